Source: an optimization exercise on an open RTL-to-GDS flow (aim: small area, a short achievable clock period and few clock cycles). Production flows keep margins and buffers that such runs may drop.
Only simulation tests tie the RTL to the original design; equivalence was not proved.
Order is by start time. A run may have started before the one above it ended, and the first run may already hold edits.
Not every run is shown, and edits may drop behaviour that the tests do not exercise.
Power is estimated from default activity; no workload was simulated.

==> flow/design.v <==
module pq_search_mem (
  input             clock,
  input             reset,
  input      [2:0]  rd_address,
  output     [71:0] rd_data,
  input      [2:0]  wr_address,
  input      [3:0]  wr_mask,
  input      [71:0] wr_data,
  input             wr_write,
  input      [5:0]  srch_refID,
  input      [5:0]  srch_heapSize,
  output     [5:0]  srch_res,
  input             srch_search,
  output            srch_error,
  output reg        srch_done
);
  localparam S_IDLE = 2'd0, S_SEARCH = 2'd1, S_SETUP = 2'd2;
  reg [71:0] mem [0:7];
  reg [2:0]  rdAddrReg;
  reg [2:0]  wrAddrReg;
  reg [1:0]  stateReg;
  reg [5:0]  pointerReg;
  reg        errorFlag;
  reg [2:0]  rdAddr;
  reg [2:0]  wrAddr;
  reg [71:0] wrData;
  reg [3:0]  wrMask;
  reg        write;
  reg [1:0]  stateNext;
  reg [5:0]  pointerNext;
  reg        errorNext;
  wire [71:0] rdData = mem[rdAddrReg];
  assign rd_data = rdData;
  wire [3:0] resVec;
  assign resVec[0] = rdData[5:0]   == srch_refID;
  assign resVec[1] = rdData[23:18] == srch_refID;
  assign resVec[2] = rdData[41:36] == srch_refID;
  assign resVec[3] = rdData[59:54] == srch_refID;
  wire [1:0] resIdx = resVec[0] ? 2'd0 : resVec[1] ? 2'd1 : resVec[2] ? 2'd2 : 2'd3;
  wire [5:0] heapSizeM1 = srch_heapSize - 6'd1;
  wire [5:0] lastAddr = (srch_heapSize == 6'd0) ? 6'd0 : {2'b00, heapSizeM1[5:2]};
  wire [5:0] pointerInc = pointerReg + 6'd1;
  assign srch_res = pointerReg;
  assign srch_error = errorFlag;
  always @* begin
    rdAddr = rd_address;
    wrAddr = wr_address;
    wrData = wr_data;
    wrMask = wr_mask;
    write = wr_write;
    srch_done = 1'b1;
    stateNext = stateReg;
    pointerNext = pointerReg;
    errorNext = errorFlag;
    case (stateReg)
      S_SETUP: begin
        srch_done = 1'b0;
        pointerNext = pointerInc;
        wrAddr = pointerReg[2:0];
        wrData = {72{1'b1}};
        wrMask = 4'hf;
        write = 1'b1;
        if (pointerReg == 6'd9) stateNext = S_IDLE;
      end
      S_IDLE: begin
        if (srch_search) begin
          pointerNext = 6'd0;
          rdAddr = 3'd0;
          errorNext = 1'b0;
          stateNext = S_SEARCH;
        end
      end
      S_SEARCH: begin
        errorNext = 1'b0;
        srch_done = 1'b0;
        rdAddr = pointerInc[2:0];
        pointerNext = pointerInc;
        if ((resVec != 4'd0) || !srch_search) begin
          stateNext = S_IDLE;
          pointerNext = {pointerReg[3:0], 2'b00} + {4'd0, resIdx} + 6'd1;
        end else if (pointerReg >= lastAddr) begin
          errorNext = 1'b1;
          stateNext = S_IDLE;
        end
      end
      default: ;
    endcase
  end
  always @(posedge clock) begin
    rdAddrReg <= rdAddr;
    wrAddrReg <= wrAddr;
    if (write) begin
      if (wrMask[0]) mem[wrAddrReg][17:0]  <= wrData[17:0];
      if (wrMask[1]) mem[wrAddrReg][35:18] <= wrData[35:18];
      if (wrMask[2]) mem[wrAddrReg][53:36] <= wrData[53:36];
      if (wrMask[3]) mem[wrAddrReg][71:54] <= wrData[71:54];
    end
    if (reset) begin
      stateReg <= S_SETUP;
      pointerReg <= 6'd0;
      errorFlag <= 1'b0;
    end else begin
      stateReg <= stateNext;
      pointerReg <= pointerNext;
      errorFlag <= errorNext;
    end
  end
endmodule
module pq_min_finder (
  input  [17:0] v0,
  input  [17:0] v1,
  input  [17:0] v2,
  input  [17:0] v3,
  input  [17:0] v4,
  output [17:0] res,
  output [2:0]  index
);
  wire s01 = (((v0[9:6]) < (v1[9:6])) || (((v0[9:6]) == (v1[9:6])) && ((v0[17:10]) < (v1[17:10])))) || (((v0[9:6]) == (v1[9:6])) && ((v0[17:10]) == (v1[17:10])));
  wire [17:0] r01 = s01 ? v0 : v1;
  wire [2:0]  i01 = s01 ? 3'd0 : 3'd1;
  wire s012 = (((r01[9:6]) < (v2[9:6])) || (((r01[9:6]) == (v2[9:6])) && ((r01[17:10]) < (v2[17:10])))) || (((r01[9:6]) == (v2[9:6])) && ((r01[17:10]) == (v2[17:10])));
  wire [17:0] r012 = s012 ? r01 : v2;
  wire [2:0]  i012 = s012 ? i01 : 3'd2;
  wire s0123 = (((r012[9:6]) < (v3[9:6])) || (((r012[9:6]) == (v3[9:6])) && ((r012[17:10]) < (v3[17:10])))) || (((r012[9:6]) == (v3[9:6])) && ((r012[17:10]) == (v3[17:10])));
  wire [17:0] r0123 = s0123 ? r012 : v3;
  wire [2:0]  i0123 = s0123 ? i012 : 3'd3;
  wire s4 = (((r0123[9:6]) < (v4[9:6])) || (((r0123[9:6]) == (v4[9:6])) && ((r0123[17:10]) < (v4[17:10])))) || (((r0123[9:6]) == (v4[9:6])) && ((r0123[17:10]) == (v4[17:10])));
  assign res = s4 ? r0123 : v4;
  assign index = s4 ? i0123 : 3'd4;
endmodule
module pq_heapifier (
  input             clock,
  input             reset,
  input             heapifyUp,
  input             heapifyDown,
  output reg        done,
  output            swapped,
  input      [5:0]  idx,
  input      [5:0]  heapSize,
  output reg [2:0]  rd_address,
  input      [71:0] rd_data,
  output reg [2:0]  wr_address,
  output reg [3:0]  wr_mask,
  output reg [71:0] wr_data,
  output reg        wr_write,
  input      [17:0] head_rdData,
  output reg [17:0] head_wrData,
  output reg        head_write
);
  localparam IDLE = 4'd0, PRE_UP1 = 4'd1, PRE_DOWN1 = 4'd2, PRE_UP2 = 4'd3, PRE_DOWN2 = 4'd4,
             READ_UP = 4'd5, READ_DOWN = 4'd6, WB_UP1 = 4'd7, WB_DOWN1 = 4'd8,
             WB_UP2 = 4'd9, WB_DOWN2 = 4'd10;
  reg [3:0]  stateReg;
  reg [5:0]  indexReg;
  reg        swappedReg;
  reg [71:0] parentReg;
  reg [71:0] childrenReg;
  reg [2:0]  minIndexReg;
  reg [3:0]  stateNext;
  reg [5:0]  indexNext;
  reg        swappedNext;
  reg [71:0] parentNext;
  reg [71:0] childrenNext;
  reg [5:0]  addressIndex;
  wire [5:0] addrM1 = addressIndex - 6'd1;
  wire [2:0] ramAddressChildren = addressIndex[2:0];
  wire [2:0] ramAddressParent = addrM1[4:2];
  wire [5:0] idxM1 = indexReg - 6'd1;
  wire [1:0] parentOffset = (indexReg == 6'd0) ? 2'd0 : idxM1[1:0];
  wire [17:0] parent = parentReg[parentOffset*18 +: 18];
  wire [17:0] minRes;
  wire [2:0]  minIndex;
  pq_min_finder u_minFinder (
    .v0(parent), .v1(childrenReg[17:0]), .v2(childrenReg[35:18]),
    .v3(childrenReg[53:36]), .v4(childrenReg[71:54]),
    .res(minRes), .index(minIndex)
  );
  wire [5:0] nextIndexUp = {2'b00, idxM1[5:2]};
  wire [7:0] nextIndexDownW = {indexReg, 2'b00} + {5'd0, minIndexReg};
  wire [5:0] nextIndexDown = nextIndexDownW[5:0];
  wire [7:0] nextIndexDownSh = {nextIndexDown, 2'b00};
  wire swapRequired = minIndex != 3'd0;
  wire [2:0] minIndexM1 = minIndex - 3'd1;
  wire [1:0] childSlot = minIndexM1[1:0];
  assign swapped = swappedReg;
  always @* begin
    done = 1'b0;
    stateNext = stateReg;
    indexNext = indexReg;
    swappedNext = swappedReg;
    addressIndex = indexReg;
    case (stateReg)
      IDLE: begin
        done = 1'b1;
        indexNext = idx;
        if (heapifyUp) begin
          swappedNext = 1'b0;
          stateNext = PRE_UP1;
        end else if (heapifyDown) begin
          swappedNext = 1'b0;
          stateNext = PRE_DOWN1;
        end else begin
          stateNext = IDLE;
        end
      end
      PRE_UP1: stateNext = PRE_UP2;
      PRE_UP2: stateNext = READ_UP;
      READ_UP: stateNext = WB_UP1;
      WB_UP1: begin
        stateNext = WB_UP2;
        if (!swapRequired) stateNext = IDLE;
        else swappedNext = 1'b1;
      end
      WB_UP2: begin
        stateNext = READ_UP;
        indexNext = nextIndexUp;
        addressIndex = nextIndexUp;
        if (indexReg == 6'd0) stateNext = IDLE;
      end
      PRE_DOWN1: stateNext = PRE_DOWN2;
      PRE_DOWN2: stateNext = READ_DOWN;
      READ_DOWN: stateNext = WB_DOWN1;
      WB_DOWN1: begin
        stateNext = WB_DOWN2;
        if (!swapRequired) stateNext = IDLE;
        else swappedNext = 1'b1;
      end
      WB_DOWN2: begin
        stateNext = READ_DOWN;
        indexNext = nextIndexDown;
        addressIndex = nextIndexDown;
        if (nextIndexDownSh >= {2'b00, heapSize}) stateNext = IDLE;
      end
      default: ;
    endcase
  end
  always @* begin
    rd_address = 3'd0;
    wr_address = 3'd0;
    wr_data = childrenReg;
    wr_write = 1'b0;
    wr_mask = 4'hf;
    head_write = 1'b0;
    head_wrData = parentReg[17:0];
    parentNext = parentReg;
    childrenNext = childrenReg;
    case (stateReg)
      PRE_UP1: rd_address = ramAddressChildren;
      PRE_UP2: begin
        rd_address = ramAddressParent;
        childrenNext = rd_data;
      end
      READ_UP: begin
        wr_address = ramAddressChildren;
        if (indexReg == 6'd0) parentNext[17:0] = head_rdData;
        else parentNext = rd_data;
      end
      WB_UP1: begin
        wr_address = ramAddressParent;
        if (swapRequired) begin
          wr_data = childrenReg;
          wr_data[childSlot*18 +: 18] = parent;
          wr_write = 1'b1;
        end
      end
      WB_UP2: begin
        rd_address = ramAddressParent;
        childrenNext = parentReg;
        childrenNext[parentOffset*18 +: 18] = minRes;
        if (swapRequired) begin
          if (indexReg == 6'd0) begin
            head_wrData = minRes;
            head_write = 1'b1;
          end else begin
            wr_data = parentReg;
            wr_data[parentOffset*18 +: 18] = minRes;
            wr_write = 1'b1;
          end
        end
      end
      PRE_DOWN1: rd_address = ramAddressParent;
      PRE_DOWN2: begin
        rd_address = ramAddressChildren;
        if (indexReg == 6'd0) parentNext[17:0] = head_rdData;
        else parentNext = rd_data;
      end
      READ_DOWN: begin
        wr_address = ramAddressParent;
        childrenNext = rd_data;
      end
      WB_DOWN1: begin
        wr_address = ramAddressChildren;
        if (swapRequired) begin
          if (indexReg == 6'd0) begin
            head_wrData = minRes;
            head_write = 1'b1;
          end else begin
            wr_data = parentReg;
            wr_data[parentOffset*18 +: 18] = minRes;
            wr_write = 1'b1;
          end
        end
      end
      WB_DOWN2: begin
        rd_address = ramAddressChildren;
        parentNext = childrenReg;
        parentNext[childSlot*18 +: 18] = parent;
        if (swapRequired) begin
          wr_data = childrenReg;
          wr_data[childSlot*18 +: 18] = parent;
          wr_write = 1'b1;
        end
      end
      default: ;
    endcase
  end
  always @(posedge clock) begin
    minIndexReg <= minIndex;
    if (reset) begin
      stateReg <= IDLE;
      indexReg <= 6'd0;
      swappedReg <= 1'b0;
      parentReg <= 72'd0;
      childrenReg <= 72'd0;
    end else begin
      stateReg <= stateNext;
      indexReg <= indexNext;
      swappedReg <= swappedNext;
      parentReg <= parentNext;
      childrenReg <= childrenNext;
    end
  end
endmodule
module pq_queue_control (
  input             clock,
  input             reset,
  output            head_valid,
  output            head_none,
  output     [17:0] head_data,
  input             cmd_valid,
  input             cmd_op,
  input      [11:0] cmd_prio,      
  input      [5:0]  cmd_refID,
  output reg        cmd_done,
  output            cmd_result,
  output     [11:0] cmd_rm_prio,   
  output reg [2:0]  rd_address,
  input      [71:0] rd_data,
  output reg [2:0]  wr_address,
  output reg [3:0]  wr_mask,
  output reg [71:0] wr_data,
  output reg        wr_write,
  output     [5:0]  srch_refID,
  output     [5:0]  srch_heapSize,
  input      [5:0]  srch_res,
  output reg        srch_search,
  input             srch_error,
  input             srch_done
);
  localparam IDLE = 4'd0, HEAD_INSERTION = 4'd1, NORMAL_INSERTION = 4'd2, INIT_SEARCH = 4'd3,
             WAIT_FOR_SEARCH = 4'd4, RESET_CELL = 4'd5, LAST_REMOVAL = 4'd6, HEAD_REMOVAL = 4'd7,
             TAIL_REMOVAL = 4'd8, REMOVAL = 4'd9, WAIT_FOR_HEAPIFY_UP = 4'd10,
             WAIT_FOR_HEAPIFY_DOWN = 4'd11;
  reg [3:0]  stateReg;
  reg [5:0]  heapSizeReg;
  reg [17:0] headReg;
  reg [71:0] tempReg;
  reg [5:0]  removalIndex;
  reg [11:0] removedPrio;
  reg        headValid;
  reg        errorReg;
  reg [3:0]  stateNext;
  reg [5:0]  heapSizeNext;
  reg [17:0] headNext;
  reg [71:0] tempNext;
  reg [5:0]  removalIndexNext;
  reg [11:0] removedPrioNext;
  reg        headValidNext;
  reg        errorNext;
  reg [5:0]  wrIndex;
  reg [5:0]  rdIndex;
  wire [5:0] wrIndexM1 = wrIndex - 6'd1;
  wire [5:0] rdIndexM1 = rdIndex - 6'd1;
  wire [2:0] wrIndexToRam = wrIndexM1[4:2];
  wire [2:0] rdIndexToRam = rdIndexM1[4:2];
  wire [1:0] wrIndexOffset = (wrIndex == 6'd0) ? 2'd0 : wrIndexM1[1:0];
  wire [1:0] rdIndexOffset = (rdIndex == 6'd0) ? 2'd0 : rdIndexM1[1:0];
  wire [5:0] incHeapsize = heapSizeReg + 6'd1;
  wire [5:0] decHeapsize = heapSizeReg - 6'd1;
  reg        hf_heapifyUp;
  reg        hf_heapifyDown;
  reg [5:0]  hf_idx;
  wire       hf_done;
  wire       hf_swapped;
  wire [2:0] hf_rd_address;
  wire [2:0] hf_wr_address;
  wire [3:0] hf_wr_mask;
  wire [71:0] hf_wr_data;
  wire       hf_wr_write;
  wire [17:0] hf_head_wrData;
  wire       hf_head_write;
  pq_heapifier u_heapifier (
    .clock(clock), .reset(reset),
    .heapifyUp(hf_heapifyUp), .heapifyDown(hf_heapifyDown),
    .done(hf_done), .swapped(hf_swapped), .idx(hf_idx), .heapSize(heapSizeReg),
    .rd_address(hf_rd_address), .rd_data(rd_data),
    .wr_address(hf_wr_address), .wr_mask(hf_wr_mask), .wr_data(hf_wr_data), .wr_write(hf_wr_write),
    .head_rdData(headReg), .head_wrData(hf_head_wrData), .head_write(hf_head_write)
  );
  wire [17:0] cmdElem = {cmd_prio, cmd_refID};
  wire [17:0] tempAtRd = tempReg[rdIndexOffset*18 +: 18];
  wire [17:0] rdAtRd = rd_data[rdIndexOffset*18 +: 18];
  wire [17:0] rdAtWr = rd_data[wrIndexOffset*18 +: 18];
  wire [7:0]  remShift = {removalIndex, 2'b00} + 8'd1;
  wire [5:0]  removalIndexM1 = removalIndex - 6'd1;
  wire [5:0]  heapSizeM1 = heapSizeReg - 6'd1;
  assign head_data = headReg;
  assign head_none = heapSizeReg == 6'd0;
  assign head_valid = headValid;
  assign cmd_result = errorReg;
  assign cmd_rm_prio = removedPrio;
  assign srch_refID = cmd_refID;
  assign srch_heapSize = heapSizeReg;
  always @* begin
    stateNext = stateReg;
    heapSizeNext = heapSizeReg;
    headNext = hf_head_write ? hf_head_wrData : headReg;
    tempNext = tempReg;
    removalIndexNext = removalIndex;
    removedPrioNext = removedPrio;
    headValidNext = headValid;
    errorNext = errorReg;
    wrIndex = 6'd0;
    rdIndex = 6'd0;
    hf_heapifyUp = 1'b0;
    hf_heapifyDown = 1'b0;
    hf_idx = heapSizeReg;
    rd_address = hf_rd_address;
    wr_address = hf_wr_address;
    wr_data = hf_wr_data;
    wr_write = hf_wr_write;
    wr_mask = hf_wr_mask;
    cmd_done = 1'b0;
    srch_search = 1'b0;
    case (stateReg)
      IDLE: begin
        cmd_done = 1'b1;
        wrIndex = heapSizeReg;
        rdIndex = decHeapsize;
        wr_address = wrIndexToRam;
        rd_address = rdIndexToRam;
        if (heapSizeReg != 6'd0) headValidNext = 1'b1;
        if (cmd_valid) begin
          errorNext = 1'b0;
          if (cmd_op) begin
            headValidNext = 1'b0;
            stateNext = NORMAL_INSERTION;
            if (heapSizeReg == 6'd33) begin
              errorNext = 1'b1;
              stateNext = IDLE;
            end else if (heapSizeReg == 6'd0) begin
              stateNext = HEAD_INSERTION;
            end
          end else begin
            headValidNext = 1'b0;
            if (heapSizeReg != 6'd0) begin
              if (heapSizeReg == 6'd1 && headReg[5:0] != cmd_refID) begin
                errorNext = 1'b1;
                stateNext = IDLE;
                removedPrioNext = 12'd0;
              end else if (heapSizeReg == 6'd1 && headReg[5:0] == cmd_refID) begin
                stateNext = LAST_REMOVAL;
              end else begin
                stateNext = INIT_SEARCH;
              end
            end else begin
              removedPrioNext = 12'd0;
              stateNext = IDLE;
              errorNext = 1'b1;
            end
          end
        end
      end
      HEAD_INSERTION: begin
        headNext = cmdElem;
        heapSizeNext = incHeapsize;
        stateNext = IDLE;
      end
      NORMAL_INSERTION: begin
        wrIndex = heapSizeReg;
        wr_data[wrIndexOffset*18 +: 18] = cmdElem;
        wr_mask = 4'b0001 << wrIndexOffset;
        wr_write = 1'b1;
        heapSizeNext = incHeapsize;
        hf_idx = (heapSizeReg < 6'd5) ? 6'd0 : {2'b00, heapSizeM1[5:2]};
        hf_heapifyUp = 1'b1;
        stateNext = WAIT_FOR_HEAPIFY_UP;
      end
      INIT_SEARCH: begin
        srch_search = 1'b1;
        heapSizeNext = decHeapsize;
        rdIndex = decHeapsize;
        tempNext = rd_data;
        wrIndex = decHeapsize;
        wr_address = wrIndexToRam;
        stateNext = WAIT_FOR_SEARCH;
        headValidNext = 1'b1;
        if (headReg[5:0] == cmd_refID) begin
          stateNext = HEAD_REMOVAL;
          headValidNext = 1'b0;
          removedPrioNext = headReg[17:6];
        end else if (rdAtRd[5:0] == cmd_refID) begin
          stateNext = TAIL_REMOVAL;
          removedPrioNext = rdAtRd[17:6];
        end
      end
      WAIT_FOR_SEARCH: begin
        wrIndex = heapSizeReg;
        wr_address = wrIndexToRam;
        rdIndex = srch_res;
        rd_address = rdIndexToRam;
        srch_search = 1'b1;
        if (srch_error) begin
          removedPrioNext = 12'd0;
          errorNext = 1'b1;
          stateNext = IDLE;
          heapSizeNext = incHeapsize;
          srch_search = 1'b0;
        end else if (srch_done) begin
          removalIndexNext = srch_res;
          stateNext = RESET_CELL;
          srch_search = 1'b0;
        end
      end
      RESET_CELL: begin
        rdIndex = heapSizeReg;
        wr_data[rdIndexOffset*18 +: 18] = {18{1'b1}};
        wr_mask = 4'b0001 << rdIndexOffset;
        wr_write = 1'b1;
        wrIndex = removalIndex;
        wr_address = wrIndexToRam;
        removedPrioNext = rdAtWr[17:6];
        stateNext = REMOVAL;
      end
      LAST_REMOVAL: begin
        removedPrioNext = headReg[17:6];
        heapSizeNext = decHeapsize;
        stateNext = IDLE;
      end
      HEAD_REMOVAL: begin
        rdIndex = heapSizeReg;
        wrIndex = removalIndex;
        headNext = tempAtRd;
        wr_data[rdIndexOffset*18 +: 18] = {18{1'b1}};
        wr_mask = 4'b0001 << rdIndexOffset;
        wr_write = 1'b1;
        hf_heapifyDown = 1'b1;
        hf_idx = 6'd0;
        stateNext = WAIT_FOR_HEAPIFY_DOWN;
      end
      TAIL_REMOVAL: begin
        wrIndex = heapSizeReg;
        wr_data[wrIndexOffset*18 +: 18] = {18{1'b1}};
        wr_mask = 4'b0001 << wrIndexOffset;
        wr_write = 1'b1;
        stateNext = IDLE;
      end
      REMOVAL: begin
        wrIndex = removalIndex;
        rdIndex = heapSizeReg;
        wr_data[wrIndexOffset*18 +: 18] = tempAtRd;
        wr_mask = 4'b0001 << wrIndexOffset;
        wr_write = 1'b1;
        hf_heapifyUp = 1'b1;
        hf_idx = (removalIndex < 6'd5) ? 6'd0 : {2'b00, removalIndexM1[5:2]};
        stateNext = WAIT_FOR_HEAPIFY_UP;
      end
      WAIT_FOR_HEAPIFY_UP: begin
        stateNext = WAIT_FOR_HEAPIFY_UP;
        if (hf_done) begin
          stateNext = IDLE;
          if (!cmd_op && !hf_swapped && (remShift < 8'd33)) begin
            hf_idx = removalIndex;
            hf_heapifyDown = 1'b1;
            stateNext = WAIT_FOR_HEAPIFY_DOWN;
          end
        end else begin
          hf_heapifyUp = 1'b1;
        end
      end
      WAIT_FOR_HEAPIFY_DOWN: begin
        stateNext = WAIT_FOR_HEAPIFY_DOWN;
        if (hf_done) stateNext = IDLE;
        else hf_heapifyDown = 1'b1;
      end
      default: ;
    endcase
  end
  always @(posedge clock) begin
    if (reset) begin
      stateReg <= IDLE;
      heapSizeReg <= 6'd0;
      headReg <= {18{1'b1}};
      tempReg <= 72'd0;
      removalIndex <= 6'd0;
      removedPrio <= 12'd0;
      headValid <= 1'b1;
      errorReg <= 1'b0;
    end else begin
      stateReg <= stateNext;
      heapSizeReg <= heapSizeNext;
      headReg <= headNext;
      tempReg <= tempNext;
      removalIndex <= removalIndexNext;
      removedPrio <= removedPrioNext;
      headValid <= headValidNext;
      errorReg <= errorNext;
    end
  end
endmodule
module PriorityQueue (
  input         clock,
  input         reset,
  output        io_head_valid,
  output        io_head_none,
  output [7:0]  io_head_prio_cycle,
  output [3:0]  io_head_prio_superCycle,
  output [5:0]  io_head_refID,
  input         io_cmd_valid,
  input         io_cmd_op,
  input  [7:0]  io_cmd_prio_cycle,
  input  [3:0]  io_cmd_prio_superCycle,
  input  [5:0]  io_cmd_refID,
  output        io_cmd_done,
  output        io_cmd_result,
  output [7:0]  io_cmd_rm_prio_cycle,
  output [3:0]  io_cmd_rm_prio_superCycle
);
  wire [2:0]  rd_address;
  wire [71:0] rd_data;
  wire [2:0]  wr_address;
  wire [3:0]  wr_mask;
  wire [71:0] wr_data;
  wire        wr_write;
  wire [5:0]  srch_refID;
  wire [5:0]  srch_heapSize;
  wire [5:0]  srch_res;
  wire        srch_search;
  wire        srch_error;
  wire        srch_done;
  wire        queue_done;
  wire [17:0] head_data;
  wire [11:0] rm_prio;
  pq_search_mem u_mem (
    .clock(clock), .reset(reset),
    .rd_address(rd_address), .rd_data(rd_data),
    .wr_address(wr_address), .wr_mask(wr_mask), .wr_data(wr_data), .wr_write(wr_write),
    .srch_refID(srch_refID), .srch_heapSize(srch_heapSize), .srch_res(srch_res),
    .srch_search(srch_search), .srch_error(srch_error), .srch_done(srch_done)
  );
  pq_queue_control u_queue (
    .clock(clock), .reset(reset),
    .head_valid(io_head_valid), .head_none(io_head_none), .head_data(head_data),
    .cmd_valid(io_cmd_valid), .cmd_op(io_cmd_op),
    .cmd_prio({io_cmd_prio_cycle, io_cmd_prio_superCycle}), .cmd_refID(io_cmd_refID),
    .cmd_done(queue_done), .cmd_result(io_cmd_result), .cmd_rm_prio(rm_prio),
    .rd_address(rd_address), .rd_data(rd_data),
    .wr_address(wr_address), .wr_mask(wr_mask), .wr_data(wr_data), .wr_write(wr_write),
    .srch_refID(srch_refID), .srch_heapSize(srch_heapSize), .srch_res(srch_res),
    .srch_search(srch_search), .srch_error(srch_error), .srch_done(srch_done)
  );
  assign io_head_prio_cycle = head_data[17:10];
  assign io_head_prio_superCycle = head_data[9:6];
  assign io_head_refID = head_data[5:0];
  assign io_cmd_done = srch_done && queue_done;
  assign io_cmd_rm_prio_cycle = rm_prio[11:4];
  assign io_cmd_rm_prio_superCycle = rm_prio[3:0];
endmodule
==> flow/run.sh <==
#!/bin/bash
# synth_recipe.tcl (not shown) runs the flow's synth.tcl, then flattens the netlist and writes it again
# the make line also repeats each setting of config.mk as NAME=value (left out here)
make -C /OpenROAD-flow-scripts/flow DESIGN_CONFIG=/design/flow/config.mk WORK_HOME=/design/flow/orfs CLKGATE_MAP_FILE= SYNTH_SCRIPT=/design/flow/synth_recipe.tcl finish
==> flow/config.mk <==
export PLATFORM = sky130hd
export DESIGN_NAME = PriorityQueue
export DESIGN_NICKNAME = PriorityQueue
export VERILOG_FILES = /design/flow/design.v
export SDC_FILE = /design/flow/constraint.sdc
export NUM_CORES = 4
export LEC_CHECK = 0
export CAP_MARGIN = 20
export CORE_MARGIN = 2
export CORE_UTILIZATION = 30
export SETUP_SLACK_MARGIN = 0.6
export SLEW_MARGIN = 20
==> flow/constraint.sdc <==
create_clock -name core_clock -period 12.0 [get_ports {clock}]
set_input_delay 2.4000 -clock core_clock [delete_from_list [all_inputs] [get_ports {clock}]]
set_output_delay 2.4000 -clock core_clock [all_outputs]
set_load 0.01 [all_outputs]
==> run_results.csv, run 1 <==
group,metric,value,unit
synth,synth-main-ff-cell,"edfxtp_1",
synth,synth_cell_type_count,103,
die,core_area,0.165,mm^2
clock_tree,cts_tree,"done",
worst_setup_path,cpPeakStageDelay,530,ps
worst_setup_path,arrival,11650,ps
global_routing,grt_start_max_net_pins,79,
placement,dp.final_hpwl,235000,um
synth,synth_seq_area_share,46.5,%
drt,dr.pass1.iters,7,
die,dieArea,0.169,mm^2
clock_tree,clock-root-buffer,"clkbuf_16",
worst_setup_path,end_kind,"flop",
drt,first_iter_violations,7758,
sta,rsz0062_at_grt,"no",
worst_setup_path,critical_path_class,"reg2reg",
sta,skew,62.1,ps
worst_setup_path,start_kind,"flop",
finish,layout-drive-gt1-share,19.9,%
worst_setup_path,cpMaxStageDelayCell,"a211oi_1",
sta,hold-worst-slack,464,ps
clock_tree,clock-sinks,869,
placement,port_buffers,55,
global_routing,grtUsageTotal,35.3,%
global_routing,antenna_found_initial,33,
worst_setup_path,crit_required,12510,ps
sta,setup_slack,864,ps
finish,multi_input_area,0.0252,mm^2
placement,post-place-ws,-155,ps
clock_tree,clk_pin_slew,60,ps
synth,synth.avg_cell_area,10.2,um^2
synth,async_reset_ff_share,0,%
sta,hold_viol,0,
synth,synth_enable_flop_cells,576,
drt,drt-vias-per-instance,6.45,
worst_setup_path,crit_top_cell,"buf_4",
synth,syn-cell-area,0.0498,mm^2
die,start_util,30.2,%
sta,relSlewSlack,18.0,%
sta,finalCritPeriodShare,92.8,%
synth,netlist_top_cells_area,"edfxtp_1 35%, dfxtp_1 12%, mux4_2 6.0%",
sta,finalCriticalPeriod,11140,ps
clock_tree,cts_buffer_depth,3,
hold_path,hp-class,"reg2reg",
synth,yosysTopAreaCellShare,34.7,%
clock_tree,numCtsBuffers,99,
drt,wl,307000,um
finish,area_growth,19.9,%
global_routing,overflow,0,
status,status,"no timing/DRC/antenna violations",
drt,drc,0,
die,fp.dieH,411,um
synth,synthCells,4899,
drt,routedWlPerCell,41.0,um
global_routing,grt_pass1_vias,45121,
die,chipWidth,411,um
finish,fillers,16501,
drt,ant_nets,0,
die,io_pins,56,
global_routing,grt_pass1_wl,408000,um
finish,seq_area,0.0232,mm^2
clock_tree,clkLatencyLatePin,780,ps
sta,max_freq,0.0898,GHz
sta,setup_viol_count_final,0,
synth,yosys_warnings,3,
die,rows,149,
flow_run,max_cap_violations,0,
sta,fin_tns_setup,0,ps
synth,synth_top_cell_by_area,"edfxtp_1",
finish,fin_util,36.2,%
worst_setup_path,worstPathMaxFanout,18,
placement,gp_congestion,1.08,
synth,ys_ff_latch,869,
sta,worst-slew-pin-transition,1230,ps
finish,nNetsFinal,5318,
clock_tree,cts_max_level,3,
sta,finalMaxSlewViolations,0,
drt,vias,48291,
==> metrics by stage <==
stage               std cells  cell area (um^2)
floorplan                4899             49800
global placement         7279             55800
detailed placement       7280             55900
CTS                      7469             59400
global route             7474             59600
finish                   7491             59700
==> cells by family (layout without fill, tap and decap cells) <==
family	Yosys count	in the layout	share of synthesized area [%]
xor+xnor	59	59	1.04
other cells	0	17	0
flops	869	869	46.5
mux	330	330	10.1
compound gates	1561	1562	22.5
simple gates	1475	1475	13.3
fa+ha+maj	96	96	2.41
buf+inv	509	894	4.19
==> worst paths after layout <==
path	from	end	slack, ps	cells past startpoint
hold reg to reg	u_queue.tempReg[18]	u_queue.tempReg[18]	460	2
hold / removal	u_queue.tempReg[18]	u_queue.tempReg[18]	460	2
setup / recovery	u_queue.u_heapifier.indexReg[0]	u_mem.mem[1][24]	860	50
setup reg to reg	u_queue.u_heapifier.indexReg[0]	u_mem.mem[1][24]	860	50
==> registers in the layout, summed over array words and instances (netlist names), 2 cells and up, named ones only <==
| name | flops |
|---|---|
| u_queue.heapSizeReg | 6 |
| u_queue.removedPrio | 12 |
| u_mem.wrAddrReg | 3 |
| u_queue.tempReg | 72 |
| u_queue.headReg | 18 |
| u_mem.pointerReg | 6 |
| u_queue.u_heapifier.indexReg | 6 |
| u_queue.stateReg | 4 |
| u_queue.u_heapifier.parentReg | 72 |
| u_queue.removalIndex | 6 |
| u_queue.u_heapifier.childrenReg | 72 |
| u_mem.mem | 576 |
| u_mem.stateReg | 2 |
| u_queue.u_heapifier.minIndexReg | 3 |
| u_queue.u_heapifier.stateReg | 4 |
==> placed cells by master, fill, tap and decap left out, types with 43 or more instances in the layout <==
cell type        instances
nor2_1                 566
a211oi_1               114
dfxtp_1                289
o211ai_1                74
inv_1                  125
ha_1                    92
a31oi_1                 54
a21oi_1                258
clkdlybuf4s50_1         54
and2_1                  48
o21ai_0                219
nand3_1                 91
buf_4                  505
a221oi_1               140
mux2i_1                138
clkbuf_16               99
a22oi_1                 96
nand2_1                380
edfxtp_1               576
o221ai_1                51
o22ai_1                 80
nor2_2                  43
mux4_2                 133
a221o_1                 44
nor3_1                 110
==> routing by layer <==
metal | GRT usage [%] | wire length (um) | vias to the layer above
met5 | 0 | 170 | -
met2 | 51.5 | 128000 | 3252
met1 | 46.3 | 125000 | 24445
met4 | 21.0 | 22600 | 22
li1 | - | - | 19701
met3 | 9.81 | 31800 | 871
==> area by class of cell <==
cell class,count,area share (%)
repair buffers,576,7.73
clock buffers,113,4.26
inverters,133,0.838
clock inverters,72,1.50
well taps,2189,4.59
flip-flops and latches,869,38.8
multi-input cells,3522,42.2
diodes,17,0.0713
==> what timing repair did <==
action / CTS / global route
resized for setup: 15 / 45
endpoints found under the setup margin: 511 / 1221
pin swaps: 2 / 4
setup buffers: 4 / 3
cloned: 0 / 1
hold buffers: 0 / 0
==> Yosys cell counts, types with 16 or more instances <==
| library cell | count |
|---|---|
| a2111oi_0 | 16 |
| o211ai_1 | 74 |
| ha_1 | 95 |
| mux2_2 | 39 |
| a211o_1 | 20 |
| mux2i_1 | 157 |
| nand4_1 | 39 |
| o31ai_1 | 26 |
| o2bb2ai_1 | 25 |
| o22ai_1 | 83 |
| xnor2_1 | 39 |
| o21ai_1 | 19 |
| o221ai_1 | 54 |
| nand3_1 | 91 |
| a22oi_1 | 98 |
| o21ai_0 | 232 |
| nor2b_1 | 44 |
| mux4_2 | 133 |
| nand2_1 | 380 |
| buf_2 | 55 |
| a22o_1 | 34 |
| a221o_1 | 44 |
| a31oi_1 | 55 |
| and3_1 | 19 |
| a21o_1 | 36 |
| and2_1 | 48 |
| dfxtp_1 | 293 |
| edfxtp_1 | 576 |
| a211oi_1 | 121 |
| nand2b_1 | 33 |
| buf_1 | 24 |
| a221oi_1 | 146 |
| nor2_1 | 612 |
| xor2_1 | 20 |
| clkbuf_1 | 276 |
| a21oi_1 | 263 |
| a222oi_1 | 26 |
| nor3_1 | 117 |
| inv_1 | 126 |
==> worst max-delay path, delay by kind of cell (launching register included) <==
kind / cells / cell delay, ps
buffers and inverters: 12 / 2170
flip-flops: 1 / 370
multiplexers: 1 / 320
AO/OA/AOI/OAI: 22 / 4970
AND/OR/NAND/NOR: 9 / 1230
adder cells (fa/ha/maj): 6 / 1760
Testbench counts, summed over its fixed seeds: cycles 35,271.
Power of run 1 is left out: the tool's default activity adds up to more than one toggle a clock period on the data nets, which glitch-free logic cannot reach.
==> run 2: changes to the inputs <==
==> flow/design.v (replaced) <==
module pq_le12 (
  input  [11:0] na,    
  input  [11:0] b,
  output        le
);
  wire [11:0] g = b & na;
  wire [11:0] p = b | na;
  wire [5:0]  g1, p1;
  wire [2:0]  g2, p2;
  genvar j;
  generate
    for (j = 0; j < 6; j = j + 1) begin : g_l1
      assign g1[j] = g[2*j+1] | (p[2*j+1] & g[2*j]);
      assign p1[j] = p[2*j+1] & p[2*j];
    end
    for (j = 0; j < 3; j = j + 1) begin : g_l2
      assign g2[j] = g1[2*j+1] | (p1[2*j+1] & g1[2*j]);
      assign p2[j] = p1[2*j+1] & p1[2*j];
    end
  endgenerate
  assign le = g2[2] | (p2[2] & (g2[1] | (p2[1] & (g2[0] | p2[0]))));
endmodule
module pq_slotmux #(parameter W = 18) (
  input          selL,
  input          selN,
  input          selR,
  input          selH,
  input  [W-1:0] left,
  input  [W-1:0] newe,
  input  [W-1:0] right,
  input  [W-1:0] hold,
  output [W-1:0] out
);
  assign out = ({W{selL}} & left) | ({W{selN}} & newe) |
               ({W{selR}} & right) | ({W{selH}} & hold);
endmodule
module PriorityQueue (
  input         clock,
  input         reset,
  output        io_head_valid,
  output        io_head_none,
  output [7:0]  io_head_prio_cycle,
  output [3:0]  io_head_prio_superCycle,
  output [5:0]  io_head_refID,
  input         io_cmd_valid,
  input         io_cmd_op,
  input  [7:0]  io_cmd_prio_cycle,
  input  [3:0]  io_cmd_prio_superCycle,
  input  [5:0]  io_cmd_refID,
  output        io_cmd_done,
  output        io_cmd_result,
  output [7:0]  io_cmd_rm_prio_cycle,
  output [3:0]  io_cmd_rm_prio_superCycle
);
  localparam N = 33;
  localparam W = 18;             
  reg  [W-1:0] s [0:N-1];
  reg          pValid;           
  reg          pOp;
  reg  [W-1:0] pElem;            
  reg  [N-1:0] le;               
  reg  [N-1:0] match;            
  reg  [5:0]   clrCnt;           
  reg          idle;             
  reg  [W-1:0] headReg;
  reg          headNone;
  reg          headValid;
  reg          resultReg;
  reg  [11:0]  rmPrioReg;
  wire         full = ~&s[N-1][5:0];
  wire         ins = pValid & pOp & ~full;
  wire         rem = pValid & ~pOp;
  wire [N-1:0] after;    
  wire [W-1:0] sn [0:N-1];
  wire [11:0]  ck = {io_cmd_prio_superCycle, io_cmd_prio_cycle};
  wire [11:0]  nck = ~ck;
  wire [W-1:0] cElem = {ck, io_cmd_refID};
  wire         cValid = io_cmd_valid & idle;
  wire [N-1:0] cLe;      
  wire [N-1:0] cMatch;   
  wire [11:0]  cRm [0:N-1];
  genvar i;
  generate
    for (i = 0; i < N; i = i + 1) begin : g_slot
      if (i == 0) begin : g_first
        assign after[i] = match[i];
        assign cRm[i] = {12{cMatch[i]}} & sn[i][17:6];
      end else begin : g_rest
        assign after[i] = after[i-1] | match[i];
        assign cRm[i] = cRm[i-1] | ({12{cMatch[i]}} & sn[i][17:6]);
      end
      wire [W-1:0] left  = (i == 0) ? {W{1'b0}} : s[(i == 0) ? 0 : i-1];
      wire [W-1:0] right = (i == N-1) ? {W{1'b1}} : s[(i == N-1) ? i : i+1];
      wire         lle   = (i == 0) ? 1'b0 : le[(i == 0) ? 0 : i-1];
      wire selL = ins & lle;
      wire selN = ins & le[i] & ~lle;
      wire selR = ~idle | (rem & after[i]);
      wire selH = ~(selL | selN | selR);
      pq_slotmux #(.W(W)) u_mux (
        .selL(selL), .selN(selN), .selR(selR), .selH(selH),
        .left(left), .newe(pElem), .right(right), .hold(s[i]), .out(sn[i])
      );
      if (i == N-1) begin : g_lelast
        assign cLe[i] = 1'b1;
      end else begin : g_le
        pq_le12 u_le (.na(nck), .b(sn[i][17:6]), .le(cLe[i]));
      end
      assign cMatch[i] = sn[i][5:0] == io_cmd_refID;
      always @(posedge clock) begin
        s[i] <= sn[i];
        le[i] <= cLe[i];
        match[i] <= cMatch[i];
      end
    end
  endgenerate
  wire fullN = ~&sn[N-1][5:0];
  wire cIns = cValid & io_cmd_op & ~fullN & cLe[0];
  wire cRemHead = cValid & ~io_cmd_op & cMatch[0];
  wire [W-1:0] headNext = cIns ? cElem : cRemHead ? sn[1] : sn[0];
  wire headNoneNext = ~cIns & (cRemHead ? &sn[1][5:0] : &sn[0][5:0]);
  always @(posedge clock) begin
    pValid <= cValid & ~reset;
    pOp <= io_cmd_op;
    pElem <= cElem;
    headReg <= headNext;
    headNone <= headNoneNext;
    headValid <= ~headNoneNext;
    resultReg <= io_cmd_op ? fullN : ~|cMatch;
    rmPrioReg <= cRm[N-1];
    if (reset) begin
      clrCnt <= N;
      idle <= 1'b0;
    end else if (!idle) begin
      clrCnt <= clrCnt - 6'd1;
      idle <= clrCnt == 6'd1;
    end
  end
  assign io_cmd_done = idle;
  assign io_cmd_result = resultReg;
  assign io_cmd_rm_prio_superCycle = rmPrioReg[11:8];
  assign io_cmd_rm_prio_cycle = rmPrioReg[7:0];
  assign io_head_none = headNone;
  assign io_head_valid = headValid;
  assign io_head_prio_superCycle = headReg[17:14];
  assign io_head_prio_cycle = headReg[13:6];
  assign io_head_refID = headReg[5:0];
endmodule
==> flow/flow/run.sh (new file) <==
#!/bin/bash
set -euo pipefail
MARGIN=$(cat flow/margin.txt)
bash standard.sh SETUP_SLACK_MARGIN=$MARGIN finish > flow_make.log 2>&1
==> flow/flow/margin.txt (new file) <==
8.0
==> flow/standard.sh (new file) <==
#!/bin/bash
# synth_recipe.tcl (not shown) runs the flow's synth.tcl, then flattens the netlist and writes it again
# the make line also repeats each setting of config.mk as NAME=value (left out here)
make -C /OpenROAD-flow-scripts/flow DESIGN_CONFIG=/design/flow/config.mk WORK_HOME=/design/flow/orfs CLKGATE_MAP_FILE= SYNTH_SCRIPT=/design/flow/synth_recipe.tcl "${@:-finish}"
--- a/flow/config.mk
+++ b/flow/config.mk
@@ -9,4 +9,4 @@
 export CORE_MARGIN = 2
 export CORE_UTILIZATION = 30
-export SETUP_SLACK_MARGIN = 0.6
 export SLEW_MARGIN = 20
+export SYNTH_HIERARCHICAL = 1
removed: flow/run.sh
==> run_results.csv, run 2 <==
group,metric,value,unit
worst_setup_path,critical_path_class,"reg2reg",
pwr,power.leakage,19.9,nW
worst_setup_path,arrival,4670,ps
sta,rsz0062_at_grt,"yes",
finish,multi_input_area,0.0281,mm^2
pwr,power,15.1,mW
placement,port_buffers,55,
synth,netlist_top_cells_area,"dfxtp_1 33%, a22oi_1 14%, a22oi_2 10%",
worst_setup_path,crit_family,"simple AND/OR/NAND/NOR gates",
sta,hold-worst-slack,502,ps
sta,finalCritPeriodShare,34.4,%
synth,yosys_warnings,9,
sta,worst-slew-pin-transition,1110,ps
drt,first_iter_violations,7334,
pwr,net-switching-power,7.20,mW
synth,synth_commonest_cells,"840 x a22oi_1, 721 x nand2_1, 719 x dfxtp_1",
drt,drt-vias-per-instance,6.50,
global_routing,grt_start_max_net_pins,65,
clock_tree,clkLatencyLatePin,700,ps
sta,finalMaxSlewViolations,0,
die,io_pins,56,
flow_run,max_cap_violations,0,
finish,seq_area,0.0144,mm^2
drt,dr.pass1.iters,6,
sta,skew,29.5,ps
placement,dp.final_hpwl,156000,um
sta,setup_slack,7880,ps
global_routing,overflow,0,
clock_tree,hold_buffers,0,
pwr,ir_drop,0.115,mV
synth,yosysMostFrequentCell,"a22oi_1",
sta,finalCriticalPeriod,4120,ps
finish,fin_util,36.3,%
drt,wl,233000,um
sta,max_freq,0.242,GHz
drt,vias,45330,
finish,layout-drive-gt1-share,28.5,%
pwr,seqPwrFrac,32.4,%
finish,largest_reg_flops,594,
global_routing,top_usage_layer,"met2",
global_routing,grt_util_met3,7.96,%
sta,hold_viol,0,
synth,syn-cell-area,0.0437,mm^2
clock_tree,clk_pin_slew,70,ps
worst_setup_path,crit_top_cell,"buf_6",
finish,layout_commonest_cell,"a22oi_1",
sta,relSlewSlack,26.2,%
die,core_area,0.145,mm^2
drt,routedWlPerCell,33.5,um
die,chipWidth,386,um
synth,synth_top_cell_by_area,"dfxtp_1",
finish,nNetsFinal,5011,
pwr,power_frac_comb,49.8,%
die,start_util,30.1,%
synth,synth.avg_cell_area,9.17,um^2
clock_tree,clock-root-buffer,"clkbuf_16",
clock_tree,numCtsBuffers,85,
clock_tree,cts_tree,"done",
placement,gp_congestion,1.10,
worst_setup_path,crit_required,12550,ps
global_routing,grtUsageTotal,29.8,%
global_routing,antenna_found_initial,11,
drt,drc,0,
placement,post-place-ws,6030,ps
finish,area_growth,20.7,%
clock_tree,clock-sinks,719,
worst_setup_path,cp_cell_sequence,"or4_4 > nor4_4 > buf_6 > buf_6 > buf_4 > nand2_4 > o21ai_2 > nand2_2 > buf_12 > nor3_4 > buf_6 > a22oi_1 > nand2_1 > xor2_2 > nor4_4 > buf_4 > nand3_1 > nand4_1 > nor4_2 > nand3_1",
synth,synth_enable_flop_cells,0,
global_routing,use_met1,38.3,%
drt,ant_nets,0,
sta,fin_tns_setup,0,ps
status,status,"no timing/DRC/antenna violations",
die,dieArea,0.149,mm^2
synth,synth_cell_type_count,68,
synth,ys_ff_latch,719,
sta,setup_viol_count_final,0,
worst_setup_path,cpMaxStageDelayCell,"or4_4",
worst_setup_path,worstPathMaxFanout,5,
synth,async_reset_ff_share,0,%
die,fp.dieH,386,um
pwr,p_sw_share,47.5,%
hold_path,hp-class,"reg2reg",
pwr,p_int,7.95,mW
synth,synthCells,4763,
finish,final_cell_mix,"812 x a22oi_1, 688 x nand2_1, 687 x dfxtp_1, 391 x a22oi_2, 280 x buf_4",
global_routing,grt_pass1_vias,41368,
worst_setup_path,end_kind,"flop",
clock_tree,cts_max_level,3,
pwr,p_clk_share,17.8,%
finish,fillers,14674,
finish,regMostFlops,"s",
global_routing,grt.met2_usage,42.9,%
global_routing,grt_pass1_wl,320000,um
synth,yosysTopAreaCellShare,33.0,%
synth,synth-main-ff-cell,"dfxtp_1",
worst_setup_path,path_buf_inv,6,
synth,synth_seq_area_share,33.0,%
worst_setup_path,cpPeakStageDelay,570,ps
clock_tree,cts_buffer_depth,3,
pwr,cellPowerDensity,287,mW/mm^2
die,rows,140,
worst_setup_path,start_kind,"flop",
## run 2: cell count changes in the layout (fill, tap and decap cells not counted), sizes merged, moves of 93 or more
| cell | delta |
|---|---|
| mux2i | -139 |
| nand2 | +340 |
| dfxtp | +426 |
| and3 | +103 |
| xor2 | +180 |
| a22oi | +1103 |
| edfxtp | -576 |
| mux4 | -133 |
| nor2 | -391 |
| ha | -93 |
| o21ai | -180 |
| buf | -148 |
| a21oi | -164 |
| inv | -128 |
## run 2: worst register-to-register path, stage by stage, from the launching register on
cell and delay (ps):
dfxtp_2 320, or4_4 570, nor4_4 190, buf_6 190
buf_6 130, buf_4 110, nand2_4 60, o21ai_2 140
nand2_2 80, buf_12 140, nor3_4 160, buf_6 140
a22oi_1 70, nand2_1 170, xor2_2 210, nor4_4 70
buf_4 170, nand3_1 150, nand4_1 290, nor4_2 490
nand3_1 130
## run 2: worst paths after layout
kind / from / endpoint / slack (ps) / cells after the start
max: match[1] / rmPrioReg[1] / 7880 / 20
max reg2reg: match[1] / rmPrioReg[1] / 7880 / 20
min reg2reg: clrCnt[5] / clrCnt[5] / 500 / 2
min: clrCnt[5] / clrCnt[5] / 500 / 2
## run 2: power groups by stage
| stage | clock, mW | combinational, mW | sequential (mW) |
|---|---|---|---|
| 2_1_floorplan | 0 | 4.63 | 4.39 |
| 3_3_place_gp | 0 | 6.36 | 4.85 |
| 3_5_place_dp | 0 | 6.42 | 4.85 |
| 4_1_cts | 2.69 | 6.94 | 4.82 |
| 5_1_grt | 2.79 | 7.83 | 4.99 |
| 6_report | 2.70 | 7.55 | 4.90 |
## run 2: logic make-up after synthesis
logic type	Yosys count	synth area share, %
compound gates	1889	36.6
xor+xnor	203	4.21
fa+ha+maj	2	0.0573
buf+inv	372	8.73
flops	719	33.0
mux	18	0.413
other cells	2	0.0172
simple gates	1558	17.1
## run 2: per-module statistics from Yosys, one instance, submodules excluded, excerpt
module / cells / flops+latches
PriorityQueue: 1853 / 719
pq_le12: 27 / 0
## run 2: cell type report
cell class | count | share of cell area (%)
clock buffers | 123 | 4.79
repair inverters | 4 | 0.0427
diodes | 3 | 0.0142
repair buffers | 446 | 9.07
well taps | 1917 | 4.55
flip-flops and latches | 719 | 27.4
clock inverters | 28 | 0.534
inverters | 20 | 0.254
multi-input cells | 3711 | 53.3
## run 2: per-layer routing
layer,vias to the layer above,wire length (um),part of all wire (%)
li1,19031,-,-
met1,22044,89300,38
met2,3417,95200,41
met3,828,29000,12
met4,10,19900,8.5
met5,-,64,0.027
## run 2: per-stage QoR
stage / cells / cell area (um^2)
floorplan: 4798 / 44300
global placement: 6588 / 45000
detailed placement: 6589 / 45000
CTS: 6868 / 51000
global route: 6968 / 52700
finish: 6971 / 52700
## run 2: timing repair
| item | 4_1_cts | 5_1_grt |
|---|---|---|
| resized for setup | 462 | 194 |
| cloned | 28 | 10 |
| setup endpoints to repair | 116 | 43 |
| buffers inserted | 100 | 89 |
| pin swaps | 45 | 67 |
Testbench counts for the RTL of run 2, summed over its fixed seeds: cycles 3,200.
==> run 3: changes to the inputs <==
--- a/flow/design.v
+++ b/flow/design.v
@@ -35,4 +35,25 @@
                ({W{selR}} & right) | ({W{selH}} & hold);
 endmodule
+module pq_prefix_or #(parameter N = 33) (
+  input  [N-1:0] x,
+  output [N-1:0] y
+);
+  localparam L = 6;            
+  wire [N-1:0] t [0:L];
+  assign t[0] = x;
+  genvar k, i;
+  generate
+    for (k = 0; k < L; k = k + 1) begin : g_lvl
+      for (i = 0; i < N; i = i + 1) begin : g_bit
+        if ((i >> k) & 1) begin : g_or
+          assign t[k+1][i] = t[k][i] | t[k][((i >> (k+1)) << (k+1)) + (1 << k) - 1];
+        end else begin : g_pass
+          assign t[k+1][i] = t[k][i];
+        end
+      end
+    end
+  endgenerate
+  assign y = t[L];
+endmodule
 module PriorityQueue (
   input         clock,
@@ -56,37 +77,35 @@
   localparam W = 18;             
   reg  [W-1:0] s [0:N-1];
-  reg          pValid;           
-  reg          pOp;
-  reg  [W-1:0] pElem;            
-  reg  [N-1:0] le;               
-  reg  [N-1:0] match;            
   reg  [5:0]   clrCnt;           
   reg          idle;             
-  reg  [W-1:0] headReg;
   reg          headNone;
   reg          headValid;
   reg          resultReg;
   reg  [11:0]  rmPrioReg;
-  wire         full = ~&s[N-1][5:0];
-  wire         ins = pValid & pOp & ~full;
-  wire         rem = pValid & ~pOp;
-  wire [N-1:0] after;    
-  wire [W-1:0] sn [0:N-1];
   wire [11:0]  ck = {io_cmd_prio_superCycle, io_cmd_prio_cycle};
   wire [11:0]  nck = ~ck;
   wire [W-1:0] cElem = {ck, io_cmd_refID};
   wire         cValid = io_cmd_valid & idle;
-  wire [N-1:0] cLe;      
-  wire [N-1:0] cMatch;   
-  wire [11:0]  cRm [0:N-1];
+  wire         full = ~&s[N-1][5:0];
+  wire         ins = cValid & io_cmd_op & ~full;
+  wire         rem = cValid & ~io_cmd_op;
+  wire [N-1:0] le;       
+  wire [N-1:0] match;    
+  wire [N-1:0] after;    
+  wire [11:0]  rmk [0:N-1];
+  pq_prefix_or #(.N(N)) u_after (.x(match), .y(after));
   genvar i;
   generate
     for (i = 0; i < N; i = i + 1) begin : g_slot
+      if (i == N-1) begin : g_lelast
+        assign le[i] = 1'b1;
+      end else begin : g_le
+        pq_le12 u_le (.na(nck), .b(s[i][17:6]), .le(le[i]));
+      end
+      assign match[i] = s[i][5:0] == io_cmd_refID;
       if (i == 0) begin : g_first
-        assign after[i] = match[i];
-        assign cRm[i] = {12{cMatch[i]}} & sn[i][17:6];
+        assign rmk[i] = {12{match[i]}} & s[i][17:6];
       end else begin : g_rest
-        assign after[i] = after[i-1] | match[i];
-        assign cRm[i] = cRm[i-1] | ({12{cMatch[i]}} & sn[i][17:6]);
+        assign rmk[i] = rmk[i-1] | ({12{match[i]}} & s[i][17:6]);
       end
       wire [W-1:0] left  = (i == 0) ? {W{1'b0}} : s[(i == 0) ? 0 : i-1];
@@ -97,35 +116,19 @@
       wire selR = ~idle | (rem & after[i]);
       wire selH = ~(selL | selN | selR);
+      wire [W-1:0] sn;
       pq_slotmux #(.W(W)) u_mux (
         .selL(selL), .selN(selN), .selR(selR), .selH(selH),
-        .left(left), .newe(pElem), .right(right), .hold(s[i]), .out(sn[i])
+        .left(left), .newe(cElem), .right(right), .hold(s[i]), .out(sn)
       );
-      if (i == N-1) begin : g_lelast
-        assign cLe[i] = 1'b1;
-      end else begin : g_le
-        pq_le12 u_le (.na(nck), .b(sn[i][17:6]), .le(cLe[i]));
-      end
-      assign cMatch[i] = sn[i][5:0] == io_cmd_refID;
-      always @(posedge clock) begin
-        s[i] <= sn[i];
-        le[i] <= cLe[i];
-        match[i] <= cMatch[i];
-      end
+      always @(posedge clock) s[i] <= sn;
     end
   endgenerate
-  wire fullN = ~&sn[N-1][5:0];
-  wire cIns = cValid & io_cmd_op & ~fullN & cLe[0];
-  wire cRemHead = cValid & ~io_cmd_op & cMatch[0];
-  wire [W-1:0] headNext = cIns ? cElem : cRemHead ? sn[1] : sn[0];
-  wire headNoneNext = ~cIns & (cRemHead ? &sn[1][5:0] : &sn[0][5:0]);
+  wire headNoneNext = ~(cValid & io_cmd_op) &
+                      ((~idle | (rem & match[0])) ? &s[1][5:0] : &s[0][5:0]);
   always @(posedge clock) begin
-    pValid <= cValid & ~reset;
-    pOp <= io_cmd_op;
-    pElem <= cElem;
-    headReg <= headNext;
     headNone <= headNoneNext;
     headValid <= ~headNoneNext;
-    resultReg <= io_cmd_op ? fullN : ~|cMatch;
-    rmPrioReg <= cRm[N-1];
+    resultReg <= io_cmd_op ? full : ~after[N-1];
+    rmPrioReg <= rmk[N-1];
     if (reset) begin
       clrCnt <= N;
@@ -142,6 +145,6 @@
   assign io_head_none = headNone;
   assign io_head_valid = headValid;
-  assign io_head_prio_superCycle = headReg[17:14];
-  assign io_head_prio_cycle = headReg[13:6];
-  assign io_head_refID = headReg[5:0];
+  assign io_head_prio_superCycle = s[0][17:14];
+  assign io_head_prio_cycle = s[0][13:6];
+  assign io_head_refID = s[0][5:0];
 endmodule
==> run_results.csv, run 3 <==
group,metric,value,unit
status,status,"no timing/DRC/antenna violations",
clock_tree,clock-root-buffer,"clkbuf_16",
drt,wl_met2,95500,um
finish,seq_area,0.0124,mm^2
worst_setup_path,start_kind,"input port",
sta,setup_viol_count_final,0,
pwr,power,14.9,mW
sta,fin_tns_setup,0,ps
flow_run,max_cap_violations,0,
drt,top_layer,"met5",
clock_tree,clk_pin_slew,60,ps
synth,yosysTopAreaCellShare,30.6,%
die,dieArea,0.137,mm^2
drt,route.met3.wl,41900,um
sta,finalCriticalPeriod,4550,ps
worst_setup_path,worstSetupStartpoint,"io_cmd_refID[0]",
finish,layout_commonest_cell,"nand2_1",
synth,netlist_top_cells_area,"dfxtp_1 31%, a22oi_1 18%, a22oi_2 11%",
synth,synth-main-ff-cell,"dfxtp_1",
synth,yosysMostFrequentCell,"a22oi_1",
placement,port_buffers,55,
die,fp.dieH,370,um
hold_path,hp-class,"reg2reg",
worst_setup_path,crit_family,"simple AND/OR/NAND/NOR gates",
finish,fillers,12571,
sta,hold_viol,0,
sta,max_freq,0.220,GHz
sta,rsz0062_at_grt,"yes",
drt,drc,0,
clock_tree,cts_max_level,3,
synth,async_reset_ff_share,0,%
synth,synth.avg_cell_area,8.97,um^2
placement,postPlaceCellArea,0.0412,mm^2
synth,synthCells,4491,
drt,drt-vias-per-instance,6.97,
drt,vias,48579,
finish,design_area,0.0568,mm^2
synth,yosys_warnings,10,
die,core_area,0.133,mm^2
clock_tree,cts_tree,"done",
placement,dp.final_hpwl,138000,um
synth,synth_commonest_cells,"940 x a22oi_1, 746 x nand2_1, 616 x dfxtp_1",
synth,ys_ff_latch,616,
clock_tree,cts_buffer_depth,3,
finish,layout-drive-gt1-share,40.2,%
synth,synth_top_cell_by_area,"dfxtp_1",
global_routing,grt_start_max_net_pins,52,
sta,worst-slew-pin-transition,1240,ps
drt,ant_nets,0,
hold_path,hold_start,"clrCnt[5]",
pwr,power.leakage,21.6,nW
global_routing,grt_pass1_wl,342000,um
finish,nNetsFinal,5149,
global_routing,overflow,0,
finish,final_cell_mix,"702 x nand2_1, 652 x a22oi_1, 651 x a22oi_2, 597 x dfxtp_1, 358 x buf_4",
drt,wl,249000,um
drt,m1WireLength,87200,um
finish,area_growth,41.1,%
die,rows,134,
die,start_util,30.2,%
global_routing,antenna_found_initial,29,
sta,finalCritPeriodShare,37.9,%
finish,regMostFlops,"s",
worst_setup_path,cpPeakStageDelay,340,ps
global_routing,grt_pass1_vias,44170,
synth,synth_enable_flop_cells,0,
finish,multi_input_area,0.0291,mm^2
sta,skew,39.7,ps
worst_setup_path,path_buf_inv,5,
sta,hold-worst-slack,513,ps
finish,largest_reg_flops,594,
pwr,cellPowerDensity,262,mW/mm^2
synth,syn-cell-area,0.0403,mm^2
worst_setup_path,r2r-start,"s[4][4]",
sta,relSlewSlack,17.5,%
clock_tree,hold_buffers,0,
drt,dr.pass1.iters,10,
synth,synth_cell_type_count,63,
drt,routedWlPerCell,35.7,um
worst_setup_path,worstPathMaxFanout,6,
worst_setup_path,critical_path_class,"in2reg",
sta,finalMaxSlewViolations,0,
placement,gp_congestion,1.06,
pwr,ir_drop,0.157,mV
synth,synth_seq_area_share,30.6,%
worst_setup_path,crit_required,12570,ps
global_routing,grtUsageTotal,34.4,%
worst_setup_path,arrival,5120,ps
drt,first_iter_violations,9294,
worst_setup_path,cpMaxStageDelayCell,"nor4_4",
worst_setup_path,end_kind,"flop",
worst_setup_path,cp_cell_sequence,"buf_16 > buf_12 > xor2_2 > nor4_4 > and2_4 > nor2_4 > and4_4 > buf_12 > buf_16 > nand4b_1 > nor2b_4 > nand2_4 > nand2_8 > nor2_4 > buf_6 > a22oi_2 > nand2_1",
die,chipWidth,370,um
clock_tree,clock-sinks,616,
clock_tree,clkLatencyLatePin,690,ps
clock_tree,numCtsBuffers,71,
die,io_pins,56,
run 3: cells by family after synthesis:
logic type,count (synthesis),synth area share (%)
compound gates,1934,40.7
other cells,2,0.0186
xor+xnor,203,4.45
flops,616,30.6
simple gates,1370,15.3
buf+inv,364,8.89
fa+ha+maj,2,0.0621
run 3: what timing repair did:
item                                     CTS  global route
endpoints found under the setup margin   627           610
resized for setup                       1246           218
cloned                                   163             9
hold endpoints to repair                   0             0
buffers inserted                         426            66
pin swaps                                767           360
run 3: worst register-to-register path, stage by stage (launching register included):
cell	delay (ps)
dfxtp_1	470
xor2_1	390
nor4_4	110
nand2_2	120
clkinv_4	70
nor3_4	190
and4_4	310
buf_12	130
buf_8	100
buf_16	110
nand4b_1	110
nand2_1	120
nand2_4	90
nor3_4	350
buf_6	190
a22oi_2	60
nand2_1	110
run 3: cell type report:
| type | count | share of cell area, % |
|---|---|---|
| Timing Repair inverter | 9 | 0.125 |
| Multi-Input combinational cell | 3573 | 51.1 |
| Inverter | 34 | 0.429 |
| Antenna cell | 21 | 0.0925 |
| Timing Repair Buffer | 820 | 18.4 |
| Tap cell | 1768 | 3.89 |
| Sequential cell | 616 | 21.8 |
| Clock inverter | 23 | 0.390 |
| Clock buffer | 103 | 3.79 |
run 3: metal layers:
layer	up-vias	global-route usage [%]
met4	32	25.3
met2	4790	46.7
met3	1510	15.6
met5	-	0.629
met1	23318	42.2
li1	18929	-
run 3: Yosys stat by module, one instance, submodules excluded, excerpt:
module,flops+latches,cells inside,area (um^2)
PriorityQueue,616,1526,18500
pq_le12,0,27,171
run 3: final timing paths:
| path | endpoint | slack, ps | depth (start not counted) |
|---|---|---|---|
| worst min register to register | clrCnt[5] | 510 | 2 |
| worst min-delay path | clrCnt[5] | 510 | 2 |
| worst max register to register | s[30][16] | 8860 | 16 |
| worst max-delay path | s[32][4] | 7450 | 17 |
run 3: per-stage QoR:
stage / cells / setup WS, ps / utilization, %
4_1_cts: 6871 / 7530 / 41.3
3_3_place_gp: 6156 / 4320 / 30.9
2_1_floorplan: 4526 / 6830 / -
6_report: 6967 / 7450 / 42.6
5_1_grt: 6946 / 7410 / 42.6
3_5_place_dp: 6156 / 4260 / 30.9
run 3: power breakdown:
group          switching (mW)  internal [mW]  total (mW)
clock                    1.01           1.31        2.32
combinational            3.10           3.22        6.32
sequential               3.14           3.10        6.24
total                    7.25           7.64        14.9
Testbench counts for the RTL of run 3, summed over its fixed seeds: cycles 3,200.
==> run 4: changes to the inputs <==
==> flow/flow/margin.txt (replaced) <==
8.4
==> run_results.csv, run 4 <==
group,metric,value,unit
global_routing,antenna_found_initial,23,
synth,yosysMostFrequentCell,"a22oi_1",
finish,regMostFlops,"s",
finish,fillers,12586,
worst_setup_path,arrival,5210,ps
clock_tree,hold_buffers,0,
placement,post-place-ws,4250,ps
synth,synth-main-ff-cell,"dfxtp_1",
synth,synth_commonest_cells,"940 x a22oi_1, 746 x nand2_1, 616 x dfxtp_1",
worst_setup_path,r2r-start,"s[21][5]",
global_routing,grt_pass1_wl,341000,um
drt,drc,0,
sta,fin_tns_setup,0,ps
synth,synth.avg_cell_area,8.97,um^2
drt,drt-vias-per-instance,6.94,
synth,synthCells,4491,
finish,nNetsFinal,5101,
sta,hold_viol,0,
die,chipWidth,370,um
global_routing,overflow,0,
clock_tree,cts_max_level,3,
placement,port_buffers,55,
die,start_util,30.2,%
worst_setup_path,start_kind,"input port",
global_routing,grt_start_max_net_pins,54,
global_routing,grt_pass1_vias,43698,
synth,syn-cell-area,0.0403,mm^2
placement,dp.final_hpwl,135000,um
synth,ys_ff_latch,616,
hold_path,hold_start,"clrCnt[5]",
die,rows,134,
worst_setup_path,end_kind,"flop",
die,fp.dieH,370,um
global_routing,grt.met2_usage,46.6,%
global_routing,use_met1,41.5,%
drt,wl,250000,um
finish,layout-drive-gt1-share,38.1,%
sta,max_freq,0.215,GHz
hold_path,hp-class,"reg2reg",
drt,ant_nets,0,
sta,setup_slack,7350,ps
finish,multi_input_area,0.0284,mm^2
clock_tree,cts_tree,"done",
finish,largest_reg_flops,594,
status,status,"no timing/DRC/antenna violations",
sta,rsz0062_at_grt,"yes",
synth,async_reset_ff_share,0,%
die,core_area,0.133,mm^2
synth,synth_enable_flop_cells,0,
synth,synth_seq_area_share,30.6,%
worst_setup_path,critical_path_class,"in2reg",
worst_setup_path,cp_cell_sequence,"buf_16 > buf_16 > xor2_4 > nor4_4 > and2_4 > nor4_4 > and4_4 > nand4b_1 > nor2b_4 > nand2_4 > nand2_8 > nor2_4 > buf_6 > clkbuf_16 > a22oi_2 > nand2_1",
worst_setup_path,crit_required,12560,ps
pwr,cellPowerDensity,260,mW/mm^2
synth,yosysTopAreaCellShare,30.6,%
clock_tree,cts_buffer_depth,3,
die,io_pins,56,
synth,synth_top_cell_by_area,"dfxtp_1",
clock_tree,clock-sinks,616,
drt,vias,47961,
sta,worst-slew-pin-transition,1110,ps
finish,area_growth,38.3,%
global_routing,grt_util_met3,15.5,%
finish,final_cell_mix,"729 x a22oi_1, 709 x nand2_1, 597 x dfxtp_1, 574 x a22oi_2, 308 x buf_4",
pwr,power.leakage,21.3,nW
worst_setup_path,worstSetupStartpoint,"io_cmd_refID[5]",
sta,relSlewSlack,25.7,%
sta,finalCritPeriodShare,38.7,%
worst_setup_path,worstPathMaxFanout,5,
synth,yosys_warnings,10,
global_routing,grtUsageTotal,34.3,%
sta,finalMaxSlewViolations,0,
finish,seq_area,0.0124,mm^2
clock_tree,clk_pin_slew,60,ps
synth,netlist_top_cells_area,"dfxtp_1 31%, a22oi_1 18%, a22oi_2 11%",
synth,synth_cell_type_count,63,
worst_setup_path,rrSetupSlack,8850,ps
clock_tree,numCtsBuffers,74,
die,dieArea,0.137,mm^2
clock_tree,clock-root-buffer,"clkbuf_16",
global_routing,top_usage_layer,"met2",
flow_run,max_cap_violations,0,
finish,layout_commonest_cell,"a22oi_1",
drt,routedWlPerCell,36.2,um
worst_setup_path,cpMaxStageDelayCell,"nor4_4",
clock_tree,clkLatencyLatePin,690,ps
worst_setup_path,cpPeakStageDelay,550,ps
drt,first_iter_violations,8309,
drt,dr.pass1.iters,10,
sta,skew,29.7,ps
sta,hold-worst-slack,509,ps
placement,gp_congestion,1.05,
sta,finalCriticalPeriod,4650,ps
pwr,ir_drop,0.139,mV
sta,setup_viol_count_final,0,
run 4: cell counts after synthesis:
No cell type changed its count.
run 4: per-stage QoR:
stage / total power, mW / util (%) / area, um^2 / cells
5_1_grt: 14.8 / 41.8 / 55700 / 6900
4_1_cts: 13.6 / 40.3 / 53700 / 6819
3_5_place_dp: 10.0 / 31.0 / 41300 / 6168
2_1_floorplan: 7.96 / - / 41000 / 4526
6_report: 14.5 / 41.8 / 55700 / 6908
3_3_place_gp: 9.93 / 31.0 / 41300 / 6168
run 4: layout make-up:
type                            count  share of cell area (%)
Multi-Input combinational cell   3570                    50.9
Sequential cell                   616                    22.3
Timing Repair Buffer              770                    18.0
Clock buffer                      112                    3.98
Tap cell                         1768                    3.97
Inverter                           34                   0.411
Clock inverter                     16                   0.216
Timing Repair inverter             11                   0.155
Antenna cell                       11                  0.0494
run 4: logic make-up (layout without fill, tap and decap cells):
group / count (synthesis) / count (layout) / synth area share, %
AOI/OAI and AO/OA: 1934 / 1934 / 40.7
xor gates and xnor gates: 203 / 203 / 4.45
adders and majority gates: 2 / 2 / 0.0621
buffers and inverters: 364 / 943 / 8.89
DFF: 616 / 616 / 30.6
other: 2 / 48 / 0.0186
and+or+nand+nor: 1370 / 1394 / 15.3
run 4: Yosys stat by module (local to each module, per instance), excerpt:
module,times used,cell area (um^2),cells inside
PriorityQueue,1,18500,1526
pq_le12,32,171,27
run 4: power breakdown:
part	leakage [nW]	total (mW)	switching, mW	internal (mW)
Sequential	5.18	6.06	2.96	3.11
Combinational	14.9	6.16	3.05	3.11
Clock	1.16	2.29	0.995	1.29
run 4: routing by layer:
metal / part of all wire, % / vias up
li1: - / 18744
met1: 35 / 22910
met2: 38 / 4807
met3: 16 / 1480
met4: 11 / 20
met5: 0.13 / -
run 4: path summary, 6_finish.rpt:
path / cells past startpoint / to
setup / recovery: 16 / s[32][9]
hold / removal: 2 / clrCnt[5]
setup reg to reg: 14 / s[32][15]
hold reg to reg: 2 / clrCnt[5]
run 4: critical path: cells and delay by family:
| family | cells | cell delay (ps) |
|---|---|---|
| AO/OA/AOI/OAI | 1 | 130 |
| AND/OR/NAND/NOR | 10 | 1830 |
| buffers and inverters | 4 | 620 |
| XOR/XNOR | 1 | 190 |
run 4: what timing repair did:
action	4_1_cts	5_1_grt
setup buffers	374	58
gates cloned	149	20
resized for setup	1273	225
setup endpoints to repair	643	615
pin swaps	461	319
==> run 5: changes to the inputs <==
--- a/flow/design.v
+++ b/flow/design.v
@@ -77,35 +77,36 @@
   localparam W = 18;             
   reg  [W-1:0] s [0:N-1];
+  reg          pValid;           
+  reg          pOp;
+  reg  [W-1:0] pElem;            
+  reg  [N-1:0] le;               
+  reg  [N-1:0] match;            
   reg  [5:0]   clrCnt;           
   reg          idle;             
+  reg  [W-1:0] headReg;
   reg          headNone;
   reg          headValid;
   reg          resultReg;
   reg  [11:0]  rmPrioReg;
+  wire         full = ~&s[N-1][5:0];
+  wire         ins = pValid & pOp & ~full;
+  wire         rem = pValid & ~pOp;
+  wire [N-1:0] after;    
+  wire [W-1:0] sn [0:N-1];
   wire [11:0]  ck = {io_cmd_prio_superCycle, io_cmd_prio_cycle};
   wire [11:0]  nck = ~ck;
   wire [W-1:0] cElem = {ck, io_cmd_refID};
   wire         cValid = io_cmd_valid & idle;
-  wire         full = ~&s[N-1][5:0];
-  wire         ins = cValid & io_cmd_op & ~full;
-  wire         rem = cValid & ~io_cmd_op;
-  wire [N-1:0] le;       
-  wire [N-1:0] match;    
-  wire [N-1:0] after;    
-  wire [11:0]  rmk [0:N-1];
+  wire [N-1:0] cLe;      
+  wire [N-1:0] cMatch;   
+  wire [11:0]  cRm [0:N-1];
   pq_prefix_or #(.N(N)) u_after (.x(match), .y(after));
   genvar i;
   generate
     for (i = 0; i < N; i = i + 1) begin : g_slot
-      if (i == N-1) begin : g_lelast
-        assign le[i] = 1'b1;
-      end else begin : g_le
-        pq_le12 u_le (.na(nck), .b(s[i][17:6]), .le(le[i]));
-      end
-      assign match[i] = s[i][5:0] == io_cmd_refID;
       if (i == 0) begin : g_first
-        assign rmk[i] = {12{match[i]}} & s[i][17:6];
+        assign cRm[i] = {12{cMatch[i]}} & sn[i][17:6];
       end else begin : g_rest
-        assign rmk[i] = rmk[i-1] | ({12{match[i]}} & s[i][17:6]);
+        assign cRm[i] = cRm[i-1] | ({12{cMatch[i]}} & sn[i][17:6]);
       end
       wire [W-1:0] left  = (i == 0) ? {W{1'b0}} : s[(i == 0) ? 0 : i-1];
@@ -116,19 +117,35 @@
       wire selR = ~idle | (rem & after[i]);
       wire selH = ~(selL | selN | selR);
-      wire [W-1:0] sn;
       pq_slotmux #(.W(W)) u_mux (
         .selL(selL), .selN(selN), .selR(selR), .selH(selH),
-        .left(left), .newe(cElem), .right(right), .hold(s[i]), .out(sn)
+        .left(left), .newe(pElem), .right(right), .hold(s[i]), .out(sn[i])
       );
-      always @(posedge clock) s[i] <= sn;
+      if (i == N-1) begin : g_lelast
+        assign cLe[i] = 1'b1;
+      end else begin : g_le
+        pq_le12 u_le (.na(nck), .b(sn[i][17:6]), .le(cLe[i]));
+      end
+      assign cMatch[i] = sn[i][5:0] == io_cmd_refID;
+      always @(posedge clock) begin
+        s[i] <= sn[i];
+        le[i] <= cLe[i];
+        match[i] <= cMatch[i];
+      end
     end
   endgenerate
-  wire headNoneNext = ~(cValid & io_cmd_op) &
-                      ((~idle | (rem & match[0])) ? &s[1][5:0] : &s[0][5:0]);
+  wire fullN = ~&sn[N-1][5:0];
+  wire cIns = cValid & io_cmd_op & ~fullN & cLe[0];
+  wire cRemHead = cValid & ~io_cmd_op & cMatch[0];
+  wire [W-1:0] headNext = cIns ? cElem : cRemHead ? sn[1] : sn[0];
+  wire headNoneNext = ~cIns & (cRemHead ? &sn[1][5:0] : &sn[0][5:0]);
   always @(posedge clock) begin
+    pValid <= cValid & ~reset;
+    pOp <= io_cmd_op;
+    pElem <= cElem;
+    headReg <= headNext;
     headNone <= headNoneNext;
     headValid <= ~headNoneNext;
-    resultReg <= io_cmd_op ? full : ~after[N-1];
-    rmPrioReg <= rmk[N-1];
+    resultReg <= io_cmd_op ? fullN : ~|cMatch;
+    rmPrioReg <= cRm[N-1];
     if (reset) begin
       clrCnt <= N;
@@ -145,6 +162,6 @@
   assign io_head_none = headNone;
   assign io_head_valid = headValid;
-  assign io_head_prio_superCycle = s[0][17:14];
-  assign io_head_prio_cycle = s[0][13:6];
-  assign io_head_refID = s[0][5:0];
+  assign io_head_prio_superCycle = headReg[17:14];
+  assign io_head_prio_cycle = headReg[13:6];
+  assign io_head_refID = headReg[5:0];
 endmodule
==> flow/flow/margin.txt (replaced) <==
8.2
==> run_results.csv, run 5 <==
group,metric,value,unit
die,rows,139,
clock_tree,cts_tree,"done",
worst_setup_path,r2r-start,"match[11]",
drt,top_layer,"met5",
sta,hold_viol,0,
synth,async_reset_ff_share,0,%
finish,layout-drive-gt1-share,28.1,%
placement,postPlaceCellArea,0.0445,mm^2
finish,design_area,0.0530,mm^2
drt,ant_nets,0,
worst_setup_path,r2r_end,"rmPrioReg[1]",
die,core_area,0.144,mm^2
sta,max_freq,0.244,GHz
finish,largest_reg_flops,594,
clock_tree,clock-root-buffer,"clkbuf_16",
clock_tree,clk_pin_slew,70,ps
sta,relSlewSlack,36.0,%
drt,m1WireLength,91200,um
pwr,power.leakage,20.0,nW
sta,rsz0062_at_grt,"yes",
sta,finalCritPeriodShare,34.1,%
synth,synth-main-ff-cell,"dfxtp_1",
sta,setup_viol_count_final,0,
global_routing,grt_start_max_net_pins,85,
drt,routedWlPerCell,33.4,um
worst_setup_path,path_buf_inv,3,
sta,setup_slack,7910,ps
drt,drt-vias-per-instance,6.58,
worst_setup_path,start_kind,"flop",
finish,nNetsFinal,5009,
die,chipWidth,385,um
flow_run,max_cap_violations,0,
hold_path,min_path_cells,2,
clock_tree,numCtsBuffers,84,
sta,fin_tns_setup,0,ps
global_routing,antenna_found_initial,22,
worst_setup_path,worstPathMaxFanout,19,
worst_setup_path,cp_cell_sequence,"nor4_4 > and4_4 > buf_12 > nand4b_1 > nand2_1 > nand2_1 > buf_12 > nor3_4 > buf_4 > a22oi_1 > nand2_1 > xor2_2 > nor4_4 > nand3_1 > nand4_1 > nor4_4 > nand3_1",
synth,ys_ff_latch,719,
worst_setup_path,crit_family,"simple AND/OR/NAND/NOR gates",
synth,synthCells,4750,
placement,port_buffers,55,
worst_setup_path,crit_required,12610,ps
synth,yosysMostFrequentCell,"a22oi_1",
sta,hold-worst-slack,521,ps
clock_tree,hold_buffers,0,
sta,finalCriticalPeriod,4090,ps
worst_setup_path,critical_path_class,"reg2reg",
synth,synth_top_cell_by_area,"dfxtp_1",
placement,gp_congestion,1.10,
finish,layout_commonest_cell,"a22oi_1",
drt,first_iter_violations,7105,
sta,finalMaxSlewViolations,0,
pwr,power,15.2,mW
synth,synth_seq_area_share,33.0,%
clock_tree,cts_max_level,3,
synth,syn-cell-area,0.0436,mm^2
synth,synth.avg_cell_area,9.19,um^2
die,start_util,30.3,%
clock_tree,clock-sinks,719,
finish,fillers,14478,
sta,worst-slew-pin-transition,961,ps
synth,yosysTopAreaCellShare,33.0,%
worst_setup_path,cpPeakStageDelay,600,ps
die,dieArea,0.149,mm^2
worst_setup_path,arrival,4700,ps
synth,synth_enable_flop_cells,0,
placement,post-place-ws,5750,ps
hold_path,hold_end,"clrCnt[5]",
finish,area_growth,21.5,%
sta,skew,26.9,ps
hold_path,hp-class,"reg2reg",
synth,synth_commonest_cells,"875 x a22oi_1, 753 x nand2_1, 719 x dfxtp_1",
placement,dp.final_hpwl,152000,um
pwr,cellPowerDensity,287,mW/mm^2
die,io_pins,56,
placement,post-place-cells,6541,
pwr,ir_drop,0.136,mV
die,fp.dieH,385,um
synth,synth_cell_type_count,63,
drt,route.met3.wl,30300,um
global_routing,overflow,0,
finish,instances_no_fill,6961,
finish,final_cell_mix,"865 x a22oi_1, 724 x nand2_1, 690 x dfxtp_1, 373 x a22oi_2, 264 x buf_4",
worst_setup_path,r2r_cells,17,
drt,vias,45795,
worst_setup_path,rrSetupSlack,7910,ps
finish,regMostFlops,"s",
status,status,"no timing/DRC/antenna violations",
finish,seq_area,0.0144,mm^2
drt,wl_met2,92600,um
drt,drc,0,
hold_path,hold_start,"clrCnt[5]",
worst_setup_path,cpMaxStageDelayCell,"nor4_4",
synth,netlist_top_cells_area,"dfxtp_1 33%, a22oi_1 15%, a22oi_2 10%",
drt,dr.pass1.iters,9,
global_routing,grtUsageTotal,29.2,%
global_routing,grt_pass1_vias,40911,
global_routing,grt_pass1_wl,315000,um
worst_setup_path,end_kind,"flop",
clock_tree,cts_buffer_depth,3,
finish,fin_util,36.8,%
drt,wl,232000,um
finish,multi_input_area,0.0282,mm^2
clock_tree,clkLatencyLatePin,690,ps
synth,yosys_warnings,10,
run 5: worst reg2reg max path: stages, from the launching register on:
cell      delay, ps
dfxtp_2         340
nor4_4          380
and4_4          320
buf_12          170
nand4b_1        120
nand2_1          80
nand2_1          90
buf_12          200
nor3_4          210
buf_4           180
a22oi_1          70
nand2_1         150
xor2_2          100
nor4_4          600
nand3_1         460
nand4_1         330
nor4_4          110
nand3_1         110
run 5: cells by family (layout without fill, tap and decap cells):
logic type / after synthesis / after routing / share of synthesized area, %
multiplexers: 18 / 18 / 0.413
other: 2 / 50 / 0.0172
buffers and inverters: 363 / 609 / 8.59
AND/OR/NAND/NOR: 1565 / 1579 / 17.3
AO/OA/AOI/OAI: 1878 / 1878 / 36.5
adder cells (fa/ha/maj): 2 / 2 / 0.0573
XOR/XNOR: 203 / 203 / 4.14
flip-flops: 719 / 719 / 33.0
run 5: area by class of cell:
type | count | area share, %
well taps | 1903 | 4.49
repair buffers | 442 | 9.64
flip-flops and latches | 719 | 27.2
multi-input cells | 3717 | 53.2
repair inverters | 5 | 0.0661
clock buffers | 120 | 4.58
inverters | 16 | 0.189
clock inverters | 26 | 0.548
diodes | 13 | 0.0614
run 5: how the worst max path moves through the flow:
| stage | from | endpoint | slack, ps | cells after the start |
|---|---|---|---|---|
| final | match[11] | rmPrioReg[1] | 7910 | 17 |
| after global routing | match[11] | rmPrioReg[4] | 7980 | 17 |
| after CTS | match[8] | rmPrioReg[4] | 7980 | 17 |
| after detailed placement | io_cmd_prio_superCycle[1] | headReg[17] | 5750 | 11 |
| after global placement | io_cmd_prio_superCycle[1] | headReg[17] | 5780 | 11 |
| after floorplan | io_cmd_prio_superCycle[2] | headReg[0] | 7110 | 11 |
run 5: what timing repair did:
item,in CTS,in global routing
resized for setup,470,275
gates cloned,38,15
pin swaps,34,71
setup endpoints to repair,132,61
setup buffers,73,135
run 5: power by group:
part	total, mW	switching (mW)	internal (mW)
Combinational	7.68	4.88	2.80
Sequential	4.88	1.34	3.55
Clock	2.64	1.13	1.51
run 5: Yosys stat by module (local to each module, per instance), a selection:
| module | times used | flip-flops and latches | cell area (um^2) |
|---|---|---|---|
| pq_le12 | 32 | 0 | 171 |
| PriorityQueue | 1 | 719 | 21800 |
run 5: per-layer routing:
metal	GRT usage, %	vias up
li1	-	18978
met1	38.5	22338
met2	41.0	3614
met3	9.14	843
met4	18.3	22
met5	0.0975	-
Testbench counts for the RTL of run 5, summed over its fixed seeds: cycles 3,200.
==> run 6: changes to the inputs <==
--- a/flow/design.v
+++ b/flow/design.v
@@ -100,5 +100,9 @@
   wire [N-1:0] cLe;      
   wire [N-1:0] cMatch;   
-  wire [11:0]  cRm [0:N-1];
+  wire [11:0]  cRm [0:N-1];    
+  wire [N-1:0] eqS;      
+  wire         eqP = pElem[5:0] == io_cmd_refID;
+  wire         pRemSame = pValid & ~pOp & eqP;
+  wire         pInsSame = pValid & pOp & ~full & eqP;
   pq_prefix_or #(.N(N)) u_after (.x(match), .y(after));
   genvar i;
@@ -106,7 +110,7 @@
     for (i = 0; i < N; i = i + 1) begin : g_slot
       if (i == 0) begin : g_first
-        assign cRm[i] = {12{cMatch[i]}} & sn[i][17:6];
+        assign cRm[i] = {12{eqS[i]}} & s[i][17:6];
       end else begin : g_rest
-        assign cRm[i] = cRm[i-1] | ({12{cMatch[i]}} & sn[i][17:6]);
+        assign cRm[i] = cRm[i-1] | ({12{eqS[i]}} & s[i][17:6]);
       end
       wire [W-1:0] left  = (i == 0) ? {W{1'b0}} : s[(i == 0) ? 0 : i-1];
@@ -126,5 +130,8 @@
         pq_le12 u_le (.na(nck), .b(sn[i][17:6]), .le(cLe[i]));
       end
-      assign cMatch[i] = sn[i][5:0] == io_cmd_refID;
+      assign eqS[i] = s[i][5:0] == io_cmd_refID;
+      wire eqLeft  = (i == 0) ? 1'b0 : eqS[(i == 0) ? 0 : i-1];
+      wire eqRight = (i == N-1) ? 1'b0 : eqS[(i == N-1) ? i : i+1];
+      assign cMatch[i] = (selL & eqLeft) | (selN & eqP) | (selR & eqRight) | (selH & eqS[i]);
       always @(posedge clock) begin
         s[i] <= sn[i];
@@ -146,6 +153,6 @@
     headNone <= headNoneNext;
     headValid <= ~headNoneNext;
-    resultReg <= io_cmd_op ? fullN : ~|cMatch;
-    rmPrioReg <= cRm[N-1];
+    resultReg <= io_cmd_op ? fullN : (pRemSame | (~pInsSame & ~|eqS));
+    rmPrioReg <= pRemSame ? 12'd0 : pInsSame ? pElem[17:6] : cRm[N-1];
     if (reset) begin
       clrCnt <= N;
==> flow/flow/margin.txt (replaced) <==
8.3
==> run_results.csv, run 6 <==
group,metric,value,unit
clock_tree,cts_buffer_depth,3,
pwr,p_int,7.81,mW
sta,rsz0062_at_grt,"yes",
synth,async_reset_ff_share,0,%
worst_setup_path,arrival,4470,ps
die,rows,139,
synth,synthCells,4770,
worst_setup_path,start_kind,"input port",
global_routing,grtUsageTotal,30.3,%
pwr,p_clk_share,19.8,%
synth,synth_cell_type_count,63,
global_routing,overflow,0,
synth,yosysTopAreaCellShare,33.1,%
synth,synth_commonest_cells,"938 x a22oi_1, 812 x nand2_1, 719 x dfxtp_1",
worst_setup_path,end_kind,"flop",
synth,netlist_top_cells_area,"dfxtp_1 33%, a22oi_1 16%, a22oi_2 10%",
worst_setup_path,r2r_cells,13,
synth,synth.avg_cell_area,9.11,um^2
synth,yosys_warnings,10,
drt,drc,0,
pwr,power_frac_comb,38.1,%
sta,hold_viol,0,
placement,port_buffers,55,
finish,fillers,14527,
global_routing,grt_pass1_vias,42785,
pwr,seqPwrFrac,42.1,%
drt,first_iter_violations,8435,
sta,hold-worst-slack,509,ps
die,fp.dieH,385,um
worst_setup_path,worstPathMaxFanout,8,
placement,dp.final_hpwl,147000,um
die,io_pins,56,
pwr,net-switching-power,6.91,mW
clock_tree,hold_buffers,0,
global_routing,grt_start_max_net_pins,58,
finish,regMostFlops,"s",
global_routing,grt_pass1_wl,326000,um
synth,synthAdderAreaFrac,0.0576,%
sta,relSlewSlack,35.3,%
drt,drt-vias-per-instance,6.68,
synth,synth-main-ff-cell,"dfxtp_1",
placement,gp_congestion,1.07,
synth,synthMuxAreaShare,0.463,%
drt,dr.pass1.iters,9,
finish,final_cell_mix,"908 x a22oi_1, 798 x nand2_1, 692 x dfxtp_1, 394 x a22oi_2, 280 x buf_4",
sta,setup_viol_count_final,0,
pwr,p_sw_share,47.0,%
status,status,"no timing/DRC/antenna violations",
clock_tree,cts_tree,"done",
clock_tree,clock-root-buffer,"clkbuf_16",
sta,max_freq,0.257,GHz
synth,synth_top_cell_by_area,"dfxtp_1",
flow_run,max_cap_violations,0,
pwr,cellPowerDensity,279,mW/mm^2
die,core_area,0.144,mm^2
clock_tree,cts_max_level,3,
pwr,power.leakage,19.8,nW
clock_tree,numCtsBuffers,87,
finish,area_growth,21.4,%
synth,syn-cell-area,0.0435,mm^2
synth,yosysMostFrequentCell,"a22oi_1",
drt,vias,46520,
synth,synth_seq_area_share,33.1,%
die,dieArea,0.148,mm^2
finish,layout-drive-gt1-share,27.2,%
drt,ant_nets,0,
die,chipWidth,385,um
hold_path,hold_end,"clrCnt[1]",
drt,routedWlPerCell,33.8,um
hold_path,hp-class,"reg2reg",
sta,finalCritPeriodShare,32.4,%
worst_setup_path,crit_required,12580,ps
hold_path,min_path_cells,2,
synth,synth_compound_area_share,39.6,%
worst_setup_path,r2r_end,"g_slot[7].lle",
sta,skew,31.9,ps
worst_setup_path,rrSetupSlack,8350,ps
sta,finalCriticalPeriod,3880,ps
worst_setup_path,critical_path_class,"in2reg",
synth,synth_enable_flop_cells,0,
sta,finalMaxSlewViolations,0,
clock_tree,clkLatencyLatePin,710,ps
finish,nNetsFinal,5006,
die,start_util,30.3,%
synth,synth_top_family_by_area,"compound AO/OA/AOI/OAI gates",
sta,fin_tns_setup,0,ps
clock_tree,clock-sinks,719,
finish,largest_reg_flops,594,
synth,synth-xor-area-share,4.21,%
finish,layout_commonest_cell,"a22oi_1",
synth,synthSimpleGateAreaFrac,14.1,%
pwr,ir_drop,0.123,mV
hold_path,hold_start,"clrCnt[1]",
global_routing,antenna_found_initial,33,
clock_tree,clk_pin_slew,60,ps
synth,ys_ff_latch,719,
worst_setup_path,r2r-start,"s[32][2]",
drt,wl,236000,um
sta,worst-slew-pin-transition,968,ps
## run 6: logic make-up after synthesis
group           after synthesis
xor+xnor                    209
fa+ha+maj                     2
buf+inv                     402
other cells                   2
simple gates               1372
flops                       719
compound gates             2044
mux                          20
## run 6: layer usage
metal / GRT usage [%] / vias to the layer above / share of wire [%]
met5: 0 / - / 0.074
met1: 38.0 / 22881 / 37
met4: 21.7 / 28 / 8.5
met3: 9.85 / 966 / 14
li1: - / 19004 / -
met2: 43.5 / 3641 / 41
## run 6: power by group through the flow
| stage | Sequential, mW | Clock [mW] | Combinational [mW] |
|---|---|---|---|
| final | 6.20 | 2.91 | 5.61 |
| after CTS | 5.96 | 2.91 | 5.32 |
| after global placement | 5.99 | 0 | 4.97 |
| after floorplan | 4.64 | 0 | 4.15 |
| after global routing | 6.12 | 3.01 | 5.99 |
| after detailed placement | 5.95 | 0 | 5.05 |
## run 6: per-stage QoR
step           setup slack [ps]  instances  util, %  area, um^2  power, mW
2_1_floorplan              7080       4805        -       44500       8.80
3_3_place_gp               5630       6529     31.2       44800       11.0
3_5_place_dp               6240       6530     31.2       44800       11.0
4_1_cts                    8170       6884     35.9       51500       14.2
5_1_grt                    8080       6958     36.7       52800       15.1
6_report                   8120       6966     36.7       52800       14.7
## run 6: Yosys stat by module (local to each module, per instance), excerpt
module / cells / flip-flops and latches / cell area [um^2]
PriorityQueue: 1805 / 719 / 21700
pq_le12: 27 / 0 / 171
## run 6: how the worst max path moves through the flow
stage                               to  cells after the start                      start  slack (ps)
final                       headReg[2]                     11            io_cmd_refID[4]        8120
after global routing         headValid                     10            io_cmd_refID[4]        8080
after CTS                   headReg[2]                     12            io_cmd_refID[1]        8170
after detailed placement    headReg[0]                     11       io_cmd_prio_cycle[6]        6240
after global placement    rmPrioReg[5]                     10            io_cmd_refID[2]        5630
after floorplan            headReg[16]                      9  io_cmd_prio_superCycle[2]        7080
## run 6: final cells by class
type                       instances  area (um^2)  share of cell area (%)
timing repair inverter            14          104                   0.197
antenna                            9         22.5                  0.0427
tap                             1903         2380                    4.51
clock buffer                     120         2510                    4.76
inverter                          18          131                   0.249
multi-input combinational       3687        27400                    51.9
sequential                       719        14500                    27.4
clock inverter                    41          579                    1.10
timing repair buffer             455         5190                    9.83
## run 6: critical path, cell delays in order
cell     delay [ps]
buf_16          150
buf_16          170
xor2_2          150
nor4_2          330
and2_4          210
a22oi_2          70
a211o_4         410
buf_12          160
buf_6           110
mux2i_1         170
a21oi_1          90
## run 6: timing repair
action	4_1_cts	5_1_grt
setup buffers	154	66
gates resized for setup	463	133
gates cloned	39	7
setup endpoints to repair	142	67
pin swaps	67	54
Testbench counts for the RTL of run 6, summed over its fixed seeds: cycles 3,200.
==> run 7: changes to the inputs <==
--- a/flow/config.mk
+++ b/flow/config.mk
@@ -9,4 +9,6 @@
 export CORE_MARGIN = 2
 export CORE_UTILIZATION = 30
+export CTS_BUF_LIST = sky130_fd_sc_hd__clkbuf_8
 export SLEW_MARGIN = 20
 export SYNTH_HIERARCHICAL = 1
+export TNS_END_PERCENT = 0
==> run_results.csv, run 7 <==
group,metric,value,unit
sta,max_freq,0.257,GHz
clock_tree,cts_max_level,4,
synth,synth_top_cell_by_area,"dfxtp_1",
sta,finalCritPeriodShare,32.5,%
placement,gp_congestion,1.07,
global_routing,overflow,0,
global_routing,grt_util_met3,7.41,%
clock_tree,cts_buffer_depth,3,
global_routing,grt.met2_usage,42.2,%
worst_setup_path,worstSetupStartpoint,"io_cmd_refID[3]",
global_routing,grt_start_max_net_pins,91,
pwr,power.leakage,18.9,nW
clock_tree,clkLatencyLatePin,870,ps
drt,first_iter_violations,7606,
synth,synth_compound_area_share,39.6,%
finish,regMostFlops,"s",
die,start_util,30.3,%
drt,ant_nets,0,
finish,layout-drive-gt1-share,23.6,%
synth,synth-xor-area-share,4.21,%
placement,port_buffers,55,
pwr,cellPowerDensity,279,mW/mm^2
sta,hold-worst-slack,511,ps
worst_setup_path,r2r_cells,13,
worst_setup_path,critical_path_class,"in2reg",
synth,synth_top_family_by_area,"compound AO/OA/AOI/OAI gates",
placement,post-place-cells,6552,
synth,synth_commonest_cells,"938 x a22oi_1, 812 x nand2_1, 719 x dfxtp_1",
finish,fillers,14803,
sta,relSlewSlack,33.6,%
placement,dp.final_hpwl,147000,um
sta,setup_viol_count_final,0,
sta,skew,54.7,ps
global_routing,grt_pass1_vias,42069,
synth,netlist_top_cells_area,"dfxtp_1 33%, a22oi_1 16%, a22oi_2 10%",
finish,area_growth,15.0,%
synth,synth_cell_type_count,63,
finish,largest_reg_flops,594,
die,fp.dieH,385,um
drt,drt-vias-per-instance,6.61,
worst_setup_path,worstPathMaxFanout,13,
worst_setup_path,cpMaxStageDelayCell,"a221oi_1",
sta,finalCriticalPeriod,3900,ps
finish,multi_input_area,0.0263,mm^2
synth,synth_seq_area_share,33.1,%
hold_path,hp-class,"reg2reg",
synth,syn-cell-area,0.0435,mm^2
finish,design_area,0.0500,mm^2
global_routing,grtUsageTotal,28.3,%
global_routing,grt_pass1_wl,307000,um
synth,async_reset_ff_share,0,%
sta,worst-slew-pin-transition,993,ps
synth,synthCells,4770,
finish,nNetsFinal,4973,
sta,rsz0062_at_grt,"yes",
synth,synthAdderAreaFrac,0.0576,%
drt,wl,229000,um
worst_setup_path,cp_cell_sequence,"buf_12 > clkbuf_16 > xor2_1 > nor3_2 > buf_6 > buf_4 > a22o_1 > a221oi_1 > and3_1 > a21oi_1",
drt,drc,0,
die,chipWidth,385,um
worst_setup_path,crit_required,12730,ps
finish,fin_util,34.8,%
worst_setup_path,r2r_end,"g_slot[12].lle",
worst_setup_path,rrSetupSlack,8220,ps
drt,dr.pass1.iters,19,
synth,synth_enable_flop_cells,0,
hold_path,hold_end,"clrCnt[5]",
hold_path,hold_start,"clrCnt[5]",
hold_path,min_path_cells,2,
sta,finalMaxSlewViolations,0,
finish,instances_no_fill,6961,
finish,seq_area,0.0145,mm^2
drt,routedWlPerCell,32.8,um
synth,yosysMostFrequentCell,"a22oi_1",
drt,vias,46039,
sta,hold_viol,0,
die,core_area,0.144,mm^2
global_routing,top_usage_layer,"met2",
global_routing,use_met1,36.1,%
synth,synth.avg_cell_area,9.11,um^2
finish,layout_commonest_cell,"a22oi_1",
worst_setup_path,cpPeakStageDelay,470,ps
worst_setup_path,arrival,4630,ps
worst_setup_path,end_kind,"flop",
die,dieArea,0.148,mm^2
status,status,"no timing/DRC/antenna violations",
clock_tree,numCtsBuffers,134,
die,io_pins,56,
worst_setup_path,start_kind,"input port",
worst_setup_path,path_buf_inv,4,
clock_tree,cts_tree,"done",
worst_setup_path,crit_family,"buffers and inverters",
worst_setup_path,r2r-start,"s[32][5]",
die,rows,139,
clock_tree,clk_pin_slew,70,ps
synth,ys_ff_latch,719,
clock_tree,clock-sinks,719,
clock_tree,clock-root-buffer,"clkbuf_8",
flow_run,max_cap_violations,0,
synth,yosys_warnings,10,
global_routing,antenna_found_initial,23,
synth,synth-main-ff-cell,"dfxtp_1",
synth,synthSimpleGateAreaFrac,14.1,%
synth,synthMuxAreaShare,0.463,%
sta,fin_tns_setup,0,ps
placement,postPlaceCellArea,0.0445,mm^2
pwr,ir_drop,0.106,mV
synth,yosysTopAreaCellShare,33.1,%
finish,final_cell_mix,"926 x a22oi_1, 808 x nand2_1, 691 x dfxtp_1, 376 x a22oi_2, 250 x buf_4",
==> run 7: where the power goes <==
group | switching (mW) | total [mW] | internal [mW]
clock network | 1.18 | 2.43 | 1.25
logic | 2.97 | 5.38 | 2.40
registers | 2.58 | 6.12 | 3.54
==> run 7: final cells by class <==
type	instances	share of cell area, %
Timing Repair Buffer	385	7.99
Multi-Input combinational cell	3684	52.6
Inverter	18	0.268
Tap cell	1903	4.76
Clock buffer	166	4.57
Timing Repair inverter	7	0.110
Sequential cell	719	28.9
Clock inverter	68	0.711
Antenna cell	11	0.0551
==> run 7: worst max path at each step <==
stage          slack [ps]  depth (start not counted)              to
6_report             8100                         10   rmPrioReg[10]
5_1_grt              8090                         13  g_slot[12].lle
4_1_cts              8120                          2     io_cmd_done
3_5_place_dp         6030                          9    rmPrioReg[1]
3_3_place_gp         6110                          9    rmPrioReg[9]
2_1_floorplan        7060                          9      headReg[5]
==> run 7: per-layer routing <==
layer	up-vias	wire length, um
met5	-	113
met3	907	29600
met1	22457	85200
met4	18	19000
met2	3649	94600
li1	19008	-
==> run 7: cells by family (layout without fill, tap and decap cells) <==
| kind of cell | count (synthesis) | after routing |
|---|---|---|
| AO/OA/AOI/OAI | 2044 | 2044 |
| AND/OR/NAND/NOR | 1372 | 1372 |
| flip-flops | 719 | 719 |
| buffers and inverters | 402 | 644 |
| XOR/XNOR | 209 | 209 |
| multiplexers | 20 | 20 |
| adder cells (fa/ha/maj) | 2 | 2 |
| other | 2 | 48 |
==> run 7: per-module statistics from Yosys (local to each module, per instance), a selection <==
module,flip-flops and latches,cells
PriorityQueue,719,1805
pq_le12,0,27
==> run 7: per-stage QoR <==
step                setup WS [ps]  power (mW)
floorplan                    7060        8.68
global placement             6110        10.9
detailed placement           6030        10.9
CTS                          8120        13.4
global route                 8090        14.4
finish                       8100        13.9
==> run 7: worst reg2reg max path, stage by stage (launching register included) <==
cell and delay, ps:
dfxtp_1 410, nand4_1 350, nor2_4 240, buf_12 310, and2_1 300, buf_4 290
nor2b_2 380, buf_4 280, a22oi_1 100, nand2_1 150, o22a_1 150, a221oi_1 80
or3_1 440, a211oi_2 190
==> run 7: repair_timing <==
action	CTS	global route
setup buffers	37	96
pin swaps	7	27
resized for setup	267	145
hold buffers	0	0
setup endpoints to repair	136	98
cloned	14	17
==> run 8: changes to the inputs <==
--- a/flow/config.mk
+++ b/flow/config.mk
@@ -8,5 +8,5 @@
 export CAP_MARGIN = 20
 export CORE_MARGIN = 2
-export CORE_UTILIZATION = 30
+export CORE_UTILIZATION = 45
 export CTS_BUF_LIST = sky130_fd_sc_hd__clkbuf_8
 export SLEW_MARGIN = 20
==> run_results.csv, run 8 <==
group,metric,value,unit
sta,fin_tns_setup,0,ps
synth,syn-cell-area,0.0435,mm^2
synth,yosysTopAreaCellShare,33.1,%
synth,synth-main-ff-cell,"dfxtp_1",
sta,setup_slack,8130,ps
finish,layout-drive-gt1-share,22.7,%
die,dieArea,0.0991,mm^2
clock_tree,cts_buffer_depth,3,
pwr,net-switching-power,6.62,mW
finish,nNetsFinal,4901,
sta,rsz0062_at_grt,"yes",
worst_setup_path,start_kind,"input port",
worst_setup_path,worstSetupStartpoint,"io_cmd_refID[0]",
die,core_area,0.0963,mm^2
worst_setup_path,r2r_cells,11,
pwr,power.leakage,18.5,nW
synth,synth-xor-area-share,4.21,%
synth,synth.avg_cell_area,9.11,um^2
synth,async_reset_ff_share,0,%
clock_tree,clkLatencyLatePin,870,ps
drt,vias,44738,
drt,ant_nets,0,
placement,postPlaceCellArea,0.0436,mm^2
drt,first_iter_violations,6896,
sta,setup_viol_count_final,0,
synth,netlist_top_cells_area,"dfxtp_1 33%, a22oi_1 16%, a22oi_2 10%",
die,chipWidth,315,um
status,status,"no timing/DRC/antenna violations",
pwr,cellPowerDensity,286,mW/mm^2
clock_tree,clock-root-buffer,"clkbuf_8",
synth,synth_top_family_by_area,"compound AO/OA/AOI/OAI gates",
drt,route.met3.wl,28400,um
drt,drt-vias-per-instance,7.14,
synth,synthAdderAreaFrac,0.0576,%
synth,yosys_warnings,10,
finish,design_area,0.0484,mm^2
flow_run,max_cap_violations,0,
placement,port_buffers,55,
placement,post-place-ws,5930,ps
drt,top_layer,"met5",
worst_setup_path,r2r-start,"idle",
sta,finalCritPeriodShare,32.2,%
finish,final_cell_mix,"932 x a22oi_1, 802 x nand2_1, 690 x dfxtp_1, 370 x a22oi_2, 205 x buf_4",
die,rows,114,
drt,wl,220000,um
hold_path,hold_start,"clrCnt[5]",
die,start_util,45.2,%
sta,relSlewSlack,27.9,%
drt,drc,0,
synth,synthSimpleGateAreaFrac,14.1,%
synth,ys_ff_latch,719,
global_routing,grt_pass1_vias,41150,
sta,worst-slew-pin-transition,1080,ps
pwr,power_frac_comb,38.1,%
finish,fin_util,50.2,%
worst_setup_path,critical_path_class,"in2reg",
worst_setup_path,rrSetupSlack,8230,ps
pwr,seqPwrFrac,44.0,%
pwr,p_sw_share,47.9,%
worst_setup_path,arrival,4640,ps
drt,m1WireLength,85100,um
finish,largest_reg_flops,594,
synth,synth_top_cell_by_area,"dfxtp_1",
clock_tree,numCtsBuffers,135,
synth,synthCells,4770,
pwr,p_clk_share,17.9,%
pwr,power,13.8,mW
drt,routedWlPerCell,35.1,um
sta,skew,48.6,ps
worst_setup_path,r2r_end,"g_slot[7].lle",
drt,wl_met2,90900,um
drt,dr.pass1.iters,7,
hold_path,hold_end,"clrCnt[5]",
finish,regMostFlops,"s",
sta,finalMaxSlewViolations,0,
clock_tree,clk_pin_slew,70,ps
synth,synth_cell_type_count,63,
finish,fillers,9180,
synth,synth_commonest_cells,"938 x a22oi_1, 812 x nand2_1, 719 x dfxtp_1",
pwr,ir_drop,0.148,mV
die,fp.dieH,315,um
global_routing,grt_start_max_net_pins,94,
placement,dp.final_hpwl,145000,um
worst_setup_path,crit_required,12770,ps
placement,gp_congestion,1.07,
worst_setup_path,end_kind,"flop",
sta,finalCriticalPeriod,3870,ps
clock_tree,cts_max_level,4,
global_routing,grt_pass1_wl,299000,um
clock_tree,clock-sinks,719,
synth,yosysMostFrequentCell,"a22oi_1",
finish,layout_commonest_cell,"a22oi_1",
hold_path,min_path_cells,2,
synth,synthMuxAreaShare,0.463,%
synth,synth_compound_area_share,39.6,%
hold_path,hp-class,"reg2reg",
sta,hold_viol,0,
clock_tree,cts_tree,"done",
worst_setup_path,worstPathMaxFanout,18,
sta,max_freq,0.258,GHz
synth,synth_seq_area_share,33.1,%
die,io_pins,56,
finish,area_growth,11.2,%
global_routing,antenna_found_initial,23,
pwr,p_int,7.21,mW
global_routing,grtUsageTotal,41.4,%
synth,synth_enable_flop_cells,0,
global_routing,overflow,0,
## run 8: how the worst max path moves through the flow
stage,endpoint,slack [ps]
4_1_cts,io_cmd_rm_prio_cycle[1],8170
5_1_grt,headReg[1],8130
6_report,rmPrioReg[10],8130
2_1_floorplan,headReg[5],7060
3_5_place_dp,headReg[1],5930
3_3_place_gp,rmPrioReg[3],5860
## run 8: critical path, stage by stage
cell and delay (ps):
buf_6 270, xnor2_1 170, nand4_1 180, nor3_4 850, a22o_1 270, a221oi_2 80
and3_1 220, a21oi_1 130
## run 8: Yosys stat by module (local to each module, per instance), excerpt
module / flip-flops and latches / cells / cell area, um^2 / copies in the design
PriorityQueue: 719 / 1805 / 21700 / 1
pq_le12: 0 / 27 / 171 / 32
## run 8: power groups by stage
stage                     registers (mW)  logic [mW]  clock network [mW]
after floorplan                     4.62        4.07                   0
after global placement              5.95        4.90                   0
after detailed placement            5.92        4.95                   0
after CTS                           5.89        5.03                2.48
after global routing                6.04        5.68                2.59
final                               6.09        5.27                2.47
## run 8: kinds of logic after synthesis
kind of cell             Yosys count
XOR/XNOR                         209
adder cells (fa/ha/maj)            2
other                              2
flip-flops                       719
buffers and inverters            402
AO/OA/AOI/OAI                   2044
AND/OR/NAND/NOR                 1372
multiplexers                      20
## run 8: per-layer routing
layer / vias to the layer above / track usage, %
li1: 18849 / -
met1: 21806 / 54.0
met2: 3270 / 59.9
met3: 795 / 12.1
met4: 18 / 25.0
met5: - / 0
## run 8: final cells by class
class / count / area [um^2] / area share, %
Sequential cell: 719 / 14500 / 29.9
Multi-Input combinational cell: 3684 / 26200 / 54.2
Timing Repair inverter: 1 / 8.76 / 0.0181
Antenna cell: 19 / 47.5 / 0.0983
Inverter: 18 / 126 / 0.261
Clock inverter: 70 / 438 / 0.906
Clock buffer: 164 / 2260 / 4.67
Tap cell: 1276 / 1600 / 3.30
Timing Repair Buffer: 318 / 3210 / 6.63
## run 8: through the flow
step	cells	hold slack, ps
floorplan	4805	467
global placement	5915	497
detailed placement	5915	492
CTS	6183	523
global route	6256	568
finish	6269	519
## run 8: repair_timing
action,4_1_cts,5_1_grt
gates resized for setup,313,104
hold buffers,0,0
setup endpoints to repair,219,99
pin swaps,8,16
buffers inserted,25,53
cloned,9,14
==> run 9: changes to the inputs <==
--- a/flow/config.mk
+++ b/flow/config.mk
@@ -8,5 +8,5 @@
 export CAP_MARGIN = 20
 export CORE_MARGIN = 2
-export CORE_UTILIZATION = 45
+export CORE_UTILIZATION = 55
 export CTS_BUF_LIST = sky130_fd_sc_hd__clkbuf_8
 export SLEW_MARGIN = 20
==> run_results.csv, run 9 <==
group,metric,value,unit
drt,first_iter_violations,8128,
drt,routedWlPerCell,36.7,um
clock_tree,numCtsBuffers,133,
synth,syn-cell-area,0.0435,mm^2
die,dieArea,0.0813,mm^2
worst_setup_path,crit_required,12700,ps
pwr,ir_drop,0.181,mV
worst_setup_path,critical_path_class,"in2reg",
sta,relSlewSlack,7.86,%
global_routing,grt_pass1_vias,41722,
synth,yosys_warnings,10,
worst_setup_path,rrSetupSlack,8250,ps
synth,async_reset_ff_share,0,%
hold_path,hp-class,"reg2reg",
clock_tree,clock-sinks,719,
worst_setup_path,arrival,4580,ps
pwr,power.leakage,18.6,nW
pwr,seqPwrFrac,44.0,%
placement,postPlaceCellArea,0.0433,mm^2
finish,design_area,0.0483,mm^2
hold_path,hold_start,"clrCnt[1]",
worst_setup_path,crit_family,"buffers and inverters",
sta,hold_viol,0,
worst_setup_path,r2r-start,"idle",
worst_setup_path,end_kind,"flop",
global_routing,grt_util_met3,18.4,%
finish,nNetsFinal,4910,
global_routing,grtUsageTotal,50.4,%
die,rows,103,
pwr,p_sw_share,48.1,%
drt,dr.pass1.iters,9,
hold_path,min_path_cells,2,
sta,rsz0062_at_grt,"yes",
drt,ant_nets,0,
clock_tree,cts_max_level,4,
sta,hold-worst-slack,512,ps
global_routing,antenna_found_initial,27,
finish,final_cell_mix,"931 x a22oi_1, 804 x nand2_1, 692 x dfxtp_1, 371 x a22oi_2, 203 x nor2_1",
finish,regMostFlops,"s",
flow_run,max_cap_violations,0,
worst_setup_path,crit_top_cell,"nor3_2",
finish,fillers,6928,
die,core_area,0.0786,mm^2
synth,synthCells,4770,
pwr,power,13.8,mW
sta,worst-slew-pin-transition,1380,ps
synth,synth.avg_cell_area,9.11,um^2
die,start_util,55.3,%
placement,gp_congestion,1.10,
sta,finalMaxSlewViolations,0,
die,chipWidth,285,um
synth,yosysMostFrequentCell,"a22oi_1",
synth,synth-main-ff-cell,"dfxtp_1",
synth,synth_commonest_cells,"938 x a22oi_1, 812 x nand2_1, 719 x dfxtp_1",
die,fp.dieH,285,um
finish,area_growth,11.1,%
pwr,power_frac_comb,38.5,%
global_routing,overflow,0,
sta,finalCriticalPeriod,3870,ps
die,io_pins,56,
finish,fin_util,61.4,%
worst_setup_path,path_buf_inv,5,
status,status,"no timing/DRC/antenna violations",
drt,drc,0,
drt,wl,222000,um
sta,fin_tns_setup,0,ps
sta,setup_viol_count_final,0,
clock_tree,hold_buffers,0,
worst_setup_path,start_kind,"input port",
clock_tree,cts_tree,"done",
hold_path,hold_end,"clrCnt[1]",
global_routing,top_usage_layer,"met2",
finish,layout_commonest_cell,"a22oi_1",
global_routing,use_met1,63.8,%
clock_tree,cts_buffer_depth,3,
drt,drt-vias-per-instance,7.63,
clock_tree,clock-root-buffer,"clkbuf_8",
pwr,cellPowerDensity,286,mW/mm^2
synth,synth_cell_type_count,63,
sta,finalCritPeriodShare,32.3,%
synth,synth_seq_area_share,33.1,%
worst_setup_path,r2r_cells,11,
synth,ys_ff_latch,719,
placement,dp.final_hpwl,141000,um
worst_setup_path,cpPeakStageDelay,540,ps
finish,largest_reg_flops,594,
global_routing,grt.met2_usage,70.5,%
synth,synth_enable_flop_cells,0,
finish,layout-drive-gt1-share,22.8,%
global_routing,grt_start_max_net_pins,69,
synth,netlist_top_cells_area,"dfxtp_1 33%, a22oi_1 16%, a22oi_2 10%",
worst_setup_path,r2r_end,"g_slot[3].lle",
pwr,p_clk_share,17.6,%
worst_setup_path,worstPathMaxFanout,11,
global_routing,grt_pass1_wl,300000,um
placement,port_buffers,55,
synth,synth_top_cell_by_area,"dfxtp_1",
worst_setup_path,cp_cell_sequence,"buf_2 > buf_12 > buf_16 > xor2_1 > nor3_2 > buf_6 > buf_4 > a22oi_2 > nand4_1 > nor3_2 > a21oi_1",
clock_tree,clkLatencyLatePin,830,ps
worst_setup_path,cpMaxStageDelayCell,"a22oi_2",
synth,yosysTopAreaCellShare,33.1,%
drt,vias,46214,
sta,skew,35.2,ps
clock_tree,clk_pin_slew,60,ps
sta,max_freq,0.258,GHz
pwr,net-switching-power,6.65,mW
pwr,p_int,7.16,mW
## run 9: changes by cell type in the layout (fill, tap and decap cells not counted), sizes merged
cell / previous run / this run
buf: 285 / 260
clkbuf: 175 / 186
clkdlybuf4s15: 0 / 10
clkinv: 14 / 20
clkinvlp: 12 / 18
dlymetal6s2s: 8 / 3
dlygate4sd2: 0 / 4
a211o: 33 / 35
bufbuf: 8 / 10
bufinv: 3 / 1
clkdlybuf4s50: 6 / 8
## run 9: area by class of cell
type                            count  area, um^2  area share, %
Inverter                           18         115          0.238
Multi-Input combinational cell   3686       26300           54.4
Timing Repair inverter              9        67.6          0.140
Antenna cell                       19        47.5         0.0984
Clock buffer                      162        2230           4.62
Sequential cell                   719       14500           29.9
Clock inverter                     72         400          0.829
Timing Repair Buffer              319        3400           7.05
Tap cell                         1050        1310           2.72
## run 9: Yosys stat by module, one instance, submodules excluded, excerpt
module | cells | cell area [um^2] | times used | flops+latches
pq_le12 | 27 | 171 | 32 | 0
PriorityQueue | 1805 | 21700 | 1 | 719
## run 9: timing repair
item,CTS,global route
gates cloned,26,10
gates resized for setup,278,122
endpoints found under the setup margin,132,99
pin swaps,8,15
setup buffers,37,41
## run 9: how the worst max path moves through the flow
| stage | depth (start not counted) | slack (ps) | start | end |
|---|---|---|---|---|
| 6_report | 11 | 8130 | io_cmd_refID[3] | rmPrioReg[8] |
| 5_1_grt | 10 | 8140 | io_cmd_refID[1] | resultReg |
| 4_1_cts | 12 | 8150 | s[32][4] | g_slot[12].lle |
| 3_5_place_dp | 11 | 5720 | io_cmd_prio_superCycle[1] | headReg[5] |
| 3_3_place_gp | 9 | 5680 | io_cmd_refID[1] | rmPrioReg[5] |
| 2_1_floorplan | 9 | 7060 | io_cmd_prio_superCycle[2] | headReg[5] |
## run 9: layer usage
layer / share of wire [%] / routed length, um
met1: 36 / 80600
met2: 40 / 88000
met3: 15 / 33700
met4: 8.9 / 19900
met5: 0.067 / 148
## run 9: cell families after synthesis
family / Yosys count / share of synthesized area [%]
AO/OA/AOI/OAI: 2044 / 39.6
AND/OR/NAND/NOR: 1372 / 14.1
flip-flops: 719 / 33.1
buffers and inverters: 402 / 8.42
XOR/XNOR: 209 / 4.21
multiplexers: 20 / 0.463
adder cells (fa/ha/maj): 2 / 0.0576
other: 2 / 0.0173
## run 9: per-stage QoR
step	cells	worst slack [ps]
6_report	6054	8130
5_1_grt	6037	8140
4_1_cts	5984	8150
3_5_place_dp	5687	5720
3_3_place_gp	5687	5680
2_1_floorplan	4805	7060
## run 9: worst reg2reg max path, stage by stage (launching register included)
cell	delay [ps]
dfxtp_4	350
buf_4	110
buf_4	430
nand2_1	760
nor3_2	480
buf_4	340
a22oi_2	100
nand2_1	160
o22a_1	160
a221oi_1	70
or3_1	430
a211oi_2	260
## run 9: power by group through the flow
stage	combinational [mW]	clock, mW	sequential (mW)
2_1_floorplan	4.07	0	4.62
3_3_place_gp	4.86	0	5.88
3_5_place_dp	4.93	0	5.85
4_1_cts	5.05	2.41	5.82
5_1_grt	5.68	2.52	5.99
6_report	5.31	2.43	6.07
==> run 10: changes to the inputs <==
--- a/flow/design.v
+++ b/flow/design.v
@@ -89,4 +89,5 @@
   reg          resultReg;
   reg  [11:0]  rmPrioReg;
+  wire clearNext = reset | (~idle & (clrCnt != 6'd1));
   wire         full = ~&s[N-1][5:0];
   wire         ins = pValid & pOp & ~full;
@@ -119,5 +120,5 @@
       wire selL = ins & lle;
       wire selN = ins & le[i] & ~lle;
-      wire selR = ~idle | (rem & after[i]);
+      wire selR = rem & after[i];
       wire selH = ~(selL | selN | selR);
       pq_slotmux #(.W(W)) u_mux (
@@ -137,5 +138,5 @@
         s[i] <= sn[i];
         le[i] <= cLe[i];
-        match[i] <= cMatch[i];
+        match[i] <= cMatch[i] | ((i == 0) & clearNext);
       end
     end
@@ -147,6 +148,6 @@
   wire headNoneNext = ~cIns & (cRemHead ? &sn[1][5:0] : &sn[0][5:0]);
   always @(posedge clock) begin
-    pValid <= cValid & ~reset;
-    pOp <= io_cmd_op;
+    pValid <= clearNext | (cValid & ~reset);
+    pOp <= io_cmd_op & ~clearNext;
     pElem <= cElem;
     headReg <= headNext;
==> flow/flow/run.sh (replaced) <==
#!/bin/bash
set -euo pipefail
MARGIN=$(cat flow/margin.txt)
bash standard.sh SETUP_SLACK_MARGIN=$MARGIN \
  "BUFFER_PORTS_ARGS=-buffer_cell sky130_fd_sc_hd__buf_4" finish > flow_make.log 2>&1
==> flow/flow/margin.txt (replaced) <==
8.4
--- a/flow/config.mk
+++ b/flow/config.mk
@@ -8,5 +8,5 @@
 export CAP_MARGIN = 20
 export CORE_MARGIN = 2
-export CORE_UTILIZATION = 55
+export CORE_UTILIZATION = 45
 export CTS_BUF_LIST = sky130_fd_sc_hd__clkbuf_8
 export SLEW_MARGIN = 20
==> run_results.csv, run 10 <==
group,metric,value,unit
finish,fillers,9240,
worst_setup_path,end_kind,"flop",
die,start_util,45.4,%
pwr,ir_drop,0.160,mV
synth,synth.avg_cell_area,9.11,um^2
sta,finalMaxSlewViolations,0,
clock_tree,cts_tree,"done",
die,core_area,0.0950,mm^2
synth,synthCells,4739,
clock_tree,clock-sinks,719,
finish,seq_area,0.0145,mm^2
pwr,p_sw_share,48.7,%
worst_setup_path,critical_path_class,"in2reg",
finish,regMostFlops,"s",
pwr,p_int,7.40,mW
synth,synth_top_cell_by_area,"dfxtp_1",
finish,largest_reg_flops,594,
die,dieArea,0.0984,mm^2
worst_setup_path,worstPathMaxFanout,35,
finish,layout-drive-gt1-share,21.5,%
die,chipWidth,314,um
global_routing,overflow,0,
synth,async_reset_ff_share,0,%
clock_tree,clock-root-buffer,"clkbuf_8",
sta,setup_viol_count_final,0,
synth,ys_ff_latch,719,
sta,fin_tns_setup,0,ps
pwr,net-switching-power,7.01,mW
die,rows,113,
finish,multi_input_area,0.0258,mm^2
sta,skew,49.2,ps
pwr,power_frac_comb,42.7,%
flow_run,max_cap_violations,0,
placement,postPlaceCellArea,0.0434,mm^2
hold_path,hp-class,"reg2reg",
drt,ant_nets,0,
placement,post-place-cells,5906,
drt,drt-vias-per-instance,7.14,
die,fp.dieH,314,um
drt,wl,209000,um
placement,dp.final_hpwl,143000,um
drt,first_iter_violations,6574,
synth,synth_seq_area_share,33.4,%
global_routing,grt_pass1_vias,40540,
finish,area_growth,9.99,%
clock_tree,cts_buffer_depth,3,
global_routing,antenna_found_initial,19,
sta,finalCritPeriodShare,32.0,%
synth,yosys_warnings,10,
synth,synth_commonest_cells,"1002 x a22oi_1, 763 x nand2_1, 719 x dfxtp_1",
pwr,seqPwrFrac,40.1,%
finish,nNetsFinal,4862,
synth,syn-cell-area,0.0432,mm^2
finish,design_area,0.0475,mm^2
clock_tree,numCtsBuffers,138,
synth,netlist_top_cells_area,"dfxtp_1 33%, a22oi_1 17%, a22oi_2 11%",
pwr,p_clk_share,17.3,%
placement,port_buffers,55,
clock_tree,clkLatencyLatePin,870,ps
finish,instances_no_fill,6218,
pwr,power.leakage,18.2,nW
sta,rsz0062_at_grt,"yes",
finish,layout_commonest_cell,"a22oi_1",
worst_setup_path,crit_required,12720,ps
drt,dr.pass1.iters,8,
sta,finalCriticalPeriod,3840,ps
clock_tree,cts_max_level,4,
clock_tree,clk_pin_slew,70,ps
global_routing,grtUsageTotal,39.8,%
worst_setup_path,start_kind,"input port",
die,io_pins,56,
synth,yosysTopAreaCellShare,33.4,%
worst_setup_path,arrival,4570,ps
synth,yosysMostFrequentCell,"a22oi_1",
pwr,cellPowerDensity,304,mW/mm^2
finish,final_cell_mix,"987 x a22oi_1, 760 x nand2_1, 689 x dfxtp_1, 378 x a22oi_2, 226 x nor2_1",
synth,synth_enable_flop_cells,0,
global_routing,grt_start_max_net_pins,96,
sta,hold_viol,0,
drt,vias,44397,
clock_tree,hold_buffers,0,
sta,worst-slew-pin-transition,1330,ps
drt,drc,0,
sta,relSlewSlack,10.5,%
status,status,"no timing/DRC/antenna violations",
sta,max_freq,0.260,GHz
synth,synth-main-ff-cell,"dfxtp_1",
synth,synth_cell_type_count,56,
global_routing,grt_pass1_wl,291000,um
drt,routedWlPerCell,33.6,um
placement,gp_congestion,1.06,
## run 10: cell count changes after synthesis, sizes merged, moves of 21 or more
cell    delta
xnor2     +24
nor2      +22
clkbuf    -21
a221o     +27
inv       +38
nor2b     -27
a222oi    -29
nand2     -49
a221oi    -26
a22oi     +63
xor2      -25
## run 10: power groups by stage
stage,logic [mW],clock network [mW],registers [mW]
floorplan,4.97,0,4.49
global placement,5.75,0,5.68
detailed placement,5.82,0,5.65
CTS,5.90,2.49,5.61
global route,6.63,2.60,5.74
finish,6.15,2.49,5.77
## run 10: critical path, stage by stage
cell     delay [ps]
buf_4           120
buf_16          310
xnor2_1         130
nand4_1         110
nor3_2           40
buf_4           250
a22oi_2         400
nand2_1         260
nor4_1          340
a21oi_1         110
## run 10: final timing paths
check | slack (ps) | depth (start not counted) | start | end
setup / recovery | 8160 | 10 | io_cmd_refID[0] | rmPrioReg[6]
hold / removal | 530 | 2 | clrCnt[1] | clrCnt[1]
setup reg to reg | 8320 | 16 | s[32][1] | headReg[10]
hold reg to reg | 530 | 2 | clrCnt[1] | clrCnt[1]
## run 10: modules after synthesis, one instance, submodules excluded, a selection
module         times used  area (um^2)  cells  flip-flops and latches
pq_le12                32          171     27                       0
PriorityQueue           1        21300   1774                     719
## run 10: cell type report
type                       instances  share of cell area [%]
timing repair buffer             266                    5.34
clock buffer                     173                    5.02
timing repair inverter             8                   0.100
sequential                       719                    30.5
tap                             1265                    3.33
inverter                          56                   0.577
multi-input combinational       3649                    54.4
clock inverter                    74                   0.765
antenna                            8                  0.0422
## run 10: logic make-up (layout without fill, tap and decap cells)
| logic type | count (synthesis) | after routing | share of synthesized area [%] |
|---|---|---|---|
| adder cells (fa/ha/maj) | 2 | 2 | 0.0580 |
| AO/OA/AOI/OAI | 2071 | 2071 | 40.2 |
| other | 2 | 45 | 0.0174 |
| buffers and inverters | 406 | 577 | 8.32 |
| multiplexers | 19 | 19 | 0.441 |
| AND/OR/NAND/NOR | 1312 | 1312 | 13.4 |
| XOR/XNOR | 208 | 208 | 4.22 |
| flip-flops | 719 | 719 | 33.4 |
## run 10: stage by stage
stage / utilization, % / setup WS, ps / power [mW] / hold WS [ps]
2_1_floorplan: - / 7060 / 9.46 / 467
3_3_place_gp: 45.7 / 6320 / 11.4 / 499
3_5_place_dp: 45.7 / 6250 / 11.5 / 516
4_1_cts: 49.2 / 8210 / 14.0 / 529
5_1_grt: 49.9 / 8170 / 15.0 / 578
6_report: 50.0 / 8160 / 14.4 / 525
## run 10: timing repair
item / in CTS / in global routing
gates resized for setup: 78 / 89
endpoints found under the hold margin: 0 / 0
buffers inserted: 27 / 16
pin swaps: 11 / 5
gates cloned: 3 / 11
endpoints found under the setup margin: 132 / 99
## run 10: per-layer routing
metal  GRT usage, %  vias up  wire length (um)
met5              0        -               122
met4           22.2       18             13800
met3           10.8      715             25000
met2           59.0     3155             88200
met1           52.3    21750             81800
li1               -    18759                 -
Testbench counts for the RTL of run 10, summed over its fixed seeds: cycles 3,200.
==> run 11: changes to the inputs <==
--- a/flow/config.mk
+++ b/flow/config.mk
@@ -9,5 +9,4 @@
 export CORE_MARGIN = 2
 export CORE_UTILIZATION = 45
-export CTS_BUF_LIST = sky130_fd_sc_hd__clkbuf_8
 export SLEW_MARGIN = 20
 export SYNTH_HIERARCHICAL = 1
==> run_results.csv, run 11 <==
group,metric,value,unit
synth,yosys_warnings,10,
worst_setup_path,worstPathMaxFanout,37,
drt,first_iter_violations,6903,
synth,async_reset_ff_share,0,%
synth,syn-cell-area,0.0432,mm^2
hold_path,hp-class,"reg2reg",
worst_setup_path,start_kind,"flop",
sta,setup_slack,8130,ps
sta,skew,39.9,ps
worst_setup_path,cpMaxStageDelayCell,"dfxtp_1",
finish,area_growth,11.6,%
drt,ant_nets,0,
worst_setup_path,arrival,4430,ps
sta,finalCritPeriodShare,32.2,%
sta,relSlewSlack,23.1,%
drt,wl,214000,um
clock_tree,cts_tree,"done",
worst_setup_path,path_buf_inv,4,
worst_setup_path,cpPeakStageDelay,550,ps
pwr,power,14.7,mW
finish,layout-drive-gt1-share,20.8,%
finish,regMostFlops,"s",
worst_setup_path,crit_required,12560,ps
finish,layout_commonest_cell,"a22oi_1",
pwr,ir_drop,0.161,mV
global_routing,grt_pass1_wl,303000,um
synth,synth_cell_type_count,56,
status,status,"no timing/DRC/antenna violations",
synth,netlist_top_cells_area,"dfxtp_1 33%, a22oi_1 17%, a22oi_2 11%",
sta,rsz0062_at_grt,"yes",
pwr,power.leakage,18.4,nW
worst_setup_path,end_kind,"flop",
synth,yosysMostFrequentCell,"a22oi_1",
sta,finalCriticalPeriod,3870,ps
global_routing,antenna_found_initial,15,
finish,nNetsFinal,4826,
placement,port_buffers,55,
drt,vias,44210,
worst_setup_path,rrSetupSlack,8130,ps
synth,synth_enable_flop_cells,0,
worst_setup_path,cp_cell_sequence,"nand4_1 > nor2_4 > buf_12 > nand2_1 > inv_1 > buf_6 > a22oi_1 > nand2_1 > o22a_1 > a221oi_1 > or3_1 > a211oi_2 > nand4_1 > buf_4 > nor2_1 > a21oi_1",
synth,synth_commonest_cells,"1002 x a22oi_1, 763 x nand2_1, 719 x dfxtp_1",
synth,yosysTopAreaCellShare,33.4,%
clock_tree,clkLatencyLatePin,690,ps
finish,final_cell_mix,"983 x a22oi_1, 760 x nand2_1, 702 x dfxtp_1, 382 x a22oi_2, 226 x nor2_1",
global_routing,overflow,0,
synth,synth_top_cell_by_area,"dfxtp_1",
clock_tree,cts_buffer_depth,3,
global_routing,grt_pass1_vias,40652,
sta,worst-slew-pin-transition,1150,ps
finish,largest_reg_flops,594,
clock_tree,hold_buffers,0,
die,core_area,0.0950,mm^2
synth,synth.avg_cell_area,9.11,um^2
die,dieArea,0.0984,mm^2
drt,routedWlPerCell,34.8,um
global_routing,grt_start_max_net_pins,73,
die,fp.dieH,314,um
die,start_util,45.4,%
synth,synthCells,4739,
die,rows,113,
placement,post-place-ws,6250,ps
pwr,cellPowerDensity,305,mW/mm^2
die,io_pins,56,
flow_run,max_cap_violations,0,
synth,synth-main-ff-cell,"dfxtp_1",
global_routing,grtUsageTotal,42.0,%
sta,setup_viol_count_final,0,
clock_tree,numCtsBuffers,85,
synth,ys_ff_latch,719,
placement,dp.final_hpwl,143000,um
drt,dr.pass1.iters,7,
sta,max_freq,0.258,GHz
synth,synth_seq_area_share,33.4,%
clock_tree,clock-sinks,719,
sta,fin_tns_setup,0,ps
drt,drc,0,
clock_tree,clk_pin_slew,60,ps
drt,drt-vias-per-instance,7.20,
sta,finalMaxSlewViolations,0,
placement,gp_congestion,1.06,
sta,hold_viol,0,
clock_tree,cts_max_level,3,
clock_tree,clock-root-buffer,"clkbuf_16",
worst_setup_path,crit_family,"simple AND/OR/NAND/NOR gates",
worst_setup_path,critical_path_class,"reg2reg",
die,chipWidth,314,um
==> run 11: cell counts after synthesis <==
No cell type changed its count.
==> run 11: timing repair <==
action,4_1_cts,5_1_grt
setup endpoints to repair,118,79
pin swaps,21,3
hold endpoints to repair,0,0
cloned,22,0
gates resized for setup,119,28
setup buffers,52,0
==> run 11: logic make-up (layout without fill, tap and decap cells) <==
logic type      Yosys count  count (layout)  synth area share [%]
other cells               2              47                0.0174
compound gates         2071            2071                  40.2
mux                      19              19                 0.441
xor+xnor                208             208                  4.22
fa+ha+maj                 2               2                0.0580
buf+inv                 406             498                  8.32
flops                   719             719                  33.4
simple gates           1312            1312                  13.4
==> run 11: area by class of cell <==
type / count / area, um^2
sequential: 719 / 14400
multi-input combinational: 3649 / 25900
clock buffer: 115 / 2440
antenna: 10 / 25.0
clock inverter: 36 / 437
inverter: 56 / 251
timing repair buffer: 285 / 3110
fill: 9053 / 46800
tap: 1265 / 1580
timing repair inverter: 6 / 42.5
==> run 11: path summary, 6_finish.rpt <==
| kind | startpoint | to | cells after the start |
|---|---|---|---|
| worst max register to register | pOp | headReg[10] | 16 |
| worst min register to register | clrCnt[1] | clrCnt[1] | 2 |
| worst min-delay path | clrCnt[1] | clrCnt[1] | 2 |
| worst max-delay path | pOp | headReg[10] | 16 |
==> run 11: metrics by stage <==
| stage | instances | hold slack [ps] | instance area [um^2] | util, % |
|---|---|---|---|---|
| 6_report | 6141 | 525 | 48200 | 50.7 |
| 5_1_grt | 6132 | 579 | 48100 | 50.7 |
| 4_1_cts | 6131 | 529 | 48000 | 50.5 |
| 3_5_place_dp | 5906 | 516 | 43400 | 45.7 |
| 3_3_place_gp | 5906 | 499 | 43400 | 45.7 |
| 2_1_floorplan | 4774 | 467 | 43400 | - |
==> run 11: worst min-delay path, cell delays in order (launching register included) <==
cell,delay (ps)
dfxtp_1,350
a21oi_1,80
nor2_1,70
==> run 11: Yosys stat by module (local to each module, per instance), excerpt <==
module	cells	times used	cell area, um^2	flip-flops and latches
PriorityQueue	1774	1	21300	719
pq_le12	27	32	171	0
==> run 11: report_power, final <==
part	switching (mW)	internal (mW)	leakage [nW]
Clock	1.13	1.62	1.43
Sequential	2.30	3.47	6.01
Combinational	3.54	2.62	11.0
==> run 11: per-layer routing <==
| layer | wire, um | track usage [%] |
|---|---|---|
| met5 | 228 | 1.16 |
| met4 | 15800 | 27.3 |
| met3 | 26900 | 12.6 |
| met2 | 88200 | 60.1 |
| met1 | 82800 | 54.5 |
==> run 12: changes to the inputs <==
--- a/flow/design.v
+++ b/flow/design.v
@@ -77,6 +77,6 @@
   localparam W = 18;             
   reg  [W-1:0] s [0:N-1];
-  reg          pValid;           
-  reg          pOp;
+  reg          pIns;             
+  reg          pRem;             
   reg  [W-1:0] pElem;            
   reg  [N-1:0] le;               
@@ -90,7 +90,6 @@
   reg  [11:0]  rmPrioReg;
   wire clearNext = reset | (~idle & (clrCnt != 6'd1));
-  wire         full = ~&s[N-1][5:0];
-  wire         ins = pValid & pOp & ~full;
-  wire         rem = pValid & ~pOp;
+  wire         ins = pIns;
+  wire         rem = pRem;
   wire [N-1:0] after;    
   wire [W-1:0] sn [0:N-1];
@@ -104,6 +103,6 @@
   wire [N-1:0] eqS;      
   wire         eqP = pElem[5:0] == io_cmd_refID;
-  wire         pRemSame = pValid & ~pOp & eqP;
-  wire         pInsSame = pValid & pOp & ~full & eqP;
+  wire         pRemSame = pRem & eqP;
+  wire         pInsSame = pIns & eqP;
   pq_prefix_or #(.N(N)) u_after (.x(match), .y(after));
   genvar i;
@@ -148,6 +147,6 @@
   wire headNoneNext = ~cIns & (cRemHead ? &sn[1][5:0] : &sn[0][5:0]);
   always @(posedge clock) begin
-    pValid <= clearNext | (cValid & ~reset);
-    pOp <= io_cmd_op & ~clearNext;
+    pIns <= ~clearNext & cValid & io_cmd_op & ~fullN;
+    pRem <= clearNext | (cValid & ~io_cmd_op);
     pElem <= cElem;
     headReg <= headNext;
--- a/flow/config.mk
+++ b/flow/config.mk
@@ -9,4 +9,5 @@
 export CORE_MARGIN = 2
 export CORE_UTILIZATION = 45
+export CTS_BUF_LIST = sky130_fd_sc_hd__clkbuf_8
 export SLEW_MARGIN = 20
 export SYNTH_HIERARCHICAL = 1
==> run_results.csv, run 12 <==
group,metric,value,unit
finish,layout-drive-gt1-share,21.9,%
finish,largest_reg_flops,594,
synth,synth_enable_flop_cells,0,
finish,final_cell_mix,"935 x a22oi_1, 787 x nand2_1, 687 x dfxtp_1, 375 x a22oi_2, 232 x nor2_1",
synth,synth_commonest_cells,"947 x a22oi_1, 787 x nand2_1, 719 x dfxtp_1",
global_routing,overflow,0,
sta,rsz0062_at_grt,"yes",
synth,yosys_warnings,10,
worst_setup_path,start_kind,"input port",
drt,routedWlPerCell,34.9,um
drt,wl,218000,um
status,status,"no timing/DRC/antenna violations",
synth,synthCells,4756,
worst_setup_path,path_buf_inv,3,
sta,finalCritPeriodShare,32.3,%
worst_setup_path,arrival,4560,ps
global_routing,grt_start_max_net_pins,97,
finish,seq_area,0.0145,mm^2
die,dieArea,0.0990,mm^2
sta,hold_viol,0,
die,chipWidth,315,um
worst_setup_path,critical_path_class,"in2reg",
sta,finalCriticalPeriod,3870,ps
sta,setup_viol_count_final,0,
worst_setup_path,crit_family,"buffers and inverters",
clock_tree,cts_buffer_depth,3,
die,core_area,0.0953,mm^2
global_routing,grt_pass1_wl,302000,um
sta,skew,61.8,ps
placement,port_buffers,55,
worst_setup_path,cpPeakStageDelay,610,ps
pwr,ir_drop,0.144,mV
clock_tree,cts_max_level,4,
sta,fin_tns_setup,0,ps
drt,drc,0,
synth,synth_cell_type_count,57,
synth,synth_seq_area_share,33.1,%
global_routing,grt_util_met3,11.5,%
worst_setup_path,cp_cell_sequence,"buf_12 > clkbuf_16 > xor2_2 > nor4_4 > nand3_2 > buf_4 > o311ai_0",
synth,syn-cell-area,0.0434,mm^2
finish,layout_commonest_cell,"a22oi_1",
placement,gp_congestion,1.08,
drt,drt-vias-per-instance,7.17,
worst_setup_path,worstPathMaxFanout,45,
global_routing,antenna_found_initial,10,
global_routing,grtUsageTotal,41.5,%
finish,multi_input_area,0.0258,mm^2
synth,synth-main-ff-cell,"dfxtp_1",
clock_tree,clkLatencyLatePin,890,ps
drt,dr.pass1.iters,6,
synth,yosysTopAreaCellShare,33.1,%
die,fp.dieH,315,um
finish,instances_no_fill,6244,
finish,area_growth,9.55,%
global_routing,use_met1,55.1,%
finish,regMostFlops,"s",
sta,relSlewSlack,29.3,%
drt,ant_nets,0,
placement,dp.final_hpwl,145000,um
pwr,power.leakage,18.2,nW
finish,fillers,9108,
clock_tree,numCtsBuffers,138,
drt,vias,44777,
die,start_util,45.6,%
synth,yosysMostFrequentCell,"a22oi_1",
worst_setup_path,cpMaxStageDelayCell,"o311ai_0",
hold_path,hp-class,"reg2reg",
sta,max_freq,0.258,GHz
drt,first_iter_violations,7736,
die,io_pins,56,
clock_tree,clock-root-buffer,"clkbuf_8",
synth,synth_top_cell_by_area,"dfxtp_1",
global_routing,grt_pass1_vias,40294,
worst_setup_path,crit_required,12680,ps
placement,post-place-cells,5905,
synth,ys_ff_latch,719,
clock_tree,cts_tree,"done",
global_routing,grt.met2_usage,59.6,%
global_routing,top_usage_layer,"met2",
pwr,cellPowerDensity,302,mW/mm^2
die,rows,113,
clock_tree,clk_pin_slew,60,ps
pwr,power,14.4,mW
sta,worst-slew-pin-transition,1060,ps
synth,async_reset_ff_share,0,%
synth,synth.avg_cell_area,9.13,um^2
flow_run,max_cap_violations,0,
sta,finalMaxSlewViolations,0,
finish,nNetsFinal,4900,
clock_tree,clock-sinks,719,
synth,netlist_top_cells_area,"dfxtp_1 33%, a22oi_1 16%, a22oi_2 10%",
worst_setup_path,end_kind,"flop",
==> run 12: cell types whose count changed after synthesis, moves of 16 or more <==
| cell | before | now |
|---|---|---|
| a22oi_1 | 1002 | 947 |
| a221oi_1 | 74 | 105 |
| o311ai_0 | 0 | 31 |
| a221o_1 | 29 | 1 |
| inv_1 | 56 | 81 |
| nand2_1 | 763 | 787 |
| and2_1 | 26 | 5 |
| a22o_1 | 40 | 56 |
==> run 12: worst paths after layout <==
check                   from             end  slack [ps]  depth (start not counted)
max          io_cmd_refID[1]       match[21]        8130                          7
min                clrCnt[5]       clrCnt[5]         510                          2
max reg2reg         match[0]  g_slot[13].lle        8180                         14
min reg2reg        clrCnt[5]       clrCnt[5]         510                          2
==> run 12: where the power goes <==
group	switching, mW	leakage [nW]	internal, mW	total (mW)
registers	2.44	6.02	3.51	5.94
logic	3.41	10.6	2.56	5.97
clock network	1.18	1.52	1.25	2.43
total	7.03	18.2	7.32	14.4
==> run 12: per-stage QoR <==
stage / worst slack, ps / hold WS (ps) / utilization [%] / area [um^2]
floorplan: 7060 / 464 / - / 43600
global route: 8150 / 547 / 49.9 / 47600
detailed placement: 6480 / 493 / 45.5 / 43300
finish: 8130 / 506 / 49.9 / 47600
global placement: 6510 / 485 / 45.5 / 43300
CTS: 8180 / 510 / 49.0 / 46700
==> run 12: repair_timing <==
| item | 4_1_cts | 5_1_grt |
|---|---|---|
| cloned | 10 | 17 |
| resized for setup | 106 | 46 |
| pin swaps | 7 | 7 |
| hold buffers | 0 | 0 |
| hold endpoints to repair | 0 | 0 |
| buffers inserted | 17 | 52 |
| endpoints found under the setup margin | 156 | 123 |
==> run 12: layout make-up <==
cell class / count / share of cell area, %
clock inverters: 71 / 0.744
multi-input cells: 3643 / 54.2
inverters: 81 / 0.797
flip-flops and latches: 719 / 30.4
clock buffers: 166 / 4.80
repair buffers: 277 / 5.57
repair inverters: 16 / 0.179
diodes: 6 / 0.0315
well taps: 1265 / 3.33
==> run 12: tightest hold or removal path, stage by stage, from the launching register on <==
cell and delay, ps:
dfxtp_1 350, xor2_1 70, nand2b_1 60
==> run 12: Yosys stat by module, one instance, submodules excluded, a selection <==
module	flip-flops and latches	cells
pq_le12	0	27
PriorityQueue	719	1791
==> run 12: layer usage <==
layer  vias up  part of all wire [%]
met5         -                 0.041
met1     21530                    38
met3       840                    13
li1      18831                     -
met4        16                   7.5
met2      3560                    41
==> run 12: kinds of logic (layout without fill, tap and decap cells) <==
group | after synthesis | after routing | share of synthesized area (%)
multiplexers | 19 | 19 | 0.438
AO/OA/AOI/OAI | 2071 | 2071 | 40.2
flip-flops | 719 | 719 | 33.1
adder cells (fa/ha/maj) | 2 | 2 | 0.0576
XOR/XNOR | 209 | 209 | 4.27
buffers and inverters | 429 | 611 | 8.87
other | 2 | 43 | 0.0173
AND/OR/NAND/NOR | 1305 | 1305 | 13.1
Testbench counts for the RTL of run 12, summed over its fixed seeds: cycles 3,200.
==> run 13: changes to the inputs <==
--- a/flow/config.mk
+++ b/flow/config.mk
@@ -9,5 +9,7 @@
 export CORE_MARGIN = 2
 export CORE_UTILIZATION = 45
-export CTS_BUF_LIST = sky130_fd_sc_hd__clkbuf_8
+export CTS_BUF_LIST = sky130_fd_sc_hd__clkbuf_16
+export CTS_CLUSTER_DIAMETER = 60
+export CTS_CLUSTER_SIZE = 16
 export SLEW_MARGIN = 20
 export SYNTH_HIERARCHICAL = 1
==> run_results.csv, run 13 <==
group,metric,value,unit
synth,yosysTopAreaCellShare,33.1,%
clock_tree,clk_pin_slew,70,ps
clock_tree,cts_max_level,3,
global_routing,grtUsageTotal,42.9,%
synth,synthMuxAreaShare,0.438,%
synth,yosys_warnings,10,
drt,drt-vias-per-instance,7.38,
clock_tree,clock-sinks,719,
pwr,power.leakage,18.5,nW
sta,worst-slew-pin-transition,1030,ps
finish,design_area,0.0487,mm^2
drt,routedWlPerCell,37.1,um
global_routing,grt_pass1_vias,40298,
synth,synth_compound_area_share,40.2,%
worst_setup_path,critical_path_class,"in2reg",
sta,rsz0062_at_grt,"yes",
sta,finalCriticalPeriod,3950,ps
drt,wl,230000,um
finish,layout_commonest_cell,"a22oi_1",
clock_tree,numCtsBuffers,80,
synth,synthAdderAreaFrac,0.0576,%
global_routing,grt_start_max_net_pins,97,
synth,synth.avg_cell_area,9.13,um^2
sta,finalCritPeriodShare,32.9,%
die,io_pins,56,
placement,port_buffers,55,
finish,layout-drive-gt1-share,21.9,%
pwr,net-switching-power,7.13,mW
clock_tree,hold_buffers,0,
drt,vias,45681,
finish,nNetsFinal,4878,
drt,dr.pass1.iters,8,
drt,first_iter_violations,8334,
clock_tree,cts_tree,"done",
synth,synth-xor-area-share,4.27,%
global_routing,antenna_found_initial,13,
die,core_area,0.0953,mm^2
synth,synth-main-ff-cell,"dfxtp_1",
sta,setup_viol_count_final,0,
pwr,cellPowerDensity,301,mW/mm^2
sta,fin_tns_setup,0,ps
synth,netlist_top_cells_area,"dfxtp_1 33%, a22oi_1 16%, a22oi_2 10%",
synth,syn-cell-area,0.0434,mm^2
worst_setup_path,worstPathMaxFanout,16,
placement,postPlaceCellArea,0.0433,mm^2
synth,ys_ff_latch,719,
die,rows,113,
synth,synthCells,4756,
finish,regMostFlops,"s",
worst_setup_path,crit_required,12570,ps
die,chipWidth,315,um
worst_setup_path,start_kind,"input port",
synth,synthSimpleGateAreaFrac,13.1,%
synth,synth_seq_area_share,33.1,%
global_routing,overflow,0,
sta,relSlewSlack,31.1,%
synth,synth_cell_type_count,57,
hold_path,hp-class,"reg2reg",
global_routing,grt_pass1_wl,309000,um
sta,skew,46.5,ps
pwr,ir_drop,0.152,mV
die,start_util,45.6,%
pwr,p_clk_share,18.1,%
die,fp.dieH,315,um
synth,synth_enable_flop_cells,0,
pwr,p_int,7.52,mW
clock_tree,cts_buffer_depth,3,
pwr,power_frac_comb,41.1,%
synth,async_reset_ff_share,0,%
sta,max_freq,0.253,GHz
clock_tree,clkLatencyLatePin,700,ps
pwr,p_sw_share,48.7,%
worst_setup_path,arrival,4520,ps
drt,drc,0,
finish,area_growth,12.0,%
finish,largest_reg_flops,594,
finish,final_cell_mix,"930 x a22oi_1, 786 x nand2_1, 698 x dfxtp_1, 380 x a22oi_2, 233 x buf_4",
flow_run,max_cap_violations,0,
synth,synth_top_family_by_area,"compound AO/OA/AOI/OAI gates",
placement,gp_congestion,1.08,
status,status,"no timing/DRC/antenna violations",
pwr,seqPwrFrac,40.8,%
drt,ant_nets,0,
worst_setup_path,end_kind,"flop",
clock_tree,clock-root-buffer,"clkbuf_16",
placement,dp.final_hpwl,145000,um
synth,synth_commonest_cells,"947 x a22oi_1, 787 x nand2_1, 719 x dfxtp_1",
sta,finalMaxSlewViolations,0,
synth,yosysMostFrequentCell,"a22oi_1",
sta,hold-worst-slack,511,ps
sta,hold_viol,0,
die,dieArea,0.0990,mm^2
synth,synth_top_cell_by_area,"dfxtp_1",
[run 13: cell counts after synthesis]
No cell type changed its count.
[run 13: power by group through the flow]
| stage | clock (mW) | combinational, mW | sequential (mW) |
|---|---|---|---|
| after floorplan | 0 | 4.74 | 4.55 |
| after global placement | 0 | 5.53 | 5.82 |
| after detailed placement | 0 | 5.57 | 5.78 |
| after CTS | 2.63 | 5.76 | 5.76 |
| after global routing | 2.73 | 6.45 | 5.91 |
| final | 2.64 | 6.02 | 5.98 |
[run 13: repair_timing]
item                       CTS  global route
setup endpoints to repair  131           109
pin swaps                   20            18
hold endpoints to repair     0             0
buffers inserted            59            29
resized for setup          158            66
gates cloned                24            20
[run 13: per-layer routing]
layer  share of wire [%]  vias to the layer above  track usage [%]
met5               0.080                        -                0
met4                 8.9                       16             28.0
met3                  15                     1016             14.1
met2                  39                     4009             60.4
met1                  37                    21841             55.8
li1                    -                    18799                -
[run 13: critical path: stages]
cell and delay (ps):
buf_16 200, buf_16 200, xor2_1 190, nor3_2 70, buf_4 240, a22oi_1 550, nand3_1 250, o32a_1 380
[run 13: area by class of cell]
cell class	instances	area, um^2
fill	8970	46600
multi-input combinational	3643	26000
sequential	719	14400
timing repair buffer	318	3500
clock buffer	81	2030
tap	1265	1580
clock inverter	66	716
inverter	81	369
timing repair inverter	11	62.6
antenna	3	7.51
[run 13: per-stage QoR]
step | utilization, % | power, mW | std cells | setup WS (ps)
after floorplan | - | 9.28 | 4791 | 7060
after global placement | 45.5 | 11.3 | 5905 | 6510
after detailed placement | 45.5 | 11.4 | 5905 | 6480
after CTS | 50.1 | 14.2 | 6135 | 8180
after global routing | 51.1 | 15.1 | 6185 | 8070
final | 51.1 | 14.6 | 6187 | 8050
[run 13: logic make-up (layout without fill, tap and decap cells)]
| family | count (synthesis) | after routing |
|---|---|---|
| other | 2 | 40 |
| buffers and inverters | 429 | 557 |
| adder cells (fa/ha/maj) | 2 | 2 |
| XOR/XNOR | 209 | 209 |
| AO/OA/AOI/OAI | 2071 | 2071 |
| AND/OR/NAND/NOR | 1305 | 1305 |
| flip-flops | 719 | 719 |
| multiplexers | 19 | 19 |
[run 13: final timing paths]
| check | startpoint | endpoint | slack [ps] | depth (start not counted) |
|---|---|---|---|---|
| max | io_cmd_refID[3] | rmPrioReg[3] | 8050 | 8 |
| min | clrCnt[5] | clrCnt[5] | 510 | 2 |
| max reg2reg | match[0] | g_slot[10].lle | 8160 | 13 |
| min reg2reg | clrCnt[5] | clrCnt[5] | 510 | 2 |
[run 13: per-module statistics from Yosys, one instance, submodules excluded, excerpt]
module,flops+latches,cells,copies in the design
PriorityQueue,719,1791,1
pq_le12,0,27,32
==> run 14: changes to the inputs <==
--- a/flow/design.v
+++ b/flow/design.v
@@ -77,6 +77,6 @@
   localparam W = 18;             
   reg  [W-1:0] s [0:N-1];
-  reg          pIns;             
-  reg          pRem;             
+  reg          pValid;           
+  reg          pOp;
   reg  [W-1:0] pElem;            
   reg  [N-1:0] le;               
@@ -90,6 +90,7 @@
   reg  [11:0]  rmPrioReg;
   wire clearNext = reset | (~idle & (clrCnt != 6'd1));
-  wire         ins = pIns;
-  wire         rem = pRem;
+  wire         full = ~&s[N-1][5:0];
+  wire         ins = pValid & pOp & ~full;
+  wire         rem = pValid & ~pOp;
   wire [N-1:0] after;    
   wire [W-1:0] sn [0:N-1];
@@ -103,6 +104,6 @@
   wire [N-1:0] eqS;      
   wire         eqP = pElem[5:0] == io_cmd_refID;
-  wire         pRemSame = pRem & eqP;
-  wire         pInsSame = pIns & eqP;
+  wire         pRemSame = pValid & ~pOp & eqP;
+  wire         pInsSame = pValid & pOp & ~full & eqP;
   pq_prefix_or #(.N(N)) u_after (.x(match), .y(after));
   genvar i;
@@ -147,6 +148,6 @@
   wire headNoneNext = ~cIns & (cRemHead ? &sn[1][5:0] : &sn[0][5:0]);
   always @(posedge clock) begin
-    pIns <= ~clearNext & cValid & io_cmd_op & ~fullN;
-    pRem <= clearNext | (cValid & ~io_cmd_op);
+    pValid <= clearNext | (cValid & ~reset);
+    pOp <= io_cmd_op & ~clearNext;
     pElem <= cElem;
     headReg <= headNext;
--- a/flow/config.mk
+++ b/flow/config.mk
@@ -9,7 +9,6 @@
 export CORE_MARGIN = 2
 export CORE_UTILIZATION = 45
-export CTS_BUF_LIST = sky130_fd_sc_hd__clkbuf_16
-export CTS_CLUSTER_DIAMETER = 60
-export CTS_CLUSTER_SIZE = 16
+export CTS_BUF_LIST = sky130_fd_sc_hd__clkbuf_8
+export PLACE_DENSITY = 0.75
 export SLEW_MARGIN = 20
 export SYNTH_HIERARCHICAL = 1
==> run_results.csv, run 14 <==
group,metric,value,unit
synth,synth_commonest_cells,"1002 x a22oi_1, 763 x nand2_1, 719 x dfxtp_1",
synth,yosysTopAreaCellShare,33.4,%
global_routing,grt_pass1_vias,41538,
pwr,ir_drop,0.139,mV
drt,wl,197000,um
clock_tree,cts_tree,"done",
worst_setup_path,worstSetupStartpoint,"io_cmd_refID[5]",
sta,setup_slack,8160,ps
finish,layout-drive-gt1-share,21.3,%
hold_path,hp-class,"reg2reg",
sta,fin_tns_setup,0,ps
drt,vias,44651,
worst_setup_path,arrival,4580,ps
sta,worst-slew-pin-transition,1290,ps
status,status,"no timing/DRC/antenna violations",
worst_setup_path,worstPathMaxFanout,19,
synth,ys_ff_latch,719,
worst_setup_path,r2r_cells,16,
drt,ant_nets,0,
sta,max_freq,0.260,GHz
worst_setup_path,r2r_end,"headReg[1]",
synth,synth-main-ff-cell,"dfxtp_1",
die,dieArea,0.0984,mm^2
synth,synth.avg_cell_area,9.11,um^2
sta,setup_viol_count_final,0,
synth,syn-cell-area,0.0432,mm^2
drt,drt-vias-per-instance,7.22,
sta,relSlewSlack,14.1,%
sta,finalCritPeriodShare,32.0,%
finish,largest_reg_flops,594,
finish,regMostFlops,"s",
drt,dr.pass1.iters,9,
clock_tree,clkLatencyLatePin,810,ps
clock_tree,clock-sinks,719,
die,fp.dieH,314,um
global_routing,grtUsageTotal,38.1,%
die,rows,113,
sta,finalCriticalPeriod,3840,ps
worst_setup_path,endpoint,"rmPrioReg[1]",
finish,area_growth,9.29,%
synth,synth_cell_type_count,56,
clock_tree,hold_buffers,0,
drt,drc,0,
worst_setup_path,start_kind,"input port",
global_routing,grt_start_max_net_pins,96,
flow_run,max_cap_violations,0,
synth,synth_seq_area_share,33.4,%
placement,dp.final_hpwl,134000,um
worst_setup_path,crit_required,12730,ps
worst_setup_path,critical_path_class,"in2reg",
worst_setup_path,r2r-start,"pValid",
placement,port_buffers,55,
drt,first_iter_violations,7565,
finish,seq_area,0.0145,mm^2
clock_tree,cts_max_level,3,
pwr,power.leakage,18.0,nW
die,chipWidth,314,um
die,io_pins,56,
finish,final_cell_mix,"989 x a22oi_1, 759 x nand2_1, 694 x dfxtp_1, 376 x a22oi_2, 222 x buf_4",
hold_path,hold_start,"clrCnt[1]",
synth,yosysMostFrequentCell,"a22oi_1",
synth,yosys_warnings,10,
global_routing,grt_pass1_wl,282000,um
sta,rsz0062_at_grt,"yes",
placement,gp_congestion,1.09,
drt,routedWlPerCell,31.9,um
synth,synth_top_cell_by_area,"dfxtp_1",
die,start_util,45.4,%
clock_tree,numCtsBuffers,120,
pwr,cellPowerDensity,299,mW/mm^2
finish,nNetsFinal,4844,
sta,finalMaxSlewViolations,0,
synth,synthCells,4739,
worst_setup_path,rrSetupSlack,8280,ps
global_routing,antenna_found_initial,21,
finish,fillers,8799,
synth,synth_enable_flop_cells,0,
worst_setup_path,end_kind,"flop",
clock_tree,cts_buffer_depth,3,
synth,async_reset_ff_share,0,%
finish,layout_commonest_cell,"a22oi_1",
finish,multi_input_area,0.0259,mm^2
synth,netlist_top_cells_area,"dfxtp_1 33%, a22oi_1 17%, a22oi_2 11%",
placement,post-place-ws,6470,ps
clock_tree,clock-root-buffer,"clkbuf_8",
sta,hold_viol,0,
sta,skew,52.0,ps
clock_tree,clk_pin_slew,70,ps
die,core_area,0.0950,mm^2
global_routing,overflow,0,
run 14: worst min path at each step:
stage / cells after the start / slack [ps] / end
after CTS: 2 / 530 / clrCnt[1]
after global routing: 2 / 550 / clrCnt[1]
final: 2 / 520 / clrCnt[1]
after detailed placement: 2 / 510 / clrCnt[1]
after floorplan: 2 / 470 / s[32][17]
after global placement: 2 / 500 / clrCnt[1]
run 14: power breakdown:
part	total, mW	leakage, nW	internal [mW]	switching [mW]
sequential	5.74	6.02	3.48	2.26
combinational	6.14	10.5	2.63	3.51
clock	2.23	1.44	1.16	1.07
run 14: modules after synthesis, one instance, submodules excluded, excerpt:
module         flip-flops and latches  cells  area, um^2  copies in the design
pq_le12                             0     27         171                    32
PriorityQueue                     719   1774       21300                     1
run 14: layout make-up:
class / count / share of cell area [%]
antenna: 6 / 0.0318
clock inverter: 66 / 0.642
inverter: 56 / 0.642
tap: 1265 / 3.36
timing repair inverter: 8 / 0.0955
sequential: 719 / 30.6
clock buffer: 153 / 4.46
multi-input combinational: 3650 / 54.9
timing repair buffer: 265 / 5.24
run 14: cells by family (layout without fill, tap and decap cells):
| family | after synthesis | after routing | share of synthesized area [%] |
|---|---|---|---|
| compound gates | 2071 | 2071 | 40.2 |
| simple gates | 1312 | 1313 | 13.4 |
| flops | 719 | 719 | 33.4 |
| buf+inv | 406 | 548 | 8.32 |
| xor+xnor | 208 | 208 | 4.22 |
| mux | 19 | 19 | 0.441 |
| fa+ha+maj | 2 | 2 | 0.0580 |
| other cells | 2 | 43 | 0.0174 |
run 14: worst max-delay path, cell delays in order:
cell and delay [ps]:
buf_8 250, buf_8 280, xnor2_1 160, nand4_1 120, nor3_2 160, buf_4 350
a22o_1 360, a221oi_2 90, and4_1 240, a21oi_1 130
run 14: what timing repair did:
item	in CTS	in global routing
resized for setup	109	52
hold endpoints to repair	0	0
setup endpoints to repair	131	100
setup buffers	39	27
pin swaps	13	10
cloned	7	6
run 14: per-stage QoR:
step / area [um^2] / hold WS (ps) / util (%) / std cells / total power [mW]
after floorplan: 43400 / 467 / - / 4774 / 9.46
after global placement: 43300 / 501 / 45.6 / 5884 / 11.2
after detailed placement: 43300 / 512 / 45.6 / 5884 / 11.3
after CTS: 46600 / 526 / 49.1 / 6149 / 13.6
after global routing: 47200 / 548 / 49.6 / 6183 / 14.6
final: 47200 / 522 / 49.6 / 6188 / 14.1
run 14: routing by layer:
layer / global-route usage (%) / vias up / share of wire [%]
met5: 0 / - / 0.078
met4: 26.3 / 20 / 8.1
met1: 47.1 / 21275 / 36
met2: 55.3 / 3688 / 41
li1: - / 18684 / -
met3: 13.4 / 984 / 14
Testbench counts for the RTL of run 14, summed over its fixed seeds: cycles 3,200.
==> run 15: changes to the inputs <==
==> flow/flow/margin.txt (replaced) <==
8.0
--- a/flow/config.mk
+++ b/flow/config.mk
@@ -10,5 +10,4 @@
 export CORE_UTILIZATION = 45
 export CTS_BUF_LIST = sky130_fd_sc_hd__clkbuf_8
-export PLACE_DENSITY = 0.75
 export SLEW_MARGIN = 20
 export SYNTH_HIERARCHICAL = 1
==> run_results.csv, run 15 <==
group,metric,value,unit
die,dieArea,0.0984,mm^2
finish,largest_reg_flops,594,
drt,drt-vias-per-instance,7.04,
die,chipWidth,314,um
clock_tree,hold_buffers,0,
placement,postPlaceCellArea,0.0434,mm^2
pwr,power.leakage,18.0,nW
drt,dr.pass1.iters,8,
status,status,"no timing/DRC/antenna violations",
finish,instances_no_fill,6188,
global_routing,antenna_found_initial,16,
placement,dp.final_hpwl,143000,um
sta,hold-worst-slack,525,ps
drt,routedWlPerCell,32.6,um
finish,fin_util,49.1,%
global_routing,grt_pass1_vias,40413,
placement,post-place-cells,5906,
sta,fin_tns_setup,0,ps
drt,wl,202000,um
worst_setup_path,r2r-start,"pValid",
sta,finalCriticalPeriod,4120,ps
die,rows,113,
placement,post-place-ws,6250,ps
die,core_area,0.0950,mm^2
clock_tree,cts_buffer_depth,3,
global_routing,overflow,0,
drt,vias,43542,
worst_setup_path,cpPeakStageDelay,590,ps
hold_path,hp-class,"reg2reg",
worst_setup_path,critical_path_class,"in2reg",
global_routing,grt_start_max_net_pins,96,
worst_setup_path,cpMaxStageDelayCell,"buf_4",
clock_tree,clk_pin_slew,60,ps
synth,synthCells,4739,
synth,yosysTopAreaCellShare,33.4,%
sta,setup_slack,7880,ps
synth,synth_enable_flop_cells,0,
sta,rsz0062_at_grt,"yes",
finish,multi_input_area,0.0256,mm^2
synth,synth.avg_cell_area,9.11,um^2
finish,layout_commonest_cell,"a22oi_1",
synth,ys_ff_latch,719,
drt,drc,0,
synth,synth_commonest_cells,"1002 x a22oi_1, 763 x nand2_1, 719 x dfxtp_1",
synth,synth_top_cell_by_area,"dfxtp_1",
synth,syn-cell-area,0.0432,mm^2
sta,hold_viol,0,
sta,max_freq,0.243,GHz
placement,gp_congestion,1.06,
finish,fillers,9321,
synth,yosys_warnings,10,
synth,netlist_top_cells_area,"dfxtp_1 33%, a22oi_1 17%, a22oi_2 11%",
finish,nNetsFinal,4833,
finish,area_growth,8.03,%
finish,final_cell_mix,"999 x a22oi_1, 761 x nand2_1, 705 x dfxtp_1, 366 x a22oi_2, 226 x nor2_1",
sta,relSlewSlack,23.1,%
pwr,ir_drop,0.160,mV
clock_tree,clock-root-buffer,"clkbuf_8",
hold_path,hold_start,"clrCnt[1]",
synth,synth_cell_type_count,56,
worst_setup_path,end_kind,"flop",
die,fp.dieH,314,um
drt,first_iter_violations,6157,
placement,port_buffers,55,
global_routing,grt_pass1_wl,289000,um
clock_tree,cts_max_level,4,
synth,yosysMostFrequentCell,"a22oi_1",
sta,setup_viol_count_final,0,
global_routing,grtUsageTotal,39.6,%
sta,worst-slew-pin-transition,1150,ps
clock_tree,clkLatencyLatePin,870,ps
finish,regMostFlops,"s",
worst_setup_path,arrival,4830,ps
drt,ant_nets,0,
die,start_util,45.4,%
pwr,power,14.3,mW
synth,synth-main-ff-cell,"dfxtp_1",
die,io_pins,56,
finish,seq_area,0.0144,mm^2
sta,finalCritPeriodShare,34.3,%
sta,finalMaxSlewViolations,0,
clock_tree,numCtsBuffers,138,
flow_run,max_cap_violations,0,
sta,skew,48.9,ps
pwr,cellPowerDensity,306,mW/mm^2
clock_tree,cts_tree,"done",
worst_setup_path,start_kind,"input port",
synth,synth_seq_area_share,33.4,%
worst_setup_path,crit_required,12720,ps
worst_setup_path,worstPathMaxFanout,64,
clock_tree,clock-sinks,719,
worst_setup_path,cp_cell_sequence,"buf_4 > clkinvlp_4 > buf_4 > o22a_1 > a221oi_1 > or3_1 > a211oi_2 > nand4_1 > buf_4 > nor2_1 > a21oi_1",
worst_setup_path,crit_top_cell,"buf_4",
worst_setup_path,worstSetupStartpoint,"io_cmd_prio_cycle[1]",
finish,layout-drive-gt1-share,20.0,%
finish,design_area,0.0466,mm^2
synth,async_reset_ff_share,0,%
run 15: cell counts after synthesis:
No cell type changed its count.
run 15: cell families (layout without fill, tap and decap cells):
logic type / Yosys count / count (layout) / share of synthesized area (%)
xor+xnor: 208 / 208 / 4.22
compound gates: 2071 / 2071 / 40.2
mux: 19 / 19 / 0.441
simple gates: 1312 / 1312 / 13.4
other cells: 2 / 44 / 0.0174
fa+ha+maj: 2 / 2 / 0.0580
flops: 719 / 719 / 33.4
buf+inv: 406 / 548 / 8.32
run 15: worst max-delay path: cells and delay by family:
family | cells | cell delay [ps]
buffers and inverters | 4 | 1030
AOI/OAI and AO/OA | 4 | 650
and+or+nand+nor | 3 | 730
run 15: timing repair:
item,4_1_cts,5_1_grt
cloned,1,1
pin swaps,9,1
endpoints found under the setup margin,59,52
hold endpoints to repair,0,0
buffers inserted,22,4
resized for setup,24,8
run 15: routing by layer:
| metal | up-vias | track usage, % | wire, um |
|---|---|---|---|
| met1 | 21349 | 52.3 | 81400 |
| li1 | 18679 | - | - |
| met2 | 2905 | 58.3 | 85900 |
| met5 | - | 1.16 | 252 |
| met3 | 593 | 10.2 | 22100 |
| met4 | 16 | 22.4 | 12100 |
run 15: cell type report:
cell class                      instances  share of cell area (%)
Multi-Input combinational cell       3649                    55.0
Timing Repair inverter                  2                  0.0268
Timing Repair Buffer                  243                    4.25
Inverter                               56                   0.515
Sequential cell                       719                    30.9
Tap cell                             1265                    3.40
Clock inverter                         74                   0.778
Antenna cell                            7                  0.0376
Clock buffer                          173                    5.11
run 15: per-module statistics from Yosys (local to each module, per instance), a selection:
module / flip-flops and latches / cells inside / copies in the design
PriorityQueue: 719 / 1774 / 1
pq_le12: 0 / 27 / 32
run 15: path summary, 6_finish.rpt:
kind	end	slack, ps	cells past startpoint
setup / recovery	headReg[10]	7880	11
hold / removal	clrCnt[1]	530	2
setup reg to reg	headReg[10]	7910	16
hold reg to reg	clrCnt[1]	530	2
run 15: report_power, final:
part	internal, mW	total [mW]	switching, mW
registers	3.48	5.75	2.28
logic	2.56	6.04	3.47
clock network	1.30	2.48	1.18
==> run 16: changes to the inputs <==
==> flow/flow/margin.txt (replaced) <==
8.8
==> run_results.csv, run 16 <==
group,metric,value,unit
clock_tree,cts_tree,"done",
worst_setup_path,worstPathMaxFanout,35,
placement,dp.final_hpwl,143000,um
synth,synth_enable_flop_cells,0,
global_routing,grt_pass1_vias,40540,
sta,finalMaxSlewViolations,0,
synth,yosysTopAreaCellShare,33.4,%
finish,largest_reg_flops,594,
worst_setup_path,start_kind,"input port",
synth,netlist_top_cells_area,"dfxtp_1 33%, a22oi_1 17%, a22oi_2 11%",
clock_tree,clock-root-buffer,"clkbuf_8",
drt,drc,0,
finish,nNetsFinal,4862,
finish,layout-drive-gt1-share,21.5,%
finish,final_cell_mix,"987 x a22oi_1, 760 x nand2_1, 689 x dfxtp_1, 378 x a22oi_2, 226 x nor2_1",
synth,yosys_warnings,10,
sta,setup_viol_count_final,0,
clock_tree,cts_max_level,4,
hold_path,hp-class,"reg2reg",
sta,fin_tns_setup,0,ps
drt,dr.pass1.iters,8,
global_routing,grtUsageTotal,39.8,%
worst_setup_path,r2r-start,"s[32][1]",
die,rows,113,
drt,vias,44397,
synth,synth_cell_type_count,56,
placement,gp_congestion,1.06,
synth,synth_top_cell_by_area,"dfxtp_1",
die,start_util,45.4,%
synth,synthCells,4739,
clock_tree,clk_pin_slew,70,ps
die,io_pins,56,
hold_path,hold_start,"clrCnt[1]",
clock_tree,numCtsBuffers,138,
finish,layout_commonest_cell,"a22oi_1",
finish,regMostFlops,"s",
synth,synth.avg_cell_area,9.11,um^2
die,chipWidth,314,um
flow_run,max_cap_violations,0,
pwr,cellPowerDensity,304,mW/mm^2
drt,ant_nets,0,
sta,rsz0062_at_grt,"yes",
die,dieArea,0.0984,mm^2
global_routing,grt_start_max_net_pins,96,
clock_tree,cts_buffer_depth,3,
sta,worst-slew-pin-transition,1330,ps
synth,synth_commonest_cells,"1002 x a22oi_1, 763 x nand2_1, 719 x dfxtp_1",
worst_setup_path,arrival,4570,ps
worst_setup_path,worstSetupStartpoint,"io_cmd_refID[0]",
sta,hold-worst-slack,525,ps
drt,routedWlPerCell,33.6,um
synth,synth-main-ff-cell,"dfxtp_1",
sta,hold_viol,0,
placement,port_buffers,55,
worst_setup_path,crit_required,12720,ps
synth,synth_seq_area_share,33.4,%
drt,drt-vias-per-instance,7.14,
clock_tree,clkLatencyLatePin,870,ps
drt,wl,209000,um
sta,finalCritPeriodShare,32.0,%
status,status,"no timing/DRC/antenna violations",
drt,first_iter_violations,6574,
sta,relSlewSlack,10.5,%
pwr,power.leakage,18.2,nW
sta,finalCriticalPeriod,3840,ps
global_routing,overflow,0,
global_routing,grt_pass1_wl,291000,um
global_routing,antenna_found_initial,19,
synth,syn-cell-area,0.0432,mm^2
synth,async_reset_ff_share,0,%
pwr,ir_drop,0.160,mV
worst_setup_path,critical_path_class,"in2reg",
die,core_area,0.0950,mm^2
clock_tree,clock-sinks,719,
sta,setup_slack,8160,ps
sta,max_freq,0.260,GHz
synth,ys_ff_latch,719,
finish,area_growth,9.99,%
die,fp.dieH,314,um
synth,yosysMostFrequentCell,"a22oi_1",
worst_setup_path,end_kind,"flop",
sta,skew,49.2,ps
placement,post-place-ws,6250,ps
==> run 16: logic make-up (layout without fill, tap and decap cells) <==
family | count (synthesis) | in the layout | share of synthesized area, %
compound gates | 2071 | 2071 | 40.2
simple gates | 1312 | 1312 | 13.4
flops | 719 | 719 | 33.4
buf+inv | 406 | 577 | 8.32
xor+xnor | 208 | 208 | 4.22
mux | 19 | 19 | 0.441
fa+ha+maj | 2 | 2 | 0.0580
other cells | 2 | 45 | 0.0174
==> run 16: critical path: stages <==
cell,delay (ps)
buf_4,120
buf_16,310
xnor2_1,130
nand4_1,110
nor3_2,40
buf_4,250
a22oi_2,400
nand2_1,260
nor4_1,340
a21oi_1,110
==> run 16: per-layer routing <==
layer	vias up	global-route usage (%)	wire (um)
li1	18759	-	-
met1	21750	52.3	81800
met2	3155	59.0	88200
met3	715	10.8	25000
met4	18	22.2	13800
met5	-	0	122
==> run 16: report_power, final <==
part	switching (mW)	internal, mW	leakage (nW)	total [mW]
sequential	2.29	3.48	6.02	5.77
combinational	3.54	2.61	10.6	6.15
clock	1.19	1.30	1.60	2.49
==> run 16: cell type report <==
class / count / area, um^2
Tap cell: 1265 / 1580
Antenna cell: 8 / 20.0
Sequential cell: 719 / 14500
Multi-Input combinational cell: 3649 / 25800
Inverter: 56 / 274
Clock inverter: 74 / 363
Clock buffer: 173 / 2380
Fill cell: 9240 / 47500
Timing Repair Buffer: 266 / 2530
Timing Repair inverter: 8 / 47.5
==> run 16: path summary, 6_finish.rpt <==
path,cells past startpoint,slack (ps),endpoint
setup reg to reg,16,8320,headReg[10]
hold / removal,2,530,clrCnt[1]
hold reg to reg,2,530,clrCnt[1]
setup / recovery,10,8160,rmPrioReg[6]
==> run 16: per-stage QoR <==
stage          instances  power (mW)  utilization (%)  area, um^2
2_1_floorplan       4774        9.46                -       43400
3_3_place_gp        5906        11.4             45.7       43400
3_5_place_dp        5906        11.5             45.7       43400
4_1_cts             6183        14.0             49.2       46800
5_1_grt             6215        15.0             49.9       47500
6_report            6218        14.4             50.0       47500
==> run 16: timing repair <==
action                                  in CTS  in global routing
hold endpoints to repair                     0                  0
gates cloned                                 3                 11
gates resized for setup                     78                 89
endpoints found under the setup margin     467                128
buffers inserted                            27                 16
hold buffers                                 0                  0
pin swaps                                   11                  5
==> run 16: modules after synthesis, one instance, submodules excluded, a selection <==
module         area (um^2)  cells inside  flops+latches
PriorityQueue        21300          1774            719
pq_le12                171            27              0
==> run 17: changes to the inputs <==
--- a/flow/config.mk
+++ b/flow/config.mk
@@ -10,4 +10,5 @@
 export CORE_UTILIZATION = 45
 export CTS_BUF_LIST = sky130_fd_sc_hd__clkbuf_8
+export PLACE_DENSITY = 0.75
 export SLEW_MARGIN = 20
 export SYNTH_HIERARCHICAL = 1
==> run_results.csv, run 17 <==
group,metric,value,unit
synth,synth_seq_area_share,33.4,%
synth,synth_commonest_cells,"1002 x a22oi_1, 763 x nand2_1, 719 x dfxtp_1",
synth,syn-cell-area,0.0432,mm^2
finish,final_cell_mix,"989 x a22oi_1, 759 x nand2_1, 694 x dfxtp_1, 376 x a22oi_2, 222 x buf_4",
pwr,seqPwrFrac,40.7,%
sta,finalMaxSlewViolations,0,
pwr,power.leakage,18.0,nW
pwr,cellPowerDensity,299,mW/mm^2
status,status,"no timing/DRC/antenna violations",
drt,vias,44651,
sta,max_freq,0.260,GHz
drt,routedWlPerCell,31.9,um
sta,finalCriticalPeriod,3840,ps
hold_path,hp-class,"reg2reg",
sta,finalCritPeriodShare,32.0,%
worst_setup_path,start_kind,"input port",
synth,yosysTopAreaCellShare,33.4,%
clock_tree,numCtsBuffers,120,
hold_path,hold_end,"clrCnt[1]",
clock_tree,cts_buffer_depth,3,
pwr,ir_drop,0.139,mV
synth,ys_ff_latch,719,
synth,synth_enable_flop_cells,0,
synth,yosys_warnings,10,
synth,synthCells,4739,
worst_setup_path,r2r_cells,16,
pwr,net-switching-power,6.84,mW
sta,fin_tns_setup,0,ps
global_routing,grt_pass1_wl,282000,um
synth,netlist_top_cells_area,"dfxtp_1 33%, a22oi_1 17%, a22oi_2 11%",
hold_path,min_path_cells,2,
worst_setup_path,r2r_end,"headReg[1]",
placement,port_buffers,55,
sta,setup_viol_count_final,0,
hold_path,hold_start,"clrCnt[1]",
worst_setup_path,end_kind,"flop",
sta,relSlewSlack,14.1,%
die,fp.dieH,314,um
finish,multi_input_area,0.0259,mm^2
pwr,p_int,7.26,mW
worst_setup_path,worstPathMaxFanout,19,
synth,synth-main-ff-cell,"dfxtp_1",
finish,layout-drive-gt1-share,21.3,%
worst_setup_path,arrival,4580,ps
die,io_pins,56,
clock_tree,cts_tree,"done",
worst_setup_path,crit_required,12730,ps
clock_tree,clock-sinks,719,
sta,skew,52.0,ps
clock_tree,cts_max_level,3,
global_routing,overflow,0,
synth,async_reset_ff_share,0,%
pwr,p_clk_share,15.8,%
flow_run,max_cap_violations,0,
pwr,p_sw_share,48.5,%
finish,layout_commonest_cell,"a22oi_1",
global_routing,grtUsageTotal,38.1,%
die,core_area,0.0950,mm^2
synth,synth.avg_cell_area,9.11,um^2
worst_setup_path,r2r-start,"pValid",
sta,hold_viol,0,
drt,first_iter_violations,7565,
finish,largest_reg_flops,594,
die,chipWidth,314,um
placement,dp.final_hpwl,134000,um
pwr,power_frac_comb,43.5,%
global_routing,grt_start_max_net_pins,96,
drt,wl,197000,um
synth,synth_cell_type_count,56,
global_routing,antenna_found_initial,21,
global_routing,grt_pass1_vias,41538,
die,rows,113,
die,dieArea,0.0984,mm^2
synth,yosysMostFrequentCell,"a22oi_1",
sta,rsz0062_at_grt,"yes",
placement,gp_congestion,1.09,
drt,drc,0,
worst_setup_path,rrSetupSlack,8280,ps
finish,seq_area,0.0145,mm^2
finish,area_growth,9.29,%
clock_tree,clk_pin_slew,70,ps
drt,ant_nets,0,
finish,fillers,8799,
synth,synth_top_cell_by_area,"dfxtp_1",
clock_tree,clkLatencyLatePin,810,ps
drt,dr.pass1.iters,9,
sta,worst-slew-pin-transition,1290,ps
sta,hold-worst-slack,522,ps
die,start_util,45.4,%
clock_tree,clock-root-buffer,"clkbuf_8",
worst_setup_path,critical_path_class,"in2reg",
finish,regMostFlops,"s",
finish,nNetsFinal,4844,
drt,drt-vias-per-instance,7.22,
run 17: changes by cell type in the layout (fill, tap and decap cells not counted), sizes merged, moves of 2 or more:
cell      previous run  this run
bufbuf               0         2
inv                 94        84
clkbuf             179       155
diode                8         6
clkinvlp            29        31
run 17: how the worst max path moves through the flow:
stage	from	to	slack [ps]	depth (start not counted)
finish	io_cmd_refID[5]	rmPrioReg[1]	8160	10
global route	pValid	g_slot[10].lle	8160	11
CTS	rmPrioReg[8]	io_cmd_rm_prio_superCycle[0]	8240	1
detailed placement	io_cmd_refID[4]	headValid	6470	9
global placement	io_cmd_refID[4]	headValid	6500	9
floorplan	io_cmd_prio_superCycle[2]	headReg[5]	7060	9
run 17: per-layer routing:
| metal | GRT usage [%] | part of all wire [%] | up-vias |
|---|---|---|---|
| li1 | - | - | 18684 |
| met1 | 47.1 | 36 | 21275 |
| met2 | 55.3 | 41 | 3688 |
| met3 | 13.4 | 14 | 984 |
| met4 | 26.3 | 8.1 | 20 |
| met5 | 0 | 0.078 | - |
run 17: cells by family (layout without fill, tap and decap cells):
family	Yosys count	after routing	share of synthesized area, %
AOI/OAI and AO/OA	2071	2071	40.2
xor gates and xnor gates	208	208	4.22
adders and majority gates	2	2	0.0580
buffers and inverters	406	548	8.32
DFF	719	719	33.4
muxes	19	19	0.441
other	2	43	0.0174
and+or+nand+nor	1312	1313	13.4
run 17: cell type report:
| class | count | share of cell area [%] |
|---|---|---|
| timing repair inverter | 8 | 0.0955 |
| tap | 1265 | 3.36 |
| clock buffer | 153 | 4.46 |
| inverter | 56 | 0.642 |
| antenna | 6 | 0.0318 |
| timing repair buffer | 265 | 5.24 |
| clock inverter | 66 | 0.642 |
| multi-input combinational | 3650 | 54.9 |
| sequential | 719 | 30.6 |
run 17: metrics by stage:
| step | utilization, % | instances | area (um^2) | setup WS, ps | total power, mW |
|---|---|---|---|---|---|
| 2_1_floorplan | - | 4774 | 43400 | 7060 | 9.46 |
| 3_3_place_gp | 45.6 | 5884 | 43300 | 6500 | 11.2 |
| 3_5_place_dp | 45.6 | 5884 | 43300 | 6470 | 11.3 |
| 4_1_cts | 49.1 | 6149 | 46600 | 8240 | 13.6 |
| 5_1_grt | 49.6 | 6183 | 47200 | 8160 | 14.6 |
| 6_report | 49.6 | 6188 | 47200 | 8160 | 14.1 |
run 17: critical path, cell delays in order:
cell and delay, ps:
buf_8 250, buf_8 280, xnor2_1 160, nand4_1 120
nor3_2 160, buf_4 350, a22o_1 360, a221oi_2 90
and4_1 240, a21oi_1 130
run 17: what timing repair did:
action / CTS / global route
gates cloned: 7 / 6
hold endpoints to repair: 0 / 0
buffers inserted: 39 / 27
resized for setup: 109 / 52
pin swaps: 13 / 10
hold buffers: 0 / 0
setup endpoints to repair: 338 / 133
run 17: per-module statistics from Yosys (local to each module, per instance), excerpt:
module	flip-flops and latches	cell area, um^2	cells
PriorityQueue	719	21300	1774
pq_le12	0	171	27
run 17: power by group through the flow:
stage	Clock, mW	Combinational (mW)	Sequential [mW]
after floorplan	0	4.97	4.49
after global placement	0	5.63	5.60
after detailed placement	0	5.75	5.58
after CTS	2.22	5.86	5.55
after global routing	2.33	6.60	5.69
final	2.23	6.14	5.74

## separate check: timing with driven ports
The flow's constraints put no driver on any port. The routed layouts listed below were extracted and timed again, unchanged, in two steps.
Step 1, drivers: a clkbuf_16 drives clock and a buf_2 each remaining input, both assumed.
Step 2 times the ports against the registers' clock, not the clock port: input delays grow and output delays shrink by t, the midpoint of the rising clock arrivals with the driver on.
a / b / c = ideal / step 1 / step 2; a / b = the first two.
run | t, ns | setup slack, ns | latest minus earliest clock arrival (ns) | worst data-port slew with drivers (ns)
run 1 | 0.820 | 0.864 / 0.864 / 0.864 | 0.062 / 0.062 | 0.08
run 2 | 0.764 | 7.875 / 7.875 / 7.175 | 0.030 / 0.030 | 0.06
run 3 | 0.750 | 7.450 / 7.108 / 6.358 | 0.040 / 0.039 | 0.53
run 4 | 0.750 | 7.354 / 7.092 / 6.342 | 0.031 / 0.031 | 0.45
run 5 | 0.754 | 7.909 / 7.909 / 7.207 | 0.027 / 0.027 | 0.09
run 6 | 0.774 | 8.115 / 7.975 / 7.201 | 0.034 / 0.034 | 0.33
run 7 | 0.907 | 8.104 / 8.025 / 7.117 | 0.057 / 0.057 | 0.20
run 8 | 0.922 | 8.131 / 8.122 / 7.238 | 0.051 / 0.051 | 0.06
run 9 | 0.889 | 8.129 / 8.121 / 7.266 | 0.039 / 0.039 | 0.07
run 10 | 0.907 | 8.156 / 8.165 / 7.258 | 0.059 / 0.060 | 0.30
run 11 | 0.745 | 8.131 / 8.035 / 7.290 | 0.040 / 0.040 | 0.29
run 12 | 0.931 | 8.126 / 8.109 / 7.192 | 0.063 / 0.063 | 0.09
run 13 | 0.750 | 8.049 / 7.880 / 7.130 | 0.047 / 0.046 | 0.34
run 14 | 0.859 | 8.158 / 8.171 / 7.316 | 0.052 / 0.052 | 0.08
run 15 | 0.907 | 7.882 / 7.905 / 7.019 | 0.059 / 0.059 | 0.05
run 16 | 0.907 | 8.156 / 8.165 / 7.258 | 0.059 / 0.060 | 0.30
run 17 | 0.859 | 8.158 / 8.171 / 7.316 | 0.052 / 0.052 | 0.08
After both steps setup and hold are still met in every run listed. The setup slack of run 3, which loses most, moves by -0.342 ns with the drivers and by -1.092 ns with both steps.
